This is an optimization exercise on Yosys and OpenROAD, whose aim is small area, not a production implementation.
Where RTL was checked, it was by simulation tests only, not by an equivalence proof against the original.
Order is by start time. A run may have started before the one above it ended, and the first run may already hold edits.
Not every run is shown, and edits may drop behaviour that the tests do not exercise.
No functional check of the RTL was part of runs 1 to 7, 20 and 23.
No driver is modelled on the clock port, so clocking that relies on it looks cheaper here than on a real chip.
Power and IR drop assume default switching activity.

### run.sh
#!/bin/bash
# synth_recipe.tcl (not shown) runs the flow's synth.tcl, then flattens the netlist and writes it again
# the make line also repeats each setting of config.mk as NAME=value (left out here)
make -C /OpenROAD-flow-scripts/flow DESIGN_CONFIG=/design/flow/config.mk WORK_HOME=/design/flow/orfs CLKGATE_MAP_FILE= SYNTH_SCRIPT=/design/flow/synth_recipe.tcl finish
### config.mk
export PLATFORM = sky130hd
export DESIGN_NAME = microcontroller
export DESIGN_NICKNAME = microcontroller
export VERILOG_FILES = /design/flow/design.v
export SDC_FILE = /design/flow/constraint.sdc
export NUM_CORES = 4
export LEC_CHECK = 0
export CAP_MARGIN = 20
export CORE_MARGIN = 2
export CORE_UTILIZATION = 40
export SLEW_MARGIN = 20
### constraint.sdc
create_clock -name core_clock -period 7.0 [get_ports {clk}]
set_input_delay 1.4000 -clock core_clock [delete_from_list [all_inputs] [get_ports {clk}]]
set_output_delay 1.4000 -clock core_clock [all_outputs]
set_load 0.01 [all_outputs]
### design.v
module alu #(parameter n = 8)(
            input [n-1 : 0] A,B,
            input [2:0] op,
            input clk,en,rst,mov_sel,
            output reg [n-1 : 0] sum, 
            output reg o_flag,z_flag,n_flag
            );
    reg [n-1 : 0] sum_q;
    reg o_q,z_q,n_q;
    reg [n-1 : 0] r_sum;
    reg r_o,r_z,r_n;
    always @(*) begin
        r_sum = sum_q;
        r_o = o_q;
        r_z = z_q;
        r_n = n_q;
        case(op) 
            0:
            begin 
                r_sum = A + B;
                r_o = (!A[n-1]&!B[n-1]&r_sum[n-1])|(A[n-1]&B[n-1]&!r_sum[n-1]);
                r_z =(|r_sum==0) ? 1:0;
                r_n =r_sum[n-1];
            end
            1:
            begin
                r_sum = A - B;
                r_o = (!A[n-1]&B[n-1]&r_sum[n-1])|(A[n-1]&!B[n-1]&!r_sum[n-1]);
                r_z =(|r_sum==0) ? 1:0;
                r_n =r_sum[n-1];
            end
            2:
            begin
                r_sum = A & B;
                r_o = 0;
                r_z =(|r_sum==0) ? 1:0;
                r_n =r_sum[n-1];
            end
            3:
            begin
                r_sum = A | B;
                r_o = 0;
                r_z =(|r_sum==0) ? 1:0;
                r_n =r_sum[n-1];
            end
            4:
            begin
                r_sum = A ^ B;
                r_o = 0;
                r_z =(|r_sum==0) ? 1:0;
                r_n =r_sum[n-1];
            end
            5:
            begin
                r_sum = ~ A;
                r_o = 0;
                r_z =(|r_sum==0) ? 1:0;
                r_n =r_sum[n-1];
            end
            6:
            begin
                r_sum =(mov_sel==0) ? A:B;
                r_o = 0;
                r_z =(|r_sum==0) ? 1:0;
                r_n =r_sum[n-1];
            end
            default: r_sum = A + 1;
        endcase   
    end
    always @(*) begin
        if(rst)begin
            sum = 'b0;
            o_flag = 0;
            z_flag = 0;
            n_flag = 0;
        end
        else if(en) begin
            sum = r_sum;
            o_flag = r_o;
            z_flag = r_z;
            n_flag = r_n;
        end
        else begin
            sum = sum_q;
            o_flag = o_q;
            z_flag = z_q;
            n_flag = n_q;
        end
    end
    always @(posedge clk) begin
        sum_q <= sum;
        o_q <= o_flag;
        z_q <= z_flag;
        n_q <= n_flag;
    end
endmodule
module rf #(parameter M=3,
            parameter N=8)
            (input rst,clk,
            input[N-1 : 0] wd,      
            input[M-1 : 0] waddr,    
            input write,             
            input[M-1 : 0] ra,       
            input reada,             
            input [M-1 :0 ] rb ,     
            input readb,             
            output reg [N-1 : 0] qa,     
            output reg [N-1 : 0] qb     
            );
        reg [N-1 : 0] register [2**M-1 : 0];
        integer i;
        always @(posedge clk) begin
            if(rst)begin
                for(i=0;i<=2**M-1;i=i+1)
                    register[i][N-1 : 0] <= 'b0;
                qa <= 'b0;
                qb <= 'b0;
            end
            else begin
                if(write)
                    register[waddr] <= wd;
                if(reada)
                    qa <= register[ra];
                else
                    qa <= 'b0;
                if(readb)
                    qb <= register[rb];
                else
                    qb <= 'b0;
            end
        end
endmodule
module datapath #(parameter M=3,
                  parameter N=16)
                  (input [N-1 : 0] din,
                  input [M-1 : 0] waddr,ra,rb,
                  input[2:0] op,
                  input data_en,addr_en,
                  input ie,write,reada,readb,rst,clk,en,oe,
                  input [N-1 : 0] offset,
                  input bypassa,bypassb,
                  input mov_sel,
                  input rw,
                  output [N-1 : 0] addr,
                  output [N-1 : 0] dout,
                  output o_flag,z_flag,n_flag
                  );
        wire [N-1 :0] wd;
        wire [N-1 :0] qa,qb,sum;
        wire [M-1 :0] gated_ra;
        wire [M-1 :0] gated_rb;
        wire [N-1 :0] a,b;
        wire gated_reada;
        wire gated_readb;
        assign gated_ra=(bypassb==1) ? ~0:ra;
        assign gated_reada=bypassb|reada;
        assign gated_rb=(bypassb==1) ? ~0:rb;
        assign gated_readb=bypassb|readb;
        assign wd=(ie==1) ? din:sum;
        assign addr = (rw==1) ? a : (oe && addr_en) ? sum:'b0;
        assign dout= (oe && data_en) ? sum:'b0; 
        assign a=(bypassa==1) ? offset:qa;
        assign b=qb;
        rf #(M,N) rf1(rst,clk,wd,waddr,write,gated_ra,gated_reada,gated_rb,gated_readb,qa,qb);
        alu #(N) alu1(a,b,op,clk,en,rst,mov_sel,sum,o_flag,z_flag,n_flag);
endmodule
module microcode_rom(input [8:0] a,
                    input [2:0] waddr_in,
                    output reg[17:0] b,
                    output reg[2:0] waddr_out);
        always @(*)begin
            case(a)
                8'b0000_0_000:  begin 
                                b=18'b000_0000_0000_000_0100;
                                waddr_out=waddr_in;
                                end  
                8'b0000_0_010:  begin 
                                b=18'b000_0011_0000_000_0000; 
                                waddr_out=waddr_in;
                                end 
                8'b0000_0_011:  begin 
                                b=18'b000_0110_1001_000_0000; 
                                waddr_out=waddr_in;
                                end 
                8'b0000_0_100:  begin 
                                b=18'b001_0100_1101_111_0000; 
                                waddr_out={3{1'b1}};
                                end 
                8'b0000_0_001:  begin
                                b='b0;
                                waddr_out=waddr_in;
                                end 
                8'b0000_1_000:  begin 
                                b=18'b000_0000_0000_000_0100;
                                waddr_out=waddr_in;
                                end  
                8'b0000_1_010:  begin 
                                b=18'b000_0011_0000_000_0000; 
                                waddr_out=waddr_in;
                                end 
                8'b0000_1_011:  begin 
                                b=18'b000_0110_1001_000_0000; 
                                waddr_out=waddr_in;
                                end 
                8'b0000_1_100:  begin 
                                b=18'b001_0100_1101_111_0000; 
                                waddr_out={3{1'b1}};
                                end 
                8'b0000_1_001:  begin
                                b='b0;
                                waddr_out=waddr_in;
                                end 
                8'b0001_0_000:  begin 
                                b=18'b000_0000_0000_000_0100;
                                waddr_out=waddr_in;
                                end  
                8'b0001_0_010:  begin 
                                b=18'b000_0011_0000_000_0000; 
                                waddr_out=waddr_in;
                                end 
                8'b0001_0_011:  begin 
                                b=18'b000_0110_1001_001_0000; 
                                waddr_out=waddr_in;
                                end 
                8'b0001_0_100:  begin 
                                b=18'b001_0100_1101_111_0000; 
                                waddr_out={3{1'b1}};
                                end 
                8'b0001_0_001:  begin
                                b='b0;
                                waddr_out=waddr_in;
                                end 
                8'b0001_1_000:  begin 
                                b=18'b000_0000_0000_000_0100;
                                waddr_out=waddr_in;
                                end  
                8'b0001_1_010:  begin 
                                b=18'b000_0011_0000_000_0000; 
                                waddr_out=waddr_in;
                                end 
                8'b0001_1_011:  begin 
                                b=18'b000_0110_1001_001_0000; 
                                waddr_out=waddr_in;
                                end 
                8'b0001_1_100:  begin 
                                b=18'b001_0100_1101_111_0000; 
                                waddr_out={3{1'b1}};
                                end 
                8'b0001_1_001:  begin
                                b='b0;
                                waddr_out=waddr_in;
                                end 
                8'b0010_0_000:  begin 
                                b=18'b000_0000_0000_000_0100;
                                waddr_out=waddr_in;
                                end  
                8'b0010_0_010:  begin 
                                b=18'b000_0011_0000_000_0000; 
                                waddr_out=waddr_in;
                                end 
                8'b0010_0_011:  begin 
                                b=18'b000_0110_1001_010_0000; 
                                waddr_out=waddr_in;
                                end 
                8'b0010_0_100:  begin 
                                b=18'b001_0100_1101_111_0000; 
                                waddr_out={3{1'b1}};
                                end 
                8'b0010_0_001:  begin
                                b='b0;
                                waddr_out=waddr_in;
                                end 
                8'b0010_1_000:  begin 
                                b=18'b000_0000_0000_000_0100;
                                waddr_out=waddr_in;
                                end  
                8'b0010_1_010:  begin 
                                b=18'b000_0011_0000_000_0000; 
                                waddr_out=waddr_in;
                                end 
                8'b0010_1_011:  begin 
                                b=18'b000_0110_1001_010_0000; 
                                waddr_out=waddr_in;
                                end 
                8'b0010_1_100:  begin 
                                b=18'b001_0100_1101_111_0000; 
                                waddr_out={3{1'b1}};
                                end 
                8'b0010_1_001:  begin
                                b='b0;
                                waddr_out=waddr_in;
                                end 
                8'b0011_0_000:  begin 
                                b=18'b000_0000_0000_000_0100;
                                waddr_out=waddr_in;
                                end  
                8'b0011_0_010:  begin 
                                b=18'b000_0011_0000_000_0000; 
                                waddr_out=waddr_in;
                                end 
                8'b0011_0_011:  begin 
                                b=18'b000_0110_1001_011_0000; 
                                waddr_out=waddr_in;
                                end 
                8'b0011_0_100:  begin 
                                b=18'b001_0100_1101_111_0000; 
                                waddr_out={3{1'b1}};
                                end 
                8'b0011_0_001:  begin
                                b='b0;
                                waddr_out=waddr_in;
                                end 
                8'b0011_1_000:  begin 
                                b=18'b000_0000_0000_000_0100;
                                waddr_out=waddr_in;
                                end  
                8'b0011_1_010:  begin 
                                b=18'b000_0011_0000_000_0000; 
                                waddr_out=waddr_in;
                                end 
                8'b0011_1_011:  begin 
                                b=18'b000_0110_1001_011_0000; 
                                waddr_out=waddr_in;
                                end 
                8'b0011_1_100:  begin 
                                b=18'b001_0100_1101_111_0000; 
                                waddr_out={3{1'b1}};
                                end 
                8'b0011_1_001:  begin
                                b='b0;
                                waddr_out=waddr_in;
                                end 
                8'b0100_0_000:  begin 
                                b=18'b000_0000_0000_000_0100;
                                waddr_out=waddr_in;
                                end  
                8'b0100_0_010:  begin 
                                b=18'b000_0011_0000_000_0000; 
                                waddr_out=waddr_in;
                                end 
                8'b0100_0_011:  begin 
                                b=18'b000_0110_1001_100_0000; 
                                waddr_out=waddr_in;
                                end 
                8'b0100_0_100:  begin 
                                b=18'b001_0100_1101_111_0000; 
                                waddr_out={3{1'b1}};
                                end 
                8'b0100_0_001:  begin
                                b='b0;
                                waddr_out=waddr_in;
                                end 
                8'b0100_1_000:  begin 
                                b=18'b000_0000_0000_000_0100;
                                waddr_out=waddr_in;
                                end  
                8'b0100_1_010:  begin 
                                b=18'b000_0011_0000_000_0000; 
                                waddr_out=waddr_in;
                                end 
                8'b0100_1_011:  begin 
                                b=18'b000_0110_1001_100_0000; 
                                waddr_out=waddr_in;
                                end 
                8'b0100_1_100:  begin 
                                b=18'b001_0100_1101_111_0000; 
                                waddr_out={3{1'b1}};
                                end 
                8'b0100_1_001:  begin
                                b='b0;
                                waddr_out=waddr_in;
                                end 
                8'b0101_0_000:  begin 
                                b=18'b000_0000_0000_000_0100;
                                waddr_out=waddr_in;
                                end  
                8'b0101_0_010:  begin 
                                b=18'b000_0011_0000_000_0000; 
                                waddr_out=waddr_in;
                                end 
                8'b0101_0_011:  begin 
                                b=18'b000_0110_1001_101_0000; 
                                waddr_out=waddr_in;
                                end 
                8'b0101_0_100:  begin 
                                b=18'b001_0100_1101_111_0000; 
                                waddr_out={3{1'b1}};
                                end 
                8'b0101_0_001:  begin
                                b='b0;
                                waddr_out=waddr_in;
                                end 
                8'b0101_1_000:  begin 
                                b=18'b000_0000_0000_000_0100;
                                waddr_out=waddr_in;
                                end  
                8'b0101_1_010:  begin 
                                b=18'b000_0011_0000_000_0000; 
                                waddr_out=waddr_in;
                                end 
                8'b0101_1_011:  begin 
                                b=18'b000_0110_1001_101_0000; 
                                waddr_out=waddr_in;
                                end 
                8'b0101_1_100:  begin 
                                b=18'b001_0100_1101_111_0000; 
                                waddr_out={3{1'b1}};
                                end 
                8'b0101_1_001:  begin
                                b='b0;
                                waddr_out=waddr_in;
                                end 
                8'b0110_0_000:  begin 
                                b=18'b000_0000_0000_000_0100;
                                waddr_out=waddr_in;
                                end  
                8'b0110_0_010:  begin 
                                b=18'b000_0011_0000_000_0000; 
                                waddr_out=waddr_in;
                                end 
                8'b0110_0_011:  begin 
                                b=18'b000_0110_1001_110_0000; 
                                waddr_out=waddr_in;
                                end 
                8'b0110_0_100:  begin 
                                b=18'b001_0100_1101_111_0000; 
                                waddr_out={3{1'b1}};
                                end 
                8'b0110_0_001:  begin
                                b='b0;
                                waddr_out=waddr_in;
                                end 
                8'b0110_1_000:  begin 
                                b=18'b000_0000_0000_000_0100;
                                waddr_out=waddr_in;
                                end  
                8'b0110_1_010:  begin 
                                b=18'b000_0011_0000_000_0000; 
                                waddr_out=waddr_in;
                                end 
                8'b0110_1_011:  begin 
                                b=18'b000_0110_1001_110_0000; 
                                waddr_out=waddr_in;
                                end 
                8'b0110_1_100:  begin 
                                b=18'b001_0100_1101_111_0000; 
                                waddr_out={3{1'b1}};
                                end 
                8'b0110_1_001:  begin
                                b='b0;
                                waddr_out=waddr_in;
                                end 
                8'b0111_0_000:  begin 
                                b=18'b000_0000_0000_000_0100;
                                waddr_out=waddr_in;
                                end  
                8'b0111_0_010:  begin 
                                b=18'b000_0000_0000_000_0000; 
                                waddr_out=waddr_in;
                                end 
                8'b0111_0_011:  begin 
                                b=18'b000_0010_1001_000_0000; 
                                waddr_out=waddr_in;
                                end 
                8'b0111_0_100:  begin 
                                b=18'b001_0100_1101_111_0000; 
                                waddr_out={3{1'b1}};
                                end 
                8'b0111_0_001:  begin
                                b='b0;
                                waddr_out=waddr_in;
                                end 
                8'b0111_1_000:  begin 
                                b=18'b000_0000_0000_000_0100;
                                waddr_out=waddr_in;
                                end  
                8'b0111_1_010:  begin 
                                b=18'b000_0000_0000_000_0000; 
                                waddr_out=waddr_in;
                                end 
                8'b0111_1_011:  begin 
                                b=18'b000_0010_1001_000_0000; 
                                waddr_out=waddr_in;
                                end 
                8'b0111_1_100:  begin 
                                b=18'b001_0100_1101_111_0000; 
                                waddr_out={3{1'b1}};
                                end 
                8'b0111_1_001:  begin
                                b='b0;
                                waddr_out=waddr_in;
                                end 
                8'b1000_0_000:  begin
                                b=18'b000_0000_0000_000_0100;
                                waddr_out=waddr_in;
                                end 
                8'b1000_0_010:  begin
                                b=18'b001_0010_1100_110_0000;
                                waddr_out=waddr_in;
                                end 
                8'b1000_0_011:  begin
                                b=18'b001_1110_1101_110_0000;
                                waddr_out=waddr_in;
                                end 
                8'b1000_0_100:  begin
                                b=18'b001_0100_1101_111_0000;
                                waddr_out={3{1'b1}};
                                end 
                8'b1000_0_001:  begin
                                b=18'b000_0010_0000_000_0000;
                                waddr_out=waddr_in;
                                end 
                8'b1000_1_000:  begin
                                b=18'b000_0000_0000_000_0100;
                                waddr_out=waddr_in;
                                end 
                8'b1000_1_010:  begin
                                b=18'b001_0010_1100_110_0000;
                                waddr_out=waddr_in;
                                end 
                8'b1000_1_011:  begin
                                b=18'b001_1110_1101_110_0000;
                                waddr_out=waddr_in;
                                end 
                8'b1000_1_100:  begin
                                b=18'b001_0100_1101_111_0000;
                                waddr_out={3{1'b1}};
                                end 
                8'b1000_1_001:  begin
                                b=18'b000_0010_0000_000_0000;
                                waddr_out=waddr_in;
                                end 
                8'b1001_0_000:  begin
                                b=18'b000_0000_0000_000_0100;
                                waddr_out=waddr_in;
                                end 
                8'b1001_0_001:  begin
                                b=18'b000_0011_0000_000_0000;
                                waddr_out=waddr_in;
                                end 
                8'b1001_0_010:  begin
                                b=18'b001_0011_1100_110_0000;
                                waddr_out=waddr_in;
                                end 
                8'b1001_0_011:  begin
                                b=18'b110_0010_1101_110_1000;
                                waddr_out=waddr_in;
                                end 
                8'b1001_0_100:  begin
                                b=18'b001_0100_1100_111_0000;
                                waddr_out={3{1'b1}};
                                end 
                8'b1001_1_000:  begin
                                b=18'b000_0000_0000_000_0100;
                                waddr_out=waddr_in;
                                end 
                8'b1001_1_001:  begin
                                b=18'b000_0011_0000_000_0000;
                                waddr_out=waddr_in;
                                end 
                8'b1001_1_010:  begin
                                b=18'b001_0011_1100_110_0000;
                                waddr_out=waddr_in;
                                end 
                8'b1001_1_011:  begin
                                b=18'b110_0010_1101_110_1000;
                                waddr_out=waddr_in;
                                end 
                8'b1001_1_100:  begin
                                b=18'b001_0100_1100_111_0000;
                                waddr_out={3{1'b1}};
                                end 
                8'b1010_0_000:  begin
                                b=18'b000_0000_0000_000_0100; 
                                waddr_out=waddr_in;
                                end 
                8'b1010_0_011:  begin
                                b=18'b000_0100_1011_110_0000; 
                                waddr_out=waddr_in;
                                end 
                8'b1010_0_100:  begin
                                b=18'b001_0100_1101_111_0000;
                                waddr_out={3{1'b1}};
                                end 
                8'b1010_0_001:  begin
                                b='b0;
                                waddr_out=waddr_in;
                                end 
                8'b1010_0_010:  begin
                                b='b0;
                                waddr_out=waddr_in;
                                end 
                8'b1010_1_000:  begin
                                b=18'b000_0000_0000_000_0100; 
                                waddr_out=waddr_in;
                                end 
                8'b1010_1_011:  begin
                                b=18'b000_0100_1011_110_0000; 
                                waddr_out=waddr_in;
                                end 
                8'b1010_1_100:  begin
                                b=18'b001_0100_1101_111_0000;
                                waddr_out={3{1'b1}};
                                end 
                8'b1010_1_001:  begin
                                b='b0;
                                waddr_out=waddr_in;
                                end 
                8'b1010_1_010:  begin
                                b='b0;
                                waddr_out=waddr_in;
                                end 
                8'b1011_0_000:  begin 
                                b=18'b000_0000_0000_000_0100;
                                waddr_out=waddr_in;
                                end  
                8'b1011_0_010:  begin 
                                b=18'b000_0000_0000_000_0000; 
                                waddr_out=waddr_in;
                                end 
                8'b1011_0_011:  begin 
                                b=18'b000_0010_1001_000_0000; 
                                waddr_out=waddr_in;
                                end 
                8'b1011_0_100:  begin 
                                b=18'b001_0100_1101_111_0000; 
                                waddr_out={3{1'b1}};
                                end 
                8'b1011_0_001:  begin
                                b='b0;
                                waddr_out=waddr_in;
                                end 
                8'b1011_1_000:  begin 
                                b=18'b000_0000_0000_000_0100;
                                waddr_out=waddr_in;
                                end  
                8'b1011_1_010:  begin 
                                b=18'b000_0000_0000_000_0000; 
                                waddr_out=waddr_in;
                                end 
                8'b1011_1_011:  begin 
                                b=18'b000_0010_1001_000_0000; 
                                waddr_out=waddr_in;
                                end 
                8'b1011_1_100:  begin 
                                b=18'b001_0100_1101_111_0000; 
                                waddr_out={3{1'b1}};
                                end 
                8'b1011_1_001:  begin
                                b='b0;
                                waddr_out=waddr_in;
                                end 
                8'b1100_0_000:  begin
                                b=18'b000_0000_0000_000_0100;
                                waddr_out=waddr_in;
                                end  
                8'b1100_0_010:  begin
                                b=18'b000_0000_0000_000_0001;
                                waddr_out=waddr_in;
                                end  
                8'b1100_0_011:  begin
                                b=18'b000_0010_0001_000_0001; 
                                waddr_out=waddr_in;
                                end  
                8'b1100_0_100:  begin
                                b=18'b001_0100_1100_111_0001;
                                waddr_out={3{1'b1}};
                                end     
                8'b1100_0_001:  begin
                                b='b0;
                                waddr_out=waddr_in;
                                end 
                8'b1100_1_000:  begin
                                b=18'b000_0000_0000_000_0100;
                                waddr_out=waddr_in;
                                end  
                8'b1100_1_010:  begin
                                b=18'b000_0000_0000_000_0001;
                                waddr_out=waddr_in;
                                end  
                8'b1100_1_011:  begin
                                b=18'b000_0001_0001_000_0001; 
                                waddr_out=waddr_in;
                                end  
                8'b1100_1_100:  begin
                                b=18'b001_0100_1110_000_0001;
                                waddr_out={3{1'b1}};
                                end     
                8'b1100_1_001:  begin
                                b='b0;
                                waddr_out=waddr_in;
                                end 
                8'b1101_0_000:  begin
                                b=18'b000_0000_0000_000_0100;
                                waddr_out=waddr_in;
                                end  
                8'b1101_0_010:  begin
                                b=18'b000_0000_0000_000_0010;
                                waddr_out=waddr_in;
                                end  
                8'b1101_0_011:  begin
                                b=18'b000_0010_0001_000_0010; 
                                waddr_out=waddr_in;
                                end  
                8'b1101_0_100:  begin
                                b=18'b001_0100_1100_111_0010;
                                waddr_out={3{1'b1}};
                                end  
                8'b1101_0_001:  begin
                                b='b0;
                                waddr_out=waddr_in;
                                end 
                8'b1101_1_000:  begin
                                b=18'b000_0000_0000_000_0100;
                                waddr_out=waddr_in;
                                end  
                8'b1101_1_010:  begin
                                b=18'b000_0000_0000_000_0010;
                                waddr_out=waddr_in;
                                end  
                8'b1101_1_011:  begin
                                b=18'b000_0001_0001_000_0010; 
                                waddr_out=waddr_in;
                                end  
                8'b1101_1_100:  begin
                                b=18'b001_0100_1110_000_0010;
                                waddr_out={3{1'b1}};
                                end     
                8'b1101_1_001:  begin
                                b='b0;
                                waddr_out=waddr_in;
                                end 
                8'b1110_0_000:  begin
                                b=18'b000_0000_0000_000_0100;
                                waddr_out=waddr_in;
                                end  
                8'b1110_0_010:  begin
                                b=18'b000_0000_0000_000_0000;
                                waddr_out=waddr_in;
                                end  
                8'b1110_0_011:  begin
                                b=18'b000_0010_0001_000_0000; 
                                waddr_out=waddr_in;
                                end  
                8'b1110_0_100:  begin
                                b=18'b001_0100_1100_111_0000;
                                waddr_out={3{1'b1}};
                                end  
                8'b1110_0_001:  begin
                                b='b0;
                                waddr_out=waddr_in;
                                end 
                8'b1110_1_000:  begin
                                b=18'b000_0000_0000_000_0100;
                                waddr_out=waddr_in;
                                end  
                8'b1110_1_010:  begin
                                b=18'b000_0000_0000_000_0000;
                                waddr_out=waddr_in;
                                end  
                8'b1110_1_011:  begin
                                b=18'b000_0001_0001_000_0000; 
                                waddr_out=waddr_in;
                                end  
                8'b1110_1_100:  begin
                                b=18'b001_0100_1110_000_0000;
                                waddr_out={3{1'b1}};
                                end     
                8'b1110_1_001:  begin
                                b='b0;
                                waddr_out=waddr_in;
                                end 
                8'b1111_0_000:  begin
                                b=18'b000_0000_0000_000_0100;
                                waddr_out=waddr_in;
                                end  
                8'b1111_0_010:  begin
                                b=18'b000_0000_0000_000_0000;
                                waddr_out=waddr_in;
                                end  
                8'b1111_0_011:  begin
                                b=18'b000_0001_0001_000_0000; 
                                waddr_out=waddr_in;
                                end  
                8'b1111_0_100:  begin
                                b=18'b001_0100_1110_000_0000;
                                waddr_out={3{1'b1}};
                                end     
                8'b1111_0_001:  begin
                                b='b0;
                                waddr_out=waddr_in;
                                end 
                8'b1111_1_000:  begin
                                b=18'b000_0000_0000_000_0100;
                                waddr_out=waddr_in;
                                end  
                8'b1111_1_010:  begin
                                b=18'b000_0000_0000_000_0000;
                                waddr_out=waddr_in;
                                end  
                8'b1111_1_011:  begin
                                b=18'b000_0001_0001_000_0000; 
                                waddr_out=waddr_in;
                                end  
                8'b1111_1_100:  begin
                                b=18'b001_0100_1110_000_0000;
                                waddr_out={3{1'b1}};
                                end     
                8'b1111_1_001:  begin
                                b='b0;
                                waddr_out=waddr_in;
                                end 
               default:        begin
                                b='b0;
                                waddr_out=waddr_in;
                                end
            endcase
        end
endmodule
module microcode_fsm#(parameter M=3,
                      parameter N=8)
                  (input [15:0] din,
                    input o_flag,z_flag,n_flag,
                    input clk,rst,
                    output [M-1:0] waddr,
                    output [M-1:0] ra,rb,
                    output [2:0] op,
                    output [N-1:0] offset,
                    output rw,data_en,addr_en,ie,write,reada,readb,en,oe,bypassa,bypassb,mov_sel );
    reg [2:0] upc;
    wire ir;
    wire [1:0] flag_sel;
    reg [15:0] instruction;
    reg flag;
    wire [8:0] a;
    wire [17:0] b;
    always @(posedge clk) begin
        if(rst) begin
            upc <= 0;
        end
        else begin
            if(upc==4)begin
                upc <= 0;
            end
            else begin
                upc <= upc + 1;
            end
        end
    end
    microcode_rom mcr(a,instruction[11:9],b,waddr);
    always @(posedge clk) begin
        if(rst)
            instruction <= 'b0;
        else begin
            if(ir)
                instruction <= din;
            else
                instruction <= instruction;
        end
    end
    always @(posedge clk) begin
        case(flag_sel)
            2'b00:flag=o_flag;
            2'b01:flag=z_flag;
            2'b10:flag=n_flag;
            default:flag=0;
        endcase
    end
    assign a={instruction[15:12],flag,upc};
    assign rw=b[17];
    assign data_en=b[16];
    assign addr_en=b[15];
    assign ie=b[14];
    assign write=b[13];
    assign reada=b[12];
    assign readb=b[11];
    assign en=b[10];
    assign oe=b[9];
    assign bypassa=b[8];
    assign bypassb=b[7];
    assign op=b[6:4];
    assign mov_sel=b[3];
    assign ir=b[2];
    assign flag_sel=b[1:0];
    assign ra=instruction[8:6];
    assign rb=instruction[5:3];
    assign offset=(&instruction[15:14]==1) ? {{4{instruction[11]}},instruction[11:0]}: {{7{instruction[8]}},instruction[8:0]};
endmodule
module microcontroller#(parameter M=3,
                      parameter N=16)
                      (input [15:0] din,
                       input clk,rst,
                       output rw,
                       output [N-1:0] addr,
                       output [N-1:0] dout);
        wire [2:0] waddr;
        wire [2:0] ra,rb;
        wire [2:0] op;
        wire [N-1:0] offset;
        wire data_en,addr_en,ie,write,reada,readb,en,oe,bypassa,bypassb,mov_sel;
        wire o_flag,z_flag,n_flag;
        microcode_fsm #(M, N) fsm(din,o_flag,z_flag,n_flag,clk,rst,waddr,ra,rb,op,offset,
                            rw,data_en,addr_en,ie,write,reada,readb,en,oe,bypassa,bypassb,mov_sel);
        datapath #(M, N)dp(din,waddr,ra,rb,op,data_en,addr_en,ie,write,reada,readb,rst,clk,en,oe,
                    offset,bypassa,bypassb,mov_sel,rw,addr,dout,o_flag,z_flag,n_flag);
endmodule 
==> qor.txt, run 1 <==
Critical Path AT -> 5.37 ns
CP max stage cell -> clkdlybuf4s50_1
Yosys top cell area share -> 0.270
Clk buf depth -> 2
Routability Congestion -> 0.966
Leak pwr -> 5.48 nW
Drt first pass iters -> 5
Number of I/O pins -> 51
Setup violators final -> 0
Design Power -> 3.29 mW
Hold Path Class -> register to register
CTS Hold Bufs -> 0
Final period utilization -> 0.967
Standard-cell rows -> 69
Number of flops mapped to enable cells by yosys -> 128
Kind of critical path -> register to primary output
Max Cap Viol -> 0
Fin cells -> 2,065
Vias per cell -> 6.22
DR WL/cell -> 25.1 µm
DRC Markers -> 0
FFs w/ async S/R, synth -> 0
Post-synth top area cell -> edfxtp_1
Commonest non-fill, non-tap cells in the layout -> nor2_1 (230), nand2_1 (130), edfxtp_1 (128)
Worst skew pair latency -> 0.45 ns
CP max stage delay -> 0.56 ns
Crit path cell chain -> inv_1, ha_1, nand2_1, nor3_4, nor2_4, buf_12, mux2i_4, inv_1, ha_1, inv_2, a221oi_2, a21oi_2, or4_1, a21oi_1, a2111oi_1, buf_4, o41a_1, nor3_1, clkdlybuf4s50_1
Startpoint types -> register
Clk Tree Root Cell -> clkbuf_16
Global Route Usage Sum -> 0.281
Global-route wire length before repair -> 77.2 mm
Commonest non-fill, non-tap cell in the layout -> nor2_1
Proportion of layout cells with a drive suffix above 1 -> 0.132
Setup TNS -> 0 ns
TritonCTS clock tree -> yes
Cells after DPL -> 2,031
RSZ-0062 raised after global routing -> yes
Mean Syn Cell Area -> 8.95 µm²
Distinct cells, synth -> 107
Worst rel slew slack -> 0.246
Required @ worst endpoint -> 5.60 ns
Initial Util -> 0.403
DR vias -> 12,849
Area Overhead vs Synth -> 11.5%
Fmax -> 148 MHz
Net count, final -> 1,667
Final hold vios -> 0
CTS Sinks -> 199
Mapped cell area -> 14,200 µm²
Sequential-to-total area share from yosys stat -> 0.370
Total CTS buffers -> 17
Total wire length -> 51.8 mm
Iteration-0 DRC Markers -> 1,384
Minimum clock period -> 6.77 ns
H-tree levels -> 4
Syn nets -> 1,667
Hpwl dp -> 37.5 mm
Power per Cell Area -> 207 nW/µm²
Total global routing overflow -> 0
Main synth FF type -> edfxtp_1
Max Slew Vio Count -> 0
Die height -> 193 µm
Clk pin slew, worst setup/hold paths -> 0.07 ns
Worst Path Max Fanout -> 9
Width of the die -> 193 µm
Slew at the pin with the worst max-slew slack -> 1.13 ns
# diodes -> 0
Post-synthesis register bit count -> 199
Synth Instances -> 1,591
Vias in the first global route -> 12,162
Die area -> 37,100 µm²
Warnings from Yosys -> 4
Core area -> 35,300 µm²
Status -> complete, no violations
Initial antenna violation count -> 0
Clk_skew -> 0.0140 ns
Buffers added on ports -> 50
DRT antenna net count -> 0
Largest net degree at the start of global routing -> 69
Endpoint class of the critical path -> primary output
WHS -> 0.490 ns
Synth area leaders -> edfxtp_1 (27%), dfxtp_1 (10%), nor2_1 (6.1%), mux4_2 (5.1%), ha_1 (4.9%)
Max IR drop VDD -> 0.172 mV
==> flip-flops by register name, indices dropped and copies added (netlist names) <==
name             flops
dp.rf1.register    128
fsm.instruction     16
dp.rf1.qa           16
dp.alu1.n_q          1
dp.alu1.o_q          1
dp.alu1.sum_q       16
fsm.upc              3
dp.alu1.z_q          1
fsm.flag             1
dp.rf1.qb           16
==> power breakdown <==
part	internal [mW]	switching (mW)
Clock	0.533	0.469
Sequential	1.30	0.0475
Combinational	0.335	0.598
Total	2.17	1.11
==> stage by stage <==
step / area, µm² / utilization / setup slack (ns)
floorplan: 14200 / - / 1.49
global placement: 15200 / 0.430 / 0.533
detailed placement: 15200 / 0.430 / 0.464
CTS: 15800 / 0.447 / 0.0162
global route: 15900 / 0.450 / -0.0214
finish: 15900 / 0.450 / 0.229
==> cells by family after synthesis <==
group,after synthesis,synth area share
xor+xnor,31,0.0191
compound gates,387,0.191
mux,83,0.0908
simple gates,638,0.220
fa+ha+maj,59,0.0527
flops,199,0.370
buf+inv,194,0.0571
==> metal layers <==
| metal | global-route usage | vias up | part of all wire |
|---|---|---|---|
| li1 | - | 5835 | - |
| met1 | 0.378 | 6275 | 0.43 |
| met2 | 0.457 | 623 | 0.47 |
| met3 | 0.0342 | 116 | 0.065 |
| met4 | 0.118 | 0 | 0.037 |
| met5 | 0 | - | 0 |
==> critical path, delay by kind of cell, from the launching register on <==
family                     cells  cell delay, ns
and+or+nand+nor                5            1.05
DFF                            1            0.38
AOI/OAI and AO/OA              5            1.29
muxes                          1            0.29
adders and majority gates      2            0.68
buffers and inverters          6            1.21
==> cells in the mapped netlist (all sizes together) (27+ instances only) <==
master,number
buf,49
nor3,65
a21oi,61
dfxtp,71
mux4,32
nor2,241
o21ai,123
edfxtp,128
mux2i,48
ha,56
inv,68
a211oi,27
nand2,134
a221oi,43
clkbuf,76
nor2b,39
==> final timing paths <==
check	from	slack (ns)	cells after the start	end
hold reg to reg	fsm.upc[0]	0.49	1	fsm.upc[0]
hold / removal	fsm.upc[0]	0.49	1	fsm.upc[0]
setup / recovery	fsm.upc[0]	0.23	19	dout[9]
setup reg to reg	fsm.upc[0]	2.07	19	dp.rf1.register[5][9]
==> cell type report <==
| class | count | area [µm²] |
|---|---|---|
| Multi-Input combinational cell | 1198 | 8240 |
| Clock buffer | 22 | 517 |
| Tap cell | 461 | 577 |
| Fill cell | 3475 | 19400 |
| Timing Repair Buffer | 106 | 928 |
| Clock inverter | 10 | 78.8 |
| Sequential cell | 199 | 5270 |
| Inverter | 69 | 259 |
==> repair_timing <==
action	4_1_cts	5_1_grt
pin swaps	0	1
setup endpoints to repair	1	14
cloned	0	0
setup buffers	0	2
resized for setup	1	9
==> run 2: changes to the inputs <==
==> design.v (replaced) <==
module microcontroller #(parameter M = 3,
                         parameter N = 16)
                        (input  [15:0]  din,
                         input          clk, rst,
                         output         rw,
                         output [N-1:0] addr,
                         output [N-1:0] dout);
    localparam EX = 3'd0, A2 = 3'd1, A3 = 3'd2, L2 = 3'd3,
               S2 = 3'd4, S3 = 3'd5, CLR = 3'd6;
    reg [2:0]   ph;              
    reg [2:0]   st;              
    reg [111:0] rf;              
    reg [15:0]  r7, t, mar;
    reg [2:0]   rsave;           
    reg         fz, fn, fo;      
    reg         nz;              
    reg         cf;              
    wire [3:0] op = din[15:12];
    wire [2:0] rd = din[11:9];
    wire [2:0] ra = din[8:6];
    wire [2:0] rb = din[5:3];
    wire ex    = (st == EX);
    wire isbin = ~op[3] & (op[2:0] <= 3'd4);
    wire ismn  = (op == 4'd5) | (op == 4'd6);
    wire isnop = (op == 4'd7) | (op == 4'd11);
    wire isldi = (op == 4'd10);
    wire isbr  = (op[3:2] == 2'b11);
    wire isld  = (op == 4'd8);
    wire isst  = (op == 4'd9);
    wire last  = (ph == 3'd7);
    wire taken = (op[1:0] == 2'b11) | (op[1:0] == 2'b00 & fz) |
                 (op[1:0] == 2'b01 & fn) | (op[1:0] == 2'b10 & fo);
    localparam Y_ZERO = 3'd0, Y_ONE = 3'd1, Y_T = 3'd2, Y_NT = 3'd3,
               Y_OFF = 3'd4, Y_ONES = 3'd5;
    localparam F_ADD = 2'd0, F_AND = 2'd1, F_OR = 2'd2, F_XOR = 2'd3;
    reg [2:0] xsel;      
    reg       xt;        
    reg [2:0] ysel;
    reg [1:0] fn_sel;
    reg       cin0;      
    reg       we7;       
    reg       wen;       
    reg [2:0] dst;
    reg       wdin;      
    reg [1:0] tmode;     
    reg       fset, fzero, osel;
    reg [2:0] nst;
    always @(*) begin
        xsel = 3'd7; xt = 1'b0; ysel = Y_ZERO; fn_sel = F_ADD; cin0 = 1'b0;
        we7 = 1'b0; wen = 1'b0; dst = rd; wdin = 1'b0; tmode = 2'd0;
        fset = 1'b0; fzero = 1'b0; osel = 1'b0; nst = EX;
        case (st)
        EX: begin
            if (isbin) begin
                xsel = rb; tmode = 2'd1; nst = A2;
            end else if (ismn) begin
                xsel = ra; ysel = op[0] ? Y_ONES : Y_ZERO; fn_sel = F_XOR;
                wen = 1'b1; fset = 1'b1; nst = A3;
            end else if (isld | isst) begin
                xsel = ra; we7 = 1'b1; tmode = 2'd2; fset = isld;
                nst = isld ? L2 : S2;
            end else if (isbr) begin
                ysel = taken ? Y_OFF : Y_ONE; we7 = 1'b1;
                fset = taken; osel = 1'b1;
            end else begin           
                ysel = Y_ONE; we7 = 1'b1; fset = 1'b1;
                fzero = isnop; wen = isldi; wdin = isldi;
            end
        end
        A2: begin
            xsel = ra; wen = 1'b1; fset = 1'b1; nst = A3;
            case (op[2:0])
            3'd0: begin ysel = Y_T; osel = 1'b1; end
            3'd1: begin ysel = Y_NT; cin0 = 1'b1; osel = 1'b1; end
            3'd2: begin ysel = Y_T; fn_sel = F_AND; end
            3'd3: begin ysel = Y_T; fn_sel = F_OR; end
            default: begin ysel = Y_T; fn_sel = F_XOR; end
            endcase
        end
        A3: begin
            ysel = Y_ONE; we7 = 1'b1;
        end
        L2: begin
            xt = 1'b1; ysel = Y_ONE; we7 = 1'b1;
            wen = 1'b1; dst = rsave; wdin = 1'b1;
        end
        S2: begin
            xsel = rsave; xt = (rsave == 3'd7); we7 = 1'b1; fset = 1'b1;
            nst = S3;
        end
        S3: begin
            xt = 1'b1; ysel = Y_ONE; we7 = 1'b1;
        end
        default: begin               
            fn_sel = F_AND; we7 = 1'b1;
        end
        endcase
    end
    reg [1:0] xv;
    always @(*) begin
        case (xsel)
        3'd0: xv = rf[1:0];
        3'd1: xv = rf[17:16];
        3'd2: xv = rf[33:32];
        3'd3: xv = rf[49:48];
        3'd4: xv = rf[65:64];
        3'd5: xv = rf[81:80];
        3'd6: xv = rf[97:96];
        default: xv = r7[1:0];
        endcase
        if (xt) xv = t[1:0];
    end
    wire [1:0] draw = din[{ph, 1'b0} +: 2];
    wire       sxl  = ex & isldi & ph[2];
    wire       sxb  = ex & isbr & (ph[2:1] == 2'b11);
    wire [1:0] dv   = sxl ? {2{din[8]}} : sxb ? {2{din[11]}} : draw;
    reg [1:0] yv;
    always @(*) begin
        case (ysel)
        Y_ONE:  yv = {1'b0, (ph == 3'd0)};
        Y_T:    yv = t[1:0];
        Y_NT:   yv = ~t[1:0];
        Y_OFF:  yv = dv;
        Y_ONES: yv = 2'b11;
        default: yv = 2'b00;
        endcase
    end
    wire       c0 = (ph == 3'd0) ? cin0 : cf;
    wire       s0 = xv[0] ^ yv[0] ^ c0;
    wire       c1 = (xv[0] & yv[0]) | (xv[0] & c0) | (yv[0] & c0);
    wire       s1 = xv[1] ^ yv[1] ^ c1;
    wire       c2 = (xv[1] & yv[1]) | (xv[1] & c1) | (yv[1] & c1);
    wire       ovf = c1 ^ c2;
    reg [1:0] res;
    always @(*) begin
        case (fn_sel)
        F_AND: res = xv & yv;
        F_OR:  res = xv | yv;
        F_XOR: res = xv ^ yv;
        default: res = {s1, s0};
        endcase
    end
    wire [1:0] wd   = wdin ? dv : res;
    wire [1:0] fd   = fzero ? 2'b00 : wd;
    wire       clr  = (st == CLR);
    wire [1:0] r7in = we7 ? res : r7[1:0];
    wire [15:0] r7d = {r7in, r7[15:2]};
    wire       mar_ld = last & (st != S2);
    assign addr = mar_ld ? r7d : mar;
    assign dout = r7d;
    assign rw   = (st == S2) & last;
    integer k;
    always @(posedge clk) begin
        for (k = 0; k < 7; k = k + 1)
            rf[16*k +: 16] <= {(clr | (wen & (dst == k))) ? wd : rf[16*k +: 2],
                               rf[16*k+2 +: 14]};
        r7 <= r7d;
        t  <= {(tmode == 2'd1) ? res : (tmode == 2'd2) ? r7[1:0] : t[1:0], t[15:2]};
        mar <= addr;
        cf <= c2;
        nz <= ((ph != 3'd0) & nz) | (|fd);
        if (ex) rsave <= din[12] ? rb : rd;
        if (rst) begin
            ph <= 3'd0;
            st <= CLR;
            fz <= 1'b0; fn <= 1'b0; fo <= 1'b0;
        end else begin
            ph <= ph + 3'd1;
            if (last) begin
                st <= nst;
                if (fset) begin
                    fz <= ~(nz | (|fd));
                    fn <= fd[1];
                    fo <= osel & ovf;
                end
            end
        end
    end
endmodule
==> qor.txt, run 2 <==
Status -> complete, no violations
Power per Cell Area -> 289 nW/µm²
Critical Path AT -> 5.34 ns
Min-delay src -> rf[7]
CTS Sinks -> 174
Max Cap Viol -> 0
Crit path cell chain -> clkdlybuf4s50_1, buf_4, nor4bb_4, a211oi_4, o22a_2, buf_4, nor4b_1, o21ai_1, o31ai_4, buf_4, ha_1, a22o_1, o21ai_0, o21ai_2, o21ai_1, mux2_2, clkdlybuf4s50_1
Design Power -> 2.10 mW
Commonest non-fill, non-tap cell in the layout -> dfxtp_1
Startpoint types -> input pin
DRC Markers -> 0
Setup violators final -> 0
Worst skew pair latency -> 0.42 ns
Post-synth top area cell -> dfxtp_1
Max IR drop VDD -> 0.189 mV
Main synth FF type -> dfxtp_1
Max Slew Vio Count -> 0
Core area -> 14,400 µm²
Syn nets -> 518
Fmax -> 148 MHz
Total CTS buffers -> 17
Final period utilization -> 0.963
Cell Int Power -> 1.65 mW
Endpoint class of the critical path -> primary output
Vias in the first global route -> 3,730
Net count, final -> 577
Die height -> 125 µm
Standard-cell rows -> 44
Worst R2R Start -> st[1]
Worst rel slew slack -> 0.420
Mapped cell area -> 5810 µm²
Clk network pwr share -> 0.471
Switch Pwr -> 449 µW
Iteration-0 DRC Markers -> 197
Initial antenna violation count -> 0
Most frequent CP cell -> buf_4
Synth area leaders -> dfxtp_1 (59%), mux2_2 (6.8%), a21oi_1 (2.5%), buf_4 (1.9%), nand2_1 (1.9%)
CP max stage delay -> 0.55 ns
Largest net degree at the start of global routing -> 23
H-tree levels -> 4
Required @ worst endpoint -> 5.60 ns
Number of I/O pins -> 51
Post-route cell area -> 7260 µm²
Top-count cell post-synth -> dfxtp_1
Distinct cells, synth -> 67
Kind of critical path -> input pin to primary output
Layout fillers -> 1,302
DR vias -> 3,767
CP max stage cell -> clkdlybuf4s50_1
Hpwl dp -> 8.73 mm
Fin cells -> 747
Minimum clock period -> 6.74 ns
Die area -> 15,500 µm²
Yosys top cell area share -> 0.589
DR WL/cell -> 16.8 µm
Number of flops mapped to enable cells by yosys -> 3
Synth Instances -> 491
Warnings from Yosys -> 1
TritonCTS clock tree -> yes
Switching share of power -> 0.214
Global-route wire length before repair -> 19.8 mm
Commonest non-fill, non-tap cells in the layout -> dfxtp_1 (171), clkdlybuf4s50_1 (46), mux2_2 (35)
RSZ-0062 raised after global routing -> no
Slew at the pin with the worst max-slew slack -> 0.869 ns
# diodes -> 0
Clk buf depth -> 2
Drt first pass iters -> 4
Crit path max-delay family -> compound AO/OA/AOI/OAI gates
Clk Tree Root Cell -> clkbuf_16
Largest Register -> rf
Final hold vios -> 0
CTS Hold Bufs -> 0
Leak pwr -> 2.92 nW
Seq pwr share -> 0.486
Mean Syn Cell Area -> 11.8 µm²
Placed cell area -> 6480 µm²
DRT antenna net count -> 0
Initial Util -> 0.405
Buffers added on ports -> 50
Global Route Usage Sum -> 0.166
FFs w/ async S/R, synth -> 0
Post-synthesis register bit count -> 174
Critical Path Source -> din[13]
Post-synth top cells -> dfxtp_1 (171), mux2_2 (35), nand2_1 (30)
Hold Path Class -> register to register
Clk pin slew, worst setup/hold paths -> 0.07 ns
Max reg flops -> 112
Vias per cell -> 5.04
Clk_skew -> 0.0147 ns
Proportion of layout cells with a drive suffix above 1 -> 0.226
Total global routing overflow -> 0
Sequential-to-total area share from yosys stat -> 0.604
Width of the die -> 125 µm
Routability Congestion -> 0.885
Total wire length -> 12.5 mm
Worst Path Max Fanout -> 10
Area Overhead vs Synth -> 24.9%
Comb power frac -> 0.043
Cells after DPL -> 710
Worst path bufs/invs -> 5
[run 2: cell types whose count changed after synthesis, moves of 55 or more]
cell      previous run  this run
nor2_1             230        24
edfxtp_1           128         3
nand2_1            131        30
dfxtp_1             71       171
o21ai_0            114        16
clkbuf_1            76        12
nor3_1              62         7
[run 2: final cells by class]
class                           instances  area, µm²  share of cell area
Clock buffer                           20        457              0.0629
Clock inverter                         12        175              0.0241
Inverter                               11       53.8             0.00741
Multi-Input combinational cell        267       2110               0.291
Sequential cell                       174       3510               0.484
Tap cell                              184        230              0.0317
Timing Repair Buffer                   79        721              0.0993
[run 2: cell families after synthesis]
| logic type | synth area share |
|---|---|
| flip-flops | 0.604 |
| adder cells (fa/ha/maj) | 0.0219 |
| AO/OA/AOI/OAI | 0.129 |
| AND/OR/NAND/NOR | 0.0955 |
| multiplexers | 0.0938 |
| XOR/XNOR | 0.00452 |
| buffers and inverters | 0.0510 |
[run 2: layer usage]
layer	global-route usage	part of all wire
met5	0	0
met4	0.0727	0.023
met1	0.208	0.45
met2	0.266	0.47
met3	0.0473	0.050
[run 2: path summary, 6_finish.rpt]
kind,end,depth (start not counted),slack [ns]
hold / removal,rf[5],0,0.32
setup reg to reg,rf[15],14,2.56
hold reg to reg,rf[5],0,0.32
setup / recovery,addr[14],17,0.26
[run 2: power by group through the flow]
stage	registers (mW)	clock network (mW)	logic, mW
after floorplan	1.04	0	0.0542
after global placement	1.04	0	0.0841
after detailed placement	1.04	0	0.0852
after CTS	1.02	1.01	0.0879
after global routing	1.02	1.05	0.0973
final	1.02	0.986	0.0899
[run 2: per-stage QoR]
stage	util	TNS (ns)	worst slack, ns	hold slack (ns)
floorplan	-	0	0.968	0.310
global placement	0.451	-0.0229	-0.0229	0.310
detailed placement	0.451	-0.302	-0.218	0.312
CTS	0.499	0	0.0228	0.322
global route	0.505	0	0.0183	0.328
finish	0.505	0	0.256	0.320
[run 2: timing repair]
item,4_1_cts,5_1_grt
endpoints found under the setup margin,2,2
gates resized for setup,12,11
buffers inserted,1,4
pin swaps,4,6
==> run 3: changes to the inputs <==
==> flow/run.sh (new file) <==
#!/bin/bash
set -euo pipefail
bash standard.sh finish \
  "BUFFER_PORTS_ARGS=-buffer_cell sky130_fd_sc_hd__buf_1" \
  "CTS_ARGS=-sink_clustering_enable -repair_clock_nets -dont_use_dummy_load -buf_list sky130_fd_sc_hd__clkbuf_8" \
  > flow_make.log 2>&1
==> standard.sh (new file) <==
#!/bin/bash
# synth_recipe.tcl (not shown) runs the flow's synth.tcl, then flattens the netlist and writes it again
# the make line also repeats each setting of config.mk as NAME=value (left out here)
make -C /OpenROAD-flow-scripts/flow DESIGN_CONFIG=/design/flow/config.mk WORK_HOME=/design/flow/orfs CLKGATE_MAP_FILE= SYNTH_SCRIPT=/design/flow/synth_recipe.tcl "${@:-finish}"
--- a/config.mk
+++ b/config.mk
@@ -5,6 +5,7 @@
 export SDC_FILE = /design/flow/constraint.sdc
 export NUM_CORES = 4
 export LEC_CHECK = 0
+export ABC_AREA = 1
 export CAP_MARGIN = 20
 export CORE_MARGIN = 2
 export CORE_UTILIZATION = 40
removed: run.sh
==> qor.txt, run 3 <==
Status -> complete, no violations
# diodes -> 0
Iteration-0 DRC Markers -> 209
Distinct cells, synth -> 35
Hold Path Depth -> 0
Power per Cell Area -> 256 nW/µm²
CP max stage delay -> 0.53 ns
Clk buf depth -> 2
Final core occ -> 0.446
Crit path max-delay family -> simple AND/OR/NAND/NOR gates
DRC Markers -> 0
Drt first pass iters -> 4
Commonest non-fill, non-tap cell in the layout -> nand2_1
RSZ-0062 raised after global routing -> no
Routability Congestion -> 0.890
Hpwl dp -> 8.59 mm
Total wire length -> 11.5 mm
Endpoint class of the critical path -> primary output
Multi-input gate area -> 1760 µm²
Number of I/O pins -> 51
Crit path cell chain -> buf_1, inv_1, nand2_1, nand3_2, nand2_2, nand3_1, nand2_1, nand2_2, nand2_1, inv_1, nand2_2, nand2_1, nor2_1, nand2_1, a21oi_2, fa_1, inv_1, fa_1, nand2_1, and3_1, o21ai_2, nand2_1, nand2_1, buf_1
Worst Slack Setup Final -> 0.692 ns
Net count, final -> 702
Startpoint types -> input pin
Slew at the pin with the worst max-slew slack -> 0.786 ns
Largest net degree at the start of global routing -> 20
Core area -> 13,800 µm²
Required @ worst endpoint -> 5.60 ns
Setup TNS -> 0 ns
Sequential-to-total area share from yosys stat -> 0.621
Initial Util -> 0.409
Worst skew pair latency -> 0.46 ns
Worst path bufs/invs -> 5
Proportion of layout cells with a drive suffix above 1 -> 0.0609
Post-Place Worst Slack -> 0.730 ns
Layout fillers -> 1,353
Worst Path Max Fanout -> 10
Post-synthesis register bit count -> 174
Clk Tree Root Cell -> clkbuf_8
Min-delay src -> rf[45]
Mapped cell area -> 5660 µm²
Post-synth top cells -> nand2_1 (186), dfxtp_1 (171), inv_1 (61)
Die area -> 15,100 µm²
Synth area leaders -> dfxtp_1 (61%), nand2_1 (12%), inv_1 (4.0%), nand3_1 (3.2%), nor2_1 (2.6%)
Commonest non-fill, non-tap cells in the layout -> nand2_1 (186), dfxtp_1 (171), inv_1 (61)
Width of the die -> 123 µm
Worst R2R Start -> st[2]
Cells after DPL -> 836
Kind of critical path -> input pin to primary output
Global Route Usage Sum -> 0.168
Reg2Reg Capture Point -> rf[15]
H-tree levels -> 4
Clk pin slew, worst setup/hold paths -> 0.10 ns
Max Slew Vio Count -> 0
Setup violators final -> 0
FFs w/ async S/R, synth -> 0
Post-CTS setup repair buffer count -> 0
Global-route wire length before repair -> 18.8 mm
Syn nets -> 653
Vias per cell -> 4.72
Comb power frac -> 0.043
CTS Hold Bufs -> 0
Switching share of power -> 0.214
Max Cap Viol -> 0
Final hold vios -> 0
Initial antenna violation count -> 0
Final period utilization -> 0.901
Reg area -> 3510 µm²
Post-cts gate resize count -> 0
CTS Sinks -> 174
Cell Int Power -> 1.24 mW
Fmax -> 159 MHz
Switch Pwr -> 339 µW
Seq pwr share -> 0.642
Critical Path AT -> 4.91 ns
Max IR drop VDD -> 0.170 mV
Buffers added on ports -> 50
Largest Register -> rf
Main synth FF type -> dfxtp_1
Hold Path Class -> register to register
Minimum clock period -> 6.31 ns
Most frequent CP cell -> nand2_1
Total global routing overflow -> 0
Vias in the first global route -> 3,780
Clk network pwr share -> 0.316
Post-synth top area cell -> dfxtp_1
Yosys top cell area share -> 0.605
Clk_skew -> 0.0364 ns
Worst reg2reg setup slack -> 3.16 ns
DRT antenna net count -> 0
Number of flops mapped to enable cells by yosys -> 3
Synth Instances -> 626
CP max stage cell -> fa_1
Max reg flops -> 112
Area Overhead vs Synth -> 9.00%
Worst rel slew slack -> 0.475
Fin cells -> 853
Mean Syn Cell Area -> 9.03 µm²
Leak pwr -> 2.77 nW
Standard-cell rows -> 43
CP Depth -> 24
Die height -> 123 µm
TritonCTS clock tree -> yes
Top-count cell post-synth -> nand2_1
R2R depth -> 21
Worst Hold End -> rf[43]
Total CTS buffers -> 17
DR WL/cell -> 13.5 µm
Warnings from Yosys -> 1
DR vias -> 4,023
run 3: power groups by stage:
| stage | Clock (mW) | Combinational [mW] | Sequential (mW) |
|---|---|---|---|
| 3_3_place_gp | 0 | 0.0664 | 1.04 |
| 5_1_grt | 0.562 | 0.0768 | 1.02 |
| 6_report | 0.499 | 0.0674 | 1.01 |
| 3_5_place_dp | 0 | 0.0668 | 1.04 |
| 2_1_floorplan | 0 | 0.0463 | 1.03 |
| 4_1_cts | 0.524 | 0.0672 | 1.01 |
run 3: how the worst max path moves through the flow:
stage / slack (ns) / start / to
3_5_place_dp: 0.73 / din[12] / addr[15]
6_report: 0.69 / din[12] / addr[15]
4_1_cts: 0.72 / din[12] / addr[15]
5_1_grt: 0.21 / din[12] / addr[15]
3_3_place_gp: 0.76 / din[15] / addr[15]
2_1_floorplan: 1.42 / din[12] / addr[15]
run 3: routing by layer:
layer,track usage,wire (µm),vias to the layer above
met2,0.236,4870,116
met1,0.230,5690,1827
met4,0.0790,257,0
li1,-,-,2056
met5,0,0,-
met3,0.0590,725,24
run 3: area by class of cell:
| type | count | area share |
|---|---|---|
| multi-input combinational | 367 | 0.286 |
| timing repair buffer | 50 | 0.0304 |
| tap | 180 | 0.0365 |
| inverter | 65 | 0.0396 |
| sequential | 174 | 0.570 |
| clock buffer | 17 | 0.0380 |
run 3: cell families after synthesis:
group,share of synthesized area
DFF,0.621
adders and majority gates,0.0226
buffers and inverters,0.0675
AOI/OAI and AO/OA,0.0611
xor gates and xnor gates,0.00155
and+or+nand+nor,0.226
run 3: stage by stage:
| step | cell area, µm² | power [mW] | hold slack [ns] |
|---|---|---|---|
| 2_1_floorplan | 5660 | 1.08 | 0.310 |
| 3_3_place_gp | 5930 | 1.10 | 0.310 |
| 3_5_place_dp | 5930 | 1.10 | 0.312 |
| 4_1_cts | 6160 | 1.61 | 0.299 |
| 5_1_grt | 6160 | 1.66 | 0.310 |
| 6_report | 6160 | 1.58 | 0.297 |
run 3: worst reg2reg max path, delay by kind of cell, from the launching register on:
family / cells / cell delay, ns
fa+ha+maj: 2 / 0.76
compound gates: 1 / 0.20
buf+inv: 3 / 0.33
flops: 1 / 0.40
simple gates: 15 / 2.10
==> run 4: changes to the inputs <==
==> flow/run.sh (replaced) <==
#!/bin/bash
# Standard ORFS layout, except:
#  - synthesis maps with an area-only ABC script (flow/abc_area.script),
#    through a copy of ORFS's scripts folder; everything else in synthesis
#    is the standard synthesis (synth_recipe.tcl),
#  - ports are buffered with buf_1,
#  - the clock tree uses clkbuf_8 and no dummy loads.
# Each make run's output goes to its own log file here.
set -euo pipefail
rm -rf scr
cp -r "$FLOW_HOME/scripts" scr
cp flow/abc_area.script scr/abc_area.script
bash standard.sh synth "SCRIPTS_DIR=$PWD/scr" > synth_make.log 2>&1
bash standard.sh finish \
  "BUFFER_PORTS_ARGS=-buffer_cell sky130_fd_sc_hd__buf_1" \
  "CTS_ARGS=-sink_clustering_enable -repair_clock_nets -dont_use_dummy_load -buf_list sky130_fd_sc_hd__clkbuf_8" \
  > flow_make.log 2>&1
==> flow/abc_area.script (new file) <==
strash
dch -f
amap
topo
==> qor.txt, run 4 <==
Largest net degree at the start of global routing -> 21
Minimum clock period -> 6.75 ns
Cells after DPL -> 707
DR vias -> 3,584
Standard-cell rows -> 41
Max IR drop VDD -> 0.188 mV
Worst Slack Setup Final -> 0.246 ns
Post-synth top area cell -> dfxtp_1
Commonest non-fill, non-tap cell in the layout -> dfxtp_1
Largest Register -> rf
Seq pwr share -> 0.634
Initial Util -> 0.412
DRT antenna net count -> 0
Area Overhead vs Synth -> 16.3%
Slew at the pin with the worst max-slew slack -> 0.947 ns
Top-count cell post-synth -> dfxtp_1
Core area -> 12,700 µm²
Comb power frac -> 0.070
Mapped cell area -> 5220 µm²
Hold Path Depth -> 0
Number of flops mapped to enable cells by yosys -> 3
CTS Sinks -> 174
DR WL/cell -> 14.4 µm
RSZ-0062 raised after global routing -> no
Buffers added on ports -> 50
Vias per cell -> 4.92
Critical Path AT -> 5.35 ns
Power per Cell Area -> 274 nW/µm²
Width of the die -> 118 µm
Max reg flops -> 112
Vias in the first global route -> 3,455
Warnings from Yosys -> 1
Total CTS buffers -> 17
Post-synth top cells -> dfxtp_1 (171), nor2_1 (55), clkinv_1 (53)
TritonCTS clock tree -> yes
Setup violators final -> 0
Commonest non-fill, non-tap cells in the layout -> dfxtp_1 (171), nor2_1 (53), clkinv_1 (52)
Total global routing overflow -> 0
WHS -> 0.305 ns
Clk pin slew, worst setup/hold paths -> 0.08 ns
Hold Path Class -> register to register
Main synth FF type -> dfxtp_1
H-tree levels -> 4
# diodes -> 0
Cell Int Power -> 1.30 mW
Global Route Usage Sum -> 0.155
R2R depth -> 22
Global-route wire length before repair -> 16.7 mm
Mean Syn Cell Area -> 11.0 µm²
Final hold vios -> 0
Worst skew pair latency -> 0.45 ns
Initial antenna violation count -> 0
Endpoint class of the critical path -> primary output
Setup TNS -> 0 ns
Placed cell area -> 5700 µm²
Routability Congestion -> 1.01
Post-Place Worst Slack -> -0.295 ns
Final period utilization -> 0.965
Yosys top cell area share -> 0.656
Post-synthesis register bit count -> 174
Startpoint types -> input pin
Kind of critical path -> input pin to primary output
CTS Hold Bufs -> 0
Max Cap Viol -> 0
Sequential-to-total area share from yosys stat -> 0.673
Net count, final -> 586
Distinct cells, synth -> 36
Total wire length -> 10.5 mm
Clk Tree Root Cell -> clkbuf_8
Fin cells -> 729
Switch Pwr -> 359 µW
FFs w/ async S/R, synth -> 0
Die area -> 14,000 µm²
Clk buf depth -> 2
DRC Markers -> 0
Synth area leaders -> dfxtp_1 (66%), nor2_1 (4.0%), clkinv_1 (3.8%), o22ai_1 (2.9%), o22a_1 (2.9%)
Clk network pwr share -> 0.296
Max Slew Vio Count -> 0
Post-route cell area -> 6070 µm²
Number of I/O pins -> 51
Status -> complete, no violations
Drt first pass iters -> 4
Leak pwr -> 2.36 nW
Syn nets -> 502
Fmax -> 148 MHz
Die height -> 118 µm
Worst Path Max Fanout -> 3
Proportion of layout cells with a drive suffix above 1 -> 0.117
Worst rel slew slack -> 0.360
Clk_skew -> 0.0313 ns
Iteration-0 DRC Markers -> 189
Synth Instances -> 475
Hpwl dp -> 7.65 mm
Final core occ -> 0.479
Design Power -> 1.66 mW
Required @ worst endpoint -> 5.60 ns
Switching share of power -> 0.216
## run 4: path summary, 6_finish.rpt
check	startpoint	end	slack [ns]
worst max-delay path	din[14]	addr[15]	0.25
worst min register to register	rf[99]	rf[97]	0.31
worst min-delay path	rf[99]	rf[97]	0.31
worst max register to register	st[2]	fz	1.80
## run 4: timing repair
action	CTS	global route
hold endpoints to repair	0	0
endpoints found under the setup margin	4	4
buffers inserted	1	4
pin swaps	0	3
cloned	0	0
gates resized for setup	4	20
## run 4: area by class of cell
| type | count | area [µm²] |
|---|---|---|
| Fill cell | 1173 | 6600 |
| Sequential cell | 174 | 3510 |
| Multi-Input combinational cell | 234 | 1500 |
| Timing Repair Buffer | 79 | 407 |
| Clock buffer | 17 | 234 |
| Tap cell | 172 | 215 |
| Inverter | 53 | 199 |
## run 4: worst max-delay path, cell delays in order
cell and delay [ns]:
buf_1 0.12, clkinv_1 0.11, nor2_2 0.14, clkinv_1 0.10, nor3_2 0.14, nor2_1 0.10, o22ai_1 0.15, nor2_1 0.07
a2111oi_2 0.22, buf_4 0.18, clkinv_1 0.07, and3_1 0.21, a22oi_2 0.20, o221ai_2 0.14, a2111oi_4 0.33, o22ai_2 0.15
inv_2 0.10, fa_1 0.17, clkinv_1 0.10, fa_1 0.56, o32a_1 0.19, o22ai_2 0.09, o21ai_2 0.15, buf_2 0.16
## run 4: power groups by stage
stage / Combinational, mW / Clock (mW) / Sequential (mW)
after floorplan: 0.0713 / 0 / 1.07
after global placement: 0.110 / 0 / 1.07
after detailed placement: 0.113 / 0 / 1.08
after CTS: 0.114 / 0.514 / 1.05
after global routing: 0.127 / 0.553 / 1.06
final: 0.116 / 0.492 / 1.05
## run 4: cell families (layout without fill, tap and decap cells)
family,after synthesis,in the layout,share of synthesized area
AO/OA/AOI/OAI,117,117,0.154
flip-flops,174,174,0.673
AND/OR/NAND/NOR,108,108,0.0899
buffers and inverters,67,149,0.0583
adder cells (fa/ha/maj),9,9,0.0245
## run 4: routing by layer
metal | vias up | global-route usage | wire length [µm]
li1 | 1789 | - | -
met1 | 1675 | 0.201 | 4930
met2 | 103 | 0.230 | 4720
met3 | 17 | 0.0483 | 629
met4 | 0 | 0.0851 | 239
met5 | - | 0 | 0
==> run 5: changes to the inputs <==
--- a/config.mk
+++ b/config.mk
@@ -6,7 +6,8 @@
 export NUM_CORES = 4
 export LEC_CHECK = 0
 export ABC_AREA = 1
-export CAP_MARGIN = 20
+export CAP_MARGIN = 5
 export CORE_MARGIN = 2
 export CORE_UTILIZATION = 40
-export SLEW_MARGIN = 20
+export GPL_TIMING_DRIVEN = 0
+export SLEW_MARGIN = 5
==> qor.txt, run 5 <==
Power per Cell Area -> 268 nW/µm²
Routed wl met2 -> 4.76 mm
Mean Syn Cell Area -> 11.0 µm²
Number of flops mapped to enable cells by yosys -> 3
DR WL/cell -> 14.4 µm
Max reg flops -> 112
Worst rel slew slack -> 0.259
Hpwl dp -> 7.52 mm
Setup violators final -> 0
Largest Register -> rf
DRC Markers -> 0
Area Overhead vs Synth -> 18.7%
Wl on met1 -> 4.80 mm
Startpoint types -> input pin
TritonCTS clock tree -> yes
Routability Congestion -> 0.900
Yosys top cell area share -> 0.656
Total global routing overflow -> 0
Max IR drop VDD -> 0.176 mV
Sequential-to-total area share from yosys stat -> 0.673
Core area -> 12,700 µm²
Multi-input gate area -> 1630 µm²
Clk Tree Root Cell -> clkbuf_8
Mapped cell area -> 5220 µm²
Number of I/O pins -> 51
Post-synth top area cell -> dfxtp_1
CTS Sinks -> 174
Clk buf depth -> 2
Initial antenna violation count -> 0
Die area -> 14,000 µm²
Commonest non-fill, non-tap cell in the layout -> dfxtp_1
Fmax -> 147 MHz
Slew at the pin with the worst max-slew slack -> 1.11 ns
Buffers added on ports -> 50
Iteration-0 DRC Markers -> 250
Worst Path Max Fanout -> 8
Required @ worst endpoint -> 5.60 ns
Total wire length -> 10.5 mm
Syn nets -> 502
Status -> complete, no violations
Main synth FF type -> dfxtp_1
Hold Path Class -> register to register
Clk_skew -> 0.0334 ns
Max Slew Vio Count -> 0
Net count, final -> 582
Commonest non-fill, non-tap cells in the layout -> dfxtp_1 (171), nor2_1 (50), clkinv_1 (45), buf_1 (45), buf_4 (25)
DRT antenna net count -> 0
Critical Path AT -> 5.41 ns
Post-route cell area -> 6190 µm²
Global-route wire length before repair -> 16.8 mm
Final period utilization -> 0.972
Reg area -> 3510 µm²
Post-synth top cells -> dfxtp_1 (171), nor2_1 (55), clkinv_1 (53)
Top Metal Used -> met4
H-tree levels -> 4
Placed cell area -> 5620 µm²
Layout fillers -> 1,186
Vias per cell -> 5.00
Vias in the first global route -> 3,476
Die height -> 118 µm
Leak pwr -> 2.37 nW
Final core occ -> 0.489
Proportion of layout cells with a drive suffix above 1 -> 0.150
Standard-cell rows -> 41
Metal3 WL -> 637 µm
Worst skew pair latency -> 0.44 ns
RSZ-0062 raised after global routing -> yes
Endpoint class of the critical path -> primary output
Width of the die -> 118 µm
Final hold vios -> 0
Warnings from Yosys -> 1
Clk pin slew, worst setup/hold paths -> 0.06 ns
Max Cap Viol -> 0
# diodes -> 0
Synth Instances -> 475
Total CTS buffers -> 17
Largest net degree at the start of global routing -> 21
Minimum clock period -> 6.81 ns
Synth area leaders -> dfxtp_1 (66%), nor2_1 (4.0%), clkinv_1 (3.8%), o22ai_1 (2.9%), o22a_1 (2.9%)
Global Route Usage Sum -> 0.157
Initial Util -> 0.412
Top-count cell post-synth -> dfxtp_1
Post-synthesis register bit count -> 174
DR vias -> 3,626
Distinct cells, synth -> 36
FFs w/ async S/R, synth -> 0
Drt first pass iters -> 4
Kind of critical path -> input pin to primary output
run 5: cell types whose count changed in the layout (fill, tap and decap cells not counted), sizes merged:
cell,change
clkinv,-2
buf,-5
clkbuf,+1
clkinvlp,+1
inv,+1
run 5: critical path: stages:
cell        delay, ns
clkbuf_4         0.17
clkinvlp_4       0.15
nor2_4           0.07
nor3_4           0.23
nor2_2           0.09
o22ai_1          0.17
nor2_1           0.08
a2111oi_4        0.31
buf_4            0.19
clkinv_2         0.06
and3_1           0.20
a22oi_1          0.19
o221ai_1         0.15
or4_4            0.46
a21oi_4          0.15
o22ai_4          0.11
ha_4             0.23
and3_1           0.18
o32a_1           0.37
o22ai_2          0.19
o21ai_2          0.07
buf_2            0.15
run 5: metal layers:
layer	track usage	up-vias
li1	-	1790
met1	0.197	1696
met3	0.0526	26
met2	0.242	114
met4	0.0761	0
met5	0	-
run 5: path summary, 6_finish.rpt:
kind | slack [ns] | cells after the start | to | from
max | 0.19 | 22 | addr[15] | din[12]
min | 0.31 | 0 | rf[49] | rf[51]
max reg2reg | 1.10 | 23 | fz | st[2]
min reg2reg | 0.31 | 0 | rf[49] | rf[51]
run 5: what timing repair did:
action                     CTS  global route
hold buffers                 0             0
gates cloned                 0             0
gates resized for setup     36            24
buffers inserted             3             8
pin swaps                    7            12
setup endpoints to repair   14             4
run 5: final cells by class:
cell class              instances  share of cell area
plain buffers                  14              0.0170
clock buffers                  17              0.0378
inverters                      53              0.0343
multi-input cells             234               0.263
flip-flops and latches        174               0.567
well taps                     172              0.0347
repair buffers                 61              0.0461
run 5: cells by family (layout without fill, tap and decap cells):
family / Yosys count / count (layout) / share of synthesized area
flip-flops: 174 / 174 / 0.673
AO/OA/AOI/OAI: 117 / 117 / 0.154
AND/OR/NAND/NOR: 108 / 108 / 0.0899
buffers and inverters: 67 / 145 / 0.0583
adder cells (fa/ha/maj): 9 / 9 / 0.0245
run 5: where the power goes:
group	internal, mW	total [mW]	switching (mW)	leakage (nW)
Sequential	1.04	1.05	0.0144	1.41
Combinational	0.0498	0.118	0.0683	0.841
Clock	0.214	0.492	0.278	0.122
run 5: per-stage QoR:
stage	hold slack [ns]	worst slack [ns]	cells	setup TNS (ns)	power [mW]
after floorplan	0.310	0.0822	475	0	1.14
after global placement	0.310	-1.39	697	-11.20	1.18
after detailed placement	0.312	-1.45	697	-11.67	1.18
after CTS	0.312	0.0128	717	0	1.68
after global routing	0.305	-0.0600	725	-0.0646	1.74
final	0.309	0.195	725	0	1.66
==> run 6: changes to the inputs <==
--- a/config.mk
+++ b/config.mk
@@ -6,8 +6,7 @@
 export NUM_CORES = 4
 export LEC_CHECK = 0
 export ABC_AREA = 1
-export CAP_MARGIN = 5
+export CAP_MARGIN = 0
 export CORE_MARGIN = 2
 export CORE_UTILIZATION = 40
-export GPL_TIMING_DRIVEN = 0
-export SLEW_MARGIN = 5
+export SLEW_MARGIN = 0
==> qor.txt, run 6 <==
Status -> complete, no violations
Final hold vios -> 0
DRT antenna net count -> 0
Vias per cell -> 4.93
Min-delay src -> rf[99]
FFs w/ async S/R, synth -> 0
Syn nets -> 502
Sequential-to-total area share from yosys stat -> 0.673
DRC Markers -> 0
Setup violators final -> 0
Endpoint class of the critical path -> primary output
Commonest non-fill, non-tap cells in the layout -> dfxtp_1 (171), nor2_1 (54), clkinv_1 (52)
WHS -> 0.305 ns
Vias in the first global route -> 3,455
Total global routing overflow -> 0
Fmax -> 148 MHz
Grt met1 use -> 0.201
Number of I/O pins -> 51
Kind of critical path -> input pin to primary output
RSZ-0062 raised after global routing -> no
Total CTS buffers -> 17
Clk pin slew, worst setup/hold paths -> 0.08 ns
Max Cap Viol -> 0
Max reg flops -> 112
Routing usage on met3 -> 0.0483
Hold Path Depth -> 0
Initial antenna violation count -> 0
Global Route Usage Sum -> 0.155
Final period utilization -> 0.964
Critical Path AT -> 5.34 ns
Hold Path Class -> register to register
Die area -> 14,000 µm²
Commonest non-fill, non-tap cell in the layout -> dfxtp_1
DR WL/cell -> 14.4 µm
Critical Path Source -> din[14]
Grt met2 use -> 0.230
Required @ worst endpoint -> 5.60 ns
Leak pwr -> 2.36 nW
Mapped cell area -> 5220 µm²
H-tree levels -> 4
Synth Instances -> 475
Net count, final -> 586
Design Power -> 1.66 mW
Die height -> 118 µm
Main synth FF type -> dfxtp_1
Worst Path Max Fanout -> 6
Startpoint types -> input pin
Post-synth top area cell -> dfxtp_1
Initial Util -> 0.412
Synth area leaders -> dfxtp_1 (66%), nor2_1 (4.0%), clkinv_1 (3.8%), o22ai_1 (2.9%), o22a_1 (2.9%)
Top-count cell post-synth -> dfxtp_1
Standard-cell rows -> 41
Drt first pass iters -> 5
Clk buf depth -> 2
Warnings from Yosys -> 1
Reg2Reg Capture Point -> fz
Routability Congestion -> 1.01
Mean Syn Cell Area -> 11.0 µm²
Clk_skew -> 0.0304 ns
Worst skew pair latency -> 0.46 ns
Distinct cells, synth -> 36
Iteration-0 DRC Markers -> 199
Post-synth top cells -> dfxtp_1 (171), nor2_1 (55), clkinv_1 (53)
Total wire length -> 10.5 mm
Largest net degree at the start of global routing -> 21
Area Overhead vs Synth -> 16.3%
DR vias -> 3,597
Worst R2R Start -> st[2]
Post-synthesis register bit count -> 174
Worst reg2reg setup slack -> 1.82 ns
R2R depth -> 22
Max IR drop VDD -> 0.189 mV
TritonCTS clock tree -> yes
Largest Register -> rf
Minimum clock period -> 6.74 ns
Worst rel slew slack -> 0.229
Max Slew Vio Count -> 0
Yosys top cell area share -> 0.656
Global-route wire length before repair -> 16.7 mm
Buffers added on ports -> 50
Clk Tree Root Cell -> clkbuf_8
Width of the die -> 118 µm
CTS Sinks -> 174
Hpwl dp -> 7.65 mm
# diodes -> 0
Core area -> 12,700 µm²
Busiest grt layer -> met2
Worst Hold End -> rf[97]
Number of flops mapped to enable cells by yosys -> 3
Proportion of layout cells with a drive suffix above 1 -> 0.115
Power per Cell Area -> 274 nW/µm²
Slew at the pin with the worst max-slew slack -> 1.15 ns
## run 6: cell types whose count changed in the layout (fill, tap and decap cells not counted), moves of 4 or more
cell	before	now
buf_1	45	49
buf_4	25	29
clkinv_1	45	52
clkinv_2	4	0
nor2_1	50	54
## run 6: per-stage QoR
| stage | util | std cells | setup TNS (ns) | worst slack, ns | instance area [µm²] |
|---|---|---|---|---|---|
| 3_3_place_gp | 0.450 | 707 | -0.127 | -0.113 | 5700 |
| 4_1_cts | 0.470 | 725 | 0 | 0.00112 | 5950 |
| 5_1_grt | 0.479 | 729 | 0 | 0.00161 | 6070 |
| 2_1_floorplan | - | 475 | 0 | 0.0822 | 5220 |
| 6_report | 0.479 | 729 | 0 | 0.255 | 6070 |
| 3_5_place_dp | 0.450 | 707 | -0.514 | -0.295 | 5700 |
## run 6: critical path, cell delays in order
cell,delay [ns]
buf_1,0.12
clkinv_1,0.11
nor2_2,0.14
clkinv_1,0.10
nor3_2,0.14
nor2_1,0.09
buf_4,0.14
or3_1,0.33
a221oi_2,0.23
buf_4,0.18
buf_4,0.12
or3_1,0.13
nor2b_1,0.05
or4_1,0.52
a21oi_2,0.19
o22ai_2,0.12
ha_1,0.31
and3_1,0.17
o32a_1,0.37
o22ai_2,0.14
clkinv_1,0.11
buf_1,0.14
## run 6: timing repair
action | 4_1_cts | 5_1_grt
hold buffers | 0 | 0
pin swaps | 0 | 3
setup endpoints to repair | 4 | 4
buffers inserted | 1 | 4
gates resized for setup | 4 | 20
## run 6: kinds of logic (layout without fill, tap and decap cells)
kind of cell,Yosys count,after routing,share of synthesized area
AO/OA/AOI/OAI,117,117,0.154
adder cells (fa/ha/maj),9,9,0.0245
buffers and inverters,67,149,0.0583
flip-flops,174,174,0.673
AND/OR/NAND/NOR,108,108,0.0899
## run 6: layout make-up
type,count,area (µm²)
Tap cell,172,215
Multi-Input combinational cell,234,1500
Inverter,53,199
Clock buffer,17,234
Sequential cell,174,3510
Timing Repair Buffer,79,407
Fill cell,1174,6600
## run 6: where the power goes
| group | internal (mW) | switching, mW |
|---|---|---|
| combinational | 0.0497 | 0.0659 |
| sequential | 1.04 | 0.0152 |
| clock | 0.214 | 0.279 |
| total | 1.30 | 0.360 |
## run 6: metal layers
metal	part of all wire	vias to the layer above
li1	-	1786
met2	0.44	111
met5	0	-
met4	0.029	0
met1	0.47	1676
met3	0.058	24
## run 6: how the worst max path moves through the flow
stage | end | slack, ns
finish | dout[15] | 0.26
global route | addr[15] | 0.002
CTS | addr[15] | 0.001
detailed placement | addr[15] | -0.29
global placement | addr[15] | -0.11
floorplan | addr[15] | 0.08
==> run 7: changes to the inputs <==
--- a/design.v
+++ b/design.v
@@ -30,7 +30,7 @@
     wire last  = (ph == 3'd7);
     wire taken = (op[1:0] == 2'b11) | (op[1:0] == 2'b00 & fz) |
                  (op[1:0] == 2'b01 & fn) | (op[1:0] == 2'b10 & fo);
-    localparam Y_ZERO = 3'd0, Y_ONE = 3'd1, Y_T = 3'd2, Y_NT = 3'd3,
+    localparam Y_ZERO = 3'd0, Y_ONE = 3'd1, Y_T = 3'd2,
                Y_OFF = 3'd4, Y_ONES = 3'd5;
     localparam F_ADD = 2'd0, F_AND = 2'd1, F_OR = 2'd2, F_XOR = 2'd3;
     reg [2:0] xsel;      
@@ -38,6 +38,7 @@
     reg [2:0] ysel;
     reg [1:0] fn_sel;
     reg       cin0;      
+    reg       xinv;      
     reg       we7;       
     reg       wen;       
     reg [2:0] dst;
@@ -46,13 +47,13 @@
     reg       fset, fzero, osel;
     reg [2:0] nst;
     always @(*) begin
-        xsel = 3'd7; xt = 1'b0; ysel = Y_ZERO; fn_sel = F_ADD; cin0 = 1'b0;
+        xsel = 3'd7; xt = 1'b0; ysel = Y_ZERO; fn_sel = F_ADD; cin0 = 1'b0; xinv = 1'b0;
         we7 = 1'b0; wen = 1'b0; dst = rd; wdin = 1'b0; tmode = 2'd0;
         fset = 1'b0; fzero = 1'b0; osel = 1'b0; nst = EX;
         case (st)
         EX: begin
             if (isbin) begin
-                xsel = rb; tmode = 2'd1; nst = A2;
+                xsel = ra; tmode = 2'd1; nst = A2;
             end else if (ismn) begin
                 xsel = ra; ysel = op[0] ? Y_ONES : Y_ZERO; fn_sel = F_XOR;
                 wen = 1'b1; fset = 1'b1; nst = A3;
@@ -68,10 +69,10 @@
             end
         end
         A2: begin
-            xsel = ra; wen = 1'b1; fset = 1'b1; nst = A3;
+            xsel = rb; wen = 1'b1; fset = 1'b1; nst = A3;
             case (op[2:0])
             3'd0: begin ysel = Y_T; osel = 1'b1; end
-            3'd1: begin ysel = Y_NT; cin0 = 1'b1; osel = 1'b1; end
+            3'd1: begin ysel = Y_T; xinv = 1'b1; cin0 = 1'b1; osel = 1'b1; end
             3'd2: begin ysel = Y_T; fn_sel = F_AND; end
             3'd3: begin ysel = Y_T; fn_sel = F_OR; end
             default: begin ysel = Y_T; fn_sel = F_XOR; end
@@ -109,6 +110,7 @@
         default: xv = r7[1:0];
         endcase
         if (xt) xv = t[1:0];
+        if (xinv) xv = ~xv;
     end
     wire [1:0] draw = din[{ph, 1'b0} +: 2];
     wire       sxl  = ex & isldi & ph[2];
@@ -119,7 +121,6 @@
         case (ysel)
         Y_ONE:  yv = {1'b0, (ph == 3'd0)};
         Y_T:    yv = t[1:0];
-        Y_NT:   yv = ~t[1:0];
         Y_OFF:  yv = dv;
         Y_ONES: yv = 2'b11;
         default: yv = 2'b00;
@@ -147,8 +148,8 @@
     wire [15:0] r7d = {r7in, r7[15:2]};
     wire       mar_ld = last & (st != S2);
     assign addr = mar_ld ? r7d : mar;
-    assign dout = r7d;
-    assign rw   = (st == S2) & last;
+    assign dout = r7;
+    assign rw   = (st == S3) & (ph == 3'd0);
     integer k;
     always @(posedge clk) begin
         for (k = 0; k < 7; k = k + 1)
--- a/config.mk
+++ b/config.mk
@@ -6,7 +6,7 @@
 export NUM_CORES = 4
 export LEC_CHECK = 0
 export ABC_AREA = 1
-export CAP_MARGIN = 0
+export CAP_MARGIN = 20
 export CORE_MARGIN = 2
 export CORE_UTILIZATION = 40
-export SLEW_MARGIN = 0
+export SLEW_MARGIN = 20
==> qor.txt, run 7 <==
Worst Path Max Fanout -> 3
Worst skew pair latency -> 0.44 ns
Startpoint types -> input pin
Number of flops mapped to enable cells by yosys -> 3
Post-synth top area cell -> dfxtp_1
# diodes -> 0
Commonest non-fill, non-tap cells in the layout -> dfxtp_1 (171), clkinv_1 (50), nor2_1 (49)
Mapped cell area -> 5250 µm²
Kind of critical path -> input pin to primary output
Clk_skew -> 0.0402 ns
Hpwl dp -> 7.52 mm
Total CTS buffers -> 17
Global Route Usage Sum -> 0.146
Initial antenna violation count -> 0
DRC Markers -> 0
Standard-cell rows -> 41
XOR/XNOR Fraction of Synth Area -> 0
Warnings from Yosys -> 1
Design Power -> 1.68 mW
FFs w/ async S/R, synth -> 0
Routability Congestion -> 0.944
Final hold vios -> 0
Clk Tree Root Cell -> clkbuf_8
Post-synth top cells -> dfxtp_1 (171), clkinv_1 (59), nor2_1 (56)
Initial Util -> 0.413
Global-route wire length before repair -> 15.9 mm
Area Overhead vs Synth -> 19.9%
Net count, final -> 612
Endpoint class of the critical path -> primary output
TritonCTS clock tree -> yes
Final period utilization -> 0.978
Buffers added on ports -> 50
Leak pwr -> 2.46 nW
RSZ-0062 raised after global routing -> yes
Proportion of layout cells with a drive suffix above 1 -> 0.172
DR WL/cell -> 13.4 µm
DRT antenna net count -> 0
Synth area leaders -> dfxtp_1 (65%), clkinv_1 (4.2%), nor2_1 (4.0%), o22a_1 (4.0%), o22ai_1 (2.4%)
Total wire length -> 10.2 mm
Worst rel slew slack -> 0.439
Core area -> 12,700 µm²
Power per Cell Area -> 267 nW/µm²
Multiplexer area fraction after synthesis -> 0
Simple-gate share of the synthesized area -> 0.0869
Largest net degree at the start of global routing -> 19
Post-Synth Adder-Cell Area -> 0.0243
Required @ worst endpoint -> 5.60 ns
Vias per cell -> 4.81
CTS Sinks -> 174
Yosys top cell area share -> 0.652
Die height -> 119 µm
Largest Register -> rf
Drt first pass iters -> 4
Distinct cells, synth -> 34
Total global routing overflow -> 0
Post-synthesis register bit count -> 174
Max Cap Viol -> 0
Syn nets -> 509
Clk buf depth -> 2
Main synth FF type -> dfxtp_1
Clk pin slew, worst setup/hold paths -> 0.09 ns
Minimum clock period -> 6.85 ns
Largest family of logic cells by synthesized area -> compound AO/OA/AOI/OAI gates
Top-count cell post-synth -> dfxtp_1
H-tree levels -> 4
Vias in the first global route -> 3,367
Complex-gate fraction of the synthesized area -> 0.158
Commonest non-fill, non-tap cell in the layout -> dfxtp_1
Die area -> 14,100 µm²
Iteration-0 DRC Markers -> 169
Worst reg2reg setup slack -> 1.93 ns
Post-Place Worst Slack -> -0.255 ns
Max Slew Vio Count -> 0
Sequential-to-total area share from yosys stat -> 0.669
Mean Syn Cell Area -> 10.9 µm²
Setup violators final -> 0
Hold Path Class -> register to register
Width of the die -> 119 µm
Max IR drop VDD -> 0.152 mV
Critical Path AT -> 5.45 ns
Layout fillers -> 1,190
Max reg flops -> 112
Fmax -> 146 MHz
Status -> complete, no violations
Worst Slack Setup Final -> 0.154 ns
Synth Instances -> 482
Slew at the pin with the worst max-slew slack -> 0.832 ns
CTS Hold Bufs -> 0
Number of I/O pins -> 51
DR vias -> 3,631
==> run 7: cell types whose count changed after synthesis, moves of 4 or more <==
cell	before	now
clkinv_1	53	59
o21a_1	0	5
o22a_1	17	24
nand3_1	4	9
a21oi_1	21	17
o22ai_1	24	20
a221oi_1	6	2
==> run 7: through the flow <==
stage	instances	hold slack [ns]	utilization	setup TNS, ns	instance area (µm²)
finish	755	0.307	0.495	0	6300
floorplan	482	0.310	-	0	5250
global placement	730	0.310	0.460	-0.130	5850
CTS	747	0.310	0.481	0	6120
global route	755	0.309	0.495	-0.127	6300
detailed placement	730	0.312	0.460	-0.255	5850
==> run 7: area by class of cell <==
type | instances | area [µm²] | share of cell area
sequential | 174 | 3510 | 0.558
multi-input combinational | 235 | 1540 | 0.245
timing repair buffer | 98 | 568 | 0.0902
clock buffer | 17 | 234 | 0.0371
inverter | 59 | 224 | 0.0356
tap | 172 | 215 | 0.0342
==> run 7: repair_timing <==
action,in CTS,in global routing
hold endpoints to repair,0,0
setup endpoints to repair,2,2
buffers inserted,0,8
pin swaps,1,18
gates resized for setup,9,42
==> run 7: routing by layer <==
layer,GRT usage,part of all wire
met5,0,0
met4,0.0640,0.016
met3,0.0425,0.045
met2,0.221,0.47
met1,0.195,0.47
==> run 7: cell families (layout without fill, tap and decap cells) <==
logic type / count (synthesis) / in the layout
AOI/OAI and AO/OA: 119 / 119
adders and majority gates: 9 / 9
buffers and inverters: 73 / 174
DFF: 174 / 174
and+or+nand+nor: 107 / 107
==> run 7: worst paths after layout <==
kind | from | end | cells past startpoint
setup / recovery | din[13] | addr[15] | 22
hold / removal | rf[23] | rf[21] | 0
setup reg to reg | st[2] | fz | 28
hold reg to reg | rf[23] | rf[21] | 0
==> run 7: worst max-delay path, stage by stage <==
cell	delay, ns
clkbuf_2	0.12
nor2_4	0.13
buf_4	0.15
nor3_4	0.04
nor3_2	0.20
nor2_1	0.06
o21ai_1	0.36
clkinv_1	0.22
nand3_1	0.15
nor2b_1	0.08
a2111oi_4	0.33
o21ai_1	0.12
a22o_1	0.25
nor2_2	0.13
a21oi_2	0.06
fa_2	0.36
inv_2	0.07
fa_1	0.42
o32ai_2	0.29
o22ai_1	0.16
a22o_1	0.22
buf_2	0.14
==> run 7: power by group <==
part | internal, mW | switching [mW] | leakage (nW)
clock network | 0.214 | 0.271 | 0.122
logic | 0.0587 | 0.0701 | 0.925
registers | 1.05 | 0.0180 | 1.41
==> run 8: changes to the inputs <==
--- a/design.v
+++ b/design.v
@@ -34,6 +34,7 @@
                Y_OFF = 3'd4, Y_ONES = 3'd5;
     localparam F_ADD = 2'd0, F_AND = 2'd1, F_OR = 2'd2, F_XOR = 2'd3;
     reg [2:0] xsel;      
+    reg       x7;        
     reg       xt;        
     reg [2:0] ysel;
     reg [1:0] fn_sel;
@@ -47,11 +48,12 @@
     reg       fset, fzero, osel;
     reg [2:0] nst;
     always @(*) begin
-        xsel = 3'd7; xt = 1'b0; ysel = Y_ZERO; fn_sel = F_ADD; cin0 = 1'b0; xinv = 1'b0;
+        xsel = 3'd7; x7 = 1'b0; xt = 1'b0; ysel = Y_ZERO; fn_sel = F_ADD; cin0 = 1'b0; xinv = 1'b0;
         we7 = 1'b0; wen = 1'b0; dst = rd; wdin = 1'b0; tmode = 2'd0;
         fset = 1'b0; fzero = 1'b0; osel = 1'b0; nst = EX;
         case (st)
         EX: begin
+            xsel = ra;
             if (isbin) begin
                 xsel = ra; tmode = 2'd1; nst = A2;
             end else if (ismn) begin
@@ -61,10 +63,10 @@
                 xsel = ra; we7 = 1'b1; tmode = 2'd2; fset = isld;
                 nst = isld ? L2 : S2;
             end else if (isbr) begin
-                ysel = taken ? Y_OFF : Y_ONE; we7 = 1'b1;
+                x7 = 1'b1; ysel = taken ? Y_OFF : Y_ONE; we7 = 1'b1;
                 fset = taken; osel = 1'b1;
             end else begin           
-                ysel = Y_ONE; we7 = 1'b1; fset = 1'b1;
+                x7 = 1'b1; ysel = Y_ONE; we7 = 1'b1; fset = 1'b1;
                 fzero = isnop; wen = isldi; wdin = isldi;
             end
         end
@@ -97,7 +99,7 @@
         end
         endcase
     end
-    reg [1:0] xv;
+    reg [1:0] xv, xr;
     always @(*) begin
         case (xsel)
         3'd0: xv = rf[1:0];
@@ -109,6 +111,8 @@
         3'd6: xv = rf[97:96];
         default: xv = r7[1:0];
         endcase
+        xr = xv;
+        if (x7) xv = r7[1:0];
         if (xt) xv = t[1:0];
         if (xinv) xv = ~xv;
     end
@@ -147,7 +151,11 @@
     wire [1:0] r7in = we7 ? res : r7[1:0];
     wire [15:0] r7d = {r7in, r7[15:2]};
     wire       mar_ld = last & (st != S2);
-    assign addr = mar_ld ? r7d : mar;
+    wire [1:0] ta  = (ex & (isld | isst)) ? xr : xt ? t[1:0] : r7[1:0];
+    wire [1:0] tb  = (ex & isbr & taken) ? {2{din[11]}} : 2'b00;
+    wire       tc  = cf & ~(ex & (isbin | ismn)) & (st != A2);
+    wire [1:0] top = clr ? 2'b00 : ta + tb + {1'b0, tc};
+    assign addr = mar_ld ? {top, r7[15:2]} : mar;
     assign dout = r7;
     assign rw   = (st == S3) & (ph == 3'd0);
     integer k;
--- a/config.mk
+++ b/config.mk
@@ -8,5 +8,5 @@
 export ABC_AREA = 1
 export CAP_MARGIN = 20
 export CORE_MARGIN = 2
-export CORE_UTILIZATION = 40
+export CORE_UTILIZATION = 65
 export SLEW_MARGIN = 20
==> qor.txt, run 8 <==
Largest Register -> rf
Die height -> 94.5 µm
CP max stage delay -> 0.40 ns
CP max stage cell -> fa_1
Synth Instances -> 499
Worst Slack Setup Final -> 1.17 ns
Crit path max-delay family -> simple AND/OR/NAND/NOR gates
Net count, final -> 587
CP Depth -> 15
Post-CTS setup repair buffer count -> 0
Initial Util -> 0.658
Sequential-to-total area share from yosys stat -> 0.660
Max Slew Vio Count -> 0
Mean Syn Cell Area -> 10.7 µm²
Layout fillers -> 596
Commonest non-fill, non-tap cell in the layout -> dfxtp_1
Drt first pass iters -> 6
R2R depth -> 27
Clk_skew -> 0.0389 ns
Worst R2R Start -> st[0]
Main synth FF type -> dfxtp_1
Buffers added on ports -> 50
Post-synthesis register bit count -> 174
Worst reg2reg setup slack -> 1.53 ns
Most frequent CP cell -> nor2_1
Clk Tree Root Cell -> clkbuf_8
Max reg flops -> 112
Critical Path Sink -> addr[15]
FFs w/ async S/R, synth -> 0
Iteration-0 DRC Markers -> 256
Commonest non-fill, non-tap cells in the layout -> dfxtp_1 (171), clkinv_1 (69), nor2_1 (51)
Fin cells -> 662
Hold Path Class -> register to register
Yosys top cell area share -> 0.643
Proportion of layout cells with a drive suffix above 1 -> 0.0395
Die area -> 8930 µm²
Cells after DPL -> 645
Worst skew pair latency -> 0.45 ns
DR WL/cell -> 15.9 µm
Global-route wire length before repair -> 16.7 mm
Post-Place Worst Slack -> 0.971 ns
Worst rel slew slack -> 0.626
Required @ worst endpoint -> 5.60 ns
Syn nets -> 527
Number of flops mapped to enable cells by yosys -> 3
Top-count cell post-synth -> dfxtp_1
Reg2Reg Capture Point -> fz
DRC Markers -> 0
Warnings from Yosys -> 1
Hpwl dp -> 7.77 mm
Worst Path Max Fanout -> 8
Crit path cell chain -> buf_1, clkinv_1, nor2_1, nor3_1, clkinv_1, nor2_1, nor3_1, nand2_1, fa_1, nor2_1, a21oi_1, nor2_1, a21oi_1, o21ai_0, buf_1
Post-synth top area cell -> dfxtp_1
Kind of critical path -> input pin to primary output
Power per Cell Area -> 285 nW/µm²
Total CTS buffers -> 17
Post-synth top cells -> dfxtp_1 (171), clkinv_1 (69), nor2_1 (51)
Area Overhead vs Synth -> 9.12%
Critical Path AT -> 4.43 ns
Mapped cell area -> 5320 µm²
RSZ-0062 raised after global routing -> no
Total wire length -> 10.5 mm
Global Route Usage Sum -> 0.253
Largest net degree at the start of global routing -> 21
Vias in the first global route -> 3,628
Standard-cell rows -> 33
Core area -> 8090 µm²
Worst path bufs/invs -> 4
TritonCTS clock tree -> yes
# diodes -> 0
H-tree levels -> 4
Critical Path Source -> din[12]
Max IR drop VDD -> 0.162 mV
Setup TNS -> 0 ns
Width of the die -> 94.5 µm
CTS Hold Bufs -> 0
Leak pwr -> 2.19 nW
Routability Congestion -> 0.884
DRT antenna net count -> 0
Status -> complete, no violations
Total global routing overflow -> 0
CTS Sinks -> 174
Endpoint class of the critical path -> primary output
Clk pin slew, worst setup/hold paths -> 0.10 ns
Initial antenna violation count -> 0
Slew at the pin with the worst max-slew slack -> 0.561 ns
DR vias -> 3,764
Minimum clock period -> 5.83 ns
Synth area leaders -> dfxtp_1 (64%), clkinv_1 (4.9%), nor2_1 (3.6%), o22ai_1 (3.3%), o22a_1 (3.1%)
Setup violators final -> 0
Clk buf depth -> 2
Post-cts gate resize count -> 0
Startpoint types -> input pin
Final hold vios -> 0
Max Cap Viol -> 0
Final period utilization -> 0.833
Number of I/O pins -> 51
Fmax -> 171 MHz
Vias per cell -> 5.69
Distinct cells, synth -> 36
[run 8: cell types whose count changed after synthesis, moves of 5 or more]
cell | previous run | this run
clkinv_1 | 59 | 69
nand2_1 | 18 | 27
nor2_1 | 56 | 51
nor3_1 | 13 | 8
o21ai_0 | 21 | 30
o22a_1 | 24 | 19
o22ai_1 | 20 | 28
[run 8: power by group]
part	leakage (nW)	total, mW	switching, mW	internal, mW
logic	0.655	0.111	0.0657	0.0451
registers	1.41	1.05	0.0136	1.03
clock network	0.122	0.495	0.281	0.215
[run 8: worst register-to-register path, cell delays in order, from the launching register on]
cell	delay, ns
dfxtp_1	0.41
nor2_1	0.10
clkinv_1	0.07
nor2_1	0.04
buf_4	0.18
clkinv_1	0.13
nor2_1	0.06
a2111oi_0	0.39
buf_4	0.22
clkinv_1	0.10
nand3_1	0.14
o22ai_1	0.11
a2111oi_0	0.40
o21ai_0	0.23
o22ai_1	0.19
a22oi_1	0.10
o21ai_0	0.27
clkinv_1	0.18
fa_1	0.45
clkinv_1	0.10
fa_1	0.40
a2111oi_0	0.37
buf_4	0.19
a21oi_1	0.11
o21a_1	0.20
nor2_1	0.09
a22oi_1	0.07
nor2_1	0.11
[run 8: worst min-delay path by stage]
stage / to / cells past startpoint / slack (ns) / startpoint
floorplan: rf[0] / 0 / 0.31 / rf[2]
global placement: t[6] / 0 / 0.31 / t[8]
detailed placement: rf[73] / 0 / 0.31 / rf[75]
CTS: rf[109] / 0 / 0.30 / rf[111]
global route: rf[26] / 0 / 0.30 / rf[28]
finish: rf[26] / 0 / 0.31 / rf[28]
[run 8: stage by stage]
stage                     hold slack [ns]   util  area (µm²)  total power, mW
after detailed placement            0.312  0.689        5570             1.18
after CTS                           0.305  0.718        5810             1.67
after global routing                0.303  0.718        5810             1.72
final                               0.309  0.718        5810             1.65
after floorplan                     0.310      -        5320             1.14
after global placement              0.310  0.689        5570             1.18
[run 8: final cells by class]
type / count / area [µm²] / share of cell area
Clock buffer: 17 / 234 / 0.0403
Inverter: 69 / 259 / 0.0446
Multi-Input combinational cell: 242 / 1450 / 0.249
Sequential cell: 174 / 3510 / 0.605
Tap cell: 105 / 131 / 0.0226
Timing Repair Buffer: 55 / 225 / 0.0388
[run 8: logic make-up after synthesis]
| family | Yosys count | share of synthesized area |
|---|---|---|
| buffers and inverters | 83 | 0.0684 |
| DFF | 174 | 0.660 |
| adders and majority gates | 10 | 0.0277 |
| AOI/OAI and AO/OA | 127 | 0.160 |
| and+or+nand+nor | 105 | 0.0835 |
[run 8: metal layers]
metal / global-route usage / vias to the layer above / routed length, µm
li1: - / 1810 / -
met1: 0.313 / 1769 / 4500
met2: 0.408 / 151 / 5070
met3: 0.0718 / 34 / 691
met4: 0.122 / 0 / 272
met5: 0 / - / 0
==> run 9: changes to the inputs <==
==> design.v (replaced) <==
module microcontroller #(parameter M = 3,
                         parameter N = 16)
                        (input  [15:0]  din,
                         input          clk, rst,
                         output         rw,
                         output [N-1:0] addr,
                         output [N-1:0] dout);
    localparam EX = 3'd0, A3 = 3'd1, L2 = 3'd2, S2 = 3'd3,
               S3 = 3'd4, S4 = 3'd5, CLR = 3'd6;
    reg [2:0]   ph;              
    reg [2:0]   st;              
    reg [111:0] rf;              
    reg [15:0]  r7, mar;
    reg [2:0]   sa, sb;          
    reg         fz, fn, fo;      
    reg         nz;              
    reg         cf;              
    wire [3:0] op = din[15:12];
    wire [2:0] rd = din[11:9];
    wire [2:0] ra = din[8:6];
    wire [2:0] rb = din[5:3];
    wire ex    = (st == EX);
    wire isbin = ~op[3] & (op[2:0] <= 3'd4);
    wire ismn  = (op == 4'd5) | (op == 4'd6);
    wire isnop = (op == 4'd7) | (op == 4'd11);
    wire isldi = (op == 4'd10);
    wire isbr  = (op[3:2] == 2'b11);
    wire isld  = (op == 4'd8);
    wire isst  = (op == 4'd9);
    wire ld7   = isld & (rd == 3'd7);    
    wire last  = (ph == 3'd7);
    wire s34   = (st == S3) | (st == S4);
    wire taken = (op[1:0] == 2'b11) | (op[1:0] == 2'b00 & fz) |
                 (op[1:0] == 2'b01 & fn) | (op[1:0] == 2'b10 & fo);
    localparam Y_ZERO = 3'd0, Y_ONE = 3'd1, Y_Z = 3'd2, Y_NZ = 3'd3,
               Y_OFF = 3'd4, Y_ONES = 3'd5;
    localparam F_ADD = 2'd0, F_AND = 2'd1, F_OR = 2'd2, F_XOR = 2'd3;
    localparam W_RES = 2'd0, W_DIN = 2'd1, W_R7 = 2'd2;
    wire [2:0] xs  = ex ? ra : s34 ? sb : sa;
    wire [2:0] dst = ex ? (isst ? ra : rd) : xs;
    reg       x7;
    reg [2:0] ysel;
    reg [1:0] fn_sel;
    reg       cin0;      
    reg       we7;       
    reg       wen;       
    reg [1:0] wsel;
    reg       fset, fzero, fdin, osel;
    reg [2:0] nst;
    always @(*) begin
        x7 = 1'b0; ysel = Y_ZERO; fn_sel = F_ADD; cin0 = 1'b0;
        we7 = 1'b0; wen = 1'b0; wsel = W_RES;
        fset = 1'b0; fzero = 1'b0; fdin = 1'b0; osel = 1'b0; nst = EX;
        case (st)
        EX: begin
            if (isbin) begin
                wen = 1'b1; fset = 1'b1; nst = A3;
                case (op[2:0])
                3'd0: begin ysel = Y_Z; osel = 1'b1; end
                3'd1: begin ysel = Y_NZ; cin0 = 1'b1; osel = 1'b1; end
                3'd2: begin ysel = Y_Z; fn_sel = F_AND; end
                3'd3: begin ysel = Y_Z; fn_sel = F_OR; end
                default: begin ysel = Y_Z; fn_sel = F_XOR; end
                endcase
            end else if (ismn | ld7) begin
                ysel = (op == 4'd5) ? Y_ONES : Y_ZERO; fn_sel = F_XOR;
                wen = ismn; fset = 1'b1; nst = A3;
            end else if (isld | isst) begin
                we7 = 1'b1; wen = 1'b1; wsel = W_R7; fset = isld;
                nst = isld ? L2 : S2;
            end else if (isbr) begin
                x7 = 1'b1; ysel = taken ? Y_OFF : Y_ONE; we7 = 1'b1;
                fset = taken; osel = 1'b1;
            end else begin           
                x7 = 1'b1; ysel = Y_ONE; we7 = 1'b1; fset = 1'b1;
                fzero = isnop; fdin = isldi; wen = isldi; wsel = W_DIN;
            end
        end
        A3: begin
            x7 = 1'b1; ysel = Y_ONE; we7 = 1'b1;
        end
        L2: begin
            ysel = Y_ONE; we7 = 1'b1; wen = 1'b1; wsel = W_DIN;
        end
        S2: begin
            we7 = 1'b1; wen = 1'b1; wsel = W_R7; nst = S3;
        end
        S3: begin
            we7 = 1'b1; wen = 1'b1; wsel = W_R7; fset = 1'b1; nst = S4;
        end
        S4: begin
            ysel = Y_ONE; we7 = 1'b1; wen = 1'b1; wsel = W_R7;
        end
        default: begin               
            fn_sel = F_AND; we7 = 1'b1; wen = 1'b1;
        end
        endcase
    end
    function [1:0] tail(input [2:0] i, input [111:0] f, input [1:0] r);
        case (i)
        3'd0: tail = f[1:0];
        3'd1: tail = f[17:16];
        3'd2: tail = f[33:32];
        3'd3: tail = f[49:48];
        3'd4: tail = f[65:64];
        3'd5: tail = f[81:80];
        3'd6: tail = f[97:96];
        default: tail = r;
        endcase
    endfunction
    wire [1:0] xr = tail(xs, rf, r7[1:0]);
    wire [1:0] xv = x7 ? r7[1:0] : xr;
    wire [1:0] zv = tail(rb, rf, r7[1:0]);
    wire [1:0] draw = din[{ph, 1'b0} +: 2];
    wire       sxl  = ex & isldi & ph[2];
    wire       sxb  = ex & isbr & (ph[2:1] == 2'b11);
    wire [1:0] dv   = sxl ? {2{din[8]}} : sxb ? {2{din[11]}} : draw;
    reg [1:0] yv;
    always @(*) begin
        case (ysel)
        Y_ONE:  yv = {1'b0, (ph == 3'd0)};
        Y_Z:    yv = zv;
        Y_NZ:   yv = ~zv;
        Y_OFF:  yv = dv;
        Y_ONES: yv = 2'b11;
        default: yv = 2'b00;
        endcase
    end
    wire       c0 = (ph == 3'd0) ? cin0 : cf;
    wire       s0 = xv[0] ^ yv[0] ^ c0;
    wire       c1 = (xv[0] & yv[0]) | (xv[0] & c0) | (yv[0] & c0);
    wire       s1 = xv[1] ^ yv[1] ^ c1;
    wire       c2 = (xv[1] & yv[1]) | (xv[1] & c1) | (yv[1] & c1);
    wire       ovf = c1 ^ c2;
    reg [1:0] res;
    always @(*) begin
        case (fn_sel)
        F_AND: res = xv & yv;
        F_OR:  res = xv | yv;
        F_XOR: res = xv ^ yv;
        default: res = {s1, s0};
        endcase
    end
    wire [1:0] wd   = (wsel == W_DIN) ? dv : (wsel == W_R7) ? r7[1:0] : res;
    wire [1:0] fd   = fzero ? 2'b00 : fdin ? dv : res;
    wire       clr  = (st == CLR);
    wire [1:0] r7in = we7 ? res : r7[1:0];
    wire       mar_ld = last & (st != S2) & (st != S3);
    wire [1:0] ta  = ((ex & (isst | (isld & ~ld7))) | (st == L2) | (st == S4)) ? xr : r7[1:0];
    wire [1:0] tb  = (ex & isbr & taken) ? {2{din[11]}} : 2'b00;
    wire       tc  = cf & ~(ex & (isbin | ismn | isld | isst));
    wire [1:0] top = clr ? 2'b00 : ta + tb + {1'b0, tc};
    assign addr = mar_ld ? {top, r7[15:2]} : mar;
    assign dout = r7;
    assign rw   = (st == S4) & (ph == 3'd0);
    integer k;
    always @(posedge clk) begin
        for (k = 0; k < 7; k = k + 1)
            rf[16*k +: 16] <= {(clr | (wen & (dst == k))) ? wd : rf[16*k +: 2],
                               rf[16*k+2 +: 14]};
        r7 <= {r7in, r7[15:2]};
        mar <= addr;
        cf <= c2;
        nz <= ((ph != 3'd0) & nz) | (|fd);
        if (ex) begin
            sa <= dst;
            sb <= rb;
        end
        if (rst) begin
            ph <= 3'd0;
            st <= CLR;
            fz <= 1'b0; fn <= 1'b0; fo <= 1'b0;
        end else begin
            ph <= ph + 3'd1;
            if (last) begin
                st <= nst;
                if (fset) begin
                    fz <= ~(nz | (|fd));
                    fn <= fd[1];
                    fo <= osel & ovf;
                end
            end
        end
    end
endmodule
--- a/config.mk
+++ b/config.mk
@@ -8,5 +8,5 @@
 export ABC_AREA = 1
 export CAP_MARGIN = 20
 export CORE_MARGIN = 2
-export CORE_UTILIZATION = 65
+export CORE_UTILIZATION = 40
 export SLEW_MARGIN = 20
==> qor.txt, run 9 <==
CTS Sinks -> 161
DRC Markers -> 0
Top-count cell post-synth -> dfxtp_1
Cells after DPL -> 719
Setup TNS -> 0 ns
Iteration-0 DRC Markers -> 175
Required @ worst endpoint -> 7.31 ns
Initial Util -> 0.408
Final period utilization -> 0.903
Sequential-to-total area share from yosys stat -> 0.640
Width of the die -> 117 µm
Clk buf depth -> 2
Routability Congestion -> 0.926
Fin cells -> 736
Yosys top cell area share -> 0.604
Kind of critical path -> input pin to register
Area Overhead vs Synth -> 12.9%
Minimum clock period -> 6.32 ns
Vias per cell -> 5.08
Total CTS buffers -> 17
WHS -> 0.302 ns
Synth Instances -> 494
DRT antenna net count -> 0
Number of I/O pins -> 51
Comb power frac -> 0.078
Max Cap Viol -> 0
Top flop regs -> rf x112, mar x16, r7 x16
Hpwl dp -> 8.07 mm
Initial antenna violation count -> 0
Leak pwr -> 2.13 nW
Hold Path Class -> register to register
Worst path bufs/invs -> 6
Crit path max-delay family -> compound AO/OA/AOI/OAI gates
Post-synth top cells -> dfxtp_1 (155), clkinv_1 (63), nor2_1 (61)
Power per Cell Area -> 273 nW/µm²
Critical Path AT -> 6.63 ns
Standard-cell rows -> 41
Slew at the pin with the worst max-slew slack -> 0.852 ns
Mapped cell area -> 5130 µm²
Clk_skew -> 0.0261 ns
Net count, final -> 594
Layout fillers -> 1,214
FFs w/ async S/R, synth -> 0
Die area -> 13,800 µm²
CP max stage cell -> a2111oi_0
Vias in the first global route -> 3,556
Clk Tree Root Cell -> clkbuf_8
Synth area leaders -> dfxtp_1 (60%), clkinv_1 (4.6%), nor2_1 (4.5%), edfxtp_1 (3.5%), o22ai_1 (3.3%)
Main synth FF type -> dfxtp_1
Proportion of layout cells with a drive suffix above 1 -> 0.0372
Max reg flops -> 112
Syn nets -> 522
CP max stage delay -> 0.73 ns
Setup violators final -> 0
CP Depth -> 24
Commonest non-fill, non-tap cell in the layout -> dfxtp_1
Post-synthesis register bit count -> 161
Largest net degree at the start of global routing -> 21
CTS Hold Bufs -> 0
Status -> complete, no violations
Design Power -> 1.58 mW
Post-CTS setup repair buffer count -> 0
Max Slew Vio Count -> 0
Largest Register -> rf
DR vias -> 3,739
Total wire length -> 10.8 mm
Drt first pass iters -> 5
Clk pin slew, worst setup/hold paths -> 0.08 ns
TritonCTS clock tree -> yes
R2R depth -> 23
Cell Int Power -> 1.23 mW
Global Route Usage Sum -> 0.168
Startpoint types -> input pin
Mean Syn Cell Area -> 10.4 µm²
Global-route wire length before repair -> 17.4 mm
Switch Pwr -> 352 µW
Post-synth top area cell -> dfxtp_1
Buffers added on ports -> 50
Worst Path Max Fanout -> 5
Clk network pwr share -> 0.300
Die height -> 117 µm
Endpoint class of the critical path -> register
Total global routing overflow -> 0
Post-cts gate resize count -> 0
Distinct cells, synth -> 36
Hold Path Depth -> 0
Commonest non-fill, non-tap cells in the layout -> dfxtp_1 (155), clkinv_1 (63), nor2_1 (61)
Core area -> 12,600 µm²
RSZ-0062 raised after global routing -> no
Crit path cell chain -> buf_1, clkinv_1, nor2_1, clkinv_1, a211oi_1, nor2_1, clkinv_1, nor2_1, a21oi_1, o211a_1, o31a_1, a2111oi_0, a2111oi_0, clkinv_1, fa_1, clkinv_1, fa_1, nor2_1, a311oi_1, a221oi_1, or2_0, nor3_1, a21oi_1, nor2_1
Seq pwr share -> 0.622
# diodes -> 0
Final hold vios -> 0
DR WL/cell -> 14.7 µm
Number of flops mapped to enable cells by yosys -> 6
Switching share of power -> 0.222
H-tree levels -> 4
Worst rel slew slack -> 0.426
Worst skew pair latency -> 0.43 ns
Warnings from Yosys -> 1
Max IR drop VDD -> 0.0948 mV
Fmax -> 158 MHz
## run 9: cell count changes after synthesis, moves of 5 or more
| cell | before | now |
|---|---|---|
| a21oi_1 | 17 | 23 |
| clkinv_1 | 69 | 63 |
| nand3_1 | 6 | 17 |
| o21ai_0 | 30 | 17 |
| buf_4 | 14 | 0 |
| o21a_1 | 1 | 6 |
| dfxtp_1 | 171 | 155 |
| nand2_1 | 27 | 22 |
| nor2_1 | 51 | 61 |
| or2_0 | 1 | 7 |
| o221ai_1 | 3 | 8 |
## run 9: logic make-up (layout without fill, tap and decap cells)
group | count (synthesis) | in the layout | synth area share
AO/OA/AOI/OAI | 129 | 129 | 0.173
adder cells (fa/ha/maj) | 10 | 10 | 0.0288
flip-flops | 161 | 161 | 0.640
AND/OR/NAND/NOR | 131 | 131 | 0.113
buffers and inverters | 63 | 133 | 0.0461
## run 9: power by group through the flow
stage	combinational (mW)	sequential (mW)	clock, mW
floorplan	0.0801	1.00	0
finish	0.124	0.986	0.475
global route	0.136	0.991	0.534
detailed placement	0.123	1.01	0
global placement	0.121	1.00	0
CTS	0.124	0.987	0.501
## run 9: metrics by stage
step	utilization	area, µm²	setup slack, ns
after floorplan	-	5130	1.52
after global placement	0.443	5560	0.775
after detailed placement	0.443	5560	0.420
after CTS	0.461	5800	0.881
after global routing	0.461	5800	0.178
final	0.461	5800	0.682
## run 9: worst paths after layout
check / from / to / slack [ns]
worst max-delay path: din[13] / fz / 0.68
worst min-delay path: rf[14] / rf[12] / 0.30
worst max register to register: st[1] / fz / 1.25
worst min register to register: rf[14] / rf[12] / 0.30
## run 9: per-layer routing
metal / GRT usage / vias up / routed length (µm)
met2: 0.254 / 96 / 4880
met3: 0.0505 / 16 / 384
met5: 0 / - / 0
met4: 0.0722 / 0 / 191
li1: - / 1874 / -
met1: 0.224 / 1753 / 5380
## run 9: final cells by class
type                       count  area [µm²]  area share
multi-input combinational    270        1620       0.279
tap                          172         215      0.0371
sequential                   161        3280       0.566
clock buffer                  17         234      0.0404
timing repair buffer          53         210      0.0363
inverter                      63         236      0.0408
==> run 10: changes to the inputs <==
==> design.v: back to that of run 8 <==
==> qor.txt, run 10 <==
Post-Place Worst Slack -> 0.838 ns
Iteration-0 DRC Markers -> 239
Placed cell area -> 5660 µm²
Synth Instances -> 499
Final period utilization -> 0.857
Initial antenna violation count -> 0
Commonest non-fill, non-tap cell in the layout -> dfxtp_1
Setup violators final -> 0
Kind of critical path -> register to primary output
Total wire length -> 10.5 mm
Yosys top cell area share -> 0.643
Die height -> 119 µm
Mapped cell area -> 5320 µm²
Crit path cell chain -> clkinv_1, nor2_1, clkinv_1, nor2_1, a222oi_1, o21ai_0, clkinv_1, nand3_1, clkinv_1, a2111oi_0, o21ai_0, o22ai_1, fa_1, nor2_1, a21oi_1, a21oi_1, o21ai_0, buf_1
Commonest non-fill, non-tap cells in the layout -> dfxtp_1 (171), clkinv_1 (69), nor2_1 (51)
Worst rel slew slack -> 0.566
Mean Syn Cell Area -> 10.7 µm²
Area Overhead vs Synth -> 10.8%
Standard-cell rows -> 42
Critical Path AT -> 4.60 ns
Routability Congestion -> 0.873
Main synth FF type -> dfxtp_1
Vias per cell -> 4.98
CP max stage cell -> nor2_1
Drt first pass iters -> 5
Minimum clock period -> 6.00 ns
Post-synth top cells -> dfxtp_1 (171), clkinv_1 (69), nor2_1 (51)
Startpoint types -> register
Max IR drop VDD -> 0.150 mV
Width of the die -> 119 µm
Largest Register -> rf
Post-CTS setup repair buffer count -> 0
Total global routing overflow -> 0
Setup TNS -> 0 ns
Min-delay src -> rf[92]
WHS -> 0.301 ns
DR WL/cell -> 14.3 µm
CP max stage delay -> 0.52 ns
DR vias -> 3,654
Max reg flops -> 112
Die area -> 14,200 µm²
Max Cap Viol -> 0
Max Slew Vio Count -> 0
Largest net degree at the start of global routing -> 18
Number of flops mapped to enable cells by yosys -> 3
H-tree levels -> 4
Buffers added on ports -> 50
Synth area leaders -> dfxtp_1 (64%), clkinv_1 (4.9%), nor2_1 (3.6%), o22ai_1 (3.3%), o22a_1 (3.1%)
Syn nets -> 527
Worst skew pair latency -> 0.44 ns
Number of I/O pins -> 51
Crit path max-delay family -> compound AO/OA/AOI/OAI gates
Clk pin slew, worst setup/hold paths -> 0.09 ns
CTS Sinks -> 174
Switching share of power -> 0.216
Status -> complete, no violations
FFs w/ async S/R, synth -> 0
Endpoint class of the critical path -> primary output
Sequential-to-total area share from yosys stat -> 0.660
Clk buf depth -> 2
Worst path bufs/invs -> 5
Global-route wire length before repair -> 17.2 mm
Hold Path Class -> register to register
Power per Cell Area -> 280 nW/µm²
# diodes -> 0
Net count, final -> 587
Fmax -> 167 MHz
Clk Tree Root Cell -> clkbuf_8
Vias in the first global route -> 3,521
Worst Slack Setup Final -> 0.999 ns
DRC Markers -> 0
Clk_skew -> 0.0404 ns
TritonCTS clock tree -> yes
Post-cts gate resize count -> 0
Worst R2R Start -> st[0]
Worst Path Max Fanout -> 8
Seq pwr share -> 0.634
Leak pwr -> 2.19 nW
RSZ-0062 raised after global routing -> no
Post-synth top area cell -> dfxtp_1
Most frequent CP cell -> clkinv_1
Design Power -> 1.65 mW
Final hold vios -> 0
Slew at the pin with the worst max-slew slack -> 0.644 ns
Initial Util -> 0.405
Total CTS buffers -> 17
Switch Pwr -> 358 µW
DRT antenna net count -> 0
CTS Hold Bufs -> 0
Post-route cell area -> 5900 µm²
Top-count cell post-synth -> dfxtp_1
Proportion of layout cells with a drive suffix above 1 -> 0.0395
Post-synthesis register bit count -> 174
Core area -> 13,100 µm²
Warnings from Yosys -> 1
Cell Int Power -> 1.29 mW
Global Route Usage Sum -> 0.156
Distinct cells, synth -> 36
Required @ worst endpoint -> 5.60 ns
Comb power frac -> 0.067
Critical Path Source -> st[0]
Hpwl dp -> 7.75 mm
Clk network pwr share -> 0.298
## run 10: worst register-to-register path, cell delays in order (launching register included)
cell and delay (ns):
dfxtp_1 0.41, clkinv_1 0.11, nor2_1 0.15, clkinv_1 0.11, nor2_1 0.52, a222oi_1 0.18
o21ai_0 0.26, clkinv_1 0.24, nand3_1 0.15, clkinv_1 0.08, a2111oi_0 0.47, o21ai_0 0.25
o22ai_1 0.20, a22oi_1 0.10, o21ai_0 0.30, clkinv_1 0.18, fa_1 0.43, clkinv_1 0.10
fa_1 0.39, a2111oi_0 0.37, buf_4 0.19, a21oi_1 0.11, o21a_1 0.22, nor2_1 0.09
a22oi_1 0.07, nor2_1 0.12
## run 10: metrics by stage
| stage | utilization | std cells |
|---|---|---|
| final | 0.449 | 733 |
| after global routing | 0.449 | 733 |
| after CTS | 0.449 | 733 |
| after detailed placement | 0.431 | 716 |
| after global placement | 0.431 | 716 |
| after floorplan | - | 499 |
## run 10: layout make-up
cell class	instances	area, µm²
clock buffers	17	234
fillers	1276	7240
inverters	69	259
multi-input cells	242	1450
flip-flops and latches	174	3510
well taps	176	220
repair buffers	55	225
## run 10: power by group through the flow
stage | Combinational (mW) | Sequential [mW] | Clock, mW
finish | 0.111 | 1.05 | 0.493
global route | 0.123 | 1.05 | 0.558
CTS | 0.112 | 1.05 | 0.517
detailed placement | 0.111 | 1.07 | 0
global placement | 0.110 | 1.07 | 0
floorplan | 0.0733 | 1.07 | 0
## run 10: layer usage
layer  part of all wire  track usage  vias up
met3              0.046       0.0474       18
met2               0.45        0.244      102
met5                  0            0        -
met1               0.48        0.203     1721
met4              0.018       0.0640        0
li1                   -            -     1813
## run 10: final timing paths
kind              depth (start not counted)  slack, ns        to
hold / removal                            0       0.30    rf[90]
setup / recovery                         18        1.0  addr[15]
hold reg to reg                           0       0.30    rf[90]
setup reg to reg                         25       1.15        fz
## run 10: logic make-up after synthesis
logic type | count (synthesis) | synth area share
fa+ha+maj | 10 | 0.0277
compound gates | 127 | 0.160
buf+inv | 83 | 0.0684
flops | 174 | 0.660
simple gates | 105 | 0.0835
==> run 11: changes to the inputs <==
==> design.v: back to that of run 9 <==
==> flow/run.sh (replaced) <==
#!/bin/bash
# Standard ORFS layout, except:
#  - synthesis maps with an area-only ABC script (flow/abc_area.script) and
#    leaves adders to ABC (no full-adder extraction); it runs the standard flow's own
#    synthesis script (synth_recipe.tcl) on a copy of ORFS's scripts folder
#    that differs only in abc_area.script,
#  - ports are buffered with buf_1,
#  - the clock tree is built from clkbuf_4 without dummy loads, and
#    flow/post_cts.tcl upsizes the clock buffers whose sinks see a slow edge.
# Each make run's output goes to its own log file here.
set -euo pipefail
rm -rf scr
cp -r "$FLOW_HOME/scripts" scr
cp flow/abc_area.script scr/abc_area.script
bash standard.sh synth "SCRIPTS_DIR=$PWD/scr" "ADDER_MAP_FILE=" > synth_make.log 2>&1
bash standard.sh finish \
  "BUFFER_PORTS_ARGS=-buffer_cell sky130_fd_sc_hd__buf_1" \
  "CTS_ARGS=-sink_clustering_enable -repair_clock_nets -dont_use_dummy_load -buf_list sky130_fd_sc_hd__clkbuf_4" \
  "POST_CTS_TCL=$PWD/flow/post_cts.tcl" \
  > flow_make.log 2>&1
==> flow/post_cts.tcl (new file) <==
# Upsize the clock buffers whose sinks see a slow clock edge to clkbuf_8,
# then legalize the placement again.
estimate_parasitics -placement
proc worst_sink_slew {b} {
  set w 0
  set net [get_nets -of_objects [get_pins [get_name $b]/X]]
  foreach p [get_pins -of_objects $net] {
    if {[get_property $p direction] != "input"} continue
    foreach pr {slew_max_rise slew_max_fall} {
      catch { set s [get_property $p $pr]; if {$s > $w} {set w $s} }
    }
  }
  return $w
}
set n 0
foreach b [get_cells clkbuf_*] {
  if {[get_property $b ref_name] != "sky130_fd_sc_hd__clkbuf_4"} continue
  set s [worst_sink_slew $b]
  if {$s > 0.100} {
    replace_cell $b sky130_fd_sc_hd__clkbuf_8
    puts "post_cts: [get_name $b] clkbuf_4 -> clkbuf_8 (sink slew $s)"
    incr n
  }
}
puts "post_cts: upsized $n clock buffers"
if {$n > 0} {
  detailed_placement
  check_placement -verbose
  estimate_parasitics -placement
}
==> qor.txt, run 11 <==
Status -> complete, no violations
Vias in the first global route -> 3,618
Max Cap Viol -> 0
Setup TNS -> 0 ns
Top-count cell post-synth -> dfxtp_1
Warnings from Yosys -> 1
Worst R2R Start -> st[1]
Worst path bufs/invs -> 5
Commonest non-fill, non-tap cells in the layout -> dfxtp_1 (155), clkinv_1 (65), nor2_1 (53)
Synth area leaders -> dfxtp_1 (62%), clkinv_1 (4.9%), o22ai_1 (4.9%), nor2_1 (4.0%), edfxtp_1 (3.6%)
Buffers added on ports -> 50
Minimum clock period -> 6.01 ns
Width of the die -> 116 µm
Slew at the pin with the worst max-slew slack -> 0.806 ns
Synth Instances -> 489
Hpwl dp -> 8.38 mm
DR vias -> 3,767
Core area -> 12,100 µm²
FFs w/ async S/R, synth -> 0
Main synth FF type -> dfxtp_1
Leak pwr -> 2.00 nW
Vias per cell -> 5.19
Critical Path AT -> 4.61 ns
Die area -> 13,400 µm²
Iteration-0 DRC Markers -> 271
Number of flops mapped to enable cells by yosys -> 6
TritonCTS clock tree -> yes
DR WL/cell -> 15.6 µm
Drt first pass iters -> 5
DRT antenna net count -> 0
Commonest non-fill, non-tap cell in the layout -> dfxtp_1
Design Power -> 1.51 mW
Worst Path Max Fanout -> 5
Global-route wire length before repair -> 18.1 mm
Routability Congestion -> 0.930
Total global routing overflow -> 0
Initial Util -> 0.413
Critical Path Source -> din[13]
Proportion of layout cells with a drive suffix above 1 -> 0.0358
Sequential-to-total area share from yosys stat -> 0.656
RSZ-0062 raised after global routing -> no
Area Overhead vs Synth -> 12.1%
Largest net degree at the start of global routing -> 19
Final period utilization -> 0.858
Cell Int Power -> 1.17 mW
Largest Register -> rf
Total wire length -> 11.3 mm
Setup violators final -> 0
Kind of critical path -> input pin to primary output
CP max stage delay -> 0.36 ns
CTS Sinks -> 161
Clk pin slew, worst setup/hold paths -> 0.09 ns
WHS -> 0.306 ns
Worst Slack Setup Final -> 0.993 ns
Net count, final -> 578
Distinct cells, synth -> 33
CP Depth -> 18
Min-delay src -> rf[77]
Hold Path Class -> register to register
DRC Markers -> 0
Fin cells -> 726
Die height -> 116 µm
Power per Cell Area -> 268 nW/µm²
Seq pwr share -> 0.637
Worst skew pair latency -> 0.43 ns
Clk network pwr share -> 0.288
Switch Pwr -> 339 µW
Endpoint class of the critical path -> primary output
Initial antenna violation count -> 0
Standard-cell rows -> 40
Clk_skew -> 0.0299 ns
Post-Place Worst Slack -> 1.04 ns
Final hold vios -> 0
Post-synthesis register bit count -> 161
Mapped cell area -> 5010 µm²
Required @ worst endpoint -> 5.60 ns
Worst rel slew slack -> 0.457
Syn nets -> 507
Crit path cell chain -> buf_1, clkinv_1, nand2_1, clkinv_1, a41oi_1, a21oi_1, nor3_1, a311oi_1, o31ai_1, clkinv_1, nand2_1, nor2_1, o21ai_0, nor2_1, a21oi_1, o21ai_0, o21ai_0, buf_1
R2R depth -> 20
Switching share of power -> 0.225
Global Route Usage Sum -> 0.180
Crit path max-delay family -> compound AO/OA/AOI/OAI gates
Startpoint types -> input pin
Comb power frac -> 0.075
Top flop regs -> rf x112, mar x16, r7 x16
Hold Path Depth -> 0
Layout fillers -> 1,184
Post-synth top area cell -> dfxtp_1
Number of I/O pins -> 51
Fmax -> 166 MHz
# diodes -> 0
Post-synth top cells -> dfxtp_1 (155), clkinv_1 (65), nor2_1 (53)
CP max stage cell -> a41oi_1
Mean Syn Cell Area -> 10.2 µm²
Max Slew Vio Count -> 0
Max reg flops -> 112
Yosys top cell area share -> 0.620
Cells after DPL -> 709
Max IR drop VDD -> 0.123 mV
-- run 11: cell types whose count changed after synthesis, moves of 6 or more --
cell / previous run / this run
nand3_1: 6 / 14
ha_1: 7 / 0
o22ai_1: 28 / 39
dfxtp_1: 171 / 155
buf_4: 14 / 0
nor4_1: 1 / 7
nor3_1: 8 / 16
o21ai_0: 30 / 24
-- run 11: final timing paths --
path | end | slack [ns]
setup / recovery | addr[15] | 0.99
hold / removal | rf[75] | 0.31
setup reg to reg | rf[14] | 1.84
hold reg to reg | rf[75] | 0.31
-- run 11: cells by family (layout without fill, tap and decap cells) --
group	after synthesis	in the layout	synth area share
AO/OA/AOI/OAI	130	130	0.178
AND/OR/NAND/NOR	133	133	0.118
buffers and inverters	65	134	0.0487
flip-flops	161	161	0.656
-- run 11: metrics by stage --
step / area [µm²] / utilization
2_1_floorplan: 5010 / -
3_3_place_gp: 5420 / 0.448
3_5_place_dp: 5420 / 0.448
5_1_grt: 5610 / 0.464
6_report: 5610 / 0.464
-- run 11: power groups by stage --
stage / clock network, mW / logic [mW] / registers (mW)
floorplan: 0 / 0.0734 / 0.980
global placement: 0 / 0.113 / 0.981
detailed placement: 0 / 0.114 / 0.982
global route: 0.492 / 0.125 / 0.964
finish: 0.434 / 0.113 / 0.960
-- run 11: cell type report --
| type | count | area (µm²) | area share |
|---|---|---|---|
| inverter | 65 | 244 | 0.0435 |
| timing repair buffer | 52 | 203 | 0.0361 |
| sequential | 161 | 3280 | 0.585 |
| clock buffer | 17 | 190 | 0.0339 |
| tap | 168 | 210 | 0.0374 |
| multi-input combinational | 263 | 1480 | 0.264 |
-- run 11: metal layers --
| layer | vias to the layer above | GRT usage | wire (µm) |
|---|---|---|---|
| met1 | 1757 | 0.220 | 5050 |
| met2 | 116 | 0.293 | 5430 |
| met5 | - | 0 | 0 |
| met4 | 0 | 0.0730 | 236 |
| li1 | 1873 | - | - |
| met3 | 21 | 0.0601 | 594 |
==> run 12: changes to the inputs <==
==> flow/run.sh (replaced) <==
#!/bin/bash
# Standard ORFS layout, except:
#  - synthesis maps with an area-only ABC script (flow/abc_area.script) and
#    leaves adders to ABC (no full-adder extraction); it runs the standard flow's own
#    synthesis script (synth_recipe.tcl) on a copy of ORFS's scripts folder
#    that differs only in abc_area.script,
#  - ports are buffered with buf_1,
#  - the clock tree is built from clkbuf_2 without dummy loads, and
#    flow/post_cts.tcl sizes each leaf clock buffer for a clock edge of at most 115 ps.
# Each make run's output goes to its own log file here.
set -euo pipefail
rm -rf scr
cp -r "$FLOW_HOME/scripts" scr
cp flow/abc_area.script scr/abc_area.script
bash standard.sh synth "SCRIPTS_DIR=$PWD/scr" "ADDER_MAP_FILE=" > synth_make.log 2>&1
bash standard.sh finish \
  "BUFFER_PORTS_ARGS=-buffer_cell sky130_fd_sc_hd__buf_1" \
  "CTS_ARGS=-sink_clustering_enable -repair_clock_nets -dont_use_dummy_load -buf_list sky130_fd_sc_hd__clkbuf_2" \
  "POST_CTS_TCL=$PWD/flow/post_cts.tcl" \
  > flow_make.log 2>&1
==> flow/post_cts.tcl (replaced) <==
# Size each leaf clock buffer to the smallest clkbuf whose sinks see a
# clock edge of at most 115 ps (placement parasitics), then legalize the
# placement again.
set lim 0.115
set sizes {sky130_fd_sc_hd__clkbuf_2 sky130_fd_sc_hd__clkbuf_4
           sky130_fd_sc_hd__clkbuf_8 sky130_fd_sc_hd__clkbuf_16}
proc worst_sink_slew {b} {
  set w 0
  set net [get_nets -of_objects [get_pins [get_name $b]/X]]
  foreach p [get_pins -of_objects $net] {
    if {[get_property $p direction] != "input"} continue
    foreach pr {slew_max_rise slew_max_fall} {
      catch { set s [get_property $p $pr]; if {$s > $w} {set w $s} }
    }
  }
  return $w
}
proc size_leaf {b sizes lim start} {
  set i $start
  foreach sz [lrange $sizes $start end] {
    replace_cell $b $sz
    estimate_parasitics -placement
    if {[worst_sink_slew $b] <= $lim} break
    incr i
  }
  return $i
}
estimate_parasitics -placement
foreach b [get_cells clkbuf_*] {
  if {[get_name $b] == "clkbuf_0_clk"} continue
  size_leaf $b $sizes $lim 0
}
# upsizing leaves loads the root: check again
for {set pass 0} {$pass < 3} {incr pass} {
  set fixed 0
  foreach b [get_cells clkbuf_*] {
    if {[get_name $b] == "clkbuf_0_clk"} continue
    if {[worst_sink_slew $b] > $lim} {
      set cur [lsearch $sizes [get_property $b ref_name]]
      if {$cur < [expr [llength $sizes] - 1]} { size_leaf $b $sizes $lim [expr $cur + 1]; incr fixed }
    }
  }
  if {$fixed == 0} break
}
foreach b [get_cells clkbuf_*] {
  puts "post_cts: [get_name $b] [get_property $b ref_name] sink slew [worst_sink_slew $b]"
}
detailed_placement
check_placement -verbose
estimate_parasitics -placement
==> qor.txt, run 12 <==
Status -> complete, no violations
DRT antenna net count -> 0
Number of I/O pins -> 51
Sequential-to-total area share from yosys stat -> 0.656
Synth Instances -> 489
Vias in the first global route -> 3,578
WHS -> 0.298 ns
CTS Sinks -> 161
CP max stage cell -> or3_1
RSZ-0062 raised after global routing -> no
Leak pwr -> 1.98 nW
Comb power frac -> 0.077
Max IR drop VDD -> 0.134 mV
Width of the die -> 116 µm
Clk network pwr share -> 0.268
Commonest non-fill, non-tap cells in the layout -> dfxtp_1 (155), clkinv_1 (65), nor2_1 (53)
Yosys top cell area share -> 0.620
Syn nets -> 507
Most frequent CP cell -> o21ai_0
Drt first pass iters -> 6
Crit path max-delay family -> compound AO/OA/AOI/OAI gates
Clk pin slew, worst setup/hold paths -> 0.11 ns
Synth area leaders -> dfxtp_1 (62%), clkinv_1 (4.9%), o22ai_1 (4.9%), nor2_1 (4.0%), edfxtp_1 (3.6%)
Endpoint class of the critical path -> primary output
Critical Path AT -> 4.82 ns
Routability Congestion -> 0.930
Worst Path Max Fanout -> 8
Post-synth top area cell -> dfxtp_1
Setup violators final -> 0
Total wire length -> 11.4 mm
Die height -> 116 µm
Mean Syn Cell Area -> 10.2 µm²
Post-synth top cells -> dfxtp_1 (155), clkinv_1 (65), nor2_1 (53)
Iteration-0 DRC Markers -> 245
Warnings from Yosys -> 1
Buffers added on ports -> 50
Area Overhead vs Synth -> 11.5%
Main synth FF type -> dfxtp_1
FFs w/ async S/R, synth -> 0
Proportion of layout cells with a drive suffix above 1 -> 0.0358
Vias per cell -> 5.22
Minimum clock period -> 6.22 ns
Cell Int Power -> 1.13 mW
Distinct cells, synth -> 33
Kind of critical path -> register to primary output
Fin cells -> 726
Commonest non-fill, non-tap cell in the layout -> dfxtp_1
Post-synthesis register bit count -> 161
Fmax -> 161 MHz
DR vias -> 3,788
Global-route wire length before repair -> 18.0 mm
Standard-cell rows -> 40
Power per Cell Area -> 263 nW/µm²
Setup TNS -> 0 ns
Worst path bufs/invs -> 3
Max Slew Vio Count -> 0
Layout fillers -> 1,188
Worst rel slew slack -> 0.455
TritonCTS clock tree -> yes
Worst skew pair latency -> 0.70 ns
Largest net degree at the start of global routing -> 19
Initial Util -> 0.413
Switching share of power -> 0.228
Hpwl dp -> 8.38 mm
Slew at the pin with the worst max-slew slack -> 0.809 ns
DRC Markers -> 0
Crit path cell chain -> clkinv_1, nand2_1, nor2_1, nor2_1, clkinv_1, o221ai_1, o21ai_0, or3_1, o22ai_1, nor3_1, o221ai_1, o21ai_0, o22ai_1, nand2_1, o21ai_0, nor2_1, a21oi_1, o21ai_0, o21ai_0, buf_1
Clk_skew -> 0.0369 ns
Die area -> 13,400 µm²
Top flop regs -> rf x112, mar x16, r7 x16
Max Cap Viol -> 0
Startpoint types -> register
Required @ worst endpoint -> 5.60 ns
Multi-input gate area -> 1480 µm²
Total global routing overflow -> 0
Switch Pwr -> 334 µW
Largest Register -> rf
Final hold vios -> 0
# diodes -> 0
Seq pwr share -> 0.655
CP max stage delay -> 0.48 ns
Net count, final -> 578
Final period utilization -> 0.889
Reg area -> 3280 µm²
Final core occ -> 0.461
Hold Path Class -> register to register
Max reg flops -> 112
Top-count cell post-synth -> dfxtp_1
Core area -> 12,100 µm²
Cells after DPL -> 709
Mapped cell area -> 5010 µm²
DR WL/cell -> 15.7 µm
Initial antenna violation count -> 0
Global Route Usage Sum -> 0.179
Number of flops mapped to enable cells by yosys -> 6
[run 12: stage by stage]
stage | setup slack (ns) | cell area, µm² | power [mW]
final | 0.775 | 5580 | 1.47
after floorplan | 1.76 | 5010 | 1.05
after global routing | 0.189 | 5580 | 1.54
after global placement | 1.18 | 5420 | 1.09
after detailed placement | 1.04 | 5420 | 1.10
[run 12: worst paths after layout]
| check | slack [ns] | endpoint | depth (start not counted) | from |
|---|---|---|---|---|
| min | 0.30 | rf[109] | 0 | rf[111] |
| min reg2reg | 0.30 | rf[109] | 0 | rf[111] |
| max | 0.78 | addr[15] | 20 | st[1] |
| max reg2reg | 1.83 | rf[14] | 20 | st[1] |
[run 12: cell families (layout without fill, tap and decap cells)]
logic type	after synthesis	count (layout)	synth area share
buf+inv	65	134	0.0487
simple gates	133	133	0.118
flops	161	161	0.656
compound gates	130	130	0.178
[run 12: area by class of cell]
type / instances / area share
flip-flops and latches: 161 / 0.588
multi-input cells: 263 / 0.266
inverters: 65 / 0.0437
well taps: 168 / 0.0377
repair buffers: 52 / 0.0363
clock buffers: 17 / 0.0280
[run 12: per-layer routing]
layer	track usage	routed length [µm]
met1	0.222	5140
met2	0.294	5440
met3	0.0513	573
met4	0.0778	234
met5	0	0
[run 12: power by group through the flow]
stage | Sequential [mW] | Combinational, mW | Clock (mW)
after floorplan | 0.980 | 0.0734 | 0
after global placement | 0.981 | 0.113 | 0
after detailed placement | 0.982 | 0.114 | 0
after global routing | 0.964 | 0.125 | 0.450
final | 0.960 | 0.113 | 0.393
==> run 13: changes to the inputs <==
--- a/flow/run.sh
+++ b/flow/run.sh
@@ -1,6 +1,7 @@
 #!/bin/bash
 # Standard ORFS layout, except:
-#  - synthesis maps with an area-only ABC script (flow/abc_area.script) and
+#  - synthesis restructures with &deepsyn and maps with amap, for area
+#    (flow/abc_area.script), and
 #    leaves adders to ABC (no full-adder extraction); it runs the standard flow's own
 #    synthesis script (synth_recipe.tcl) on a copy of ORFS's scripts folder
 #    that differs only in abc_area.script,
==> flow/abc_area.script (replaced) <==
strash
&get -n
&deepsyn -T 30 -S 1
&put
amap
topo
==> qor.txt, run 13 <==
Status -> complete, no violations
Worst rel slew slack -> 0.370
Largest net degree at the start of global routing -> 19
Syn nets -> 477
Setup violators final -> 0
Final period utilization -> 0.816
Kind of critical path -> register to primary output
Vias in the first global route -> 3,358
Clk_skew -> 0.0296 ns
Initial Util -> 0.407
Core area -> 11,900 µm²
Warnings from Yosys -> 1
Crit path cell chain -> clkinv_1, nand2_1, nor2_1, a222oi_1, nor2_1, a222oi_1, clkinv_1, o221ai_1, o22ai_1, o21ai_0, o21ai_0, nand2_1, o211ai_1, o21ai_0, buf_1
Width of the die -> 114 µm
Mean Syn Cell Area -> 10.6 µm²
Worst path bufs/invs -> 3
Mapped cell area -> 4850 µm²
Sequential-to-total area share from yosys stat -> 0.678
Endpoint class of the critical path -> primary output
Crit path max-delay family -> compound AO/OA/AOI/OAI gates
Largest Register -> rf
Clk pin slew, worst setup/hold paths -> 0.10 ns
Iteration-0 DRC Markers -> 331
# diodes -> 0
Area Overhead vs Synth -> 11.1%
Main synth FF type -> dfxtp_1
Fmax -> 175 MHz
Startpoint types -> register
Most frequent CP cell -> o21ai_0
Commonest non-fill, non-tap cells in the layout -> dfxtp_1 (155), clkinv_1 (83), buf_1 (50)
Placed cell area -> 5230 µm²
Worst Path Max Fanout -> 12
DR vias -> 3,530
Critical Path AT -> 4.32 ns
FFs w/ async S/R, synth -> 0
Number of flops mapped to enable cells by yosys -> 6
Global Route Usage Sum -> 0.175
RSZ-0062 raised after global routing -> no
Leak pwr -> 1.94 nW
Post-synthesis register bit count -> 161
Hpwl dp -> 8.05 mm
Synth area leaders -> dfxtp_1 (64%), clkinv_1 (6.4%), o21ai_0 (3.7%), edfxtp_1 (3.7%), nor2_1 (3.3%)
Buffers added on ports -> 50
Commonest non-fill, non-tap cell in the layout -> dfxtp_1
Post-synth top area cell -> dfxtp_1
CP max stage cell -> a222oi_1
Slew at the pin with the worst max-slew slack -> 0.942 ns
Max Cap Viol -> 0
Worst skew pair latency -> 0.67 ns
Standard-cell rows -> 40
Die height -> 114 µm
DR WL/cell -> 15.8 µm
Drt first pass iters -> 5
Yosys top cell area share -> 0.640
Post-route cell area -> 5380 µm²
Number of I/O pins -> 51
Routability Congestion -> 0.916
Total wire length -> 10.7 mm
Proportion of layout cells with a drive suffix above 1 -> 0.0342
Max Slew Vio Count -> 0
Top flop regs -> rf x112, mar x16, r7 x16
DRC Markers -> 0
Top-count cell post-synth -> dfxtp_1
Power per Cell Area -> 277 nW/µm²
Synth Instances -> 459
Setup TNS -> 0 ns
TritonCTS clock tree -> yes
Initial antenna violation count -> 0
Global-route wire length before repair -> 17.2 mm
Max reg flops -> 112
Hold Path Class -> register to register
Vias per cell -> 5.24
CTS Sinks -> 161
Required @ worst endpoint -> 5.60 ns
Post-synth top cells -> dfxtp_1 (155), clkinv_1 (83), nor2_1 (42)
Distinct cells, synth -> 30
Total global routing overflow -> 0
Max IR drop VDD -> 0.175 mV
Die area -> 13,000 µm²
Final hold vios -> 0
Net count, final -> 547
DRT antenna net count -> 0
CP max stage delay -> 0.70 ns
Minimum clock period -> 5.72 ns
## run 13: changes by cell type after synthesis, moves of 4 or more
cell | previous run | this run
a222oi_1 | 0 | 11
a31oi_1 | 1 | 5
clkinv_1 | 65 | 83
nand2_1 | 29 | 22
nand3_1 | 14 | 1
nor2_1 | 53 | 42
nor3_1 | 16 | 10
nor4_1 | 7 | 2
o21ai_0 | 24 | 36
o22ai_1 | 39 | 22
or3_1 | 4 | 0
## run 13: metrics by stage
stage / utilization / hold WS [ns] / setup WS (ns) / total power [mW] / std cells
finish: 0.452 / 0.304 / 1.28 / 1.49 / 674
global route: 0.452 / 0.314 / 0.868 / 1.56 / 674
detailed placement: 0.439 / 0.312 / 1.39 / 1.12 / 657
global placement: 0.439 / 0.310 / 1.21 / 1.12 / 657
floorplan: - / 0.310 / 2.33 / 1.08 / 459
## run 13: report_power, final
group / internal, mW / total (mW) / leakage [nW] / switching, mW
Sequential: 0.967 / 0.981 / 1.31 / 0.0138
Combinational: 0.0469 / 0.119 / 0.535 / 0.0721
Clock: 0.137 / 0.388 / 0.0907 / 0.251
Total: 1.15 / 1.49 / 1.94 / 0.337
## run 13: layout make-up
cell class	instances	area, µm²
clock buffers	17	156
fillers	1163	6530
inverters	83	312
multi-input cells	215	1250
flip-flops and latches	161	3280
well taps	147	184
repair buffers	51	195
## run 13: cells by family (layout without fill, tap and decap cells)
logic type             count (synthesis)  in the layout  share of synthesized area
AO/OA/AOI/OAI                        129            129                      0.183
buffers and inverters                 83            151                     0.0643
flip-flops                           161            161                      0.678
AND/OR/NAND/NOR                       86             86                     0.0751
## run 13: routing by layer
layer / up-vias / GRT usage / share of wire
met5: - / 0 / 0
met4: 0 / 0.0894 / 0.029
met3: 25 / 0.0598 / 0.062
met2: 127 / 0.269 / 0.46
met1: 1651 / 0.218 / 0.45
li1: 1727 / - / -
## run 13: worst paths after layout
path	from	to	slack, ns	cells past startpoint
setup / recovery	st[1]	addr[15]	1.28	15
hold / removal	rf[67]	rf[65]	0.30	0
setup reg to reg	st[1]	rf[78]	2.44	16
hold reg to reg	rf[67]	rf[65]	0.30	0
==> run 14: changes to the inputs <==
--- a/design.v
+++ b/design.v
@@ -150,7 +150,7 @@
     wire [1:0] tb  = (ex & isbr & taken) ? {2{din[11]}} : 2'b00;
     wire       tc  = cf & ~(ex & (isbin | ismn | isld | isst));
     wire [1:0] top = clr ? 2'b00 : ta + tb + {1'b0, tc};
-    assign addr = mar_ld ? {top, r7[15:2]} : mar;
+    assign addr = mar_ld ? {r7in, r7[15:2]} : mar;
     assign dout = r7;
     assign rw   = (st == S4) & (ph == 3'd0);
     integer k;
==> qor.txt, run 14 <==
Warnings from Yosys -> 1
Sequential-to-total area share from yosys stat -> 0.697
Fmax -> 154 MHz
CTS Sinks -> 161
Width of the die -> 113 µm
Kind of critical path -> input pin to primary output
Critical Path AT -> 5.08 ns
Buffers added on ports -> 50
Largest family of logic cells by synthesized area -> compound AO/OA/AOI/OAI gates
Global Route Usage Sum -> 0.160
Worst Path Max Fanout -> 10
Layout fillers -> 1,104
FFs w/ async S/R, synth -> 0
Multiplexer area fraction after synthesis -> 0
DR WL/cell -> 15.0 µm
Final hold vios -> 0
Post-Synth Adder-Cell Area -> 0
TritonCTS clock tree -> yes
Setup violators final -> 0
CP max stage delay -> 0.34 ns
# diodes -> 0
Complex-gate fraction of the synthesized area -> 0.176
Clk pin slew, worst setup/hold paths -> 0.11 ns
Required @ worst endpoint -> 5.60 ns
Number of I/O pins -> 51
Iteration-0 DRC Markers -> 286
Setup TNS -> 0 ns
Largest net degree at the start of global routing -> 20
Hold Path Depth -> 0
Standard-cell rows -> 39
Post-synth top area cell -> dfxtp_1
Hpwl dp -> 7.15 mm
Reg area -> 3280 µm²
Worst R2R Start -> st[0]
Crit path max-delay family -> compound AO/OA/AOI/OAI gates
Design Power -> 1.37 mW
Worst path bufs/invs -> 4
Initial Util -> 0.411
Max IR drop VDD -> 0.195 mV
Mean Syn Cell Area -> 10.9 µm²
Worst skew pair latency -> 0.68 ns
Crit path cell chain -> buf_1, a22oi_1, a31oi_2, o21ai_0, o21ai_0, clkinv_1, a32oi_1, a21oi_1, nor2_1, a21oi_1, a31oi_1, nor2_1, o21ai_0, clkinv_1, nor2_1, o211ai_1, o22ai_1, a22o_1, buf_1
Startpoint types -> input pin
CP Depth -> 19
Number of flops mapped to enable cells by yosys -> 6
XOR/XNOR Fraction of Synth Area -> 0
Commonest non-fill, non-tap cell in the layout -> dfxtp_1
Commonest non-fill, non-tap cells in the layout -> dfxtp_1 (155), clkinv_1 (67), buf_1 (50)
Fin cells -> 646
Max Cap Viol -> 0
R2R depth -> 19
Status -> complete, no violations
Endpoint class of the critical path -> primary output
Max reg flops -> 112
Initial antenna violation count -> 0
Final core occ -> 0.459
WHS -> 0.304 ns
Min-delay src -> rf[74]
Routability Congestion -> 0.945
Vias per cell -> 5.14
Global-route wire length before repair -> 15.4 mm
Max Slew Vio Count -> 0
Worst reg2reg setup slack -> 2.30 ns
Final period utilization -> 0.926
Main synth FF type -> dfxtp_1
Drt first pass iters -> 5
Clk_skew -> 0.0534 ns
Top-count cell post-synth -> dfxtp_1
Net count, final -> 523
Slew at the pin with the worst max-slew slack -> 0.834 ns
Minimum clock period -> 6.48 ns
Yosys top cell area share -> 0.659
Multi-input gate area -> 1180 µm²
Synth area leaders -> dfxtp_1 (66%), clkinv_1 (5.3%), edfxtp_1 (3.8%), nor2_1 (3.6%), o21ai_0 (3.2%)
Synth Instances -> 433
Largest Register -> rf
Power per Cell Area -> 260 nW/µm²
Syn nets -> 451
Reg2Reg Capture Point -> rf[111]
Top flop regs -> rf x112, mar x16, r7 x16
Simple-gate share of the synthesized area -> 0.0733
Hold Path Class -> register to register
Distinct cells, synth -> 28
Cells after DPL -> 629
Total global routing overflow -> 0
RSZ-0062 raised after global routing -> no
Vias in the first global route -> 3,086
CP max stage cell -> buf_1
Die area -> 12,700 µm²
Worst rel slew slack -> 0.444
Post-synth top cells -> dfxtp_1 (155), clkinv_1 (67), nor2_1 (45)
Core area -> 11,500 µm²
Post-synthesis register bit count -> 161
DR vias -> 3,319
DRT antenna net count -> 0
Leak pwr -> 1.91 nW
Total wire length -> 9.69 mm
Die height -> 113 µm
Mapped cell area -> 4710 µm²
Area Overhead vs Synth -> 11.8%
DRC Markers -> 0
Proportion of layout cells with a drive suffix above 1 -> 0.0437
Worst Hold End -> rf[72]
run 14: cell types whose count changed in the layout (fill, tap and decap cells not counted), sizes merged, moves of 3 or more:
cell / change
a211oi: +3
a22o: +16
clkinv: -16
nand3: +5
nor2: +3
o211ai: +3
o21a: -3
o21ai: -6
o221ai: -6
o22a: -14
or2: -5
run 14: kinds of logic (layout without fill, tap and decap cells):
family,after synthesis,after routing
and+or+nand+nor,85,85
DFF,161,161
AOI/OAI and AO/OA,120,120
buffers and inverters,67,137
run 14: worst register-to-register path, stage by stage, from the launching register on:
cell and delay (ns):
dfxtp_1 0.38, nor2_1 0.16, clkinv_1 0.14, nor2_2 0.46, clkinv_1 0.29, o22ai_1 0.24
a21oi_1 0.14, a211oi_1 0.44, clkinv_1 0.15, o32ai_1 0.43, nor2_1 0.06, o21ai_0 0.32
clkinv_1 0.17, nor2_1 0.17, nand2_1 0.07, o211ai_1 0.11, o21ai_0 0.17, a222oi_1 0.28
buf_4 0.22, o21ai_0 0.13
run 14: area by class of cell:
type,instances,area share
flip-flops and latches,161,0.623
multi-input cells,205,0.225
inverters,67,0.0477
repair buffers,53,0.0399
well taps,143,0.0340
clock buffers,17,0.0304
run 14: worst max path at each step:
| stage | startpoint | to |
|---|---|---|
| final | din[13] | addr[15] |
| after global routing | din[13] | addr[15] |
| after global placement | din[13] | addr[15] |
| after floorplan | din[14] | addr[15] |
| after detailed placement | din[13] | addr[15] |
run 14: per-stage QoR:
stage,worst slack [ns],instance area [µm²]
2_1_floorplan,1.61,4710
3_3_place_gp,0.870,5100
3_5_place_dp,0.627,5100
5_1_grt,0.0825,5270
6_report,0.520,5270
run 14: where the power goes:
group	switching (mW)	internal [mW]	total, mW
clock network	0.254	0.141	0.395
logic	0.0318	0.0153	0.0471
registers	0.00317	0.926	0.930
run 14: metal layers:
metal / part of all wire / GRT usage / vias to the layer above
li1: - / - / 1667
met1: 0.49 / 0.215 / 1540
met2: 0.44 / 0.236 / 99
met3: 0.053 / 0.0562 / 13
met4: 0.016 / 0.0675 / 0
met5: 0 / 0 / -
==> run 15: changes to the inputs <==
--- a/design.v
+++ b/design.v
@@ -108,8 +108,7 @@
         default: tail = r;
         endcase
     endfunction
-    wire [1:0] xr = tail(xs, rf, r7[1:0]);
-    wire [1:0] xv = x7 ? r7[1:0] : xr;
+    wire [1:0] xv = x7 ? r7[1:0] : tail(xs, rf, r7[1:0]);
     wire [1:0] zv = tail(rb, rf, r7[1:0]);
     wire [1:0] draw = din[{ph, 1'b0} +: 2];
     wire       sxl  = ex & isldi & ph[2];
@@ -146,10 +145,6 @@
     wire       clr  = (st == CLR);
     wire [1:0] r7in = we7 ? res : r7[1:0];
     wire       mar_ld = last & (st != S2) & (st != S3);
-    wire [1:0] ta  = ((ex & (isst | (isld & ~ld7))) | (st == L2) | (st == S4)) ? xr : r7[1:0];
-    wire [1:0] tb  = (ex & isbr & taken) ? {2{din[11]}} : 2'b00;
-    wire       tc  = cf & ~(ex & (isbin | ismn | isld | isst));
-    wire [1:0] top = clr ? 2'b00 : ta + tb + {1'b0, tc};
     assign addr = mar_ld ? {r7in, r7[15:2]} : mar;
     assign dout = r7;
     assign rw   = (st == S4) & (ph == 3'd0);
--- a/flow/run.sh
+++ b/flow/run.sh
@@ -7,7 +7,7 @@
 #    that differs only in abc_area.script,
 #  - ports are buffered with buf_1,
 #  - the clock tree is built from clkbuf_2 without dummy loads, and
-#    flow/post_cts.tcl sizes each leaf clock buffer for a clock edge of at most 115 ps.
+#    flow/post_cts.tcl sizes each leaf clock buffer for a clock edge of at most 120 ps.
 # Each make run's output goes to its own log file here.
 set -euo pipefail
 rm -rf scr
--- a/flow/post_cts.tcl
+++ b/flow/post_cts.tcl
@@ -1,7 +1,7 @@
 # Size each leaf clock buffer to the smallest clkbuf whose sinks see a
-# clock edge of at most 115 ps (placement parasitics), then legalize the
+# clock edge of at most 120 ps (placement parasitics), then legalize the
 # placement again.
-set lim 0.115
+set lim 0.120
 set sizes {sky130_fd_sc_hd__clkbuf_2 sky130_fd_sc_hd__clkbuf_4
            sky130_fd_sc_hd__clkbuf_8 sky130_fd_sc_hd__clkbuf_16}
 proc worst_sink_slew {b} {
==> qor.txt, run 15 <==
Die area -> 12,800 µm²
Crit path max-delay family -> compound AO/OA/AOI/OAI gates
CP max stage delay -> 0.42 ns
Net count, final -> 535
Clk_skew -> 0.0380 ns
DR WL/cell -> 15.0 µm
XOR/XNOR Fraction of Synth Area -> 0
Drt first pass iters -> 17
Number of I/O pins -> 51
Leak pwr -> 1.96 nW
Complex-gate fraction of the synthesized area -> 0.177
Cells after DPL -> 641
Top-count cell post-synth -> dfxtp_1
Largest Register -> rf
Total global routing overflow -> 0
Worst rel slew slack -> 0.349
Hold Path Depth -> 0
Mapped cell area -> 4750 µm²
Fmax -> 151 MHz
Startpoint types -> input pin
Top flop regs -> rf x112, mar x16, r7 x16
Initial antenna violation count -> 0
Core area -> 11,500 µm²
Initial Util -> 0.412
Power per Cell Area -> 271 nW/µm²
Multiplexer area fraction after synthesis -> 0
Setup TNS -> 0 ns
CP max stage cell -> or3_1
Required @ worst endpoint -> 5.60 ns
Vias in the first global route -> 3,143
Worst reg2reg setup slack -> 2.38 ns
Clk pin slew, worst setup/hold paths -> 0.11 ns
Max IR drop VDD -> 0.136 mV
Final period utilization -> 0.944
Min-delay src -> rf[94]
Setup violators final -> 0
Die height -> 113 µm
Status -> complete, no violations
Main synth FF type -> dfxtp_1
Final hold vios -> 0
Reg area -> 3280 µm²
Warnings from Yosys -> 1
Commonest non-fill, non-tap cells in the layout -> dfxtp_1 (155), clkinv_1 (70), buf_1 (48)
Mean Syn Cell Area -> 10.8 µm²
Multi-input gate area -> 1210 µm²
Minimum clock period -> 6.61 ns
Post-synth top cells -> dfxtp_1 (155), clkinv_1 (71), nor2_1 (45)
Synth Instances -> 440
Post-synth top area cell -> dfxtp_1
Largest net degree at the start of global routing -> 20
Width of the die -> 113 µm
Critical Path AT -> 5.21 ns
Hold Path Class -> register to register
Max Cap Viol -> 0
DRT antenna net count -> 0
Crit path cell chain -> clkbuf_2, clkinv_1, buf_4, nand2_1, a21oi_1, or3_1, nor3_2, clkinv_1, o221ai_1, o21a_1, a31o_1, o21bai_1, o221a_1, or2_0, o21ai_0, clkinv_1, nor2_1, nor2_1, a211o_1, nor2_1, a21oi_1, o21ai_0, buf_1
Reg2Reg Capture Point -> rf[31]
Distinct cells, synth -> 32
WHS -> 0.307 ns
Post-synthesis register bit count -> 161
Iteration-0 DRC Markers -> 258
Max reg flops -> 112
Global-route wire length before repair -> 15.8 mm
Layout fillers -> 1,084
Worst Path Max Fanout -> 6
DR vias -> 3,365
Proportion of layout cells with a drive suffix above 1 -> 0.0583
Total wire length -> 9.86 mm
Endpoint class of the critical path -> primary output
Global Route Usage Sum -> 0.162
DRC Markers -> 0
Kind of critical path -> input pin to primary output
Syn nets -> 458
TritonCTS clock tree -> yes
Worst Hold End -> rf[92]
FFs w/ async S/R, synth -> 0
# diodes -> 0
Area Overhead vs Synth -> 12.4%
CTS Sinks -> 161
Hpwl dp -> 7.36 mm
Routability Congestion -> 0.949
Max Slew Vio Count -> 0
Slew at the pin with the worst max-slew slack -> 0.972 ns
Worst R2R Start -> st[1]
Number of flops mapped to enable cells by yosys -> 6
Yosys top cell area share -> 0.654
Standard-cell rows -> 39
Simple-gate share of the synthesized area -> 0.0754
Sequential-to-total area share from yosys stat -> 0.692
Synth area leaders -> dfxtp_1 (65%), clkinv_1 (5.6%), edfxtp_1 (3.8%), nor2_1 (3.6%), o21ai_0 (3.0%)
Buffers added on ports -> 50
Vias per cell -> 5.11
Worst path bufs/invs -> 6
R2R depth -> 20
Fin cells -> 658
Largest family of logic cells by synthesized area -> compound AO/OA/AOI/OAI gates
Post-Synth Adder-Cell Area -> 0
Worst skew pair latency -> 0.69 ns
Commonest non-fill, non-tap cell in the layout -> dfxtp_1
Design Power -> 1.45 mW
==> run 15: cell count changes after synthesis, sizes merged, moves of 3 or more <==
cell | previous run | this run
nand2 | 22 | 27
a22oi | 3 | 6
clkinv | 67 | 71
o31ai | 0 | 4
o22ai | 23 | 20
o22a | 1 | 15
nand3 | 6 | 3
a22o | 16 | 0
a31oi | 6 | 3
==> run 15: layout make-up <==
class	count	share of cell area
inverters	71	0.0499
well taps	143	0.0335
multi-input cells	208	0.226
repair buffers	58	0.0469
clock buffers	17	0.0281
flip-flops and latches	161	0.615
==> run 15: logic make-up (layout without fill, tap and decap cells) <==
logic type / count (synthesis) / after routing
flip-flops: 161 / 161
AND/OR/NAND/NOR: 88 / 88
buffers and inverters: 71 / 146
AO/OA/AOI/OAI: 120 / 120
==> run 15: worst max-delay path by stage <==
stage / startpoint / endpoint / slack [ns] / depth (start not counted)
2_1_floorplan: din[14] / addr[15] / 0.74 / 20
3_3_place_gp: din[12] / addr[15] / 0.34 / 22
3_5_place_dp: din[12] / addr[15] / 0.11 / 22
5_1_grt: din[15] / addr[15] / -0.01 / 22
6_report: din[13] / addr[15] / 0.39 / 23
==> run 15: stage by stage <==
stage / utilization / instance area, µm² / worst slack [ns]
finish: 0.463 / 5340 / 0.389
global placement: 0.449 / 5170 / 0.338
global route: 0.463 / 5340 / -0.0120
floorplan: - / 4750 / 0.736
detailed placement: 0.449 / 5170 / 0.114
==> run 15: power by group <==
| part | internal (mW) | total, mW | switching, mW |
|---|---|---|---|
| Sequential | 0.949 | 0.958 | 0.00845 |
| Clock | 0.132 | 0.390 | 0.258 |
| Combinational | 0.0396 | 0.0992 | 0.0596 |
| Total | 1.12 | 1.45 | 0.326 |
==> run 15: worst reg2reg max path, delay by kind of cell (launching register included) <==
family,cells,cell delay [ns]
AO/OA/AOI/OAI,8,2.16
AND/OR/NAND/NOR,8,1.00
buffers and inverters,4,0.85
flip-flops,1,0.46
==> run 15: per-layer routing <==
layer,up-vias,share of wire,track usage
met5,-,0,0
met4,0,0.019,0.0683
met3,15,0.056,0.0498
met2,100,0.44,0.236
met1,1567,0.49,0.224
li1,1683,-,-
==> run 16: changes to the inputs <==
==> flow/run.sh (replaced) <==
#!/bin/bash
# Standard ORFS layout, except:
#  - synthesis restructures the logic with ABC's &deepsyn and maps it with
#    amap, for area (flow/abc_area.script), and leaves adders to ABC (no
#    full-adder extraction).  It runs the standard flow's own synthesis script
#    (synth_recipe.tcl) on copies of ORFS's scripts folder that differ only
#    in abc_area.script; it does so for three &deepsyn seeds in parallel and
#    keeps the synthesis with the smallest cell area,
#  - ports are buffered with buf_1,
#  - the clock tree is built from clkbuf_2 without dummy loads, and
#    flow/post_cts.tcl sizes each leaf clock buffer for a clock edge of at
#    most 120 ps.
# Each tool run's output goes to its own log file here.
set -euo pipefail
seeds="1 2 3"
for s in $seeds; do
  rm -rf "scr_$s" "orfs_$s"
  cp -r "$FLOW_HOME/scripts" "scr_$s"
  sed "s/SEED/$s/" flow/abc_area.script > "scr_$s/abc_area.script"
  sed "s#WORK_HOME=[^ ]*#WORK_HOME=$PWD/orfs_$s#" standard.sh > "standard_$s.sh"
  bash "standard_$s.sh" synth "SCRIPTS_DIR=$PWD/scr_$s" "ADDER_MAP_FILE=" \
    > "synth_make_$s.log" 2>&1 &
done
wait
best=""; best_area=""
for s in $seeds; do
  a=$(awk '/Chip area/ {print $NF}' "orfs_$s/reports/sky130hd/microcontroller/base/synth_stat.txt")
  echo "seed $s: synthesis cell area $a" >> synth_pick.log
  if [[ -z "$best" ]] || awk -v a="$a" -v b="$best_area" 'BEGIN {exit !(a < b)}'; then
    best=$s; best_area=$a
  fi
done
echo "kept seed $best" >> synth_pick.log
rm -rf orfs
cp -a "orfs_$best" orfs
bash standard.sh finish \
  "BUFFER_PORTS_ARGS=-buffer_cell sky130_fd_sc_hd__buf_1" \
  "CTS_ARGS=-sink_clustering_enable -repair_clock_nets -dont_use_dummy_load -buf_list sky130_fd_sc_hd__clkbuf_2" \
  "POST_CTS_TCL=$PWD/flow/post_cts.tcl" \
  > flow_make.log 2>&1
==> flow/abc_area.script (replaced) <==
strash
&get -n
&deepsyn -T 30 -S SEED
&put
amap
topo
==> qor.txt, run 16 <==
Commonest non-fill, non-tap cells in the layout -> dfxtp_1 (155), clkinv_1 (54), buf_1 (50)
Fmax -> 157 MHz
Initial antenna violation count -> 1
Net count, final -> 521
Worst Path Max Fanout -> 10
CP max stage delay -> 0.60 ns
Worst Slack Setup Final -> 0.638 ns
Global Route Usage Sum -> 0.165
Sequential-to-total area share from yosys stat -> 0.699
Worst rel slew slack -> 0.479
Area Overhead vs Synth -> 11.4%
Minimum clock period -> 6.36 ns
Reg2Reg Capture Point -> rf[79]
Number of flops mapped to enable cells by yosys -> 6
Synth area leaders -> dfxtp_1 (66%), clkinv_1 (4.3%), edfxtp_1 (3.8%), o21ai_0 (3.6%), nor2_1 (3.0%)
DR vias -> 3,374
Standard-cell rows -> 39
Critical Path AT -> 4.96 ns
Worst skew pair latency -> 0.69 ns
Syn nets -> 448
RSZ-0062 raised after global routing -> no
Commonest non-fill, non-tap cell in the layout -> dfxtp_1
Layout fillers -> 1,089
DRT antenna net count -> 0
Width of the die -> 112 µm
Top flop regs -> rf x112, mar x16, r7 x16
CP max stage cell -> nor2_1
Hpwl dp -> 7.33 mm
Vias in the first global route -> 3,203
Post-synth top cells -> dfxtp_1 (155), clkinv_1 (54), nor2_1 (38)
DRC Markers -> 0
Endpoint class of the critical path -> primary output
Worst R2R Start -> st[0]
WHS -> 0.284 ns
Initial Util -> 0.411
Final period utilization -> 0.909
Die height -> 112 µm
Slew at the pin with the worst max-slew slack -> 0.779 ns
Max Cap Viol -> 0
Worst reg2reg setup slack -> 2.05 ns
Setup TNS -> 0 ns
Required @ worst endpoint -> 5.60 ns
Iteration-0 DRC Markers -> 280
Global-route wire length before repair -> 15.8 mm
Final hold vios -> 0
Warnings from Yosys -> 1
Placed cell area -> 5080 µm²
Max reg flops -> 112
Power per Cell Area -> 262 nW/µm²
Top-count cell post-synth -> dfxtp_1
Post-synthesis register bit count -> 161
Max Slew Vio Count -> 0
Max IR drop VDD -> 0.222 mV
Core area -> 11,400 µm²
Hold Path Class -> register to register
Critical Path Source -> st[0]
Critical Path Sink -> addr[15]
Fin cells -> 645
Vias per cell -> 5.23
Synth Instances -> 430
Total global routing overflow -> 0
DR WL/cell -> 15.4 µm
Largest Register -> rf
Post-Place Worst Slack -> 1.06 ns
Largest net degree at the start of global routing -> 19
Total wire length -> 9.93 mm
Crit path cell chain -> clkinv_1, nand2_1, nor2_1, clkinv_1, nor2_1, o21ai_0, clkinv_1, o21ai_0, a31oi_1, o22ai_1, a21oi_1, nor2_1, nor2_1, nor2_1, o21a_1, o32a_1, o22ai_1, a22o_1, buf_1
Post-route cell area -> 5230 µm²
Proportion of layout cells with a drive suffix above 1 -> 0.0419
Mapped cell area -> 4700 µm²
Startpoint types -> register
TritonCTS clock tree -> yes
Distinct cells, synth -> 30
Clk pin slew, worst setup/hold paths -> 0.11 ns
Die area -> 12,600 µm²
CTS Sinks -> 161
Main synth FF type -> dfxtp_1
Reg area -> 3280 µm²
Cells after DPL -> 625
Drt first pass iters -> 10
Number of I/O pins -> 51
FFs w/ async S/R, synth -> 0
Post-synth top area cell -> dfxtp_1
Leak pwr -> 1.93 nW
Most frequent CP cell -> nor2_1
Routability Congestion -> 0.943
Mean Syn Cell Area -> 10.9 µm²
Buffers added on ports -> 50
R2R depth -> 20
Clk_skew -> 0.0576 ns
Kind of critical path -> register to primary output
Yosys top cell area share -> 0.660
Status -> complete, no violations
Multi-input gate area -> 1210 µm²
Setup violators final -> 0
==> run 16: how the worst min path moves through the flow <==
| stage | startpoint | slack (ns) | end | depth (start not counted) |
|---|---|---|---|---|
| floorplan | rf[2] | 0.31 | rf[0] | 0 |
| global placement | rf[92] | 0.31 | rf[90] | 0 |
| detailed placement | rf[107] | 0.31 | rf[105] | 0 |
| global route | rf[13] | 0.28 | rf[11] | 0 |
| finish | rf[13] | 0.28 | rf[11] | 0 |
==> run 16: area by class of cell <==
| type | instances | share of cell area |
|---|---|---|
| Antenna cell | 1 | 0.000478 |
| Clock buffer | 17 | 0.0270 |
| Inverter | 54 | 0.0387 |
| Multi-Input combinational cell | 215 | 0.232 |
| Sequential cell | 161 | 0.627 |
| Tap cell | 143 | 0.0342 |
| Timing Repair Buffer | 54 | 0.0406 |
==> run 16: worst max-delay path, delay by kind of cell (launching register included) <==
family	cells	cell delay, ns
AO/OA/AOI/OAI	9	1.59
buffers and inverters	4	0.81
flip-flops	1	0.38
AND/OR/NAND/NOR	6	1.50
==> run 16: kinds of logic after synthesis <==
group,synth area share
buffers and inverters,0.0431
flip-flops,0.699
AND/OR/NAND/NOR,0.0764
AO/OA/AOI/OAI,0.182
==> run 16: layer usage <==
| layer | track usage | up-vias | part of all wire |
|---|---|---|---|
| met3 | 0.0680 | 28 | 0.070 |
| met5 | 0 | - | 0 |
| li1 | - | 1664 | - |
| met4 | 0.0789 | 0 | 0.027 |
| met1 | 0.220 | 1556 | 0.47 |
| met2 | 0.231 | 126 | 0.43 |
==> run 16: report_power, final <==
group          total, mW  internal (mW)  switching [mW]  leakage, nW
logic             0.0504         0.0154          0.0350        0.544
clock network      0.374          0.123           0.252       0.0851
registers          0.944          0.938         0.00593         1.31
total               1.37           1.08           0.292         1.93
==> run 16: per-stage QoR <==
| stage | util | total power [mW] |
|---|---|---|
| finish | 0.458 | 1.37 |
| global route | 0.458 | 1.44 |
| detailed placement | 0.445 | 1.01 |
| global placement | 0.445 | 1.01 |
| floorplan | - | 0.993 |
==> run 17: changes to the inputs <==
--- a/config.mk
+++ b/config.mk
@@ -8,5 +8,5 @@
 export ABC_AREA = 1
 export CAP_MARGIN = 20
 export CORE_MARGIN = 2
-export CORE_UTILIZATION = 40
+export CORE_UTILIZATION = 55
 export SLEW_MARGIN = 20
==> qor.txt, run 17 <==
Status -> complete, no violations
DR vias -> 3,381
Mean Syn Cell Area -> 10.9 µm²
Warnings from Yosys -> 1
Worst rel slew slack -> 0.557
Layout fillers -> 685
Synth Instances -> 430
Setup violators final -> 0
Iteration-0 DRC Markers -> 281
Buffers added on ports -> 50
Global Route Usage Sum -> 0.232
Startpoint types -> register
Initial antenna violation count -> 0
Grt met1 use -> 0.301
Standard-cell rows -> 33
Die area -> 9300 µm²
Setup TNS -> 0 ns
Clk pin slew, worst setup/hold paths -> 0.10 ns
Post-synthesis register bit count -> 161
Final hold vios -> 0
TritonCTS clock tree -> yes
Switching share of power -> 0.217
Vias per cell -> 5.58
Die height -> 96.4 µm
Busiest grt layer -> met2
Proportion of layout cells with a drive suffix above 1 -> 0.0439
Fmax -> 160 MHz
Design Power -> 1.39 mW
DR WL/cell -> 16.6 µm
Final period utilization -> 0.890
Max reg flops -> 112
Yosys top cell area share -> 0.660
Top flop regs -> rf x112, mar x16, r7 x16
Largest Register -> rf
Number of I/O pins -> 51
Kind of critical path -> register to primary output
Switch Pwr -> 301 µW
Top-count cell post-synth -> dfxtp_1
Total global routing overflow -> 0
Most frequent CP cell -> clkinv_1
Width of the die -> 96.4 µm
CTS Sinks -> 161
FFs w/ async S/R, synth -> 0
DRT antenna net count -> 0
Post-synth top area cell -> dfxtp_1
Global-route wire length before repair -> 16.0 mm
Net count, final -> 521
Commonest non-fill, non-tap cells in the layout -> dfxtp_1 (155), clkinv_1 (54), buf_1 (50)
Clk_skew -> 0.0406 ns
Worst skew pair latency -> 0.64 ns
Number of flops mapped to enable cells by yosys -> 6
Hpwl dp -> 7.35 mm
Vias in the first global route -> 3,206
# diodes -> 0
Required @ worst endpoint -> 5.60 ns
Core area -> 8260 µm²
Post-synth top cells -> dfxtp_1 (155), clkinv_1 (54), nor2_1 (38)
CP max stage cell -> dfxtp_1
Power per Cell Area -> 267 nW/µm²
Mapped cell area -> 4700 µm²
DRC Markers -> 0
Initial Util -> 0.569
Distinct cells, synth -> 30
Crit path cell chain -> clkinv_1, nand2_1, nor2_2, clkinv_1, o22ai_1, a21oi_1, clkinv_1, o31ai_1, clkinv_1, o22ai_1, nor2_1, nor2_1, clkinv_1, a21oi_1, a21oi_1, o22ai_1, o21ai_0, buf_1
Max Slew Vio Count -> 0
Commonest non-fill, non-tap cell in the layout -> dfxtp_1
Max IR drop VDD -> 0.238 mV
Routability Congestion -> 1.04
Critical Path AT -> 4.83 ns
Endpoint class of the critical path -> primary output
Area Overhead vs Synth -> 10.6%
Largest net degree at the start of global routing -> 19
Main synth FF type -> dfxtp_1
Drt first pass iters -> 6
Comb power frac -> 0.036
Syn nets -> 448
Slew at the pin with the worst max-slew slack -> 0.659 ns
Clk network pwr share -> 0.282
RSZ-0062 raised after global routing -> no
Grt met2 use -> 0.378
CP max stage delay -> 0.50 ns
Worst Path Max Fanout -> 10
Hold Path Class -> register to register
Minimum clock period -> 6.23 ns
Seq pwr share -> 0.681
Routing usage on met3 -> 0.0690
Max Cap Viol -> 0
Sequential-to-total area share from yosys stat -> 0.699
Total wire length -> 10.0 mm
Leak pwr -> 1.94 nW
Cell Int Power -> 1.09 mW
Synth area leaders -> dfxtp_1 (66%), clkinv_1 (4.3%), edfxtp_1 (3.8%), o21ai_0 (3.6%), nor2_1 (3.0%)
==> run 17: cell counts after synthesis <==
No cell type changed its count.
==> run 17: metrics by stage <==
stage / instance area (µm²) / setup WS (ns) / instances / util / hold slack, ns
after global placement: 5040 / 1.15 / 588 / 0.610 / 0.310
final: 5200 / 0.769 / 606 / 0.629 / 0.311
after global routing: 5200 / 0.0665 / 606 / 0.629 / 0.309
after floorplan: 4700 / 1.67 / 430 / - / 0.310
after detailed placement: 5040 / 1.17 / 588 / 0.610 / 0.312
==> run 17: routing by layer <==
layer  wire length, µm  vias up  part of all wire
met3               642       11             0.064
met1              4650     1589              0.46
met5                 0        -                 0
li1                  -     1650                 -
met2              4630      131              0.46
met4               107        0             0.011
==> run 17: area by class of cell <==
class / instances / area [µm²] / share of cell area
Sequential cell: 161 / 3280 / 0.632
Multi-Input combinational cell: 215 / 1210 / 0.234
Timing Repair Buffer: 54 / 215 / 0.0414
Inverter: 54 / 203 / 0.0390
Clock buffer: 17 / 150 / 0.0289
Tap cell: 105 / 131 / 0.0253
==> run 17: power groups by stage <==
stage | Combinational (mW) | Clock, mW | Sequential [mW]
after global placement | 0.0483 | 0 | 0.965
after detailed placement | 0.0488 | 0 | 0.966
after global routing | 0.0558 | 0.443 | 0.947
final | 0.0503 | 0.391 | 0.944
after floorplan | 0.0295 | 0 | 0.964
==> run 17: cells by family (layout without fill, tap and decap cells) <==
logic type	Yosys count	in the layout	synth area share
buffers and inverters	54	125	0.0431
AO/OA/AOI/OAI	128	128	0.182
flip-flops	161	161	0.699
AND/OR/NAND/NOR	87	87	0.0764
==> run 17: worst paths after layout <==
path	startpoint	to	slack, ns	cells after the start
worst min-delay path	rf[6]	rf[4]	0.31	0
worst min register to register	rf[6]	rf[4]	0.31	0
worst max register to register	st[0]	rf[78]	2.27	19
worst max-delay path	st[0]	addr[14]	0.77	18
==> run 17: critical path, delay by kind of cell, from the launching register on <==
kind,cells,cell delay (ns)
AOI/OAI and AO/OA,8,1.97
buffers and inverters,6,1.12
DFF,1,0.50
and+or+nand+nor,4,0.62
==> run 18: changes to the inputs <==
--- a/flow/run.sh
+++ b/flow/run.sh
@@ -4,7 +4,7 @@
 #    amap, for area (flow/abc_area.script), and leaves adders to ABC (no
 #    full-adder extraction).  It runs the standard flow's own synthesis script
 #    (synth_recipe.tcl) on copies of ORFS's scripts folder that differ only
-#    in abc_area.script; it does so for three &deepsyn seeds in parallel and
+#    in abc_area.script; it does so for four &deepsyn seeds in parallel and
 #    keeps the synthesis with the smallest cell area,
 #  - ports are buffered with buf_1,
 #  - the clock tree is built from clkbuf_2 without dummy loads, and
@@ -12,7 +12,7 @@
 #    most 120 ps.
 # Each tool run's output goes to its own log file here.
 set -euo pipefail
-seeds="1 2 3"
+seeds="1 2 3 4"
 for s in $seeds; do
   rm -rf "scr_$s" "orfs_$s"
   cp -r "$FLOW_HOME/scripts" "scr_$s"
==> flow/abc_area.script (replaced) <==
strash
&get -n
&deepsyn -J 100 -S SEED
&put
amap
topo
--- a/config.mk
+++ b/config.mk
@@ -8,5 +8,6 @@
 export ABC_AREA = 1
 export CAP_MARGIN = 20
 export CORE_MARGIN = 2
-export CORE_UTILIZATION = 55
+export CORE_UTILIZATION = 40
+export GPL_TIMING_DRIVEN = 0
 export SLEW_MARGIN = 20
==> qor.txt, run 18 <==
CTS Sinks -> 161
Total global routing overflow -> 0
Drt first pass iters -> 5
RSZ-0062 raised after global routing -> no
Worst rel slew slack -> 0.270
Commonest non-fill, non-tap cell in the layout -> dfxtp_1
Endpoint class of the critical path -> primary output
Clk pin slew, worst setup/hold paths -> 0.11 ns
Slew at the pin with the worst max-slew slack -> 1.10 ns
Max Cap Viol -> 0
Worst skew pair latency -> 0.67 ns
CP max stage delay -> 0.62 ns
Required @ worst endpoint -> 5.60 ns
Sequential-to-total area share from yosys stat -> 0.699
Die area -> 12,600 µm²
Worst Path Max Fanout -> 10
Setup TNS -> 0 ns
Fmax -> 157 MHz
Post-synthesis register bit count -> 161
Post-Place Worst Slack -> 0.622 ns
Synth area leaders -> dfxtp_1 (66%), clkinv_1 (4.3%), edfxtp_1 (3.8%), o21ai_0 (3.6%), nor2_1 (3.0%)
Max Slew Vio Count -> 0
DR vias -> 3,321
Power per Cell Area -> 262 nW/µm²
Distinct cells, synth -> 30
Post-route cell area -> 5230 µm²
Warnings from Yosys -> 1
Minimum clock period -> 6.37 ns
Mapped cell area -> 4700 µm²
Net count, final -> 519
Standard-cell rows -> 39
DR WL/cell -> 15.2 µm
Yosys top cell area share -> 0.660
Synth Instances -> 430
Vias per cell -> 5.17
Width of the die -> 112 µm
Syn nets -> 448
Final hold vios -> 0
Core area -> 11,400 µm²
Critical Path AT -> 4.97 ns
DRC Markers -> 0
Largest net degree at the start of global routing -> 19
Max IR drop VDD -> 0.159 mV
Max reg flops -> 112
Global-route wire length before repair -> 15.5 mm
Design Power -> 1.37 mW
Initial antenna violation count -> 0
Final core occ -> 0.458
Leak pwr -> 1.93 nW
Global Route Usage Sum -> 0.160
Initial Util -> 0.411
Routability Congestion -> 0.909
CP max stage cell -> nor2_1
TritonCTS clock tree -> yes
Startpoint types -> register
Final period utilization -> 0.910
Top-count cell post-synth -> dfxtp_1
Main synth FF type -> dfxtp_1
# diodes -> 0
Post-synth top area cell -> dfxtp_1
Commonest non-fill, non-tap cells in the layout -> dfxtp_1 (155), clkinv_1 (54), buf_1 (50)
Number of I/O pins -> 51
DRT antenna net count -> 0
Post-synth top cells -> dfxtp_1 (155), clkinv_1 (54), nor2_1 (38)
FFs w/ async S/R, synth -> 0
Setup violators final -> 0
Number of flops mapped to enable cells by yosys -> 6
Placed cell area -> 5070 µm²
Hold Path Class -> register to register
Clk_skew -> 0.0316 ns
Iteration-0 DRC Markers -> 256
Status -> complete, no violations
Most frequent CP cell -> o22ai_1
Vias in the first global route -> 3,090
Top flop regs -> rf x112, mar x16, r7 x16
Mean Syn Cell Area -> 10.9 µm²
Crit path cell chain -> clkinv_1, nand2_1, nor2_1, clkinv_1, o22ai_1, a21oi_1, clkinv_1, nand2_1, o22ai_1, nor3_1, nor2_1, a31oi_1, o22ai_1, nand2_1, o21ai_0, o21ai_0, o32a_1, o22ai_1, a22o_1, buf_1
Largest Register -> rf
Area Overhead vs Synth -> 11.2%
Worst Slack Setup Final -> 0.627 ns
Die height -> 112 µm
Buffers added on ports -> 50
Proportion of layout cells with a drive suffix above 1 -> 0.0401
Kind of critical path -> register to primary output
Total wire length -> 9.73 mm
Hpwl dp -> 7.19 mm
## run 18: kinds of logic after synthesis
group | after synthesis | share of synthesized area
buffers and inverters | 54 | 0.0431
flip-flops | 161 | 0.699
AND/OR/NAND/NOR | 87 | 0.0764
AO/OA/AOI/OAI | 128 | 0.182
## run 18: final cells by class
cell class	count	area, µm²
fill	1122	6190
sequential	161	3280
multi-input combinational	215	1220
inverter	54	203
timing repair buffer	52	198
tap	143	179
clock buffer	17	144
## run 18: worst paths after layout
check | endpoint | slack [ns] | startpoint | cells after the start
min reg2reg | rf[12] | 0.31 | rf[14] | 0
min | rf[12] | 0.31 | rf[14] | 0
max | addr[15] | 0.63 | st[0] | 20
max reg2reg | rf[78] | 1.88 | st[0] | 19
## run 18: power by group
part	total (mW)	switching, mW	internal, mW
clock network	0.372	0.247	0.125
logic	0.0502	0.0349	0.0153
registers	0.944	0.00592	0.938
## run 18: worst max-delay path, delay by kind of cell, from the launching register on
family                 cells  cell delay [ns]
AOI/OAI and AO/OA         10             1.81
DFF                        1             0.39
and+or+nand+nor            6             1.17
buffers and inverters      4             0.95
## run 18: stage by stage
step / instances / hold slack (ns)
2_1_floorplan: 430 / 0.310
3_5_place_dp: 623 / 0.312
6_report: 642 / 0.310
5_1_grt: 642 / 0.320
3_3_place_gp: 623 / 0.310
## run 18: metal layers
layer,track usage,wire [µm],vias to the layer above
met2,0.229,4270,96
met3,0.0567,537,12
met4,0.0610,154,0
met5,0,0,-
met1,0.222,4770,1563
li1,-,-,1650
==> run 19: changes to the inputs <==
--- a/config.mk
+++ b/config.mk
@@ -9,5 +9,4 @@
 export CAP_MARGIN = 20
 export CORE_MARGIN = 2
 export CORE_UTILIZATION = 40
-export GPL_TIMING_DRIVEN = 0
 export SLEW_MARGIN = 20
==> qor.txt, run 19 <==
Initial antenna violation count -> 1
Synth area leaders -> dfxtp_1 (66%), clkinv_1 (4.3%), edfxtp_1 (3.8%), o21ai_0 (3.6%), nor2_1 (3.0%)
Hold Path Depth -> 0
Minimum clock period -> 6.36 ns
DR vias -> 3,374
Proportion of layout cells with a drive suffix above 1 -> 0.0419
FFs w/ async S/R, synth -> 0
Setup TNS -> 0 ns
CP max stage delay -> 0.60 ns
Clk_skew -> 0.0576 ns
Worst reg2reg setup slack -> 2.05 ns
Top-count cell post-synth -> dfxtp_1
Required @ worst endpoint -> 5.60 ns
RSZ-0062 raised after global routing -> no
Number of flops mapped to enable cells by yosys -> 6
Top flop regs -> rf x112, mar x16, r7 x16
R2R depth -> 20
Hpwl dp -> 7.33 mm
Iteration-0 DRC Markers -> 280
DR WL/cell -> 15.4 µm
Core area -> 11,400 µm²
Endpoint class of the critical path -> primary output
Area Overhead vs Synth -> 11.4%
Worst Path Max Fanout -> 10
Status -> complete, no violations
Post-synth top area cell -> dfxtp_1
Net count, final -> 521
Number of I/O pins -> 51
Routability Congestion -> 0.943
Commonest non-fill, non-tap cell in the layout -> dfxtp_1
Standard-cell rows -> 39
Slew at the pin with the worst max-slew slack -> 0.779 ns
Warnings from Yosys -> 1
Kind of critical path -> register to primary output
Max Cap Viol -> 0
Reg2Reg Capture Point -> rf[79]
Sequential-to-total area share from yosys stat -> 0.699
Startpoint types -> register
DRC Markers -> 0
Design Power -> 1.37 mW
Main synth FF type -> dfxtp_1
Max IR drop VDD -> 0.222 mV
Global-route wire length before repair -> 15.8 mm
CP max stage cell -> nor2_1
Worst Hold End -> rf[11]
Max Slew Vio Count -> 0
Buffers added on ports -> 50
Reg area -> 3280 µm²
Multi-input gate area -> 1210 µm²
Commonest non-fill, non-tap cells in the layout -> dfxtp_1 (155), clkinv_1 (54), buf_1 (50)
Width of the die -> 112 µm
Final hold vios -> 0
Die height -> 112 µm
Global Route Usage Sum -> 0.165
Worst R2R Start -> st[0]
TritonCTS clock tree -> yes
Layout fillers -> 1,089
Leak pwr -> 1.93 nW
Worst rel slew slack -> 0.479
CTS Sinks -> 161
Power per Cell Area -> 262 nW/µm²
Die area -> 12,600 µm²
Mapped cell area -> 4700 µm²
Worst skew pair latency -> 0.69 ns
Clk pin slew, worst setup/hold paths -> 0.11 ns
Vias in the first global route -> 3,203
Synth Instances -> 430
Vias per cell -> 5.23
DRT antenna net count -> 0
Critical Path AT -> 4.96 ns
Hold Path Class -> register to register
Mean Syn Cell Area -> 10.9 µm²
Crit path cell chain -> clkinv_1, nand2_1, nor2_1, clkinv_1, nor2_1, o21ai_0, clkinv_1, o21ai_0, a31oi_1, o22ai_1, a21oi_1, nor2_1, nor2_1, nor2_1, o21a_1, o32a_1, o22ai_1, a22o_1, buf_1
Largest net degree at the start of global routing -> 19
Drt first pass iters -> 10
Fmax -> 157 MHz
Initial Util -> 0.411
Largest Register -> rf
Max reg flops -> 112
Total global routing overflow -> 0
Setup violators final -> 0
Post-synthesis register bit count -> 161
Syn nets -> 448
Final period utilization -> 0.909
Distinct cells, synth -> 30
Min-delay src -> rf[13]
Yosys top cell area share -> 0.660
Total wire length -> 9.93 mm
Most frequent CP cell -> nor2_1
Post-synth top cells -> dfxtp_1 (155), clkinv_1 (54), nor2_1 (38)
run 19: cell counts after synthesis:
Identical to the previous run, type by type.
run 19: critical path: cells and delay by family, from the launching register on:
kind,cells,cell delay [ns]
AO/OA/AOI/OAI,9,1.59
buffers and inverters,4,0.81
flip-flops,1,0.38
AND/OR/NAND/NOR,6,1.50
run 19: how the worst max path moves through the flow:
stage	slack [ns]	end	from
after floorplan	1.67	addr[15]	din[8]
after global placement	1.18	addr[15]	din[7]
after global routing	0.0007	addr[15]	st[0]
after detailed placement	1.06	addr[15]	din[14]
final	0.64	addr[15]	st[0]
run 19: cell type report:
cell class	count	share of cell area
timing repair buffer	54	0.0406
antenna	1	0.000478
clock buffer	17	0.0270
tap	143	0.0342
multi-input combinational	215	0.232
inverter	54	0.0387
sequential	161	0.627
run 19: logic make-up after synthesis:
kind of cell           synth area share
AOI/OAI and AO/OA                 0.182
buffers and inverters            0.0431
DFF                               0.699
and+or+nand+nor                  0.0764
run 19: metrics by stage:
step | utilization | cells | worst slack, ns | area [µm²] | hold WS [ns]
after floorplan | - | 430 | 1.67 | 4700 | 0.310
after global placement | 0.445 | 625 | 1.18 | 5080 | 0.310
after detailed placement | 0.445 | 625 | 1.06 | 5080 | 0.312
after global routing | 0.458 | 645 | 0.000721 | 5230 | 0.283
final | 0.458 | 645 | 0.638 | 5230 | 0.284
run 19: metal layers:
layer,up-vias,global-route usage,routed length [µm]
met4,0,0.0789,272
li1,1664,-,-
met1,1556,0.220,4700
met5,-,0,0
met3,28,0.0680,700
met2,126,0.231,4260
run 19: power by group:
| group | total (mW) | internal (mW) | switching, mW |
|---|---|---|---|
| logic | 0.0504 | 0.0154 | 0.0350 |
| clock network | 0.374 | 0.123 | 0.252 |
| registers | 0.944 | 0.938 | 0.00593 |
| total | 1.37 | 1.08 | 0.292 |
==> run 20: changes to the inputs <==
--- a/design.v
+++ b/design.v
@@ -98,13 +98,13 @@
     end
     function [1:0] tail(input [2:0] i, input [111:0] f, input [1:0] r);
         case (i)
-        3'd0: tail = f[1:0];
-        3'd1: tail = f[17:16];
-        3'd2: tail = f[33:32];
-        3'd3: tail = f[49:48];
-        3'd4: tail = f[65:64];
-        3'd5: tail = f[81:80];
-        3'd6: tail = f[97:96];
+        3'd0: tail = ~f[1:0];
+        3'd1: tail = ~f[17:16];
+        3'd2: tail = ~f[33:32];
+        3'd3: tail = ~f[49:48];
+        3'd4: tail = ~f[65:64];
+        3'd5: tail = ~f[81:80];
+        3'd6: tail = ~f[97:96];
         default: tail = r;
         endcase
     endfunction
@@ -151,7 +151,7 @@
     integer k;
     always @(posedge clk) begin
         for (k = 0; k < 7; k = k + 1)
-            rf[16*k +: 16] <= {(clr | (wen & (dst == k))) ? wd : rf[16*k +: 2],
+            rf[16*k +: 16] <= {(clr | (wen & (dst == k))) ? ~wd : rf[16*k +: 2],
                                rf[16*k+2 +: 14]};
         r7 <= {r7in, r7[15:2]};
         mar <= addr;
==> qor.txt, run 20 <==
Die area -> 12,700 µm²
Yosys top cell area share -> 0.659
Initial antenna violation count -> 0
Layout fillers -> 1,096
Total wire length -> 10.1 mm
Most frequent CP cell -> nand2_1
TritonCTS clock tree -> yes
Post-synthesis register bit count -> 161
Min-delay src -> rf[89]
Max reg flops -> 112
Critical Path AT -> 5.02 ns
Hold Path Class -> register to register
Top-count cell post-synth -> dfxtp_1
Crit path cell chain -> buf_1, clkinv_1, nor2_1, nand2_1, nand3_1, nor2b_1, o311ai_0, a22oi_1, clkinv_1, o221ai_1, nand2_1, nand2_1, nand2_1, nand2_1, o21ai_0, a221oi_1, a22oi_1, a22o_1, buf_1
DRC Markers -> 0
Commonest non-fill, non-tap cell in the layout -> dfxtp_1
Global-route wire length before repair -> 16.3 mm
Max Cap Viol -> 0
Status -> complete, no violations
DRT antenna net count -> 0
Core area -> 11,500 µm²
CTS Sinks -> 161
Synth Instances -> 423
Net count, final -> 516
Endpoint class of the critical path -> primary output
Mean Syn Cell Area -> 11.1 µm²
Final period utilization -> 0.917
Largest Register -> rf
Syn nets -> 441
Worst Path Max Fanout -> 6
Minimum clock period -> 6.42 ns
Required @ worst endpoint -> 5.60 ns
Top Metal Used -> met4
Fin cells -> 639
FFs w/ async S/R, synth -> 0
WHS -> 0.302 ns
Die height -> 113 µm
Startpoint types -> input pin
Clk pin slew, worst setup/hold paths -> 0.10 ns
Worst rel slew slack -> 0.365
Number of flops mapped to enable cells by yosys -> 6
Fmax -> 156 MHz
Post-synth top area cell -> dfxtp_1
Initial Util -> 0.411
Max Slew Vio Count -> 0
Routability Congestion -> 0.954
Routed wl met2 -> 4.47 mm
Proportion of layout cells with a drive suffix above 1 -> 0.0484
Design Power -> 1.40 mW
Slew at the pin with the worst max-slew slack -> 0.952 ns
Max IR drop VDD -> 0.216 mV
Wl on met1 -> 4.78 mm
Worst R2R Start -> st[2]
Power per Cell Area -> 266 nW/µm²
Top flop regs -> rf x112, mar x16, r7 x16
Metal3 WL -> 638 µm
Buffers added on ports -> 50
Hold Path Depth -> 0
Setup TNS -> 0 ns
DR vias -> 3,314
Synth area leaders -> dfxtp_1 (66%), clkinv_1 (4.1%), edfxtp_1 (3.8%), nor2_1 (3.3%), a22o_1 (3.0%)
Sequential-to-total area share from yosys stat -> 0.697
RSZ-0062 raised after global routing -> no
Final hold vios -> 0
Leak pwr -> 1.97 nW
DR WL/cell -> 15.8 µm
Critical Path Source -> din[12]
Area Overhead vs Synth -> 12.0%
Kind of critical path -> input pin to primary output
Total global routing overflow -> 0
Number of I/O pins -> 51
Commonest non-fill, non-tap cells in the layout -> dfxtp_1 (155), clkinv_1 (52), buf_1 (50)
Post-synth top cells -> dfxtp_1 (155), clkinv_1 (52), nor2_1 (41)
Setup violators final -> 0
Width of the die -> 113 µm
Distinct cells, synth -> 32
Hpwl dp -> 7.36 mm
Mapped cell area -> 4710 µm²
R2R depth -> 17
Cells after DPL -> 621
Iteration-0 DRC Markers -> 359
CP max stage cell -> a221oi_1
# diodes -> 0
Largest net degree at the start of global routing -> 19
Vias per cell -> 5.19
Standard-cell rows -> 39
Warnings from Yosys -> 1
CP max stage delay -> 0.48 ns
Main synth FF type -> dfxtp_1
Drt first pass iters -> 5
Vias in the first global route -> 3,255
Global Route Usage Sum -> 0.166
Worst skew pair latency -> 0.66 ns
Clk_skew -> 0.0314 ns
-- run 20: worst max-delay path, delay by kind of cell --
kind / cells / cell delay [ns]
compound gates: 7 / 1.83
buf+inv: 4 / 0.73
simple gates: 8 / 1.07
-- run 20: kinds of logic after synthesis --
kind of cell / after synthesis / synth area share
compound gates: 117 / 0.179
buf+inv: 52 / 0.0414
simple gates: 93 / 0.0824
flops: 161 / 0.697
-- run 20: layout make-up --
cell class,instances,area [µm²],area share
inverter,52,195,0.0370
tap,143,179,0.0339
clock buffer,17,150,0.0285
sequential,161,3280,0.622
multi-input combinational,210,1240,0.235
timing repair buffer,56,230,0.0436
-- run 20: per-stage QoR --
step | utilization | area, µm² | worst slack [ns]
2_1_floorplan | - | 4710 | 1.75
3_3_place_gp | 0.446 | 5120 | 0.967
3_5_place_dp | 0.446 | 5120 | 0.738
5_1_grt | 0.460 | 5280 | 0.164
6_report | 0.460 | 5280 | 0.579
-- run 20: power by group --
part           switching [mW]  internal (mW)  leakage [nW]
logic                  0.0396         0.0194         0.566
clock network           0.254          0.131        0.0881
registers             0.00941          0.947          1.31
total                   0.303           1.10          1.97
-- run 20: worst paths after layout --
check	to	slack [ns]
hold / removal	rf[87]	0.30
hold reg to reg	rf[87]	0.30
setup / recovery	addr[15]	0.58
setup reg to reg	rf[110]	2.31
-- run 20: per-layer routing --
metal | track usage | vias up
li1 | - | 1635
met1 | 0.228 | 1523
met2 | 0.245 | 140
met3 | 0.0470 | 16
met4 | 0.0715 | 0
met5 | 0 | -
==> run 21: changes to the inputs <==
--- a/design.v
+++ b/design.v
@@ -98,13 +98,13 @@
     end
     function [1:0] tail(input [2:0] i, input [111:0] f, input [1:0] r);
         case (i)
-        3'd0: tail = ~f[1:0];
-        3'd1: tail = ~f[17:16];
-        3'd2: tail = ~f[33:32];
-        3'd3: tail = ~f[49:48];
-        3'd4: tail = ~f[65:64];
-        3'd5: tail = ~f[81:80];
-        3'd6: tail = ~f[97:96];
+        3'd0: tail = f[1:0];
+        3'd1: tail = f[17:16];
+        3'd2: tail = f[33:32];
+        3'd3: tail = f[49:48];
+        3'd4: tail = f[65:64];
+        3'd5: tail = f[81:80];
+        3'd6: tail = f[97:96];
         default: tail = r;
         endcase
     endfunction
@@ -151,7 +151,7 @@
     integer k;
     always @(posedge clk) begin
         for (k = 0; k < 7; k = k + 1)
-            rf[16*k +: 16] <= {(clr | (wen & (dst == k))) ? ~wd : rf[16*k +: 2],
+            rf[16*k +: 16] <= {(clr | (wen & (dst == k))) ? wd : rf[16*k +: 2],
                                rf[16*k+2 +: 14]};
         r7 <= {r7in, r7[15:2]};
         mar <= addr;
==> flow/run.sh (replaced) <==
#!/bin/bash
# Standard ORFS layout, except:
#  - synthesis restructures the logic with ABC's &deepsyn and maps it with
#    amap, for area, and leaves adders to ABC (no full-adder extraction).
#    It runs the standard flow's own synthesis script (synth_recipe.tcl) on copies of
#    ORFS's scripts folder that differ only in abc_area.script: eight runs,
#    four &deepsyn seeds times two scripts (flow/abc_area.script and
#    flow/abc_area_dch.script), and it keeps the one with the smallest
#    cell area,
#  - ports are buffered with buf_1,
#  - the clock tree is built from clkbuf_2 without dummy loads, and
#    flow/post_cts.tcl sizes each leaf clock buffer for a clock edge of at
#    most 120 ps.
# Each tool run's output goes to its own log file here.
set -euo pipefail
runs=""
for v in a b; do
  for s in 1 2 3 4; do
    r="$v$s"; runs="$runs $r"
    rm -rf "scr_$r" "orfs_$r"
    cp -r "$FLOW_HOME/scripts" "scr_$r"
    if [[ $v == a ]]; then src=flow/abc_area.script; else src=flow/abc_area_dch.script; fi
    sed "s/SEED/$s/" "$src" > "scr_$r/abc_area.script"
    sed "s#WORK_HOME=[^ ]*#WORK_HOME=$PWD/orfs_$r#" standard.sh > "standard_$r.sh"
    bash "standard_$r.sh" synth "SCRIPTS_DIR=$PWD/scr_$r" "ADDER_MAP_FILE=" \
      > "synth_make_$r.log" 2>&1 &
  done
done
wait
best=""; best_area=""
for r in $runs; do
  a=$(awk '/Chip area/ {print $NF}' "orfs_$r/reports/sky130hd/microcontroller/base/synth_stat.txt")
  echo "run $r: synthesis cell area $a" >> synth_pick.log
  if [[ -z "$best" ]] || awk -v a="$a" -v b="$best_area" 'BEGIN {exit !(a < b)}'; then
    best=$r; best_area=$a
  fi
done
echo "kept run $best" >> synth_pick.log
rm -rf orfs
cp -a "orfs_$best" orfs
bash standard.sh finish \
  "BUFFER_PORTS_ARGS=-buffer_cell sky130_fd_sc_hd__buf_1" \
  "CTS_ARGS=-sink_clustering_enable -repair_clock_nets -dont_use_dummy_load -buf_list sky130_fd_sc_hd__clkbuf_2" \
  "POST_CTS_TCL=$PWD/flow/post_cts.tcl" \
  > flow_make.log 2>&1
==> flow/abc_area_dch.script (new file) <==
strash
&get -n
&deepsyn -J 100 -S SEED
&put
dch -f
amap
topo
==> qor.txt, run 21 <==
Worst rel slew slack -> 0.297
Final hold vios -> 0
Net count, final -> 522
Setup violators final -> 0
Reg2Reg Capture Point -> rf[95]
Cells after DPL -> 627
Largest net degree at the start of global routing -> 19
Post-synth top area cell -> dfxtp_1
Initial antenna violation count -> 0
Setup TNS -> 0 ns
Mean Syn Cell Area -> 10.8 µm²
DRT antenna net count -> 0
Post-synth top cells -> dfxtp_1 (155), nor2_1 (62), clkinv_1 (41)
Critical Path AT -> 5.01 ns
Max Cap Viol -> 0
Worst reg2reg setup slack -> 1.63 ns
Area Overhead vs Synth -> 11.3%
TritonCTS clock tree -> yes
Largest Register -> rf
Top flop regs -> rf x112, mar x16, r7 x16
Synth area leaders -> dfxtp_1 (66%), nor2_1 (5.0%), edfxtp_1 (3.9%), o22a_1 (3.6%), o21ai_0 (3.4%)
FFs w/ async S/R, synth -> 0
Top-count cell post-synth -> dfxtp_1
Fmax -> 156 MHz
Worst Hold End -> rf[100]
Power per Cell Area -> 280 nW/µm²
Syn nets -> 451
Core area -> 11,400 µm²
Vias in the first global route -> 3,208
Leak pwr -> 1.99 nW
Minimum clock period -> 6.41 ns
Distinct cells, synth -> 33
Clk pin slew, worst setup/hold paths -> 0.11 ns
Sequential-to-total area share from yosys stat -> 0.703
Buffers added on ports -> 50
Yosys top cell area share -> 0.665
Synth Instances -> 433
Critical Path Source -> st[2]
Worst Path Max Fanout -> 8
Die height -> 112 µm
Clk_skew -> 0.0521 ns
Drt first pass iters -> 5
Crit path cell chain -> nor2_1, clkinv_1, nor2_2, clkinv_1, o22a_1, o21ai_0, clkinv_1, nor2_1, a2111oi_0, o221ai_1, o21ai_0, nor2_1, clkinv_1, nand2_1, nand2_1, a21o_1, a21oi_1, a21oi_1, a31oi_1, o22ai_1, o22a_1, buf_1
Min-delay src -> rf[102]
Total global routing overflow -> 0
Worst R2R Start -> st[2]
R2R depth -> 22
Final period utilization -> 0.916
Max IR drop VDD -> 0.151 mV
Vias per cell -> 5.16
DR vias -> 3,330
CTS Sinks -> 161
Proportion of layout cells with a drive suffix above 1 -> 0.0418
Max Slew Vio Count -> 0
RSZ-0062 raised after global routing -> no
Routability Congestion -> 0.954
Layout fillers -> 1,111
Required @ worst endpoint -> 5.60 ns
Width of the die -> 112 µm
Max reg flops -> 112
Fin cells -> 645
Post-synthesis register bit count -> 161
Commonest non-fill, non-tap cell in the layout -> dfxtp_1
Standard-cell rows -> 39
Hold Path Depth -> 0
Commonest non-fill, non-tap cells in the layout -> dfxtp_1 (155), nor2_1 (61), buf_1 (50)
# diodes -> 0
Hpwl dp -> 7.09 mm
CP max stage delay -> 0.36 ns
Startpoint types -> register
Warnings from Yosys -> 1
Number of flops mapped to enable cells by yosys -> 6
Hold Path Class -> register to register
Slew at the pin with the worst max-slew slack -> 1.05 ns
Endpoint class of the critical path -> primary output
Die area -> 12,600 µm²
Number of I/O pins -> 51
Global-route wire length before repair -> 15.6 mm
Worst skew pair latency -> 0.68 ns
Global Route Usage Sum -> 0.163
Iteration-0 DRC Markers -> 278
Initial Util -> 0.409
DR WL/cell -> 15.0 µm
Kind of critical path -> register to primary output
CP max stage cell -> dfxtp_1
Mapped cell area -> 4670 µm²
Total wire length -> 9.68 mm
Main synth FF type -> dfxtp_1
Status -> complete, no violations
Most frequent CP cell -> clkinv_1
DRC Markers -> 0
[run 21: worst max-delay path: cells and delay by family (launching register included)]
| kind | cells | cell delay (ns) |
|---|---|---|
| buffers and inverters | 5 | 0.97 |
| AOI/OAI and AO/OA | 11 | 1.83 |
| and+or+nand+nor | 6 | 1.19 |
| DFF | 1 | 0.36 |
[run 21: layer usage]
metal | GRT usage | wire [µm]
met1 | 0.209 | 4540
met3 | 0.0670 | 635
met2 | 0.241 | 4280
met4 | 0.0780 | 220
met5 | 0 | 0
[run 21: per-stage QoR]
stage / hold WS, ns / power, mW / cell area, µm² / setup slack [ns] / util
floorplan: 0.310 / 1.07 / 4670 / 1.79 / -
detailed placement: 0.312 / 1.11 / 5050 / 1.06 / 0.442
finish: 0.288 / 1.46 / 5200 / 0.585 / 0.455
global placement: 0.310 / 1.11 / 5050 / 1.19 / 0.442
global route: 0.291 / 1.53 / 5200 / 0.00167 / 0.455
[run 21: how the worst max path moves through the flow]
stage | to | cells after the start
after floorplan | addr[15] | 16
after global placement | addr[15] | 19
after detailed placement | addr[15] | 18
after global routing | addr[15] | 22
final | addr[15] | 22
[run 21: area by class of cell]
cell class,instances,area (µm²),share of cell area
inverters,41,154,0.0296
clock buffers,17,139,0.0267
repair buffers,52,203,0.0390
multi-input cells,231,1240,0.239
flip-flops and latches,161,3280,0.632
well taps,143,179,0.0344
[run 21: power breakdown]
| part | total (mW) | internal (mW) | switching (mW) |
|---|---|---|---|
| clock | 0.365 | 0.120 | 0.245 |
| sequential | 0.975 | 0.962 | 0.0133 |
| combinational | 0.116 | 0.0475 | 0.0683 |
| total | 1.46 | 1.13 | 0.327 |
[run 21: logic make-up (layout without fill, tap and decap cells)]
| group | Yosys count | after routing | synth area share |
|---|---|---|---|
| buf+inv | 41 | 110 | 0.0330 |
| compound gates | 120 | 120 | 0.166 |
| simple gates | 111 | 111 | 0.0978 |
| flops | 161 | 161 | 0.703 |
==> run 22: changes to the inputs <==
--- a/config.mk
+++ b/config.mk
@@ -8,5 +8,5 @@
 export ABC_AREA = 1
 export CAP_MARGIN = 20
 export CORE_MARGIN = 2
-export CORE_UTILIZATION = 40
+export CORE_UTILIZATION = 55
 export SLEW_MARGIN = 20
==> qor.txt, run 22 <==
CP max stage delay -> 0.42 ns
Proportion of layout cells with a drive suffix above 1 -> 0.0437
Leak pwr -> 2.00 nW
Area Overhead vs Synth -> 10.7%
Crit path cell chain -> clkinv_1, nor2_1, clkinv_1, o21ai_0, clkinv_1, a222oi_1, buf_4, clkinv_1, nor2_1, a2111oi_0, o221ai_1, o21ai_0, nor2_1, clkinv_1, nand2_1, nand2_1, a21o_1, o21ai_0, a21oi_1, o22a_1, buf_1
Fin cells -> 609
Standard-cell rows -> 33
Initial Util -> 0.568
CP max stage cell -> dfxtp_1
Synth area leaders -> dfxtp_1 (66%), nor2_1 (5.0%), edfxtp_1 (3.9%), o22a_1 (3.6%), o21ai_0 (3.4%)
Top-count cell post-synth -> dfxtp_1
Max Slew Vio Count -> 0
Startpoint types -> register
Worst path bufs/invs -> 7
Global-route wire length before repair -> 15.1 mm
Status -> complete, no violations
Distinct cells, synth -> 33
Required @ worst endpoint -> 5.60 ns
CTS Sinks -> 161
Minimum clock period -> 6.34 ns
Die area -> 9240 µm²
Syn nets -> 451
DR WL/cell -> 15.9 µm
Largest Register -> rf
Final period utilization -> 0.906
Cell Int Power -> 1.14 mW
Total global routing overflow -> 0
Post-synth top area cell -> dfxtp_1
Global Route Usage Sum -> 0.222
# diodes -> 0
Crit path max-delay family -> compound AO/OA/AOI/OAI gates
DR vias -> 3,337
Worst skew pair latency -> 0.64 ns
Setup TNS -> 0 ns
Switching share of power -> 0.228
TritonCTS clock tree -> yes
Number of I/O pins -> 51
Commonest non-fill, non-tap cells in the layout -> dfxtp_1 (155), nor2_1 (62), buf_1 (50)
Post-synthesis register bit count -> 161
Vias per cell -> 5.48
Seq pwr share -> 0.661
Most frequent CP cell -> clkinv_1
Number of flops mapped to enable cells by yosys -> 6
Vias in the first global route -> 3,173
Die height -> 96.1 µm
DRT antenna net count -> 0
Max Cap Viol -> 0
Switch Pwr -> 337 µW
Yosys top cell area share -> 0.665
Worst rel slew slack -> 0.298
Top flop regs -> rf x112, mar x16, r7 x16
Routability Congestion -> 0.900
Clk network pwr share -> 0.262
Hold Path Class -> register to register
Initial antenna violation count -> 1
Max IR drop VDD -> 0.209 mV
Width of the die -> 96.1 µm
Comb power frac -> 0.077
Iteration-0 DRC Markers -> 184
Hpwl dp -> 6.90 mm
Buffers added on ports -> 50
Max reg flops -> 112
Mean Syn Cell Area -> 10.8 µm²
Critical Path AT -> 4.94 ns
Synth Instances -> 433
RSZ-0062 raised after global routing -> no
Setup violators final -> 0
Core area -> 8220 µm²
Drt first pass iters -> 8
Warnings from Yosys -> 1
Largest net degree at the start of global routing -> 19
Post-synth top cells -> dfxtp_1 (155), nor2_1 (62), clkinv_1 (41)
Cells after DPL -> 590
Power per Cell Area -> 285 nW/µm²
DRC Markers -> 0
Mapped cell area -> 4670 µm²
FFs w/ async S/R, synth -> 0
Endpoint class of the critical path -> primary output
Sequential-to-total area share from yosys stat -> 0.703
Slew at the pin with the worst max-slew slack -> 1.05 ns
Net count, final -> 524
Total wire length -> 9.68 mm
Clk pin slew, worst setup/hold paths -> 0.10 ns
Layout fillers -> 681
Commonest non-fill, non-tap cell in the layout -> dfxtp_1
Fmax -> 158 MHz
Design Power -> 1.48 mW
Main synth FF type -> dfxtp_1
Final hold vios -> 0
Kind of critical path -> register to primary output
Worst Path Max Fanout -> 6
Clk_skew -> 0.0602 ns
## run 22: cell count changes in the layout (fill, tap and decap cells not counted)
cell	before	now
nor2_2	1	0
buf_4	2	4
nor2_1	61	62
clkbuf_2	3	2
clkbuf_8	3	4
## run 22: power by group through the flow
stage | registers [mW] | clock network, mW | logic [mW]
6_report | 0.975 | 0.386 | 0.114
5_1_grt | 0.979 | 0.433 | 0.126
3_5_place_dp | 0.997 | 0 | 0.113
3_3_place_gp | 0.995 | 0 | 0.112
2_1_floorplan | 0.993 | 0 | 0.0748
## run 22: cell type report
type                    count  area, µm²  area share
inverters                  41        154      0.0298
repair buffers             54        218      0.0421
flip-flops and latches    161       3280       0.635
clock buffers              17        148      0.0286
multi-input cells         231       1240       0.239
well taps                 105        131      0.0254
## run 22: routing by layer
layer,track usage,vias to the layer above,part of all wire
met5,0,-,0
met4,0.0952,0,0.024
met3,0.0752,24,0.068
met2,0.339,134,0.44
met1,0.286,1545,0.47
li1,-,1634,-
## run 22: logic make-up after synthesis
logic type / after synthesis / synth area share
compound gates: 120 / 0.166
buf+inv: 41 / 0.0330
flops: 161 / 0.703
simple gates: 111 / 0.0978
## run 22: metrics by stage
stage                     cell area [µm²]  setup WS, ns  hold WS (ns)   util
final                                5170         0.657         0.303  0.629
after global routing                 5170         0.144         0.310  0.629
after detailed placement             5010          1.07         0.312  0.610
after global placement               5010          1.22         0.310  0.610
after floorplan                      4670          1.79         0.310      -
## run 22: worst paths after layout
check        startpoint       end  slack [ns]  cells past startpoint
max               st[2]  addr[14]        0.66                     21
min              rf[37]    rf[35]        0.30                      0
max reg2reg       st[2]    rf[31]        1.72                     23
min reg2reg      rf[37]    rf[35]        0.30                      0
==> run 23: changes to the inputs <==
--- a/design.v
+++ b/design.v
@@ -98,13 +98,13 @@
     end
     function [1:0] tail(input [2:0] i, input [111:0] f, input [1:0] r);
         case (i)
-        3'd0: tail = f[1:0];
-        3'd1: tail = f[17:16];
-        3'd2: tail = f[33:32];
-        3'd3: tail = f[49:48];
-        3'd4: tail = f[65:64];
-        3'd5: tail = f[81:80];
-        3'd6: tail = f[97:96];
+        3'd0: tail = ~f[1:0];
+        3'd1: tail = ~f[17:16];
+        3'd2: tail = ~f[33:32];
+        3'd3: tail = ~f[49:48];
+        3'd4: tail = ~f[65:64];
+        3'd5: tail = ~f[81:80];
+        3'd6: tail = ~f[97:96];
         default: tail = r;
         endcase
     endfunction
@@ -151,7 +151,7 @@
     integer k;
     always @(posedge clk) begin
         for (k = 0; k < 7; k = k + 1)
-            rf[16*k +: 16] <= {(clr | (wen & (dst == k))) ? wd : rf[16*k +: 2],
+            rf[16*k +: 16] <= {(clr | (wen & (dst == k))) ? ~wd : rf[16*k +: 2],
                                rf[16*k+2 +: 14]};
         r7 <= {r7in, r7[15:2]};
         mar <= addr;
--- a/config.mk
+++ b/config.mk
@@ -8,5 +8,5 @@
 export ABC_AREA = 1
 export CAP_MARGIN = 20
 export CORE_MARGIN = 2
-export CORE_UTILIZATION = 55
+export CORE_UTILIZATION = 40
 export SLEW_MARGIN = 20
==> qor.txt, run 23 <==
Grt met2 use -> 0.240
Reg2Reg Capture Point -> rf[79]
Clk network pwr share -> 0.280
Busiest grt layer -> met2
Startpoint types -> input pin
Fmax -> 162 MHz
Layout fillers -> 1,076
Cell Int Power -> 1.10 mW
Comb power frac -> 0.042
Distinct cells, synth -> 32
Grt met1 use -> 0.216
Post-synth top area cell -> dfxtp_1
Proportion of layout cells with a drive suffix above 1 -> 0.0434
Final hold vios -> 0
Vias per cell -> 5.14
Critical Path AT -> 4.78 ns
Switching share of power -> 0.213
Minimum clock period -> 6.18 ns
Number of flops mapped to enable cells by yosys -> 6
Commonest non-fill, non-tap cells in the layout -> dfxtp_1 (155), nor2_1 (57), buf_1 (50)
Warnings from Yosys -> 1
Final period utilization -> 0.882
Initial Util -> 0.411
FFs w/ async S/R, synth -> 0
Initial antenna violation count -> 0
Switch Pwr -> 297 µW
CP max stage cell -> nor3_1
Post-synthesis register bit count -> 161
Placed cell area -> 5110 µm²
Die area -> 12,700 µm²
Max IR drop VDD -> 0.162 mV
Multi-input gate area -> 1250 µm²
Fin cells -> 650
Top-count cell post-synth -> dfxtp_1
Hold Path Depth -> 0
Worst path bufs/invs -> 5
Cells after DPL -> 633
Main synth FF type -> dfxtp_1
Max Cap Viol -> 0
Hold Path Class -> register to register
TritonCTS clock tree -> yes
Top flop regs -> rf x112, mar x16, r7 x16
Hpwl dp -> 7.28 mm
Kind of critical path -> input pin to primary output
Max Slew Vio Count -> 0
Clk_skew -> 0.0340 ns
Setup violators final -> 0
Design Power -> 1.39 mW
Worst Hold End -> rf[68]
Mapped cell area -> 4710 µm²
Crit path cell chain -> buf_1, clkinv_1, nor3_1, nor2_1, nor3_1, nor2_1, o21ai_0, clkinv_1, o211ai_1, o22ai_1, nor2_1, clkinv_1, o21ai_0, o21ai_0, nor2_1, o21ai_0, o21ai_0, o22ai_1, o22a_1, buf_1
Die height -> 112 µm
DRC Markers -> 0
Commonest non-fill, non-tap cell in the layout -> dfxtp_1
Slew at the pin with the worst max-slew slack -> 1.01 ns
Endpoint class of the critical path -> primary output
Vias in the first global route -> 3,271
Core area -> 11,500 µm²
DR WL/cell -> 15.2 µm
Global-route wire length before repair -> 16.0 mm
Post-synth top cells -> dfxtp_1 (155), nor2_1 (57), clkinv_1 (47)
Worst skew pair latency -> 0.69 ns
# diodes -> 0
Min-delay src -> rf[70]
Reg area -> 3280 µm²
Worst rel slew slack -> 0.322
Syn nets -> 454
Sequential-to-total area share from yosys stat -> 0.697
RSZ-0062 raised after global routing -> no
Largest Register -> rf
Synth area leaders -> dfxtp_1 (66%), nor2_1 (4.5%), edfxtp_1 (3.8%), clkinv_1 (3.7%), a21oi_1 (2.8%)
CP max stage delay -> 0.42 ns
DRT antenna net count -> 0
Max reg flops -> 112
Worst R2R Start -> st[1]
Global Route Usage Sum -> 0.164
Iteration-0 DRC Markers -> 321
Clk pin slew, worst setup/hold paths -> 0.10 ns
Worst reg2reg setup slack -> 2.38 ns
Area Overhead vs Synth -> 11.9%
Total global routing overflow -> 0
Net count, final -> 527
DR vias -> 3,338
Synth Instances -> 436
Width of the die -> 112 µm
R2R depth -> 19
Power per Cell Area -> 265 nW/µm²
Seq pwr share -> 0.678
Mean Syn Cell Area -> 10.8 µm²
Most frequent CP cell -> o21ai_0
Total wire length -> 9.89 mm
Buffers added on ports -> 50
Worst Path Max Fanout -> 7
Setup TNS -> 0 ns
Number of I/O pins -> 51
CTS Sinks -> 161
Routability Congestion -> 0.888
Post-route cell area -> 5270 µm²
Routing usage on met3 -> 0.0562
Leak pwr -> 1.92 nW
Required @ worst endpoint -> 5.60 ns
Yosys top cell area share -> 0.659
Largest net degree at the start of global routing -> 18
Standard-cell rows -> 39
Crit path max-delay family -> compound AO/OA/AOI/OAI gates
Status -> complete, no violations
Drt first pass iters -> 5
## run 23: worst reg2reg max path, cell delays in order (launching register included)
cell and delay [ns]:
dfxtp_1 0.41, clkinv_1 0.20, nand2_1 0.22, nor2_1 0.06, buf_4 0.20, a222oi_1 0.45, clkinv_1 0.28, nand2_1 0.19
o21ai_0 0.16, clkinv_1 0.09, o211ai_1 0.09, o22ai_1 0.19, and2_0 0.21, o21ai_0 0.13, o21ai_0 0.13, nor2_1 0.09
o21ai_0 0.14, o21ai_0 0.15, o21ai_0 0.81, a21oi_1 0.24
## run 23: cell families (layout without fill, tap and decap cells)
group	count (synthesis)	after routing	share of synthesized area
AO/OA/AOI/OAI	119	119	0.168
buffers and inverters	47	118	0.0375
flip-flops	161	161	0.697
AND/OR/NAND/NOR	109	109	0.0970
## run 23: power by group through the flow
| stage | Sequential (mW) | Clock (mW) | Combinational [mW] |
|---|---|---|---|
| floorplan | 0.965 | 0 | 0.0361 |
| global placement | 0.966 | 0 | 0.0581 |
| detailed placement | 0.967 | 0 | 0.0582 |
| global route | 0.947 | 0.448 | 0.0650 |
| finish | 0.945 | 0.390 | 0.0588 |
## run 23: worst max-delay path by stage
stage	start	end	slack, ns	cells past startpoint
floorplan	din[7]	addr[15]	1.81	12
global placement	din[13]	addr[15]	1.01	19
detailed placement	din[13]	addr[15]	0.91	20
global route	st[1]	addr[15]	0.43	22
finish	din[13]	addr[15]	0.82	20
## run 23: per-stage QoR
stage | hold slack, ns | setup slack (ns) | util
after floorplan | 0.310 | 1.81 | -
after detailed placement | 0.312 | 0.913 | 0.446
after global routing | 0.308 | 0.432 | 0.459
after global placement | 0.310 | 1.01 | 0.446
final | 0.299 | 0.824 | 0.459
## run 23: area by class of cell
cell class / count / share of cell area
Timing Repair Buffer: 54 / 0.0413
Multi-Input combinational cell: 228 / 0.238
Clock buffer: 17 / 0.0297
Sequential cell: 161 / 0.623
Inverter: 47 / 0.0335
Tap cell: 143 / 0.0340
## run 23: layer usage
| metal | wire, µm | share of wire | vias up |
|---|---|---|---|
| met5 | 0 | 0 | - |
| met2 | 4350 | 0.44 | 109 |
| li1 | - | - | 1661 |
| met1 | 4790 | 0.48 | 1555 |
| met4 | 150 | 0.015 | 0 |
| met3 | 606 | 0.061 | 13 |
==> run 24: changes to the inputs <==
--- a/design.v
+++ b/design.v
@@ -98,13 +98,13 @@
     end
     function [1:0] tail(input [2:0] i, input [111:0] f, input [1:0] r);
         case (i)
-        3'd0: tail = ~f[1:0];
-        3'd1: tail = ~f[17:16];
-        3'd2: tail = ~f[33:32];
-        3'd3: tail = ~f[49:48];
-        3'd4: tail = ~f[65:64];
-        3'd5: tail = ~f[81:80];
-        3'd6: tail = ~f[97:96];
+        3'd0: tail = f[1:0];
+        3'd1: tail = f[17:16];
+        3'd2: tail = f[33:32];
+        3'd3: tail = f[49:48];
+        3'd4: tail = f[65:64];
+        3'd5: tail = f[81:80];
+        3'd6: tail = f[97:96];
         default: tail = r;
         endcase
     endfunction
@@ -151,7 +151,7 @@
     integer k;
     always @(posedge clk) begin
         for (k = 0; k < 7; k = k + 1)
-            rf[16*k +: 16] <= {(clr | (wen & (dst == k))) ? ~wd : rf[16*k +: 2],
+            rf[16*k +: 16] <= {(clr | (wen & (dst == k))) ? wd : rf[16*k +: 2],
                                rf[16*k+2 +: 14]};
         r7 <= {r7in, r7[15:2]};
         mar <= addr;
--- a/flow/run.sh
+++ b/flow/run.sh
@@ -3,10 +3,10 @@
 #  - synthesis restructures the logic with ABC's &deepsyn and maps it with
 #    amap, for area, and leaves adders to ABC (no full-adder extraction).
 #    It runs the standard flow's own synthesis script (synth_recipe.tcl) on copies of
-#    ORFS's scripts folder that differ only in abc_area.script: eight runs,
-#    four &deepsyn seeds times two scripts (flow/abc_area.script and
-#    flow/abc_area_dch.script), and it keeps the one with the smallest
-#    cell area,
+#    ORFS's scripts folder that differ only in abc_area.script: sixteen
+#    runs, eight &deepsyn seeds times two scripts (flow/abc_area.script and
+#    flow/abc_area_dch.script), eight at a time, and it keeps the one with
+#    the smallest cell area,
 #  - ports are buffered with buf_1,
 #  - the clock tree is built from clkbuf_2 without dummy loads, and
 #    flow/post_cts.tcl sizes each leaf clock buffer for a clock edge of at
@@ -15,7 +15,7 @@
 set -euo pipefail
 runs=""
 for v in a b; do
-  for s in 1 2 3 4; do
+  for s in 1 2 3 4 5 6 7 8; do
     r="$v$s"; runs="$runs $r"
     rm -rf "scr_$r" "orfs_$r"
     cp -r "$FLOW_HOME/scripts" "scr_$r"
@@ -25,8 +25,8 @@
     bash "standard_$r.sh" synth "SCRIPTS_DIR=$PWD/scr_$r" "ADDER_MAP_FILE=" \
       > "synth_make_$r.log" 2>&1 &
   done
+  wait
 done
-wait
 best=""; best_area=""
 for r in $runs; do
   a=$(awk '/Chip area/ {print $NF}' "orfs_$r/reports/sky130hd/microcontroller/base/synth_stat.txt")
==> qor.txt, run 24 <==
Synth Instances -> 416
Clk pin slew, worst setup/hold paths -> 0.11 ns
Syn nets -> 434
R2R depth -> 19
Iteration-0 DRC Markers -> 345
Synth area leaders -> dfxtp_1 (67%), nor2_1 (4.3%), edfxtp_1 (3.9%), clkinv_1 (3.4%), a22o_1 (2.8%)
Standard-cell rows -> 39
Width of the die -> 112 µm
Commonest non-fill, non-tap cell in the layout -> dfxtp_1
Post-synthesis register bit count -> 161
# diodes -> 0
Number of I/O pins -> 51
Core area -> 11,400 µm²
Worst Path Max Fanout -> 13
Commonest non-fill, non-tap cells in the layout -> dfxtp_1 (155), nor2_1 (53), buf_1 (50)
Minimum clock period -> 6.41 ns
Seq pwr share -> 0.682
Hpwl dp -> 7.28 mm
Max reg flops -> 112
DR WL/cell -> 15.7 µm
Setup violators final -> 0
Global Route Usage Sum -> 0.165
Cell Int Power -> 1.09 mW
DRT antenna net count -> 0
Vias per cell -> 5.27
Switching share of power -> 0.219
Total wire length -> 9.88 mm
Fmax -> 156 MHz
Total global routing overflow -> 0
Die height -> 112 µm
Grt met2 use -> 0.257
Kind of critical path -> register to primary output
Critical Path AT -> 5.01 ns
Leak pwr -> 1.95 nW
Net count, final -> 507
DR vias -> 3,322
Comb power frac -> 0.049
Required @ worst endpoint -> 5.60 ns
Worst skew pair latency -> 0.67 ns
Top-count cell post-synth -> dfxtp_1
Post-synth top cells -> dfxtp_1 (155), nor2_1 (53), clkinv_1 (42)
Final hold vios -> 0
Max Cap Viol -> 0
Drt first pass iters -> 5
Setup TNS -> 0 ns
Initial Util -> 0.408
Max IR drop VDD -> 0.160 mV
Endpoint class of the critical path -> primary output
Sequential-to-total area share from yosys stat -> 0.707
Hold Path Depth -> 0
Status -> complete, no violations
Post-synth top area cell -> dfxtp_1
Initial antenna violation count -> 0
Routing usage on met3 -> 0.0572
Buffers added on ports -> 50
Slew at the pin with the worst max-slew slack -> 0.749 ns
Largest net degree at the start of global routing -> 19
TritonCTS clock tree -> yes
Switch Pwr -> 306 µW
Grt met1 use -> 0.204
Hold Path Class -> register to register
Routability Congestion -> 0.893
Power per Cell Area -> 271 nW/µm²
Mapped cell area -> 4640 µm²
Clk network pwr share -> 0.270
Warnings from Yosys -> 1
RSZ-0062 raised after global routing -> no
Top flop regs -> rf x112, mar x16, r7 x16
Design Power -> 1.40 mW
Yosys top cell area share -> 0.668
Number of flops mapped to enable cells by yosys -> 6
Final period utilization -> 0.916
WHS -> 0.295 ns
Distinct cells, synth -> 30
FFs w/ async S/R, synth -> 0
Max Slew Vio Count -> 0
Proportion of layout cells with a drive suffix above 1 -> 0.0431
Busiest grt layer -> met2
Global-route wire length before repair -> 15.9 mm
Clk_skew -> 0.0736 ns
Final core occ -> 0.455
Startpoint types -> register
Worst rel slew slack -> 0.496
Area Overhead vs Synth -> 11.6%
DRC Markers -> 0
Mean Syn Cell Area -> 11.2 µm²
Largest Register -> rf
Main synth FF type -> dfxtp_1
Die area -> 12,500 µm²
CTS Sinks -> 161
Vias in the first global route -> 3,209
==> run 24: cell types whose count changed after synthesis, moves of 4 or more <==
| cell | delta |
|---|---|
| o22a_1 | -4 |
| a21oi_1 | -4 |
| a31oi_1 | -5 |
| o22ai_1 | -6 |
| clkinv_1 | -5 |
| o221ai_1 | +4 |
| nor2_1 | -4 |
| a222oi_1 | +6 |
| a22oi_1 | +5 |
==> run 24: final timing paths <==
kind              slack [ns]    from  endpoint
setup / recovery        0.59   st[2]  addr[15]
setup reg to reg        2.21   st[2]   rf[111]
hold / removal          0.30  rf[75]    rf[73]
hold reg to reg         0.30  rf[75]    rf[73]
==> run 24: cells by family after synthesis <==
logic type | count (synthesis) | share of synthesized area
flops | 161 | 0.707
compound gates | 112 | 0.167
simple gates | 101 | 0.0914
buf+inv | 42 | 0.0340
==> run 24: worst max-delay path: stages, from the launching register on <==
cell and delay [ns]:
dfxtp_1 0.35, clkinv_1 0.23, nand2_1 0.24, clkinv_1 0.39
a222oi_1 0.44, buf_4 0.19, clkinv_1 0.12, nor2_1 0.27
a222oi_1 0.11, a222oi_1 0.42, nor2_1 0.12, o21ai_0 0.32
clkinv_1 0.15, nor2_1 0.12, nor2_1 0.07, o22ai_1 0.24
o22ai_1 0.15, o21ai_0 0.23, buf_1 0.20
==> run 24: per-stage QoR <==
stage / worst slack, ns / instance area (µm²) / std cells
final: 0.587 / 5180 / 630
after global routing: 0.0467 / 5180 / 630
after detailed placement: 0.915 / 5020 / 610
after global placement: 1.16 / 5020 / 610
after floorplan: 1.69 / 4640 / 416
==> run 24: cell type report <==
class	instances	area (µm²)
Tap cell	143	179
Fill cell	1101	6190
Multi-Input combinational cell	213	1200
Timing Repair Buffer	54	213
Inverter	42	158
Clock buffer	17	145
Sequential cell	161	3280
==> run 24: power groups by stage <==
stage / Clock (mW) / Combinational, mW / Sequential [mW]
floorplan: 0 / 0.0405 / 0.974
global placement: 0 / 0.0664 / 0.975
detailed placement: 0 / 0.0667 / 0.976
global route: 0.434 / 0.0743 / 0.958
finish: 0.378 / 0.0681 / 0.955
==> run 24: per-layer routing <==
| layer | part of all wire | routed length [µm] | vias up |
|---|---|---|---|
| li1 | - | - | 1604 |
| met1 | 0.45 | 4420 | 1569 |
| met2 | 0.46 | 4530 | 125 |
| met3 | 0.062 | 615 | 24 |
| met4 | 0.032 | 312 | 0 |
| met5 | 0 | 0 | - |

[separate check: timing with driven ports]
In the flow no input, the clock included, has a driving cell. The finished layouts below were timed again as built, in two steps.
Step 1 assumes that a clkbuf_16 drives the clock port and a buf_2 every other input.
Step 2 adds t to the input delays and takes it off the output delays; t is the mean of the earliest and latest rising clock arrival at the registers after step 1. Input paths then give back, and output paths get back, about the clock's delay inside the block.
a / b / c = ideal / step 1 / step 2; a / b = the first two.
run	t (ns)	setup slack, ns	hold slack, ns	clock arrival spread, ns	worst data-port slew with drivers (ns)
run 1	0.490	0.229 / 0.180 / 0.670	0.490 / 0.490 / 0.490	0.015 / 0.014	0.03
run 2	0.460	0.256 / 0.230 / 0.230	0.320 / 0.320 / 0.320	0.015 / 0.015	0.04
run 3	0.471	0.692 / 0.663 / 0.663	0.297 / 0.297 / 0.297	0.042 / 0.042	0.04
run 4	0.472	0.246 / 0.218 / 0.218	0.305 / 0.305 / 0.305	0.031 / 0.031	0.04
run 5	0.459	0.195 / 0.166 / 0.166	0.309 / 0.309 / 0.309	0.034 / 0.034	0.04
run 6	0.473	0.255 / 0.227 / 0.227	0.305 / 0.305 / 0.305	0.030 / 0.030	0.04
run 7	0.449	0.154 / 0.131 / 0.131	0.307 / 0.307 / 0.307	0.040 / 0.041	0.04
run 8	0.465	1.167 / 1.145 / 0.896	0.309 / 0.309 / 0.309	0.039 / 0.039	0.03
run 9	0.450	0.682 / 0.693 / 0.243	0.302 / 0.302 / 0.302	0.026 / 0.026	0.03
run 10	0.451	0.999 / 0.966 / 0.785	0.301 / 0.301 / 0.301	0.040 / 0.041	0.03
run 11	0.453	0.993 / 0.973 / 0.973	0.306 / 0.306 / 0.306	0.032 / 0.032	0.05
run 12	0.710	0.775 / 0.744 / 0.953	0.298 / 0.298 / 0.298	0.038 / 0.038	0.05
run 13	0.689	1.285 / 1.255 / 1.282	0.304 / 0.304 / 0.304	0.032 / 0.031	0.03
run 14	0.685	0.520 / 0.484 / 0.484	0.304 / 0.304 / 0.304	0.054 / 0.053	0.04
run 15	0.707	0.389 / 0.356 / 0.356	0.307 / 0.307 / 0.307	0.038 / 0.038	0.04
run 16	0.688	0.638 / 0.609 / 0.877	0.284 / 0.284 / 0.284	0.059 / 0.059	0.04
run 17	0.651	0.769 / 0.739 / 1.007	0.311 / 0.311 / 0.311	0.041 / 0.041	0.04
run 18	0.683	0.627 / 0.595 / 0.795	0.310 / 0.310 / 0.310	0.032 / 0.032	0.04
run 19	0.688	0.638 / 0.609 / 0.877	0.284 / 0.284 / 0.284	0.059 / 0.059	0.04
run 20	0.675	0.579 / 0.555 / 0.555	0.302 / 0.302 / 0.302	0.035 / 0.036	0.03
run 21	0.682	0.585 / 0.553 / 0.910	0.288 / 0.288 / 0.288	0.052 / 0.052	0.05
run 22	0.637	0.657 / 0.627 / 1.035	0.303 / 0.303 / 0.303	0.061 / 0.061	0.03
run 23	0.705	0.824 / 0.789 / 0.789	0.299 / 0.299 / 0.299	0.034 / 0.034	0.04
run 24	0.663	0.587 / 0.557 / 0.825	0.295 / 0.295 / 0.295	0.073 / 0.074	0.03
After both steps every run listed still meets setup and hold. For run 9, which loses most, drivers alone change the setup slack by +0.011 ns; drivers and shift together by -0.439 ns.
